Background: an optimization exercise with open tools, aiming at small area and a short achievable clock period. Do not read the settings as production practice.
The RTL was checked by simulation tests, not by an equivalence proof against the original design.
Runs are listed by start time; runs that overlapped did not see each other's results, and the first one shown may already differ from the original design.
Not every run is shown, and edits may drop behaviour that the tests do not exercise.
No activity file was given, so power comes from the tool's default toggle rates.

<file path="flow/config.mk">
export PLATFORM = sky130hd
export DESIGN_NAME = alu16_top
export DESIGN_NICKNAME = alu16_top
export VERILOG_FILES = /design/flow/design.v
export SDC_FILE = /design/flow/constraint.sdc
export NUM_CORES = 4
export LEC_CHECK = 0
export CAP_MARGIN = 20
export CORE_MARGIN = 2
export CORE_UTILIZATION = 40
export SLEW_MARGIN = 20
</file>
<file path="flow/constraint.sdc">
create_clock -name core_clock -period 4.7 [get_ports {clk}]
set_input_delay 0.9400 -clock core_clock [delete_from_list [all_inputs] [get_ports {clk}]]
set_output_delay 0.9400 -clock core_clock [all_outputs]
set_load 0.01 [all_outputs]
</file>
<file path="flow/design.v">
module alu16_top(clk, valA, valB, aluop, sub, lr, cc, result);
	input clk;
	input [15:0] valA, valB;
	input [3:0] aluop;
	input sub, lr;
	output reg [3:0] cc;
	output reg [15:0] result;
	reg [15:0] a_q, b_q;
	reg [3:0] op_q;
	reg sub_q, lr_q;
	wire [3:0] cc_w;
	wire [15:0] result_w;
	ALU alu(.valA(a_q), .valB(b_q), .aluop(op_q), .sub(sub_q), .lr(lr_q), .cc(cc_w), .result(result_w));
	always @(posedge clk) begin
		a_q <= valA;
		b_q <= valB;
		op_q <= aluop;
		sub_q <= sub;
		lr_q <= lr;
		cc <= cc_w;
		result <= result_w;
	end
endmodule

module PG_Gen(A, B, P, G);
	input A, B;
	output P, G;
	assign P = A ^ B;  
	assign G = A & B;  
endmodule
module black_cell(Pin1, Pin2, Gin1, Gin2, P, G);
	input Pin1, Pin2, Gin1, Gin2;
	output P, G;
	assign P = Pin1 & Pin2;
	assign G = Gin2 | (Pin2 & Gin1);
endmodule
module Carry_Gen(P, G, Cin, Cout);
	input P, G, Cin;
	output Cout;
	assign Cout = G | (P & Cin);
endmodule
module KSA(A, B, Cin, Sum, Cout);
	input [15:0] A, B;
	input Cin;
	output [15:0] Sum;
	output Cout;
	wire [15:0] P_st_1, G_st_1, P_A, G_A, P_B, G_B, P_C, G_C, P_D, G_D, P_E, G_E;
	wire [16:1] Carry;
	PG_Gen PG_Gen0(.A(A[0]), .B(B[0]), .P(P_st_1[0]), .G(G_st_1[0]));
	PG_Gen PG_Gen1(.A(A[1]), .B(B[1]), .P(P_st_1[1]), .G(G_st_1[1]));
	PG_Gen PG_Gen2(.A(A[2]), .B(B[2]), .P(P_st_1[2]), .G(G_st_1[2]));
	PG_Gen PG_Gen3(.A(A[3]), .B(B[3]), .P(P_st_1[3]), .G(G_st_1[3]));
	PG_Gen PG_Gen4(.A(A[4]), .B(B[4]), .P(P_st_1[4]), .G(G_st_1[4]));
	PG_Gen PG_Gen5(.A(A[5]), .B(B[5]), .P(P_st_1[5]), .G(G_st_1[5]));
	PG_Gen PG_Gen6(.A(A[6]), .B(B[6]), .P(P_st_1[6]), .G(G_st_1[6]));
	PG_Gen PG_Gen7(.A(A[7]), .B(B[7]), .P(P_st_1[7]), .G(G_st_1[7]));
	PG_Gen PG_Gen8(.A(A[8]), .B(B[8]), .P(P_st_1[8]), .G(G_st_1[8]));
	PG_Gen PG_Gen9(.A(A[9]), .B(B[9]), .P(P_st_1[9]), .G(G_st_1[9]));
	PG_Gen PG_Gen10(.A(A[10]), .B(B[10]), .P(P_st_1[10]), .G(G_st_1[10]));
	PG_Gen PG_Gen11(.A(A[11]), .B(B[11]), .P(P_st_1[11]), .G(G_st_1[11]));
	PG_Gen PG_Gen12(.A(A[12]), .B(B[12]), .P(P_st_1[12]), .G(G_st_1[12]));
	PG_Gen PG_Gen13(.A(A[13]), .B(B[13]), .P(P_st_1[13]), .G(G_st_1[13]));
	PG_Gen PG_Gen14(.A(A[14]), .B(B[14]), .P(P_st_1[14]), .G(G_st_1[14]));
	PG_Gen PG_Gen15(.A(A[15]), .B(B[15]), .P(P_st_1[15]), .G(G_st_1[15]));
	black_cell BC_A0(.Pin2(P_st_1[0]), .Gin2(G_st_1[0]), .Pin1(1'b0), .Gin1(Cin), .P(P_A[0]), .G(G_A[0]));
	black_cell BC_A1(.Pin2(P_st_1[1]), .Gin2(G_st_1[1]), .Pin1(P_st_1[0]), .Gin1(G_st_1[0]), .P(P_A[1]), .G(G_A[1]));
	black_cell BC_A2(.Pin2(P_st_1[2]), .Gin2(G_st_1[2]), .Pin1(P_st_1[1]), .Gin1(G_st_1[1]), .P(P_A[2]), .G(G_A[2]));
	black_cell BC_A3(.Pin2(P_st_1[3]), .Gin2(G_st_1[3]), .Pin1(P_st_1[2]), .Gin1(G_st_1[2]), .P(P_A[3]), .G(G_A[3]));
	black_cell BC_A4(.Pin2(P_st_1[4]), .Gin2(G_st_1[4]), .Pin1(P_st_1[3]), .Gin1(G_st_1[3]), .P(P_A[4]), .G(G_A[4]));
	black_cell BC_A5(.Pin2(P_st_1[5]), .Gin2(G_st_1[5]), .Pin1(P_st_1[4]), .Gin1(G_st_1[4]), .P(P_A[5]), .G(G_A[5]));
	black_cell BC_A6(.Pin2(P_st_1[6]), .Gin2(G_st_1[6]), .Pin1(P_st_1[5]), .Gin1(G_st_1[5]), .P(P_A[6]), .G(G_A[6]));
	black_cell BC_A7(.Pin2(P_st_1[7]), .Gin2(G_st_1[7]), .Pin1(P_st_1[6]), .Gin1(G_st_1[6]), .P(P_A[7]), .G(G_A[7]));
	black_cell BC_A8(.Pin2(P_st_1[8]), .Gin2(G_st_1[8]), .Pin1(P_st_1[7]), .Gin1(G_st_1[7]), .P(P_A[8]), .G(G_A[8]));
	black_cell BC_A9(.Pin2(P_st_1[9]), .Gin2(G_st_1[9]), .Pin1(P_st_1[8]), .Gin1(G_st_1[8]), .P(P_A[9]), .G(G_A[9]));
	black_cell BC_A10(.Pin2(P_st_1[10]), .Gin2(G_st_1[10]), .Pin1(P_st_1[9]), .Gin1(G_st_1[9]), .P(P_A[10]), .G(G_A[10]));
	black_cell BC_A11(.Pin2(P_st_1[11]), .Gin2(G_st_1[11]), .Pin1(P_st_1[10]), .Gin1(G_st_1[10]), .P(P_A[11]), .G(G_A[11]));
	black_cell BC_A12(.Pin2(P_st_1[12]), .Gin2(G_st_1[12]), .Pin1(P_st_1[11]), .Gin1(G_st_1[11]), .P(P_A[12]), .G(G_A[12]));
	black_cell BC_A13(.Pin2(P_st_1[13]), .Gin2(G_st_1[13]), .Pin1(P_st_1[12]), .Gin1(G_st_1[12]), .P(P_A[13]), .G(G_A[13]));
	black_cell BC_A14(.Pin2(P_st_1[14]), .Gin2(G_st_1[14]), .Pin1(P_st_1[13]), .Gin1(G_st_1[13]), .P(P_A[14]), .G(G_A[14]));
	black_cell BC_A15(.Pin2(P_st_1[15]), .Gin2(G_st_1[15]), .Pin1(P_st_1[14]), .Gin1(G_st_1[14]), .P(P_A[15]), .G(G_A[15]));
	black_cell BC_B1(.Pin2(P_A[1]), .Gin2(G_A[1]), .Pin1(1'b0), .Gin1(Cin), .P(P_B[1]), .G(G_B[1]));
	black_cell BC_B2(.Pin2(P_A[2]), .Gin2(G_A[2]), .Pin1(P_A[0]), .Gin1(G_A[0]), .P(P_B[2]), .G(G_B[2]));
	black_cell BC_B3(.Pin2(P_A[3]), .Gin2(G_A[3]), .Pin1(P_A[1]), .Gin1(G_A[1]), .P(P_B[3]), .G(G_B[3]));
	black_cell BC_B4(.Pin2(P_A[4]), .Gin2(G_A[4]), .Pin1(P_A[2]), .Gin1(G_A[2]), .P(P_B[4]), .G(G_B[4]));
	black_cell BC_B5(.Pin2(P_A[5]), .Gin2(G_A[5]), .Pin1(P_A[3]), .Gin1(G_A[3]), .P(P_B[5]), .G(G_B[5]));
	black_cell BC_B6(.Pin2(P_A[6]), .Gin2(G_A[6]), .Pin1(P_A[4]), .Gin1(G_A[4]), .P(P_B[6]), .G(G_B[6]));
	black_cell BC_B7(.Pin2(P_A[7]), .Gin2(G_A[7]), .Pin1(P_A[5]), .Gin1(G_A[5]), .P(P_B[7]), .G(G_B[7]));
	black_cell BC_B8(.Pin2(P_A[8]), .Gin2(G_A[8]), .Pin1(P_A[6]), .Gin1(G_A[6]), .P(P_B[8]), .G(G_B[8]));
	black_cell BC_B9(.Pin2(P_A[9]), .Gin2(G_A[9]), .Pin1(P_A[7]), .Gin1(G_A[7]), .P(P_B[9]), .G(G_B[9]));
	black_cell BC_B10(.Pin2(P_A[10]), .Gin2(G_A[10]), .Pin1(P_A[8]), .Gin1(G_A[8]), .P(P_B[10]), .G(G_B[10]));
	black_cell BC_B11(.Pin2(P_A[11]), .Gin2(G_A[11]), .Pin1(P_A[9]), .Gin1(G_A[9]), .P(P_B[11]), .G(G_B[11]));
	black_cell BC_B12(.Pin2(P_A[12]), .Gin2(G_A[12]), .Pin1(P_A[10]), .Gin1(G_A[10]), .P(P_B[12]), .G(G_B[12]));
	black_cell BC_B13(.Pin2(P_A[13]), .Gin2(G_A[13]), .Pin1(P_A[11]), .Gin1(G_A[11]), .P(P_B[13]), .G(G_B[13]));
	black_cell BC_B14(.Pin2(P_A[14]), .Gin2(G_A[14]), .Pin1(P_A[12]), .Gin1(G_A[12]), .P(P_B[14]), .G(G_B[14]));
	black_cell BC_B15(.Pin2(P_A[15]), .Gin2(G_A[15]), .Pin1(P_A[13]), .Gin1(G_A[13]), .P(P_B[15]), .G(G_B[15]));
	black_cell BC_C3(.Pin2(P_B[3]), .Gin2(G_B[3]), .Pin1(1'b0), .Gin1(Cin), .P(P_C[3]), .G(G_C[3]));
	black_cell BC_C4(.Pin2(P_B[4]), .Gin2(G_B[4]), .Pin1(P_A[0]), .Gin1(G_A[0]), .P(P_C[4]), .G(G_C[4]));
	black_cell BC_C5(.Pin2(P_B[5]), .Gin2(G_B[5]), .Pin1(P_B[1]), .Gin1(G_B[1]), .P(P_C[5]), .G(G_C[5]));
	black_cell BC_C6(.Pin2(P_B[6]), .Gin2(G_B[6]), .Pin1(P_B[2]), .Gin1(G_B[2]), .P(P_C[6]), .G(G_C[6]));
	black_cell BC_C7(.Pin2(P_B[7]), .Gin2(G_B[7]), .Pin1(P_B[3]), .Gin1(G_B[3]), .P(P_C[7]), .G(G_C[7]));
	black_cell BC_C8(.Pin2(P_B[8]), .Gin2(G_B[8]), .Pin1(P_B[4]), .Gin1(G_B[4]), .P(P_C[8]), .G(G_C[8]));
	black_cell BC_C9(.Pin2(P_B[9]), .Gin2(G_B[9]), .Pin1(P_B[5]), .Gin1(G_B[5]), .P(P_C[9]), .G(G_C[9]));
	black_cell BC_C10(.Pin2(P_B[10]), .Gin2(G_B[10]), .Pin1(P_B[6]), .Gin1(G_B[6]), .P(P_C[10]), .G(G_C[10]));
	black_cell BC_C11(.Pin2(P_B[11]), .Gin2(G_B[11]), .Pin1(P_B[7]), .Gin1(G_B[7]), .P(P_C[11]), .G(G_C[11]));
	black_cell BC_C12(.Pin2(P_B[12]), .Gin2(G_B[12]), .Pin1(P_B[8]), .Gin1(G_B[8]), .P(P_C[12]), .G(G_C[12]));
	black_cell BC_C13(.Pin2(P_B[13]), .Gin2(G_B[13]), .Pin1(P_B[9]), .Gin1(G_B[9]), .P(P_C[13]), .G(G_C[13]));
	black_cell BC_C14(.Pin2(P_B[14]), .Gin2(G_B[14]), .Pin1(P_B[10]), .Gin1(G_B[10]), .P(P_C[14]), .G(G_C[14]));
	black_cell BC_C15(.Pin2(P_B[15]), .Gin2(G_B[15]), .Pin1(P_B[11]), .Gin1(G_B[11]), .P(P_C[15]), .G(G_C[15]));
	black_cell BC_D7(.Pin2(P_C[7]), .Gin2(G_C[7]), .Pin1(1'b0), .Gin1(Cin), .P(P_D[7]), .G(G_D[7]));
	black_cell BC_D8(.Pin2(P_C[8]), .Gin2(G_C[8]), .Pin1(P_A[0]), .Gin1(G_A[0]), .P(P_D[8]), .G(G_D[8]));
	black_cell BC_D9(.Pin2(P_C[9]), .Gin2(G_C[9]), .Pin1(P_B[1]), .Gin1(G_B[1]), .P(P_D[9]), .G(G_D[9]));
	black_cell BC_D10(.Pin2(P_C[10]), .Gin2(G_C[10]), .Pin1(P_B[2]), .Gin1(G_B[2]), .P(P_D[10]), .G(G_D[10]));
	black_cell BC_D11(.Pin2(P_C[11]), .Gin2(G_C[11]), .Pin1(P_C[3]), .Gin1(G_C[3]), .P(P_D[11]), .G(G_D[11]));
	black_cell BC_D12(.Pin2(P_C[12]), .Gin2(G_C[12]), .Pin1(P_C[4]), .Gin1(G_C[4]), .P(P_D[12]), .G(G_D[12]));
	black_cell BC_D13(.Pin2(P_C[13]), .Gin2(G_C[13]), .Pin1(P_C[5]), .Gin1(G_C[5]), .P(P_D[13]), .G(G_D[13]));
	black_cell BC_D14(.Pin2(P_C[14]), .Gin2(G_C[14]), .Pin1(P_C[6]), .Gin1(G_C[6]), .P(P_D[14]), .G(G_D[14]));
	black_cell BC_D15(.Pin2(P_C[15]), .Gin2(G_C[15]), .Pin1(P_C[7]), .Gin1(G_C[7]), .P(P_D[15]), .G(G_D[15]));
	black_cell BC_E15(.Pin2(P_D[15]), .Gin2(G_D[15]), .Pin1(1'b0), .Gin1(Cin), .P(P_E[15]), .G(G_E[15]));
	Carry_Gen carry_1(.P(P_A[0]), .G(G_A[0]), .Cin(Cin), .Cout(Carry[1]));
	Carry_Gen carry_2(.P(P_B[1]), .G(G_B[1]), .Cin(Cin), .Cout(Carry[2]));
	Carry_Gen carry_3(.P(P_B[2]), .G(G_B[2]), .Cin(Cin), .Cout(Carry[3]));
	Carry_Gen carry_4(.P(P_C[3]), .G(G_C[3]), .Cin(Cin), .Cout(Carry[4]));
	Carry_Gen carry_5(.P(P_C[4]), .G(G_C[4]), .Cin(Cin), .Cout(Carry[5]));
	Carry_Gen carry_6(.P(P_C[5]), .G(G_C[5]), .Cin(Cin), .Cout(Carry[6]));
	Carry_Gen carry_7(.P(P_C[6]), .G(G_C[6]), .Cin(Cin), .Cout(Carry[7]));
	Carry_Gen carry_8(.P(P_D[7]), .G(G_D[7]), .Cin(Cin), .Cout(Carry[8]));
	Carry_Gen carry_9(.P(P_D[8]), .G(G_D[8]), .Cin(Cin), .Cout(Carry[9]));
	Carry_Gen carry_10(.P(P_D[9]), .G(G_D[9]), .Cin(Cin), .Cout(Carry[10]));
	Carry_Gen carry_11(.P(P_D[10]), .G(G_D[10]), .Cin(Cin), .Cout(Carry[11]));
	Carry_Gen carry_12(.P(P_D[11]), .G(G_D[11]), .Cin(Cin), .Cout(Carry[12]));
	Carry_Gen carry_13(.P(P_D[12]), .G(G_D[12]), .Cin(Cin), .Cout(Carry[13]));
	Carry_Gen carry_14(.P(P_D[13]), .G(G_D[13]), .Cin(Cin), .Cout(Carry[14]));
	Carry_Gen carry_15(.P(P_D[14]), .G(G_D[14]), .Cin(Cin), .Cout(Carry[15]));
	Carry_Gen carry_16(.P(P_D[15]), .G(G_D[15]), .Cin(Cin), .Cout(Carry[16]));
	assign Sum[0] = Cin ^ P_st_1[0];
	assign Sum[1] = Carry[1] ^ P_st_1[1];
	assign Sum[2] = Carry[2] ^ P_st_1[2];
	assign Sum[3] = Carry[3] ^ P_st_1[3];
	assign Sum[4] = Carry[4] ^ P_st_1[4];
	assign Sum[5] = Carry[5] ^ P_st_1[5];
	assign Sum[6] = Carry[6] ^ P_st_1[6];
	assign Sum[7] = Carry[7] ^ P_st_1[7];
	assign Sum[8] = Carry[8] ^ P_st_1[8];
	assign Sum[9] = Carry[9] ^ P_st_1[9];
	assign Sum[10] = Carry[10] ^ P_st_1[10];
	assign Sum[11] = Carry[11] ^ P_st_1[11];
	assign Sum[12] = Carry[12] ^ P_st_1[12];
	assign Sum[13] = Carry[13] ^ P_st_1[13];
	assign Sum[14] = Carry[14] ^ P_st_1[14];
	assign Sum[15] = Carry[15] ^ P_st_1[15];
	assign Cout = Carry[16];
endmodule
module Shifter(shift, lr, in, out);
	input [3:0] shift;
	input lr;
	input [15:0] in;
	output [15:0] out;
	wire [15:0] st1, st2, st3;
	assign st1 = shift[0]? (lr? {in[14:0], 1'b0}:{in[15], in[15:1]}) : in[15:0];
	assign st2 = shift[1]? (lr? {st1[13:0], 2'b00}:{st1[15], st1[15], st1[15:2]}) : st1[15:0];
	assign st3 = shift[2]? (lr? {st2[11:0], 4'b0000}:{st2[15], st2[15], st2[15], st2[15], st2[15:4]}) : st2[15:0];
	assign out = shift[3]? 
	(lr? {st3[7:0], 8'b00000000}:{st3[15], st3[15], st3[15], st3[15], st3[15], st3[15], st3[15], st3[15], st3[15:8]}) : st3[15:0];
endmodule
module LShifter(shift, lr, in, out);
	input [3:0] shift;
	input lr;
	input [15:0] in;
	output [15:0] out;
	wire [15:0] st1, st2, st3;
	assign st1 = shift[0]? (lr? {in[14:0], 1'b0}:{1'b0, in[15:1]}) : in[15:0];
	assign st2 = shift[1]? (lr? {st1[13:0], 2'b00}:{2'b00, st1[15:2]}) : st1[15:0];
	assign st3 = shift[2]? (lr? {st2[11:0], 4'b0000}:{4'b0000, st2[15:4]}) : st2[15:0];
	assign out = shift[3]? 
	(lr? {st3[7:0], 8'b00000000}:{8'b00000000, st3[15:8]}) : st3[15:0];
endmodule
module Rotator(shift, lr, in, out);
	input [3:0] shift;
	input lr;
	input [15:0] in;
	output [15:0] out;
	wire [15:0] st1, st2, st3;
	assign st1 = shift[0]? (lr? {in[14:0], in[15]}:{in[0], in[15:1]}) : in[15:0];
	assign st2 = shift[1]? (lr? {st1[13:0], st1[15:14]}:{st1[1:0], st1[15:2]}) : st1[15:0];
	assign st3 = shift[2]? (lr? {st2[11:0], st2[15:12]}:{st2[3:0], st2[15:4]}) : st2[15:0];
	assign out = shift[3]? (lr? {st3[7:0], st3[15:8]}:{st3[7:0], st3[15:8]}) : st3[15:0];
endmodule
module ALU(valA, valB, aluop, sub, lr, cc, result);
	input [15:0] valA;
	input [15:0] valB;
	input [3:0] aluop;  
	input sub;  
	input lr;  
	output [3:0] cc;  
	output [15:0] result;
	wire [15:0] and16b, or16b, not16b, xor16b, ashift_out, lshift_out, rotate_out, add_out, svalB, result;  
	wire shift_co, add_co;
	wire [3:0] cc;
	wire N, Z, C, V;  
	assign and16b = valA & valB;
	assign or16b = valA | valB;
	assign not16b = ~valA;
	assign xor16b = valA ^ valB;
	Shifter arith_shifter(.shift(valB[3:0]), .lr(lr), .in(valA), .out(ashift_out));  
	LShifter logic_shifter(.shift(valB[3:0]), .lr(lr), .in(valA), .out(lshift_out));  
	Rotator rotator(.shift(valB[3:0]), .lr(lr), .in(valA), .out(rotate_out));
	assign svalB = sub ? ~valB : valB;
	KSA ksadder(.A(valA), .B(svalB), .Cin(sub), .Sum(add_out), .Cout(add_co));
	assign result = 
		(aluop == 4'b0000) ? add_out :  
		(aluop == 4'b0001) ? ashift_out :  
		(aluop == 4'b0010) ? lshift_out :  
		(aluop == 4'b0011) ? rotate_out :  
		(aluop == 4'b0100) ? and16b :  
		(aluop == 4'b0101) ? or16b :  
		(aluop == 4'b0110) ? not16b :  
		(aluop == 4'b0111) ? xor16b :  
		16'b0;  
	assign N = result[15];  
	assign Z = ~|result;  
	assign C = (aluop == 4'b0000) & add_co;  
	assign V = ((aluop == 4'b0001) | (aluop == 4'b0010) | (aluop == 4'b0011)) ? 
					lr & (valA > result) : 1'b0;
	assign cc = {N, Z, C, V};
endmodule
</file>
<file path="flow/run.sh">
#!/bin/bash
# synth_recipe.tcl (not shown) runs the flow's synth.tcl, then flattens the netlist and writes it again
# the make line also repeats each setting of config.mk as NAME=value (left out here)
make -C /OpenROAD-flow-scripts/flow DESIGN_CONFIG=/design/flow/config.mk WORK_HOME=/design/flow/orfs CLKGATE_MAP_FILE= SYNTH_SCRIPT=/design/flow/synth_recipe.tcl finish
</file>
==> metrics.md, run 1 <==
| Metric | Value |
|---|---|
| Post-DR wirelength/cell | 24.2 um |
| Most frequent cells in the layout | 74 x buf_4, 67 x a21oi_1, 64 x nor2_1, 64 x ha_1, 63 x inv_1 |
| CTS Buffer Depth | 2 |
| # port buffers | 58 |
| Post-CTS Setup Bufs | 0 |
| Main synth FF type | dfxtp_1 |
| WL final | 27.8 mm |
| Worst Path Class, Setup | reg -> reg |
| Peak supply drop | 182 uV |
| Post-synth EDFFs | 0 |
| Commonest non-fill, non-tap cell in the layout | buf_4 |
| Vias in the first global route | 6939 |
| Slew headroom | 50.3% |
| Crit. End Element | register |
| Via density | 6.29 |
| Site Rows | 47 |
| Avg Cell Area, Syn | 7.87 sq um |
| Clock H-tree levels | 3 |
| Comb power frac | 38.9% |
| Clock sink total | 57 |
| Core Region | 0.0165 sq mm |
| Global Route Usage Sum | 31.5% |
| Pre-antenna DRT Iters | 5 |
| Total power | roughly 2 mW |
| GP Congestion | 1.09 |
| Highest net fanout along the worst path | 31 |
| Synth warn | 1 |
| Initial antenna violation count | 0 |
| CP startpoint kind | register |
| Syn Inst Count | 854 |
| Clk pwr share | 32.9% |
| Area added between synthesis and finish | 19.9% |
| Hpwl dp | between 20 and 25 mm |
| Final Hold Fails | 0 |
| Status | no timing/DRC/antenna violations |
| Final hold slack | 0.801 ns |
| Total grt overflow | 0 |
| DRC | 0 |
| Total CTS buffers | 9 |
| RSZ-0062 raised after global routing | false |
| Clk root buf | clkbuf_16 |
| Number of diodes | 0 |
| Synth Net Count | 957 |
| Die W | ~130 um |
| Area share of the largest cell type after synthesis | between 10% and 20% |
| Mapped Area | 0.00672 sq mm |
| Area contributors post-synth | dfxtp_1 17%, ha_1 12%, mux2i_1 6.3% |
| Sequential area share after synthesis | 17.0% |
| Leading area contributor after synthesis | dfxtp_1 |
| Flop pwr share | 28.3% |
| Max-slew violations | 0 |
| Worst Hold Class | reg -> reg |
| Routed vias | 7234 |
| Post-route ant nets | 0 |
| Maxcap violations | 0 |
| Largest net degree at the start of global routing | 40 |
| Die Ht | 134 um |
| Crit path required time | 4.98 ns |
| Slew at the pin with the worst max-slew slack | approximately 0.74 ns |
| Clock insertion delay at the later pin of the skew report | 0.35 ns |
| Sw Share | 37.0% |
| Critical Path AT | 4.69 ns |
| IO Pins | 59 |
| Internal Power | 1.28 mW |
| Worst Clk Skew | 0.0124 ns |
| Tmin final | 4.41 ns |
| Worst-path clk slew | 0.06 ns |
| Initial Util | about two fifths |
| Layout cells sized above 1 | 14.7% |
| Ys async rst share | 0% |
| Initial drt markers | slightly below 900 |
| F_max | 227 MHz |
| Setup tns final | 0 ns |
| Cell area power density | 253 mW/mm^2 |
| CTS tree | built |
| Leak pwr | 3.40 nW |
| CTS Hold Buffers Added | 0 |
| Post-synth cell types | 84 |
| Setup violations, final | 0 |
| Nets | 1028 |
| Psw | 753 uW |
| Filler cell count | around 1600 |
| FF+latch count, synth | 57 |
| Global-route wire length before repair | approximately 42 mm |
| Die area | between 0.015 and 0.02 sq mm |
| Tcrit/Tclk final | a little over nine tenths |
==> sequential cells by signal, indices dropped and copies added (netlist names) <==
name and cells:
a_q 16, b_q 16, cc 4, lr_q 1, op_q 4, result 15, sub_q 1
==> routing by layer <==
layer	wire length [um]	track usage, %
met2	12100	48.3
met1	11800	42.6
met4	1220	13.5
met3	2660	7.15
met5	0	0
==> cells by family (layout without fill, tap and decap cells) <==
group                      count (synthesis)  in the layout  share of synthesized area [%]
AOI/OAI and AO/OA                        282            282                           29.3
xor gates and xnor gates                  28             28                           3.65
adders and majority gates                 64             64                           11.9
buffers and inverters                    138            214                           9.57
DFF                                       57             57                           17.0
muxes                                     61             61                           12.0
and+or+nand+nor                          224            224                           16.6
==> worst paths after layout <==
check / end / slack (ns) / depth (start not counted) / start
max: cc[0] / 0.29 / 17 / b_q[0]
min: cc[1] / 0.80 / 4 / b_q[15]
max reg2reg: cc[0] / 0.29 / 17 / b_q[0]
min reg2reg: cc[1] / 0.80 / 4 / b_q[15]
==> critical path, cell delays in order, from the launching register on <==
cell      delay [ns]
dfxtp_4         0.62
buf_4           0.32
buf_4           0.23
mux2i_1         0.39
nor2_1          0.17
nor2_1          0.24
o21ai_0         0.12
a21boi_0        0.26
nor3_1          0.08
o32ai_1         0.41
o21ai_0         0.31
inv_1           0.11
ha_1            0.24
and4_1          0.21
nand3_1         0.12
nor4_1          0.07
or3_1           0.31
nor2_1          0.11
==> Yosys cell counts (14+ instances only) <==
| library cell | instances |
|---|---|
| nor3_1 | 25 |
| nand2_1 | 53 |
| a31oi_1 | 15 |
| o21ai_0 | 41 |
| nor2_1 | 64 |
| inv_1 | 63 |
| xor2_1 | 19 |
| clkbuf_1 | 30 |
| a21oi_1 | 67 |
| a211oi_1 | 25 |
| a21o_1 | 14 |
| mux2i_1 | 42 |
| buf_2 | 25 |
| dfxtp_1 | 57 |
| ha_1 | 64 |
==> per-stage QoR <==
| stage | setup slack (ns) | area (sq um) | instances | util, % |
|---|---|---|---|---|
| 2_1_floorplan | 0.514 | 6720 | 854 | - |
| 3_3_place_gp | 0.300 | 7760 | 1134 | 47.0 |
| 3_5_place_dp | 0.292 | 7760 | 1134 | 47.0 |
| 4_1_cts | 0.292 | 8060 | 1150 | 48.7 |
| 5_1_grt | 0.0836 | 8060 | 1150 | 48.8 |
| 6_report | 0.292 | 8060 | 1150 | 48.8 |
==> what timing repair did <==
item                       4_1_cts  5_1_grt
hold endpoints to repair         0        0
setup endpoints to repair        0        1
resized for setup                0        1
==> layout make-up <==
type | instances | area (sq um) | area share [%]
Multi-Input combinational cell | 659 | 4940 | 61.3
Tap cell | 220 | 275 | 3.42
Timing Repair Buffer | 133 | 1160 | 14.4
Inverter | 65 | 244 | 3.03
Clock inverter | 5 | 53.8 | 0.668
Sequential cell | 57 | 1150 | 14.3
Clock buffer | 11 | 243 | 3.01
==> power by group through the flow <==
stage | Sequential, mW | Combinational, mW | Clock, mW
6_report | 0.576 | 0.792 | 0.669
5_1_grt | 0.580 | 0.855 | 0.701
4_1_cts | 0.575 | 0.773 | 0.682
3_5_place_dp | 0.585 | 0.767 | 0
3_3_place_gp | 0.584 | 0.775 | 0
2_1_floorplan | 0.558 | 0.508 | 0
==> run 2: changes to the inputs <==
==> flow/design.v (replaced) <==
module alu16_top(clk, valA, valB, aluop, sub, lr, cc, result);
	input clk;
	input [15:0] valA, valB;
	input [3:0] aluop;
	input sub, lr;
	output reg [3:0] cc;
	output reg [15:0] result;
	reg [15:0] a_q, b_q;
	reg [3:0] op_q;
	reg sub_q, lr_q;
	wire [3:0] cc_w;
	wire [15:0] result_w;
	ALU alu(.valA(a_q), .valB(b_q), .aluop(op_q), .sub(sub_q), .lr(lr_q), .cc(cc_w), .result(result_w));
	always @(posedge clk) begin
		a_q <= valA;
		b_q <= valB;
		op_q <= aluop;
		sub_q <= sub;
		lr_q <= lr;
		cc <= cc_w;
		result <= result_w;
	end
endmodule

module ALU(valA, valB, aluop, sub, lr, cc, result);
	input [15:0] valA;
	input [15:0] valB;
	input [3:0] aluop;
	input sub;
	input lr;
	output [3:0] cc;
	output [15:0] result;
	wire [15:0] a = valA;
	wire [3:0] s = valB[3:0];
	wire op_hi  = aluop[3];
	wire op_add = ~aluop[3] & ~aluop[2] & ~aluop[1] & ~aluop[0];
	wire op_sh  = ~aluop[3] & ~aluop[2] & (aluop[1] | aluop[0]);
	wire op_rot = ~aluop[3] & ~aluop[2] & aluop[1] & aluop[0];
	wire op_lg  = ~aluop[3] & aluop[2];
	wire [15:0] bx = valB ^ {16{sub}};
	wire [17:0] t = {1'b0, a, 1'b1} + {1'b0, bx, sub};
	wire [15:0] sum = t[16:1];
	wire co = t[17];
	wire [15:0] p = a ^ bx;
	wire [15:0] k = {a[14:0] | bx[14:0], sub};
	wire z_add = &(p ~^ k);
	reg [15:0] lg;
	always @(*) begin
		case (aluop[1:0])
			2'b00: lg = a & valB;
			2'b01: lg = a | valB;
			2'b10: lg = ~a;
			default: lg = a ^ valB;
		endcase
	end
	wire [15:0] x0 = lr ? {a[0], a[15:1]} : a;
	wire [3:0] r = s ^ {4{lr}};
	wire [15:0] x1 = r[0] ? {x0[0], x0[15:1]} : x0;
	wire [15:0] x2 = r[1] ? {x1[1:0], x1[15:2]} : x1;
	wire [15:0] x3 = r[2] ? {x2[3:0], x2[15:4]} : x2;
	wire [15:0] x4 = r[3] ? {x3[7:0], x3[15:8]} : x3;
	wire [15:0] th;
	genvar i;
	generate
		for (i = 0; i < 16; i = i + 1) begin : g_th
			assign th[i] = (i < s);
		end
	endgenerate
	wire [15:0] th_rev;
	generate
		for (i = 0; i < 16; i = i + 1) begin : g_thr
			assign th_rev[i] = th[15 - i];
		end
	endgenerate
	wire [15:0] msk = (lr ? th : th_rev) & {16{~op_rot}};
	wire fill = ~lr & ~aluop[1] & a[15];
	wire [15:0] sh = (x4 & ~msk) | (msk & {16{fill}});
	assign result = ({16{op_add}} & sum) | ({16{op_sh}} & sh) | ({16{op_lg}} & lg);
	wire z_lg = ~|lg;
	wire z_sh = ~|sh;
	wire Z = op_hi | (op_lg & z_lg) | (op_add & z_add) | (op_sh & z_sh);
	wire N = result[15];
	wire C = op_add & co;
	wire V = op_sh & lr & (a > sh);
	assign cc = {N, Z, C, V};
endmodule
==> run 2 against run 1 <==
Compared with the run above: combinational power shrank 5.2%; power is essentially flat; sequential share of layout area grew 2.2 points; area after synthesis shrank 12%; still clean; die area shrank 12%; worst hold slack lost 0.025 ns; count of clock-buffer cells in the layout is the same; highest routed layer unchanged; wire length shrank 35%; largest cell class unchanged.
==> metrics.md, run 2 <==
| Metric | Value |
|---|---|
| RSZ-0062 raised after global routing | false |
| Setup tns final | 0 ns (unchanged) |
| Routed vias | 5201 (-28%) |
| Number of diodes | 0 (unchanged) |
| Global Route Usage Sum | 23.4% (-8.1 points) |
| Clock sink total | 57 (unchanged) |
| CTS tree | built |
| Global-route wire length before repair | 28.5 mm (-33%) |
| Total grt overflow | 0 (unchanged) |
| Maxcap violations | 0 (unchanged) |
| Initial drt markers | 352 (-59%) |
| Worst-path cell chain | buf_4 -> mux2_1 -> mux2i_1 -> mux2i_1 -> mux2i_1 -> mux2_2 -> nand2_1 -> o21ai_0 -> ha_1 -> a21o_1 -> a21o_1 -> a21o_1 -> a21o_1 -> a21oi_1 -> nor2b_1 -> o21ai_0 -> a2111oi_0 |
| Sw Share | 33.8% (-3.1 points) |
| Met3 GRT Util | 4.96% (-2.2 points) |
| Initial antenna violation count | 0 (unchanged) |
| Syn Inst Count | 658 (-23%) |
| Largest net degree at the start of global routing | 53 (+33%) |
| GP Congestion | 0.981 (-10%) |
| Flop pwr share | 28.2% (about the same) |
| Layout cells sized above 1 | 11.6% (-3.1 points) |
| Busiest layer in global routing | met2 |
| Top-count cell post-synth | ha_1 |
| Die area | 0.0157 sq mm (-12%) |
| Die W | 125 um (-6.1%) |
| Filler cell count | 1376 (-16%) |
| Leading area contributor after synthesis | dfxtp_1 |
| Commonest non-fill, non-tap cell in the layout | ha_1 |
| F_max | 239 MHz (+5.2%) |
| Critical Path AT | 4.38 ns (-0.31 ns) |
| FF+latch count, synth | 57 (unchanged) |
| Synth Net Count | 776 (-19%) |
| CTS Hold Buffers Added | 0 (unchanged) |
| Post_cts resized | 0 (unchanged) |
| IO Pins | 59 (unchanged) |
| Area added between synthesis and finish | 17.8% |
| Delay-heaviest family, CP | multiplexers |
| Via density | 5.84 (-7.1%) |
| Clk root buf | clkbuf_16 |
| Status | no timing/DRC/antenna violations |
| Worst-path clk slew | 0.06 ns (about the same) |
| Post-synth EDFFs | 0 (unchanged) |
| Crit-path max cell delay | 0.64 ns (+0.02 ns) |
| Psw | 689 uW (-8.5%) |
| GR Layer Usage met1 | 30.1% (-13 points) |
| Crit path required time | 4.89 ns (-0.09 ns) |
| Tmin final | 4.19 ns (-0.217 ns) |
| Setup violations, final | 0 (unchanged) |
| Leak pwr | 3.08 nW (-9.6%) |
| Total CTS buffers | 9 (unchanged) |
| Post-route ant nets | 0 (unchanged) |
| Pre-antenna DRT Iters | 6 (+1) |
| Area contributors post-synth | dfxtp_1 19%, ha_1 17%, mux4_2 11% |
| Met2 Track Usage GR | 37.5% (-11 points) |
| Avg Cell Area, Syn | 8.97 sq um (+14%) |
| # port buffers | 58 (unchanged) |
| Clock insertion delay at the later pin of the skew report | 0.35 ns (about the same) |
| Max-slew violations | 0 (unchanged) |
| Area occupied by multi-input gates | 0.00435 sq mm (-12%) |
| Final Hold Fails | 0 (unchanged) |
| Cell area power density | 293 mW/mm^2 (+16%) |
| Clock H-tree levels | 3 (unchanged) |
| Comb power frac | 36.9% (-2.0 points) |
| Clk pwr share | 35.0% (+2.1 points) |
| Worst Hold Class | reg -> reg |
| Die Ht | 125 um (-6.1%) |
| Worst path bufs/invs | 1 (-2) |
| FF/Latch Area | 0.00114 sq mm (-0.44%) |
| Max stage delay cell, worst path | dfxtp_2 |
| Highest net fanout along the worst path | 22 (-29%) |
| WL final | 18.2 mm (-35%) |
| Crit. End Element | register |
| Most frequent cells in the layout | 79 x ha_1, 58 x inv_1, 58 x clkdlybuf4s50_1, 55 x dfxtp_1, 46 x o21ai_0 |
| Post-synth cell types | 60 (-29%) |
| Main synth FF type | dfxtp_1 |
| Slew at the pin with the worst max-slew slack | 0.984 ns (+0.248 ns) |
| Initial Util | 40.8% (+0.10 points) |
| Post-CTS Setup Bufs | 0 (unchanged) |
| Cell mode on critical path | a21o_1 |
| Total power | 2.04 mW (about the same) |
| Vias in the first global route | 5176 (-25%) |
| DRC | 0 (unchanged) |
| Worst Path Class, Setup | reg -> reg |
| Synth warn | 2 (+1) |
| Ys async rst share | 0% (unchanged) |
| Sequential area share after synthesis | 19.3% (+2.4 points) |
| Internal Power | 1.35 mW (+5.0%) |
| Slew headroom | 33.8% (-16 points) |
| Post-DR wirelength/cell | 20.4 um (-16%) |
| Mapped Area | 0.00590 sq mm (-12%) |
| Commonest cells post-synth | 79 x ha_1, 58 x inv_1, 57 x dfxtp_1 |
| Area share of the largest cell type after synthesis | 19.3% (+2.4 points) |
| CP startpoint kind | register |
| Site Rows | 44 (-6.4%) |
| Worst Clk Skew | 0.0133 ns (+0.000854 ns) |
| Peak supply drop | 260 uV (+42%) |
| Fin util | 48.0% (-0.71 points) |
| Regs by FF count | a_q x16, b_q x16, result x15 |
| Core Region | 0.0145 sq mm (-12%) |
| Nets | 819 (-20%) |
| Hpwl dp | 13.9 mm (-36%) |
| Tcrit/Tclk final | 89.2% (-4.6 points) |
| CTS Buffer Depth | 2 (unchanged) |
## run 2: cell count changes after synthesis, sizes merged, moves of 16 or more
cell	change
a211oi	-21
a21oi	-26
buf	-26
mux2	+16
nor2	-41
nor3	-16
xor2	+17
## run 2: tightest hold or removal path: cells and delay by family (launching register included)
| kind | cells | cell delay (ns) |
|---|---|---|
| compound gates | 1 | 0.06 |
| xor+xnor | 1 | 0.09 |
| fa+ha+maj | 1 | 0.17 |
| buf+inv | 1 | 0.05 |
| flops | 1 | 0.36 |
## run 2: metal layers
| metal | wire length (um) | vias to the layer above |
|---|---|---|
| met5 | 0 | - |
| met2 | 8230 | 202 |
| li1 | - | 2472 |
| met3 | 1230 | 50 |
| met1 | 7940 | 2477 |
| met4 | 764 | 0 |
## run 2: worst paths after layout
check,from,end,slack [ns],cells after the start
hold / removal,b_q[15],cc[1],0.78,4
setup / recovery,lr_q,cc[0],0.51,17
setup reg to reg,lr_q,cc[0],0.51,17
hold reg to reg,b_q[15],cc[1],0.78,4
## run 2: cells by family after synthesis
logic type      share of synthesized area (%)
compound gates                           17.2
simple gates                             10.7
buf+inv                                  7.02
mux                                      21.9
fa+ha+maj                                16.7
flops                                    19.3
xor+xnor                                 7.08
## run 2: metrics by stage
| stage | setup slack (ns) | instances | hold slack (ns) | area [sq um] |
|---|---|---|---|---|
| after floorplan | 1.29 | 658 | 0.595 | 5900 |
| after global placement | 0.834 | 874 | 0.767 | 6640 |
| after detailed placement | 0.629 | 874 | 0.765 | 6640 |
| after CTS | 0.603 | 890 | 0.777 | 6960 |
| after global routing | 0.104 | 890 | 0.825 | 6960 |
| final | 0.509 | 890 | 0.777 | 6960 |
## run 2: cell type report
cell class	count	area share (%)
Multi-Input combinational cell	502	62.6
Sequential cell	57	16.4
Timing Repair Buffer	72	9.86
Clock buffer	11	3.49
Tap cell	184	3.31
Inverter	59	3.18
Clock inverter	5	1.13
## run 2: power groups by stage
stage               Clock (mW)  Sequential (mW)  Combinational, mW
global placement             0            0.580              0.730
floorplan                    0            0.563              0.525
CTS                      0.726            0.573              0.746
detailed placement           0            0.583              0.741
finish                   0.712            0.574              0.751
global route             0.744            0.576              0.827
==> run 3: changes to the inputs <==
--- a/flow/config.mk
+++ b/flow/config.mk
@@ -6,4 +6,5 @@
 export NUM_CORES = 4
 export LEC_CHECK = 0
+export ABC_AREA = 1
 export CAP_MARGIN = 20
 export CORE_MARGIN = 2
==> run 3 against run 2 <==
Compared with the run above: critical path depth fell by 2; sequential share of layout area rose by 0.66 points; worst hold slack got worse by 0.18 ns; highest routed layer unchanged.
==> metrics.md, run 3 <==
| Metric | Value |
|---|---|
| Status | no timing/DRC/antenna violations |
| Top-count cell post-synth | nand2_1 |
| Regs by FF count | a_q x16, b_q x16, result x15 |
| Largest net degree at the start of global routing | 18 (-66%) |
| Layout cells sized above 1 | 6.63% (-5.0 points) |
| Placed Area | 0.00635 sq mm (-4.2%) |
| Cell mode on critical path | nand3_1 |
| Peak supply drop | 259 uV (-0.43%) |
| Area contributors post-synth | dfxtp_1 20%, ha_1 17%, nand2_1 13% |
| Synth warn | 2 (unchanged) |
| Main synth FF type | dfxtp_1 |
| Initial antenna violation count | 0 (unchanged) |
| Core Region | 0.0139 sq mm (-3.8%) |
| Ys async rst share | 0% (unchanged) |
| Nets | 1018 (+24%) |
| Commonest non-fill, non-tap cell in the layout | nand2_1 |
| Crit path required time | 4.90 ns (about the same) |
| Post-DR wirelength/cell | 17.7 um (-13%) |
| Filler cell count | 1449 (+5.3%) |
| Pre-antenna DRT Iters | 8 (+2) |
| Tcrit/Tclk final | 72.0% (-17 points) |
| Worst-path clk slew | 0.05 ns (about the same) |
| Global Route Usage Sum | 26.1% (+2.6 points) |
| Worst path bufs/invs | 3 (+2) |
| Slew headroom | 38.8% (+5.0 points) |
| Post-CTS Setup Bufs | 0 (unchanged) |
| Sw Share | 36.6% (+2.7 points) |
| Mapped Area | 0.00571 sq mm (-3.3%) |
| CP startpoint kind | register |
| Cell area power density | 297 mW/mm^2 (+1.4%) |
| CTS Hold Buffers Added | 0 (unchanged) |
| CTS tree | built |
| Vias in the first global route | 5281 (+2.0%) |
| Initial drt markers | 591 (+68%) |
| Leading area contributor after synthesis | dfxtp_1 |
| Sequential area share after synthesis | 20.0% (+0.67 points) |
| Critical Path AT | 3.58 ns (-0.80 ns) |
| Routed vias | 5870 (+13%) |
| CTS Buffer Depth | 2 (unchanged) |
| Crit. End Element | register |
| IO Pins | 59 (unchanged) |
| Leak pwr | 3.20 nW (+4.1%) |
| Number of diodes | 0 (unchanged) |
| Max stage delay cell, worst path | dfxtp_1 |
| Global-route wire length before repair | 29.6 mm (+3.9%) |
| Synth Net Count | 974 (+26%) |
| Area added between synthesis and finish | 16.9% |
| Final Hold Fails | 0 (unchanged) |
| Worst Clk Skew | 0.00823 ns (-0.00503 ns) |
| # port buffers | 58 (unchanged) |
| Post-route ant nets | 0 (unchanged) |
| WL final | 19.2 mm (+6.0%) |
| Avg Cell Area, Syn | 6.67 sq um (-26%) |
| DRC | 0 (unchanged) |
| Die Ht | 123 um (-1.6%) |
| Site Rows | 43 (-2.3%) |
| Syn Inst Count | 856 (+30%) |
| Clock H-tree levels | 3 (unchanged) |
| Comb power frac | 36.2% (-0.7 points) |
| Worst-path cell chain | nor2_2 -> inv_2 -> nand2_2 -> inv_2 -> nand3_1 -> nand3_1 -> nand3_1 -> nand2_1 -> inv_1 -> ha_1 -> nand2_1 -> nor2_1 -> nand4_1 -> o311ai_0 -> a31oi_1 |
| Initial Util | 41.0% (+0.18 points) |
| Setup tns final | 0 ns (unchanged) |
| Highest net fanout along the worst path | 17 (-23%) |
| F_max | 295 MHz (+24%) |
| Psw | 725 uW (+5.1%) |
| Clk pwr share | 35.1% (about the same) |
| Die W | 123 um (-1.6%) |
| Most frequent cells in the layout | 202 x nand2_1, 132 x nand3_1, 95 x inv_1, 79 x ha_1, 58 x clkdlybuf4s50_1 |
| Clock sink total | 57 (unchanged) |
| Max-slew violations | 0 (unchanged) |
| Clock insertion delay at the later pin of the skew report | 0.33 ns (-0.02 ns) |
| Clk root buf | clkbuf_16 |
| Design area | 0.00667 sq mm (-4.1%) |
| Tmin final | 3.39 ns (-0.806 ns) |
| Crit-path max cell delay | 0.92 ns (+0.28 ns) |
| GP Congestion | 0.973 (-0.81%) |
| Commonest cells post-synth | 202 x nand2_1, 132 x nand3_1, 95 x inv_1 |
| Delay-heaviest family, CP | simple AND/OR/NAND/NOR gates |
| Hpwl dp | 15.2 mm (+9.7%) |
| Internal Power | 1.26 mW (-6.7%) |
| Worst Path Class, Setup | reg -> reg |
| Via density | 5.41 (-7.4%) |
| Slew at the pin with the worst max-slew slack | 0.917 ns (-0.0679 ns) |
| Maxcap violations | 0 (unchanged) |
| Total grt overflow | 0 (unchanged) |
| Flop pwr share | 28.7% (+0.5 points) |
| Area share of the largest cell type after synthesis | 20.0% (+0.67 points) |
| RSZ-0062 raised after global routing | false |
| Post-synth cell types | 48 (-20%) |
| Total CTS buffers | 9 (unchanged) |
| Worst Hold Class | reg -> reg |
| FF+latch count, synth | 57 (unchanged) |
| Die area | 0.0152 sq mm (-3.2%) |
| Post-synth EDFFs | 0 (unchanged) |
| Setup violations, final | 0 (unchanged) |
| Post_cts resized | 0 (unchanged) |
==> run 3: cell types whose count changed after synthesis, sizes merged, moves of 10 or more <==
cell / delta
a21o: -13
inv: +49
o22ai: +10
nand3: +122
xor2: -28
mux4: -28
nand2: +164
nor2: +31
clkbuf: -15
or2: +12
mux2i: -42
xnor2: +10
o21ai: -13
mux2: -21
==> run 3: cells by family (layout without fill, tap and decap cells) <==
group | Yosys count | in the layout | synth area share, %
compound gates | 132 | 132 | 14.3
flops | 57 | 57 | 20.0
xor+xnor | 28 | 28 | 4.96
fa+ha+maj | 79 | 79 | 17.3
buf+inv | 138 | 187 | 10.5
simple gates | 422 | 422 | 32.9
==> run 3: final cells by class <==
cell class                 instances  area [sq um]  area share, %
clock buffer                      10           229           3.43
clock inverter                     6          91.3           1.37
inverter                         109           412           6.17
multi-input combinational        661          3970           59.4
sequential                        57          1140           17.1
tap                              180           225           3.37
timing repair buffer              62           611           9.15
==> run 3: routing by layer <==
metal	global-route usage (%)	part of all wire, %	up-vias
met5	0	0	-
met1	39.0	49	2627
li1	-	-	2948
met2	36.1	40	257
met3	6.23	8.1	38
met4	8.52	3.3	0
==> run 3: worst min-delay path, stage by stage (launching register included) <==
cell	delay [ns]
dfxtp_1	0.34
inv_1	0.06
nand2_1	0.06
nor2_1	0.05
nand2_1	0.06
==> run 3: final timing paths <==
check                             start     to  slack [ns]  depth (start not counted)
worst max-delay path               lr_q  cc[0]        1.31                         15
worst min-delay path            op_q[3]  cc[2]        0.60                          4
worst max register to register     lr_q  cc[0]        1.31                         15
worst min register to register  op_q[3]  cc[2]        0.60                          4
==> run 3: power by group through the flow <==
stage               logic, mW  clock network (mW)  registers, mW
global route            0.796               0.737          0.573
CTS                     0.704               0.707          0.568
finish                  0.717               0.695          0.570
detailed placement      0.699                   0          0.578
global placement        0.704                   0          0.578
floorplan               0.494                   0          0.558
==> run 3: stage by stage <==
step | hold WS [ns] | power [mW] | instances | setup WS (ns) | util [%]
4_1_cts | 0.596 | 1.98 | 1085 | 1.40 | 47.9
2_1_floorplan | 0.508 | 1.05 | 856 | 2.23 | -
5_1_grt | 0.676 | 2.11 | 1085 | 1.05 | 47.9
3_5_place_dp | 0.570 | 1.28 | 1069 | 1.41 | 45.6
3_3_place_gp | 0.582 | 1.28 | 1069 | 1.34 | 45.6
6_report | 0.596 | 1.98 | 1085 | 1.31 | 47.9
==> run 4: changes to the inputs <==
--- a/flow/config.mk
+++ b/flow/config.mk
@@ -10,3 +10,4 @@
 export CORE_MARGIN = 2
 export CORE_UTILIZATION = 40
+export SETUP_SLACK_MARGIN = 2.2
 export SLEW_MARGIN = 20
==> run 4 against run 3 <==
Compared with the run above: clock power about the same; area after synthesis is the same; synthesized cell count unchanged; core utilization grew 6.0 points; sequential cell count stayed put; clock skew about the same; sequential power about the same; final cell count increased by 1.2%; fmax is 29% higher; first-iteration DRC count shrank 13%; count of clock-buffer cells in the layout unchanged; wire length up 3.8%; critical path type unchanged; highest routed layer unchanged.
==> metrics.md, run 4 <==
| Metric | Value |
|---|---|
| Area share of the largest cell type after synthesis | 20.0% (unchanged) |
| IO Pins | 59 (unchanged) |
| Routed vias | 6005 (+2.3%) |
| Final hold slack | 0.624 ns (+0.0280 ns) |
| Worst Path Class, Setup | reg -> reg |
| Fin util | 53.9% (+6.0 points) |
| R2R Path Start | lr_q |
| Post-synth cell types | 48 (unchanged) |
| Regs by FF count | a_q x16, b_q x16, result x15 |
| Cells after DPL | 1069 (unchanged) |
| FF+latch count, synth | 57 (unchanged) |
| Fin worst setup slack | 2.08 ns (+0.766 ns) |
| DRC | 0 (unchanged) |
| Total grt overflow | 0 (unchanged) |
| Dpl ws | 1.41 ns (unchanged) |
| Max stage delay cell, worst path | dfxtp_4 |
| Initial antenna violation count | 0 (unchanged) |
| Total power | 2.11 mW (+6.7%) |
| CTS tree | built |
| Synth warn | 2 (unchanged) |
| Die W | 123 um (unchanged) |
| CTS Buffer Depth | 2 (unchanged) |
| Avg Cell Area, Syn | 6.67 sq um (unchanged) |
| Via density | 5.47 (+1.1%) |
| Commonest cells post-synth | 202 x nand2_1, 132 x nand3_1, 95 x inv_1 |
| Tmin final | 2.62 ns (-0.766 ns) |
| Ys async rst share | 0% (unchanged) |
| CP startpoint kind | register |
| CTS Hold Buffers Added | 0 (unchanged) |
| Post-DR wirelength/cell | 18.2 um (+2.6%) |
| Highest net fanout along the worst path | 16 (-1) |
| Worst-path clk slew | 0.05 ns (about the same) |
| Core Region | 0.0139 sq mm (unchanged) |
| GP Congestion | 0.973 (unchanged) |
| Cell area power density | 282 mW/mm^2 (-5.2%) |
| Clock H-tree levels | 3 (unchanged) |
| Syn Inst Count | 856 (unchanged) |
| Clock insertion delay at the later pin of the skew report | 0.32 ns (about the same) |
| Placed Area | 0.00635 sq mm (unchanged) |
| R2r endpoint | cc[0] |
| Crit-path max cell delay | 0.36 ns (-0.56 ns) |
| Worst Clk Skew | 0.00848 ns (+0.000247 ns) |
| Tcrit/Tclk final | 55.7% (-16 points) |
| Filler cell count | 1376 (-5.0%) |
| Final Hold Fails | 0 (unchanged) |
| Reg2Reg Depth | 16 (+1) |
| Post-route ant nets | 0 (unchanged) |
| Critical path depth | 16 (+1) |
| Leading area contributor after synthesis | dfxtp_1 |
| Fin cells | 1098 (+1.2%) |
| Peak supply drop | 262 uV (+1.4%) |
| Largest net degree at the start of global routing | 18 (unchanged) |
| Crit path required time | 4.90 ns (about the same) |
| Layout cells sized above 1 | 24.2% (+18 points) |
| Vias in the first global route | 5356 (+1.4%) |
| Worst Setup EP | cc[0] |
| Site Rows | 43 (unchanged) |
| Die Ht | 123 um (unchanged) |
| Initial drt markers | 514 (-13%) |
| Flop-to-flop setup slack | 2.08 ns (+0.77 ns) |
| Hold_sp | op_q[3] |
| Hpwl dp | 15.2 mm (unchanged) |
| Critical Path AT | 2.82 ns (-0.76 ns) |
| Sequential area share after synthesis | 20.0% (unchanged) |
| Worst-path cell chain | buf_4 -> buf_4 -> xor2_4 -> buf_12 -> nand3_2 -> nand3_1 -> nand2_1 -> nand2_1 -> nand3b_1 -> nand2_2 -> ha_4 -> nand2_1 -> inv_1 -> nand4_1 -> o311ai_2 -> a31oi_1 |
| RSZ-0062 raised after global routing | true |
| # port buffers | 58 (unchanged) |
| Worst Hold Class | reg -> reg |
| Nets | 1031 (+1.3%) |
| Initial Util | 41.0% (unchanged) |
| Post-synth EDFFs | 0 (unchanged) |
| Slew headroom | 48.2% (+9.4 points) |
| Top-count cell post-synth | nand2_1 |
| Delay-heaviest family, CP | simple AND/OR/NAND/NOR gates |
| Leak pwr | 3.48 nW (+8.6%) |
| Cell mode on critical path | nand2_1 |
| Main synth FF type | dfxtp_1 |
| Most frequent cells in the layout | 179 x nand2_1, 90 x inv_1, 68 x ha_1, 67 x nand3_2, 64 x nand3_1 |
| Worst path bufs/invs | 4 (+1) |
| Commonest non-fill, non-tap cell in the layout | nand2_1 |
| WL final | 20.0 mm (+3.8%) |
| Design area | 0.00751 sq mm (+12%) |
| Critical Path Start | lr_q |
| Clock sink total | 57 (unchanged) |
| Number of diodes | 0 (unchanged) |
| Maxcap violations | 0 (unchanged) |
| Global Route Usage Sum | 26.3% (+0.19 points) |
| Setup tns final | 0 ns (unchanged) |
| Mapped Area | 0.00571 sq mm (unchanged) |
| Status | no timing/DRC/antenna violations |
| Synth Net Count | 974 (unchanged) |
| Die area | 0.0152 sq mm (unchanged) |
| Area added between synthesis and finish | 31.5% |
| Clk root buf | clkbuf_16 |
| F_max | 382 MHz (+29%) |
| Global-route wire length before repair | 29.8 mm (+0.84%) |
| Area contributors post-synth | dfxtp_1 20%, ha_1 17%, nand2_1 13% |
| Max-slew violations | 0 (unchanged) |
| Crit. End Element | register |
| Total CTS buffers | 9 (unchanged) |
| Pre-antenna DRT Iters | 7 (-1) |
| Slew at the pin with the worst max-slew slack | 0.775 ns (-0.142 ns) |
| Setup violations, final | 0 (unchanged) |
run 4: cell types whose count changed in the layout (fill, tap and decap cells not counted), sizes merged:
cell / delta
buf: +11
clkbuf: +2
run 4: power by group:
part	internal, mW	switching [mW]	leakage (nW)
logic	0.339	0.511	2.85
clock network	0.465	0.230	0.145
registers	0.519	0.0502	0.480
run 4: per-layer routing:
| metal | vias up | part of all wire [%] | track usage [%] |
|---|---|---|---|
| li1 | 2985 | - | - |
| met1 | 2735 | 49 | 39.2 |
| met2 | 243 | 41 | 36.5 |
| met3 | 42 | 7.2 | 6.18 |
| met4 | 0 | 3.0 | 8.74 |
| met5 | - | 0 | 0 |
run 4: logic make-up (layout without fill, tap and decap cells):
family / count (synthesis) / after routing / synth area share [%]
buffers and inverters: 138 / 200 / 10.5
and+or+nand+nor: 422 / 422 / 32.9
AOI/OAI and AO/OA: 132 / 132 / 14.3
DFF: 57 / 57 / 20.0
adders and majority gates: 79 / 79 / 17.3
xor gates and xnor gates: 28 / 28 / 4.96
run 4: worst min path at each step:
stage                  to  slack, ns  cells after the start
finish              cc[2]       0.62                      4
CTS                 cc[2]       0.60                      4
floorplan           cc[2]       0.51                      4
global placement    cc[2]       0.58                      4
detailed placement  cc[2]       0.57                      4
global route        cc[2]       0.70                      4
run 4: area by class of cell:
cell class | instances | area, sq um | area share [%]
Clock buffer | 10 | 229 | 3.05
Clock inverter | 6 | 91.3 | 1.22
Inverter | 109 | 424 | 5.65
Multi-Input combinational cell | 661 | 4580 | 61.0
Sequential cell | 57 | 1180 | 15.7
Tap cell | 180 | 225 | 3.00
Timing Repair Buffer | 75 | 774 | 10.3
run 4: worst min-delay path, stage by stage (launching register included):
cell and delay (ns):
dfxtp_1 0.35, inv_1 0.07, nand2_1 0.06, nor2_1 0.05
nand2_1 0.06
run 4: timing repair:
item                       in CTS  in global routing
pin swaps                       3                 29
cloned                          0                  1
setup endpoints to repair      15                 10
buffers inserted                4                  8
resized for setup              40                146
==> run 5: changes to the inputs <==
==> flow/design.v (replaced) <==
module alu16_top(clk, valA, valB, aluop, sub, lr, cc, result);
	input clk;
	input [15:0] valA, valB;
	input [3:0] aluop;
	input sub, lr;
	output reg [3:0] cc;
	output reg [15:0] result;
	reg [15:0] a_q, b_q;
	reg [3:0] op_q;
	reg sub_q, lr_q;
	wire [3:0] cc_w;
	wire [15:0] result_w;
	ALU alu(.valA(a_q), .valB(b_q), .aluop(op_q), .sub(sub_q), .lr(lr_q), .cc(cc_w), .result(result_w));
	always @(posedge clk) begin
		a_q <= valA;
		b_q <= valB;
		op_q <= aluop;
		sub_q <= sub;
		lr_q <= lr;
		cc <= cc_w;
		result <= result_w;
	end
endmodule

module ALU(valA, valB, aluop, sub, lr, cc, result);
	input [15:0] valA;
	input [15:0] valB;
	input [3:0] aluop;
	input sub;
	input lr;
	output [3:0] cc;
	output [15:0] result;
	wire [15:0] a = valA;
	wire [15:0] b = valB;
	wire [3:0] s = valB[3:0];
	wire op_hi  = aluop[3];
	wire op_add = ~aluop[3] & ~aluop[2] & ~aluop[1] & ~aluop[0];
	wire op_sh  = ~aluop[3] & ~aluop[2] & (aluop[1] | aluop[0]);
	wire op_rot = ~aluop[3] & ~aluop[2] & aluop[1] & aluop[0];
	wire op_lg  = ~aluop[3] & aluop[2];
	wire [15:0] ax = a ^ {16{sub}};
	wire [15:0] g0 = b & ax;
	wire [15:0] t0 = b | ax;
	wire [15:0] g1, t1, g2, t2, g3, t3, g4;
	genvar i;
	generate
		for (i = 0; i < 16; i = i + 1) begin : g_l1
			if (i >= 1) begin
				assign g1[i] = g0[i] | (t0[i] & g0[i-1]);
				assign t1[i] = t0[i] & t0[i-1];
			end else begin
				assign g1[i] = g0[i];
				assign t1[i] = t0[i];
			end
		end
		for (i = 0; i < 16; i = i + 1) begin : g_l2
			if (i >= 2) begin
				assign g2[i] = g1[i] | (t1[i] & g1[i-2]);
				assign t2[i] = t1[i] & t1[i-2];
			end else begin
				assign g2[i] = g1[i];
				assign t2[i] = t1[i];
			end
		end
		for (i = 0; i < 16; i = i + 1) begin : g_l3
			if (i >= 4) begin
				assign g3[i] = g2[i] | (t2[i] & g2[i-4]);
				assign t3[i] = t2[i] & t2[i-4];
			end else begin
				assign g3[i] = g2[i];
				assign t3[i] = t2[i];
			end
		end
		for (i = 0; i < 16; i = i + 1) begin : g_l4
			if (i >= 8)
				assign g4[i] = g3[i] | (t3[i] & g3[i-8]);
			else
				assign g4[i] = g3[i];
		end
	endgenerate
	wire [16:0] k = {g4, 1'b0};
	wire [15:0] hx = a ^ b;
	wire [15:0] sum = hx ^ k[15:0];
	wire co = k[16] ^ sub;
	wire [15:0] kz = {sub ? g0[14:0] : t0[14:0], 1'b0};
	wire z_add = &(hx ~^ kz);
	wire lt11 = ~aluop[1];
	wire lt01 = aluop[1] | aluop[0];
	wire lt10 = aluop[0];
	wire lt00 = aluop[1] & ~aluop[0];
	wire [15:0] lg;
	generate
		for (i = 0; i < 16; i = i + 1) begin : g_lg
			assign lg[i] = b[i] ? (a[i] ? lt11 : lt01) : (a[i] ? lt10 : lt00);
		end
	endgenerate
	wire [15:0] ra1 = {a[0], a[15:1]};
	wire [15:0] ra2 = {a[1:0], a[15:2]};
	wire [15:0] x1 = s[0] ? ra1 : (lr ? ra2 : a);
	wire [3:0] r = s ^ {4{lr}};
	wire [15:0] x2 = r[1] ? {x1[1:0], x1[15:2]} : x1;
	wire [15:0] x3 = r[2] ? {x2[3:0], x2[15:4]} : x2;
	wire [15:0] x4 = r[3] ? {x3[7:0], x3[15:8]} : x3;
	wire [15:0] th;
	wire [15:0] th_rev;
	generate
		for (i = 0; i < 16; i = i + 1) begin : g_th
			assign th[i] = (i < s);
			assign th_rev[i] = (15 - i < s);
		end
	endgenerate
	wire [15:0] msk = (lr ? th : th_rev) & {16{~op_rot}};
	wire fill = ~lr & ~aluop[1] & a[15];
	wire [15:0] sh = (x4 & ~msk) | (msk & {16{fill}});
	assign result = ({16{op_add}} & sum) | ({16{op_sh}} & sh) | ({16{op_lg}} & lg);
	wire z_sh = ~|(a & ~(lr ? th_rev : th) | (a & {16{op_rot}}));
	wire z_lg = ~|lg;
	wire Z = op_hi | (op_lg & z_lg) | (op_add & z_add) | (op_sh & z_sh);
	wire N = result[15];
	wire C = op_add & co;
	wire [15:0] cg = a & ~sh;
	wire [15:0] ct = a | ~sh;
	wire [15:0] c1g, c1t, c2g, c2t, c3g, c3t;
	generate
		for (i = 0; i < 8; i = i + 1) begin : g_c1
			assign c1g[i] = cg[2*i+1] | (ct[2*i+1] & cg[2*i]);
			assign c1t[i] = ct[2*i+1] & ct[2*i];
		end
		for (i = 0; i < 4; i = i + 1) begin : g_c2
			assign c2g[i] = c1g[2*i+1] | (c1t[2*i+1] & c1g[2*i]);
			assign c2t[i] = c1t[2*i+1] & c1t[2*i];
		end
		for (i = 0; i < 2; i = i + 1) begin : g_c3
			assign c3g[i] = c2g[2*i+1] | (c2t[2*i+1] & c2g[2*i]);
		end
	endgenerate
	assign c1g[15:8] = 8'b0; assign c1t[15:8] = 8'b0;
	assign c2g[15:4] = 12'b0; assign c2t[15:4] = 12'b0;
	assign c3g[15:2] = 14'b0; assign c3t = 16'b0;
	wire gt = c3g[1] | (c2t[3] & c2t[2] & c3g[0]);
	wire V = op_sh & lr & gt;
	assign cc = {N, Z, C, V};
endmodule
==> run 5 against run 4 <==
Compared with the run above: still clean; critical path depth down 6; final area is 18% lower; power shrank 17%; sequential share of layout area rose by 3.1 points; setup slack better by 0.14 ns; global-route usage up 1.7 points; final cell count rose by 3.4%; combinational power is 28% lower; count of clock-buffer cells in the layout up 2; synthesized cell count grew 8.3%; clock skew is 0.0011 ns lower; fmax up 5.7%; largest cell class unchanged; largest power group unchanged.
==> metrics.md, run 5 <==
| Metric | Value |
|---|---|
| Synth Net Count | 966 (-0.82%) |
| Cell mode on critical path | nand2_1 |
| Worst Clk Skew | 0.00735 ns (-0.00113 ns) |
| Met2 Track Usage GR | 42.6% (+6.1 points) |
| Highest net fanout along the worst path | 9 (-7) |
| Setup violations, final | 0 (unchanged) |
| Dpl ws | 1.94 ns (+0.524 ns) |
| Largest net degree at the start of global routing | 29 (+11) |
| Main synth FF type | dfxtp_1 |
| Initial antenna violation count | 0 (unchanged) |
| Site Rows | 41 (-4.7%) |
| Crit-path max cell delay | 0.68 ns (+0.32 ns) |
| Critical Path AT | 2.67 ns (-0.15 ns) |
| R2R Path Start | a_q[2] |
| Area added between synthesis and finish | 17.4% |
| Commonest non-fill, non-tap cell in the layout | nand2_1 |
| Most frequent cells in the layout | 312 x nand2_1, 167 x nand3_1, 77 x inv_1, 68 x nor2_1, 60 x o21ai_0 |
| Flop-to-flop setup slack | 2.22 ns (+0.14 ns) |
| Avg Cell Area, Syn | 5.65 sq um (-15%) |
| WHS Endpoint | cc[2] |
| Peak supply drop | 188 uV (-28%) |
| Global-route wire length before repair | 30.7 mm (+3.1%) |
| Max stage delay cell, worst path | dfxtp_1 |
| Max-slew violations | 0 (unchanged) |
| Top-count cell post-synth | nand2_1 |
| Global Route Usage Sum | 28.0% (+1.7 points) |
| Ys async rst share | 0% (unchanged) |
| Commonest cells post-synth | 312 x nand2_1, 167 x nand3_1, 77 x inv_1 |
| Syn Inst Count | 927 (+8.3%) |
| F_max | 404 MHz (+5.7%) |
| Worst-path cell chain | xor2_1 -> nand2_1 -> a21oi_4 -> nand2_1 -> nand2_2 -> a21o_1 -> a21oi_2 -> or2_1 -> nand3_1 -> o211ai_1 |
| Post-route ant nets | 0 (unchanged) |
| Pre-antenna DRT Iters | 6 (-1) |
| Initial drt markers | 689 (+34%) |
| Initial Util | 41.2% (+0.22 points) |
| Fin worst setup slack | 2.22 ns (+0.142 ns) |
| Layout cells sized above 1 | 6.96% (-17 points) |
| Delay-heaviest family, CP | compound AO/OA/AOI/OAI gates |
| Post-DR wirelength/cell | 17.4 um (-4.2%) |
| Die W | 118 um (-4.1%) |
| Status | no timing/DRC/antenna violations |
| Slew at the pin with the worst max-slew slack | 0.584 ns (-0.190 ns) |
| R2r endpoint | result[12] |
| Placed Area | 0.00580 sq mm (-8.8%) |
| Final Hold Fails | 0 (unchanged) |
| Hold_sp | op_q[3] |
| Leading area contributor after synthesis | nand2_1 |
| # port buffers | 58 (unchanged) |
| WL final | 19.8 mm (-1.0%) |
| Design area | 0.00615 sq mm (-18%) |
| Leak pwr | 3.02 nW (-13%) |
| Die Ht | 118 um (-4.1%) |
| DRC | 0 (unchanged) |
| Hold Crit Depth | 4 (unchanged) |
| Critical path depth | 10 (-6) |
| FF+latch count, synth | 57 (unchanged) |
| Crit. End Element | register |
| Clock H-tree levels | 3 (unchanged) |
| Tcrit/Tclk final | 52.7% (-3.0 points) |
| Regs by FF count | a_q x16, b_q x16, result x15 |
| IO Pins | 59 (unchanged) |
| Number of diodes | 0 (unchanged) |
| Cell area power density | 287 mW/mm^2 (+1.9%) |
| CP startpoint kind | register |
| Slew headroom | 60.6% (+12 points) |
| CTS Hold Buffers Added | 0 (unchanged) |
| Worst path bufs/invs | 0 (-4) |
| GR Layer Usage met1 | 38.9% (-0.25 points) |
| Clock insertion delay at the later pin of the skew report | 0.33 ns (about the same) |
| Filler cell count | 1412 (+2.6%) |
| Area share of the largest cell type after synthesis | 22.4% (+2.4 points) |
| Worst-path clk slew | 0.05 ns (about the same) |
| Nets | 998 (-3.2%) |
| Synth warn | 1 (-1) |
| Busiest layer in global routing | met2 |
| Met3 GRT Util | 5.98% (-0.20 points) |
| Sequential area share after synthesis | 21.8% (+1.8 points) |
| Post-synth cell types | 45 (-6.3%) |
| Clk root buf | clkbuf_16 |
| Vias in the first global route | 5609 (+4.7%) |
| Die area | 0.0140 sq mm (-7.9%) |
| Worst Hold Class | reg -> reg |
| Mapped Area | 0.00524 sq mm (-8.2%) |
| Routed vias | 6318 (+5.2%) |
| Clock sink total | 57 (unchanged) |
| GP Congestion | 1.02 (+4.9%) |
| Total grt overflow | 0 (unchanged) |
| Post-synth EDFFs | 0 (unchanged) |
| Core Region | 0.0127 sq mm (-8.7%) |
| Worst Path Class, Setup | reg -> reg |
| Total CTS buffers | 9 (unchanged) |
| Area contributors post-synth | nand2_1 22%, dfxtp_1 22%, nand3_1 16% |
| Maxcap violations | 0 (unchanged) |
| Reg2Reg Depth | 10 (-6) |
| Tmin final | 2.48 ns (-0.142 ns) |
| CTS tree | built |
| Setup tns final | 0 ns (unchanged) |
| Via density | 5.57 (+1.8%) |
| Hpwl dp | 15.4 mm (+1.0%) |
| CTS Buffer Depth | 2 (unchanged) |
| Crit path required time | 4.89 ns (about the same) |
| RSZ-0062 raised after global routing | true |
## run 5: cell types whose count changed in the layout (fill, tap and decap cells not counted), moves of 9 or more
cell / before / now
dfxtp_1: 35 / 47
ha_1: 68 / 0
inv_1: 90 / 77
inv_2: 15 / 5
nand2_1: 179 / 312
nand2_2: 22 / 3
nand3_1: 64 / 167
nand3_2: 67 / 4
nor2_1: 48 / 68
o21ai_0: 16 / 60
xnor2_1: 17 / 8
xor2_1: 6 / 17
## run 5: layer usage
layer	vias up	share of wire, %
met3	42	9.6
met1	2830	44
met5	-	0
met2	329	44
met4	0	2.6
li1	3117	-
## run 5: area by class of cell
type                            count  area (sq um)  share of cell area (%)
Sequential cell                    57          1160                    18.8
Timing Repair Buffer               67           656                    10.7
Clock inverter                      3          17.5                   0.285
Multi-Input combinational cell    737          3520                    57.3
Clock buffer                       12           246                    4.01
Inverter                           87           338                    5.49
Tap cell                          172           215                    3.50
## run 5: logic make-up (layout without fill, tap and decap cells)
kind of cell	Yosys count	in the layout	synth area share (%)
AND/OR/NAND/NOR	575	575	47.2
AO/OA/AOI/OAI	137	137	15.4
buffers and inverters	133	169	11.5
flip-flops	57	57	21.8
XOR/XNOR	25	25	4.18
## run 5: worst reg2reg max path: stages, from the launching register on
cell and delay, ns:
dfxtp_1 0.68, xor2_1 0.28, nand2_1 0.13, a21oi_4 0.26, nand2_1 0.12, nand2_2 0.11
a21o_1 0.23, a21oi_2 0.11, or2_1 0.22, nand3_1 0.08, o211ai_1 0.12
## run 5: worst max path at each step
stage	startpoint	to	slack [ns]
3_3_place_gp	lr_q	cc[0]	1.87
5_1_grt	lr_q	cc[0]	2.12
3_5_place_dp	lr_q	cc[0]	1.94
2_1_floorplan	sub_q	cc[3]	2.86
4_1_cts	lr_q	cc[0]	2.06
6_report	a_q[2]	result[12]	2.22
## run 5: repair_timing
action | CTS | global route
setup buffers | 4 | 0
endpoints found under the setup margin | 10 | 12
gates resized for setup | 4 | 20
pin swaps | 2 | 0
## run 5: stage by stage
stage	hold WS (ns)	instances	power, mW	util (%)
2_1_floorplan	0.515	927	0.973	-
3_3_place_gp	0.659	1116	1.16	45.6
3_5_place_dp	0.647	1116	1.16	45.6
4_1_cts	0.664	1135	1.76	47.9
5_1_grt	0.713	1135	1.87	48.4
6_report	0.641	1135	1.77	48.4
## run 5: report_power, final
part / leakage [nW] / switching (mW) / internal (mW)
Sequential: 0.478 / 0.0503 / 0.519
Clock: 0.128 / 0.221 / 0.365
Combinational: 2.41 / 0.387 / 0.223
==> run 6: changes to the inputs <==
--- a/flow/config.mk
+++ b/flow/config.mk
@@ -10,4 +10,4 @@
 export CORE_MARGIN = 2
 export CORE_UTILIZATION = 40
-export SETUP_SLACK_MARGIN = 2.2
+export SETUP_SLACK_MARGIN = 2.5
 export SLEW_MARGIN = 20
==> run 6 against run 5 <==
Compared with the run above: first-iteration DRC count is 16% higher; count of clock-buffer cells in the layout stayed put; worst hold slack worse by 0.0020 ns; synthesized cell count stayed put; non-clock buffer count is 32 higher; core utilization is 7.4 points higher; sequential power is 0.7% lower; highest routed layer unchanged.
==> metrics.md, run 6 <==
| Metric | Value |
|---|---|
| Cell area power density | 267 mW/mm^2 (-7.1%) |
| IO Pins | 59 (unchanged) |
| Dpl ws | 1.94 ns (unchanged) |
| Hold_sp | op_q[3] |
| Tmin final | 2.20 ns (-0.274 ns) |
| Vias in the first global route | 5665 (+1.0%) |
| Design area | 0.00710 sq mm (+15%) |
| WL final | 21.2 mm (+7.0%) |
| Die Ht | 118 um (unchanged) |
| Setup violations, final | 0 (unchanged) |
| WHS Endpoint | cc[2] |
| Site Rows | 41 (unchanged) |
| Crit. End Element | register |
| R2r endpoint | cc[0] |
| Post-synth EDFFs | 0 (unchanged) |
| # port buffers | 58 (unchanged) |
| Global Route Usage Sum | 28.4% (+0.37 points) |
| Initial Util | 41.2% (unchanged) |
| Ys async rst share | 0% (unchanged) |
| Mapped Area | 0.00524 sq mm (unchanged) |
| Top-count cell post-synth | nand2_1 |
| Clk root buf | clkbuf_16 |
| CP startpoint kind | register |
| Die W | 118 um (unchanged) |
| Number of diodes | 0 (unchanged) |
| Status | no timing/DRC/antenna violations |
| Commonest non-fill, non-tap cell in the layout | nand2_1 |
| Critical Path AT | 2.47 ns (-0.20 ns) |
| Initial antenna violation count | 0 (unchanged) |
| Flop-to-flop setup slack | 2.50 ns (+0.27 ns) |
| Leak pwr | 3.41 nW (+13%) |
| Clock insertion delay at the later pin of the skew report | 0.33 ns (about the same) |
| Highest net fanout along the worst path | 7 (-2) |
| Reg2Reg Depth | 16 (+6) |
| Post-DR wirelength/cell | 18.1 um (+3.7%) |
| Sequential area share after synthesis | 21.8% (unchanged) |
| Slew headroom | 56.2% (-4.5 points) |
| Total grt overflow | 0 (unchanged) |
| Total CTS buffers | 9 (unchanged) |
| Via density | 5.71 (+2.5%) |
| Final hold slack | 0.639 ns (-0.00197 ns) |
| Syn Inst Count | 927 (unchanged) |
| F_max | 454 MHz (+12%) |
| DRC | 0 (unchanged) |
| Hold Crit Depth | 4 (unchanged) |
| Max-slew violations | 0 (unchanged) |
| CTS Buffer Depth | 2 (unchanged) |
| Fin worst setup slack | 2.50 ns (+0.274 ns) |
| FF+latch count, synth | 57 (unchanged) |
| R2R Path Start | lr_q |
| Clock H-tree levels | 3 (unchanged) |
| Regs by FF count | a_q x16, b_q x16, result x15 |
| RSZ-0062 raised after global routing | true |
| Area share of the largest cell type after synthesis | 22.4% (unchanged) |
| Total power | 1.89 mW (+7.2%) |
| Synth warn | 1 (unchanged) |
| Worst Hold Class | reg -> reg |
| Worst Path Class, Setup | reg -> reg |
| Maxcap violations | 0 (unchanged) |
| Worst-path clk slew | 0.05 ns (about the same) |
| Hpwl dp | 15.4 mm (unchanged) |
| Largest net degree at the start of global routing | 29 (unchanged) |
| Final Hold Fails | 0 (unchanged) |
| CTS Hold Buffers Added | 0 (unchanged) |
| CTS tree | built |
| Initial drt markers | 801 (+16%) |
| Routed vias | 6682 (+5.8%) |
| Synth Net Count | 966 (unchanged) |
| Global-route wire length before repair | 31.2 mm (+1.5%) |
| Tcrit/Tclk final | 46.9% (-5.8 points) |
| Main synth FF type | dfxtp_1 |
| Setup tns final | 0 ns (unchanged) |
| Placed Area | 0.00580 sq mm (unchanged) |
| Nets | 1034 (+3.6%) |
| Die area | 0.0140 sq mm (unchanged) |
| Slew at the pin with the worst max-slew slack | 0.651 ns (+0.0664 ns) |
| Worst Clk Skew | 0.00700 ns (-0.000344 ns) |
| Most frequent cells in the layout | 296 x nand2_1, 108 x nand3_1, 73 x inv_1, 62 x nor2_1, 62 x nand3_2 |
| Crit path required time | 4.97 ns (+0.08 ns) |
| Area contributors post-synth | nand2_1 22%, dfxtp_1 22%, nand3_1 16% |
| Core Region | 0.0127 sq mm (unchanged) |
| Avg Cell Area, Syn | 5.65 sq um (unchanged) |
| Area added between synthesis and finish | 35.5% |
| GP Congestion | 1.02 (unchanged) |
| Pre-antenna DRT Iters | 9 (+3) |
| Post-route ant nets | 0 (unchanged) |
| Post-synth cell types | 45 (unchanged) |
| Peak supply drop | 189 uV (+0.61%) |
| Layout cells sized above 1 | 21.4% (+14 points) |
| Clock sink total | 57 (unchanged) |
| Commonest cells post-synth | 312 x nand2_1, 167 x nand3_1, 77 x inv_1 |
| Leading area contributor after synthesis | nand2_1 |
[run 6: cell count changes in the layout (fill, tap and decap cells not counted), moves of 8 or more]
cell,before,now
nand2_1,312,296
dfxtp_1,47,38
nand3_2,4,62
o21ai_1,6,14
nand2_2,3,14
buf_4,7,26
nand3_1,167,108
a21oi_2,4,12
dfxtp_4,1,10
a21oi_1,31,23
o21ai_0,60,47
[run 6: kinds of logic (layout without fill, tap and decap cells)]
family,Yosys count,after routing,share of synthesized area (%)
xor gates and xnor gates,25,25,4.18
DFF,57,57,21.8
and+or+nand+nor,575,577,47.2
buffers and inverters,133,203,11.5
AOI/OAI and AO/OA,137,137,15.4
[run 6: how the worst max path moves through the flow]
stage / startpoint / to / slack, ns / depth (start not counted)
floorplan: sub_q / cc[3] / 2.86 / 12
global placement: lr_q / cc[0] / 1.87 / 16
detailed placement: lr_q / cc[0] / 1.94 / 16
CTS: lr_q / cc[0] / 2.42 / 17
global route: lr_q / cc[0] / 2.39 / 16
finish: lr_q / cc[0] / 2.50 / 16
[run 6: metal layers]
layer	GRT usage [%]	up-vias	part of all wire (%)
met2	43.8	402	44
li1	-	3187	-
met3	5.50	61	10
met1	39.4	3032	43
met4	9.90	0	3.1
met5	0	-	0
[run 6: timing repair]
| action | CTS | global route |
|---|---|---|
| cloned | 1 | 5 |
| endpoints found under the hold margin | 0 | 0 |
| endpoints found under the setup margin | 19 | 11 |
| gates resized for setup | 39 | 152 |
| pin swaps | 3 | 18 |
| setup buffers | 4 | 30 |
[run 6: critical path, cell delays in order (launching register included)]
cell and delay [ns]:
dfxtp_4 0.44, buf_12 0.16, nor2_4 0.05, nor2_4 0.13, buf_12 0.13, buf_6 0.10, buf_8 0.13, nand3_2 0.12
nand3_1 0.12, nand3_2 0.10, nand3_1 0.12, nand3_2 0.10, a21oi_1 0.12, nand2_1 0.06, nand2_1 0.08, nand2_1 0.07
a21oi_2 0.12
[run 6: final cells by class]
cell class,instances,area [sq um]
Sequential cell,57,1190
Clock buffer,12,246
Inverter,87,368
Timing Repair inverter,2,11.3
Timing Repair Buffer,99,1030
Tap cell,172,215
Multi-Input combinational cell,739,4020
Clock inverter,3,17.5
Fill cell,1338,5620
[run 6: per-stage QoR]
step           std cells  utilization [%]
2_1_floorplan        927                -
3_3_place_gp        1116             45.6
3_5_place_dp        1116             45.6
4_1_cts             1136             48.8
5_1_grt             1171             55.8
6_report            1171             55.8
[run 6: report_power, final]
part           internal (mW)  switching (mW)
registers              0.517          0.0481
logic                  0.287           0.451
clock network          0.366           0.223
total                   1.17           0.722
==> run 7: changes to the inputs <==
==> flow/design.v (replaced) <==
module alu16_top(clk, valA, valB, aluop, sub, lr, cc, result);
	input clk;
	input [15:0] valA, valB;
	input [3:0] aluop;
	input sub, lr;
	output reg [3:0] cc;
	output reg [15:0] result;
	reg [15:0] a_q, b_q;
	reg [3:0] op_q;
	reg sub_q, lr_q;
	wire [3:0] cc_w;
	wire [15:0] result_w;
	ALU alu(.valA(a_q), .valB(b_q), .aluop(op_q), .sub(sub_q), .lr(lr_q), .cc(cc_w), .result(result_w));
	always @(posedge clk) begin
		a_q <= valA;
		b_q <= valB;
		op_q <= aluop;
		sub_q <= sub;
		lr_q <= lr;
		cc <= cc_w;
		result <= result_w;
	end
endmodule

module ALU(valA, valB, aluop, sub, lr, cc, result);
	input [15:0] valA;
	input [15:0] valB;
	input [3:0] aluop;
	input sub;
	input lr;
	output [3:0] cc;
	output [15:0] result;
	wire [15:0] a = valA;
	wire [15:0] b = valB;
	wire [3:0] s = valB[3:0];
	wire op_add = ~aluop[3] & ~aluop[2] & ~aluop[1] & ~aluop[0];
	wire op_sh  = ~aluop[3] & ~aluop[2] & (aluop[1] | aluop[0]);
	wire op_rot = ~aluop[3] & ~aluop[2] & aluop[1] & aluop[0];
	wire op_lg  = ~aluop[3] & aluop[2];
	genvar i;
	wire [15:0] ax = a ^ {16{sub}};
	wire [15:0] g0 = b & ax;
	wire [15:0] t0 = b | ax;
	wire [15:0] g1, t1, g2, t2, g3, t3, g4;
	generate
		for (i = 0; i < 16; i = i + 1) begin : g_l1
			if (i % 2 == 1) begin
				assign g1[i] = g0[i] | (t0[i] & g0[i-1]);
				assign t1[i] = t0[i] & t0[i-1];
			end else begin
				assign g1[i] = g0[i];
				assign t1[i] = t0[i];
			end
		end
		for (i = 0; i < 16; i = i + 1) begin : g_l2
			if ((i / 2) % 2 == 1) begin
				assign g2[i] = g1[i] | (t1[i] & g1[(i / 2) * 2 - 1]);
				assign t2[i] = t1[i] & t1[(i / 2) * 2 - 1];
			end else begin
				assign g2[i] = g1[i];
				assign t2[i] = t1[i];
			end
		end
		for (i = 0; i < 16; i = i + 1) begin : g_l3
			if ((i / 4) % 2 == 1) begin
				assign g3[i] = g2[i] | (t2[i] & g2[(i / 4) * 4 - 1]);
				assign t3[i] = t2[i] & t2[(i / 4) * 4 - 1];
			end else begin
				assign g3[i] = g2[i];
				assign t3[i] = t2[i];
			end
		end
		for (i = 0; i < 16; i = i + 1) begin : g_l4
			if (i >= 8)
				assign g4[i] = g3[i] | (t3[i] & g3[7]);
			else
				assign g4[i] = g3[i];
		end
	endgenerate
	wire [16:0] k = {g4, 1'b0};
	wire [15:0] hx = a ^ b;
	wire [15:0] sum = hx ^ k[15:0];
	wire co = k[16] ^ sub;
	wire [15:0] kz = {sub ? g0[14:0] : t0[14:0], 1'b0};
	wire z_add = &(hx ~^ kz);
	wire lt11 = op_lg & ~aluop[1];
	wire lt01 = op_lg & (aluop[1] | aluop[0]);
	wire lt10 = op_lg & aluop[0];
	wire lt00 = op_lg & aluop[1] & ~aluop[0];
	wire [15:0] lg;
	generate
		for (i = 0; i < 16; i = i + 1) begin : g_lg
			assign lg[i] = b[i] ? (a[i] ? lt11 : lt01) : (a[i] ? lt10 : lt00);
		end
	endgenerate
	wire [3:0] ra = lr ? (~s + 4'd1) : s;
	wire [15:0] x1 = ra[0] ? {a[0], a[15:1]} : a;
	wire [15:0] x2 = ra[1] ? {x1[1:0], x1[15:2]} : x1;
	wire [15:0] x3 = ra[2] ? {x2[3:0], x2[15:4]} : x2;
	wire [15:0] x4 = ra[3] ? {x3[7:0], x3[15:8]} : x3;
	wire [15:0] wr;
	generate
		for (i = 0; i < 16; i = i + 1) begin : g_wr
			assign wr[i] = lr ? (i < s) : (15 - i < s);
		end
	endgenerate
	wire [15:0] keep = {16{op_sh}} & ~(wr & {16{~op_rot}});
	wire fill = op_sh & ~lr & ~aluop[1] & a[15];
	wire [15:0] fl = wr & {16{fill}};
	wire [15:0] sh = (x4 & keep) | fl;
	wire [15:0] nadd = sh | lg;
	assign result = ({16{op_add}} & sum) | nadd;
	wire Z = ~|nadd & (~op_add | z_add);
	wire N = result[15];
	wire C = op_add & co;
	wire [15:0] cg = a & ~sh;
	wire [15:0] ct = a | ~sh;
	wire [7:0] c1g, c1t;
	wire [3:0] c2g, c2t;
	wire [1:0] c3g, c3t;
	generate
		for (i = 0; i < 8; i = i + 1) begin : g_c1
			assign c1g[i] = cg[2*i+1] | (ct[2*i+1] & cg[2*i]);
			assign c1t[i] = ct[2*i+1] & ct[2*i];
		end
		for (i = 0; i < 4; i = i + 1) begin : g_c2
			assign c2g[i] = c1g[2*i+1] | (c1t[2*i+1] & c1g[2*i]);
			assign c2t[i] = c1t[2*i+1] & c1t[2*i];
		end
		for (i = 0; i < 2; i = i + 1) begin : g_c3
			assign c3g[i] = c2g[2*i+1] | (c2t[2*i+1] & c2g[2*i]);
			assign c3t[i] = c2t[2*i+1] & c2t[2*i];
		end
	endgenerate
	wire gt = c3g[1] | (c3t[1] & c3g[0]);
	wire V = op_sh & lr & gt;
	assign cc = {N, Z, C, V};
endmodule
--- a/flow/config.mk
+++ b/flow/config.mk
@@ -10,4 +10,4 @@
 export CORE_MARGIN = 2
 export CORE_UTILIZATION = 40
-export SETUP_SLACK_MARGIN = 2.5
+export SETUP_SLACK_MARGIN = 2.2
 export SLEW_MARGIN = 20
==> run 7 against run 6 <==
Compared with the run above: core utilization down 4.8 points; count of clock-buffer cells in the layout rose by 2; wire length fell by 14%; critical path depth shrank 2; area after synthesis is 4.9% lower; clock power rose by 16%; register-to-register slack got worse by 0.18 ns; sequential share of layout area rose by 2.1 points; global-route usage fell by 1.1 points; final cell count fell by 6.9%; synthesized cell count fell by 6.9%; critical path type unchanged.
==> metrics.md, run 7 <==
| Metric | Value |
|---|---|
| Hpwl dp | 13.5 mm (-12%) |
| Synth Net Count | 904 (-6.4%) |
| Synth Area in Simple Gates | 45.0% (-2.2 points) |
| Commonest non-fill, non-tap cell in the layout | nand2_1 |
| Area added between synthesis and finish | 23.4% |
| IO Pins | 59 (unchanged) |
| Max stage delay cell, worst path | dfxtp_2 |
| Peak supply drop | 242 uV (+28%) |
| # port buffers | 58 (unchanged) |
| F_max | 419 MHz (-7.6%) |
| R2R Path Start | b_q[2] |
| Syn Inst Count | 863 (-6.9%) |
| Number of diodes | 0 (unchanged) |
| CTS Buffer Depth | 2 (unchanged) |
| Slew at the pin with the worst max-slew slack | 0.756 ns (+0.105 ns) |
| Largest net degree at the start of global routing | 28 (-3.4%) |
| Flop-to-flop setup slack | 2.31 ns (-0.18 ns) |
| Setup violations, final | 0 (unchanged) |
| Core Region | 0.0121 sq mm (-5.2%) |
| Total grt overflow | 0 (unchanged) |
| Worst Clk Skew | 0.00954 ns (+0.00254 ns) |
| Global-route wire length before repair | 27.7 mm (-11%) |
| Sequential area share after synthesis | 22.9% (+1.1 points) |
| Vias in the first global route | 5384 (-5.0%) |
| Post-synth EDFFs | 0 (unchanged) |
| Cell mode on critical path | nand2_1 |
| Critical Path AT | 2.67 ns (+0.20 ns) |
| Main synth FF type | dfxtp_1 |
| Clk pwr share | 38.1% (+7.0 points) |
| Filler cell count | 1265 (-5.5%) |
| Initial antenna violation count | 0 (unchanged) |
| Top-count cell post-synth | nand2_1 |
| Area share of the largest cell type after synthesis | 24.3% (+2.0 points) |
| Synth warn | 1 (unchanged) |
| Sw Share | 33.9% (-4.2 points) |
| Mux share of post-synthesis cell area | 0% (unchanged) |
| Total power | 1.80 mW (-5.0%) |
| Global Route Usage Sum | 27.3% (-1.1 points) |
| CP startpoint kind | register |
| Layout cells sized above 1 | 10.4% (-11 points) |
| WHS Endpoint | cc[0] |
| CTS Hold Buffers Added | 0 (unchanged) |
| Slew headroom | 49.5% (-6.7 points) |
| Site Rows | 40 (-2.4%) |
| Worst-path clk slew | 0.05 ns (about the same) |
| Post-route ant nets | 0 (unchanged) |
| WL final | 18.3 mm (-14%) |
| Cell area power density | 292 mW/mm^2 (+9.7%) |
| Xor/xnor cell area share of the yosys netlist | 4.75% (+0.57 points) |
| Synth Area in Compound Gates | 15.7% (+0.34 points) |
| Die area | 0.0134 sq mm (-4.8%) |
| Die W | 116 um (-2.4%) |
| Post-Synth Adder-Cell Area | 0.502% (+0.50 points) |
| Clock H-tree levels | 3 (unchanged) |
| Initial drt markers | 582 (-27%) |
| Initial Util | 41.3% (+0.12 points) |
| Avg Cell Area, Syn | 5.77 sq um (+2.1%) |
| Hold Crit Depth | 2 (-2) |
| FF/Latch Area | 0.00116 sq mm (-2.4%) |
| Worst-path cell chain | nor2_1 -> nand2_1 -> nand2_1 -> nand2_1 -> nand2_4 -> inv_2 -> nand3_1 -> nand3_1 -> nand2_1 -> a211oi_2 -> nand2_1 -> nor2_1 -> nand2_1 -> nor2_1 |
| Clk root buf | clkbuf_16 |
| Nets | 958 (-7.4%) |
| Largest family of logic cells by synthesized area | simple AND/OR/NAND/NOR gates |
| Final Hold Fails | 0 (unchanged) |
| FF+latch count, synth | 57 (unchanged) |
| Total CTS buffers | 9 (unchanged) |
| Status | no timing/DRC/antenna violations |
| Area contributors post-synth | nand2_1 24%, dfxtp_1 23%, nand3_1 9.2% |
| Worst Hold Class | reg -> reg |
| Ys async rst share | 0% (unchanged) |
| Leak pwr | 3.02 nW (-11%) |
| Crit-path max cell delay | 0.49 ns (+0.05 ns) |
| R2r endpoint | cc[2] |
| Tcrit/Tclk final | 50.8% (+3.9 points) |
| Mapped Area | 0.00498 sq mm (-4.9%) |
| Reg2Reg Depth | 14 (-2) |
| Most frequent cells in the layout | 319 x nand2_1, 91 x nand3_1, 73 x inv_1, 70 x nor2_1, 58 x clkdlybuf4s50_1 |
| RSZ-0062 raised after global routing | false |
| Clock sink total | 57 (unchanged) |
| Flop pwr share | 31.3% (+1.4 points) |
| Regs by FF count | a_q x16, b_q x16, result x15 |
| Via density | 5.39 (-5.5%) |
| Comb power frac | 30.6% (-8.4 points) |
| Crit. End Element | register |
| Routed vias | 5877 (-12%) |
| Post-synth cell types | 38 (-16%) |
| Setup tns final | 0 ns (unchanged) |
| Highest net fanout along the worst path | 17 (+10) |
| Max-slew violations | 0 (unchanged) |
| Internal Power | 1.19 mW (+1.5%) |
| Psw | 610 uW (-15%) |
| DRC | 0 (unchanged) |
| Post-DR wirelength/cell | 16.7 um (-7.3%) |
| Tmin final | 2.39 ns (+0.182 ns) |
| Clock insertion delay at the later pin of the skew report | 0.35 ns (+0.02 ns) |
| Commonest cells post-synth | 323 x nand2_1, 92 x nand3_1, 74 x inv_1 |
| Worst Path Class, Setup | reg -> reg |
| Crit path required time | 4.99 ns (+0.02 ns) |
| Maxcap violations | 0 (unchanged) |
| Hold_sp | lr_q |
| Area occupied by multi-input gates | 0.00340 sq mm (-16%) |
| GP Congestion | 0.969 (-5.0%) |
| CTS tree | built |
| Leading area contributor after synthesis | nand2_1 |
| Die Ht | 116 um (-2.4%) |
| Pre-antenna DRT Iters | 6 (-3) |
## run 7: cell count changes after synthesis, sizes merged, moves of 8 or more
cell    change
nand2      +14
a221oi     +15
nand3b      +9
o211ai      -8
nand3      -78
o21ai      -25
a21oi      +16
buf        -10
nor3       +10
a211oi     +11
## run 7: repair_timing
action / CTS / global route
resized for setup: 19 / 25
setup endpoints to repair: 12 / 13
pin swaps: 3 / 7
gates cloned: 1 / 2
buffers inserted: 9 / 5
## run 7: metal layers
| metal | GRT usage, % | part of all wire [%] | up-vias |
|---|---|---|---|
| met1 | 33.2 | 42 | 2673 |
| met2 | 45.5 | 47 | 243 |
| met4 | 13.4 | 4.2 | 0 |
| met3 | 6.07 | 6.5 | 47 |
| li1 | - | - | 2914 |
| met5 | 0 | 0 | - |
## run 7: metrics by stage
step | area, sq um | instances | hold WS (ns) | setup slack, ns | util, %
finish | 6150 | 1090 | 0.624 | 2.31 | 51.0
global route | 6150 | 1090 | 0.644 | 2.20 | 51.0
CTS | 6010 | 1083 | 0.654 | 2.20 | 49.8
detailed placement | 5570 | 1057 | 0.673 | 1.82 | 46.2
global placement | 5570 | 1057 | 0.679 | 1.80 | 46.2
floorplan | 4980 | 863 | 0.582 | 2.38 | -
## run 7: cell type report
type	count	area share [%]
clock buffers	14	4.46
clock inverters	2	0.570
inverters	84	5.44
multi-input cells	687	55.3
flip-flops and latches	57	18.9
well taps	168	3.42
repair buffers	77	11.9
repair inverters	1	0.0611
## run 7: logic make-up (layout without fill, tap and decap cells)
kind of cell | Yosys count | in the layout
AND/OR/NAND/NOR | 529 | 530
AO/OA/AOI/OAI | 127 | 128
buffers and inverters | 121 | 178
flip-flops | 57 | 57
XOR/XNOR | 27 | 27
adder cells (fa/ha/maj) | 2 | 2
## run 7: worst max path at each step
| stage | from | to | slack [ns] |
|---|---|---|---|
| after floorplan | b_q[0] | cc[0] | 2.38 |
| after global placement | op_q[1] | cc[0] | 1.80 |
| after detailed placement | op_q[1] | cc[0] | 1.82 |
| after CTS | op_q[1] | cc[0] | 2.20 |
| after global routing | sub_q | cc[1] | 2.20 |
| final | b_q[2] | cc[2] | 2.31 |
## run 7: power by group through the flow
stage | logic [mW] | clock network, mW | registers, mW
after floorplan | 0.361 | 0 | 0.558
after global placement | 0.509 | 0 | 0.570
after detailed placement | 0.509 | 0 | 0.571
after CTS | 0.523 | 0.696 | 0.563
after global routing | 0.605 | 0.718 | 0.568
final | 0.550 | 0.685 | 0.562
## run 7: worst max-delay path: cells and delay by family (launching register included)
kind / cells / cell delay [ns]
AND/OR/NAND/NOR: 12 / 1.17
flip-flops: 1 / 0.49
AO/OA/AOI/OAI: 1 / 0.39
buffers and inverters: 1 / 0.28
==> run 8: changes to the inputs <==
==> flow/flow/run.sh (new file) <==
#!/bin/bash
# The standard layout, with the port buffers made from the small
# sky130_fd_sc_hd__buf_1 instead of the cell buffer_ports picks by default.
set -euo pipefail
bash standard.sh BUFFER_PORTS_ARGS="-buffer_cell sky130_fd_sc_hd__buf_1" finish > standard.log 2>&1
==> flow/standard.sh (new file) <==
#!/bin/bash
# synth_recipe.tcl (not shown) runs the flow's synth.tcl, then flattens the netlist and writes it again
# the make line also repeats each setting of config.mk as NAME=value (left out here)
make -C /OpenROAD-flow-scripts/flow DESIGN_CONFIG=/design/flow/config.mk WORK_HOME=/design/flow/orfs CLKGATE_MAP_FILE= SYNTH_SCRIPT=/design/flow/synth_recipe.tcl "${@:-finish}"
removed: flow/run.sh
==> run 8 against run 7 <==
Compared with the run above: combinational power down 2%; core utilization down 0.39 points; final area down 0.77%; count of clock-buffer cells in the layout down 1; register-to-register slack worse by 0.08 ns; sequential power about the same; fmax down 3.1%; global-route usage down 1.6 points; non-clock buffer count up 7; wire length down 3.9%; sequential cell count unchanged.
==> metrics.md, run 8 <==
| Metric | Value |
|---|---|
| Largest family of logic cells by synthesized area | simple AND/OR/NAND/NOR gates |
| Initial Util | 41.3% (unchanged) |
| Clock sink total | 57 (unchanged) |
| Total CTS buffers | 9 (unchanged) |
| Layout cells sized above 1 | 13.7% (+3.2 points) |
| Post-route ant nets | 0 (unchanged) |
| Post-synth cell types | 38 (unchanged) |
| Area added between synthesis and finish | 22.4% |
| # port buffers | 58 (unchanged) |
| Die Ht | 116 um (unchanged) |
| Syn Inst Count | 863 (unchanged) |
| RSZ-0062 raised after global routing | false |
| Vias in the first global route | 5209 (-3.3%) |
| Commonest non-fill, non-tap cell in the layout | nand2_1 |
| Area share of the largest cell type after synthesis | 24.3% (unchanged) |
| Leak pwr | 2.99 nW (-0.99%) |
| Initial antenna violation count | 0 (unchanged) |
| Commonest cells post-synth | 323 x nand2_1, 92 x nand3_1, 74 x inv_1 |
| GP Congestion | 1.00 (+3.6%) |
| Via density | 5.45 (+1.1%) |
| Initial drt markers | 549 (-5.7%) |
| Xor/xnor cell area share of the yosys netlist | 4.75% (unchanged) |
| Slew at the pin with the worst max-slew slack | 0.681 ns (-0.0751 ns) |
| Total grt overflow | 0 (unchanged) |
| CTS Buffer Depth | 2 (unchanged) |
| Synth Area in Compound Gates | 15.7% (unchanged) |
| Nets | 967 (+0.94%) |
| Area contributors post-synth | nand2_1 24%, dfxtp_1 23%, nand3_1 9.2% |
| Leading area contributor after synthesis | nand2_1 |
| Setup tns final | 0 ns (unchanged) |
| Mux share of post-synthesis cell area | 0% (unchanged) |
| Peak supply drop | 234 uV (-3.5%) |
| Reg2Reg Depth | 17 (+3) |
| Most frequent cells in the layout | 305 x nand2_1, 84 x nand3_1, 72 x inv_1, 69 x nor2_1, 58 x buf_1 |
| Post-synth EDFFs | 0 (unchanged) |
| Fin cells | 1098 (+0.73%) |
| Tcrit/Tclk final | 52.4% (+1.6 points) |
| Synth Net Count | 904 (unchanged) |
| Post-DR wirelength/cell | 16.0 um (-4.6%) |
| Site Rows | 40 (unchanged) |
| Cell area power density | 300 mW/mm^2 (+2.6%) |
| Fin util | 50.6% (-0.39 points) |
| Avg Cell Area, Syn | 5.77 sq um (unchanged) |
| Cells after DPL | 1057 (unchanged) |
| Maxcap violations | 0 (unchanged) |
| Status | no timing/DRC/antenna violations |
| Top-count cell post-synth | nand2_1 |
| Synth warn | 1 (unchanged) |
| WHS Endpoint | b_q[13] |
| Main synth FF type | dfxtp_1 |
| Mapped Area | 0.00498 sq mm (unchanged) |
| CTS tree | built |
| DRC | 0 (unchanged) |
| Hold Crit Depth | 1 (-1) |
| Routed vias | 5986 (+1.9%) |
| R2R Path Start | b_q[0] |
| Number of diodes | 0 (unchanged) |
| Global-route wire length before repair | 26.3 mm (-5.1%) |
| Tmin final | 2.46 ns (+0.0759 ns) |
| Crit. End Element | register |
| Worst Hold Class | in -> reg |
| Post-Synth Adder-Cell Area | 0.502% (unchanged) |
| CP startpoint kind | register |
| Highest net fanout along the worst path | 8 (-9) |
| Global Route Usage Sum | 25.6% (-1.6 points) |
| Largest net degree at the start of global routing | 28 (unchanged) |
| Clk root buf | clkbuf_16 |
| Critical Path AT | 2.75 ns (+0.08 ns) |
| Clock H-tree levels | 3 (unchanged) |
| Hpwl dp | 12.6 mm (-6.9%) |
| IO Pins | 59 (unchanged) |
| Flop-to-flop setup slack | 2.24 ns (-0.08 ns) |
| Core Region | 0.0121 sq mm (unchanged) |
| FF+latch count, synth | 57 (unchanged) |
| Worst Clk Skew | 0.00562 ns (-0.00392 ns) |
| Crit path required time | 4.99 ns (about the same) |
| Clock insertion delay at the later pin of the skew report | 0.35 ns (about the same) |
| Synth Area in Simple Gates | 45.0% (unchanged) |
| Worst-path clk slew | 0.05 ns (about the same) |
| Regs by FF count | a_q x16, b_q x16, result x15 |
| Ys async rst share | 0% (unchanged) |
| F_max | 406 MHz (-3.1%) |
| WL final | 17.5 mm (-3.9%) |
| Max-slew violations | 0 (unchanged) |
| Die W | 116 um (unchanged) |
| Sequential area share after synthesis | 22.9% (unchanged) |
| R2r endpoint | cc[2] |
| Hold_sp | valB[13] |
| Worst Path Class, Setup | reg -> reg |
| Pre-antenna DRT Iters | 6 (unchanged) |
| Final Hold Fails | 0 (unchanged) |
| Die area | 0.0134 sq mm (unchanged) |
| Setup violations, final | 0 (unchanged) |
| Slew headroom | 54.5% (+5.0 points) |
[run 8: cell types whose count changed in the layout (fill, tap and decap cells not counted), moves of 4 or more]
cell / delta
clkdlybuf4s50_1: -58
buf_4: +5
nand2_2: +11
nand3_1: -7
buf_1: +58
nand2_8: +4
nand3_2: +6
nand2_1: -14
[run 8: what timing repair did]
action | in CTS | in global routing
gates cloned | 3 | 4
endpoints found under the setup margin | 18 | 16
setup buffers | 3 | 16
pin swaps | 5 | 23
hold buffers | 0 | 0
endpoints found under the hold margin | 0 | 0
gates resized for setup | 22 | 61
[run 8: report_power, final]
part           switching [mW]  internal (mW)  total [mW]
combinational           0.349          0.190       0.539
sequential             0.0408          0.520       0.561
clock                   0.226          0.503       0.729
total                   0.616           1.21        1.83
[run 8: cell families after synthesis]
group / Yosys count
AND/OR/NAND/NOR: 529
buffers and inverters: 121
AO/OA/AOI/OAI: 127
adder cells (fa/ha/maj): 2
XOR/XNOR: 27
flip-flops: 57
[run 8: critical path: stages, from the launching register on]
cell and delay [ns]:
dfxtp_4 0.35, buf_12 0.14, clkinv_16 0.07, ha_4 0.27, inv_2 0.04, nand2_4 0.11, nand2_8 0.09, nand2_2 0.09
nand2_2 0.05, nand2_2 0.07, nand3_1 0.08, nand3b_1 0.12, nand2_2 0.10, a211oi_4 0.34, nand2_1 0.11, nor2_2 0.17
nand2_1 0.08, nor2_1 0.09
[run 8: final cells by class]
cell class                      instances  area [sq um]
Clock buffer                           13           270
Timing Repair inverter                  2          22.5
Multi-Input combinational cell        688          3540
Fill cell                            1258          5960
Inverter                               84           363
Tap cell                              168           210
Timing Repair Buffer                   84           468
Sequential cell                        57          1160
Clock inverter                          2          60.1
[run 8: metal layers]
metal,vias to the layer above,track usage (%),wire [um]
li1,2934,-,-
met1,2665,31.8,7400
met2,314,40.2,7840
met3,73,5.96,1390
met4,0,16.1,906
met5,-,0,0
[run 8: how the worst max path moves through the flow]
stage / cells after the start / to / from
final: 17 / cc[2] / b_q[0]
after global placement: 16 / cc[2] / b_q[0]
after floorplan: 19 / cc[0] / b_q[0]
after global routing: 21 / cc[0] / b_q[0]
after CTS: 16 / cc[2] / b_q[0]
after detailed placement: 16 / cc[2] / b_q[0]
[run 8: per-stage QoR]
stage | cell area (sq um) | power [mW] | hold slack, ns | worst slack, ns
CTS | 5700 | 1.78 | 0.671 | 2.18
detailed placement | 5210 | 1.03 | 0.676 | 1.71
global placement | 5210 | 1.03 | 0.684 | 1.68
floorplan | 4980 | 0.919 | 0.582 | 2.38
global route | 6100 | 1.92 | 0.675 | 2.17
finish | 6100 | 1.83 | 0.680 | 2.24
==> run 9: changes to the inputs <==
==> flow/run.sh (new file) <==
#!/bin/bash
# synth_recipe.tcl (not shown) runs the flow's synth.tcl, then flattens the netlist and writes it again
# the make line also repeats each setting of config.mk as NAME=value (left out here)
make -C /OpenROAD-flow-scripts/flow DESIGN_CONFIG=/design/flow/config.mk WORK_HOME=/design/flow/orfs CLKGATE_MAP_FILE= SYNTH_SCRIPT=/design/flow/synth_recipe.tcl finish
--- a/flow/config.mk
+++ b/flow/config.mk
@@ -10,4 +10,6 @@
 export CORE_MARGIN = 2
 export CORE_UTILIZATION = 40
+export CTS_CLUSTER_DIAMETER = 300
+export CTS_CLUSTER_SIZE = 60
 export SETUP_SLACK_MARGIN = 2.2
 export SLEW_MARGIN = 20
removed: flow/flow/run.sh
removed: flow/standard.sh
==> run 9 against run 8 <==
Compared with the run above: area after synthesis stayed put; sequential power barely moved; core utilization is 0.39 points higher; count of clock-buffer cells in the layout rose by 1; final cell count down 0.73%; setup slack better by 0.076 ns; fmax up 3.2%; die area is the same; final area up 0.78%; sequential share of layout area down 0.15 points; still clean on timing, DRC and antenna; first-iteration DRC count is 6.0% higher.
==> metrics.md, run 9 <==
| Metric | Value |
|---|---|
| Leading area contributor after synthesis | nand2_1 |
| RSZ-0062 raised after global routing | false |
| FF+latch count, synth | 57 (unchanged) |
| Number of diodes | 0 (unchanged) |
| Ys async rst share | 0% (unchanged) |
| Crit. End Element | register |
| Layout cells sized above 1 | 10.4% (-3.2 points) |
| Area contributors post-synth | nand2_1 24%, dfxtp_1 23%, nand3_1 9.2% |
| Syn Inst Count | 863 (unchanged) |
| Slew at the pin with the worst max-slew slack | 0.756 ns (+0.0751 ns) |
| Die area | 0.0134 sq mm (unchanged) |
| Top-count cell post-synth | nand2_1 |
| Cell area power density | 292 mW/mm^2 (-2.6%) |
| Regs by FF count | a_q x16, b_q x16, result x15 |
| Fin util | 51.0% (+0.39 points) |
| Crit path required time | 4.99 ns (about the same) |
| IO Pins | 59 (unchanged) |
| Post-synth EDFFs | 0 (unchanged) |
| Setup violations, final | 0 (unchanged) |
| Most frequent cells in the layout | 319 x nand2_1, 91 x nand3_1, 73 x inv_1, 70 x nor2_1, 58 x clkdlybuf4s50_1 |
| Clock insertion delay at the later pin of the skew report | 0.35 ns (about the same) |
| Clock H-tree levels | 3 (unchanged) |
| DRC | 0 (unchanged) |
| Maxcap violations | 0 (unchanged) |
| Global Route Usage Sum | 27.3% (+1.6 points) |
| Fin worst setup slack | 2.31 ns (+0.0759 ns) |
| R2r endpoint | cc[2] |
| Worst-path clk slew | 0.05 ns (about the same) |
| Worst Path Class, Setup | reg -> reg |
| Largest net degree at the start of global routing | 28 (unchanged) |
| Post-route ant nets | 0 (unchanged) |
| Slew headroom | 49.5% (-5.0 points) |
| Critical Path Start | b_q[2] |
| CP startpoint kind | register |
| Final Hold Fails | 0 (unchanged) |
| Main synth FF type | dfxtp_1 |
| CTS Buffer Depth | 2 (unchanged) |
| Total power | 1.80 mW (-1.8%) |
| Initial drt markers | 582 (+6.0%) |
| Setup tns final | 0 ns (unchanged) |
| Core Region | 0.0121 sq mm (unchanged) |
| CTS tree | built |
| Fin cells | 1090 (-0.73%) |
| Total CTS buffers | 9 (unchanged) |
| Vias in the first global route | 5384 (+3.4%) |
| Post-synth cell types | 38 (unchanged) |
| Die Ht | 116 um (unchanged) |
| Tcrit/Tclk final | 50.8% (-1.6 points) |
| Peak supply drop | 242 uV (+3.6%) |
| Commonest cells post-synth | 323 x nand2_1, 92 x nand3_1, 74 x inv_1 |
| Sequential area share after synthesis | 22.9% (unchanged) |
| Avg Cell Area, Syn | 5.77 sq um (unchanged) |
| Clk root buf | clkbuf_16 |
| Initial antenna violation count | 0 (unchanged) |
| Routed vias | 5877 (-1.8%) |
| GP Congestion | 0.969 (-3.5%) |
| Mapped Area | 0.00498 sq mm (unchanged) |
| Filler cell count | 1265 (+0.56%) |
| Hpwl dp | 13.5 mm (+7.4%) |
| Synth Net Count | 904 (unchanged) |
| Reg2Reg Depth | 14 (-3) |
| Nets | 958 (-0.93%) |
| Critical Path AT | 2.67 ns (-0.08 ns) |
| Status | no timing/DRC/antenna violations |
| Flop-to-flop setup slack | 2.31 ns (+0.08 ns) |
| # port buffers | 58 (unchanged) |
| R2R Path Start | b_q[2] |
| Worst Clk Skew | 0.00954 ns (+0.00392 ns) |
| Global-route wire length before repair | 27.7 mm (+5.4%) |
| CTS Hold Buffers Added | 0 (unchanged) |
| Max-slew violations | 0 (unchanged) |
| Leak pwr | 3.02 nW (+1.0%) |
| Area share of the largest cell type after synthesis | 24.3% (unchanged) |
| Commonest non-fill, non-tap cell in the layout | nand2_1 |
| Highest net fanout along the worst path | 17 (+9) |
| Worst Setup EP | cc[2] |
| Cells after DPL | 1057 (unchanged) |
| Worst Hold Class | reg -> reg |
| Tmin final | 2.39 ns (-0.0759 ns) |
| Post-DR wirelength/cell | 16.7 um (+4.9%) |
| FF/Latch Area | 0.00116 sq mm (unchanged) |
| Dpl ws | 1.82 ns (+0.114 ns) |
| Pre-antenna DRT Iters | 6 (unchanged) |
| Total grt overflow | 0 (unchanged) |
| Initial Util | 41.3% (unchanged) |
| Area occupied by multi-input gates | 0.00340 sq mm (-4.1%) |
| Die W | 116 um (unchanged) |
| Clock sink total | 57 (unchanged) |
| Area added between synthesis and finish | 23.4% |
| Site Rows | 40 (unchanged) |
| F_max | 419 MHz (+3.2%) |
| Synth warn | 1 (unchanged) |
| Via density | 5.39 (-1.1%) |
| WL final | 18.3 mm (+4.1%) |
## run 9: cell counts after synthesis
No cell type changed its count.
## run 9: cell families (layout without fill, tap and decap cells)
family / Yosys count / in the layout / synth area share (%)
buffers and inverters: 121 / 178 / 11.2
XOR/XNOR: 27 / 27 / 4.75
flip-flops: 57 / 57 / 22.9
AND/OR/NAND/NOR: 529 / 530 / 45.0
AO/OA/AOI/OAI: 127 / 128 / 15.7
adder cells (fa/ha/maj): 2 / 2 / 0.502
## run 9: power by group
group	leakage [nW]	switching, mW	internal (mW)	total (mW)
sequential	0.481	0.0420	0.520	0.562
combinational	2.39	0.335	0.215	0.550
clock	0.153	0.233	0.452	0.685
total	3.02	0.610	1.19	1.80
## run 9: repair_timing
item / CTS / global route
buffers inserted: 9 / 5
endpoints found under the setup margin: 12 / 13
gates resized for setup: 19 / 25
pin swaps: 3 / 7
cloned: 1 / 2
## run 9: layout make-up
cell class | instances | share of cell area [%]
clock inverter | 2 | 0.570
inverter | 84 | 5.44
sequential | 57 | 18.9
multi-input combinational | 687 | 55.3
clock buffer | 14 | 4.46
timing repair buffer | 77 | 11.9
timing repair inverter | 1 | 0.0611
tap | 168 | 3.42
## run 9: stage by stage
stage | hold WS, ns | cell area (sq um)
after floorplan | 0.582 | 4980
after global placement | 0.679 | 5570
after detailed placement | 0.673 | 5570
after CTS | 0.654 | 6010
after global routing | 0.644 | 6150
final | 0.624 | 6150
## run 9: worst min path at each step
stage | startpoint | to | slack, ns | cells past startpoint
floorplan | a_q[0] | result[0] | 0.58 | 3
global placement | b_q[12] | result[12] | 0.68 | 4
detailed placement | b_q[12] | result[12] | 0.67 | 4
CTS | lr_q | cc[0] | 0.65 | 2
global route | lr_q | cc[0] | 0.64 | 2
finish | lr_q | cc[0] | 0.62 | 2
## run 9: worst max-delay path, stage by stage (launching register included)
cell	delay [ns]
dfxtp_2	0.49
nor2_1	0.09
nand2_1	0.09
nand2_1	0.05
nand2_1	0.10
nand2_4	0.15
inv_2	0.28
nand3_1	0.12
nand3_1	0.12
nand2_1	0.11
a211oi_2	0.39
nand2_1	0.09
nor2_1	0.10
nand2_1	0.06
nor2_1	0.09
## run 9: metal layers
metal	global-route usage, %	wire length [um]	vias up
li1	-	-	2914
met1	33.2	7760	2673
met2	45.5	8540	243
met3	6.07	1190	47
met4	13.4	764	0
met5	0	0	-
==> run 10: changes to the inputs <==
--- a/flow/config.mk
+++ b/flow/config.mk
@@ -9,7 +9,8 @@
 export CAP_MARGIN = 20
 export CORE_MARGIN = 2
-export CORE_UTILIZATION = 40
-export CTS_CLUSTER_DIAMETER = 300
-export CTS_CLUSTER_SIZE = 60
+export CORE_UTILIZATION = 55
+export CTS_BUF_LIST = sky130_fd_sc_hd__clkbuf_8
+export CTS_CLUSTER_DIAMETER = 200
+export CTS_CLUSTER_SIZE = 30
 export SETUP_SLACK_MARGIN = 2.2
 export SLEW_MARGIN = 20
==> run 10 against run 9 <==
Compared with the run above: fmax down 3.5%; final cell count down 5.9%; critical path depth up 5; sequential power about the same; setup slack worse by 0.087 ns; final area down 1.4%; critical path type unchanged; largest cell class unchanged; largest power group is now combinational cells.
==> metrics.md, run 10 <==
| Metric | Value |
|---|---|
| Status | no timing/DRC/antenna violations |
| Final Hold Fails | 0 (unchanged) |
| F_max | 404 MHz (-3.5%) |
| Max-slew violations | 0 (unchanged) |
| Die area | 0.00983 sq mm (-26%) |
| Peak supply drop | 203 uV (-16%) |
| Clock sink total | 57 (unchanged) |
| Sequential area share after synthesis | 22.9% (unchanged) |
| Area occupied by multi-input gates | 0.00344 sq mm (+1.2%) |
| Leading area contributor after synthesis | nand2_1 |
| CTS tree | built |
| R2r endpoint | cc[0] |
| Vias in the first global route | 5602 (+4.0%) |
| Synth Area in Compound Gates | 15.7% (unchanged) |
| Die W | 99.2 um (-14%) |
| Slew at the pin with the worst max-slew slack | 0.889 ns (+0.133 ns) |
| RSZ-0062 raised after global routing | true |
| DRC | 0 (unchanged) |
| Crit path required time | 4.98 ns (about the same) |
| GP Congestion | 1.06 (+9.4%) |
| Synth warn | 1 (unchanged) |
| IO Pins | 59 (unchanged) |
| Core Region | 0.00876 sq mm (-27%) |
| Synth Area in Simple Gates | 45.0% (unchanged) |
| Total grt overflow | 0 (unchanged) |
| Main synth FF type | dfxtp_1 |
| Post-route ant nets | 0 (unchanged) |
| Slew headroom | 40.7% (-8.8 points) |
| Layout cells sized above 1 | 10.2% (-0.17 points) |
| Initial drt markers | 1008 (+73%) |
| Leak pwr | 2.99 nW (-0.99%) |
| Fin worst setup slack | 2.23 ns (-0.0870 ns) |
| Fin util | 69.1% (+18 points) |
| Mapped Area | 0.00498 sq mm (unchanged) |
| Mux share of post-synthesis cell area | 0% (unchanged) |
| Post-DR wirelength/cell | 17.9 um (+6.9%) |
| WHS Endpoint | cc[0] |
| Post-synth EDFFs | 0 (unchanged) |
| Setup tns final | 0 ns (unchanged) |
| Site Rows | 34 (-15%) |
| Global Route Usage Sum | 35.2% (+7.9 points) |
| Xor/xnor cell area share of the yosys netlist | 4.75% (unchanged) |
| Top-count cell post-synth | nand2_1 |
| FF+latch count, synth | 57 (unchanged) |
| CTS Buffer Depth | 2 (unchanged) |
| Filler cell count | 765 (-40%) |
| Total CTS buffers | 9 (unchanged) |
| Pre-antenna DRT Iters | 12 (+6) |
| Regs by FF count | a_q x16, b_q x16, result x15 |
| Post-Synth Adder-Cell Area | 0.502% (unchanged) |
| Post-synth cell types | 38 (unchanged) |
| Initial antenna violation count | 0 (unchanged) |
| Largest net degree at the start of global routing | 29 (+3.6%) |
| Hold_sp | lr_q |
| Die Ht | 99.2 um (-14%) |
| Worst Clk Skew | 0.0116 ns (+0.00211 ns) |
| Cells after DPL | 996 (-5.8%) |
| Syn Inst Count | 863 (unchanged) |
| CP startpoint kind | register |
| Largest family of logic cells by synthesized area | simple AND/OR/NAND/NOR gates |
| Hold Crit Depth | 2 (unchanged) |
| Cell area power density | 264 mW/mm^2 (-9.6%) |
| Crit. End Element | register |
| R2R Path Start | b_q[0] |
| Clock insertion delay at the later pin of the skew report | 0.35 ns (about the same) |
| CTS Hold Buffers Added | 0 (unchanged) |
| Max stage delay cell, worst path | dfxtp_4 |
| Reg2Reg Depth | 19 (+5) |
| Global-route wire length before repair | 27.7 mm (-0.15%) |
| Routed vias | 6270 (+6.7%) |
| Fin cells | 1026 (-5.9%) |
| # port buffers | 58 (unchanged) |
| Worst Hold Class | reg -> reg |
| Tcrit/Tclk final | 52.6% (+1.9 points) |
| Cell mode on critical path | nand2_1 |
| Design area | 0.00606 sq mm (-1.4%) |
| Nets | 955 (-0.31%) |
| Worst Path Class, Setup | reg -> reg |
| Commonest non-fill, non-tap cell in the layout | nand2_1 |
| Hpwl dp | 12.9 mm (-4.9%) |
| Delay-heaviest family, CP | simple AND/OR/NAND/NOR gates |
| Placed Area | 0.00549 sq mm (-1.5%) |
| Total power | 1.60 mW (-11%) |
| Initial Util | 56.8% (+16 points) |
| Worst-path clk slew | 0.07 ns (+0.02 ns) |
| Most frequent cells in the layout | 318 x nand2_1, 90 x nand3_1, 73 x inv_1, 68 x nor2_1, 58 x clkdlybuf4s50_1 |
| Flop-to-flop setup slack | 2.23 ns (-0.09 ns) |
| Worst-path cell chain | buf_12 -> inv_12 -> ha_4 -> inv_2 -> nand2_1 -> nand2_4 -> nand2_8 -> clkinv_8 -> nand2_1 -> nand3_1 -> nand3_1 -> nand2_1 -> o21ai_0 -> nand2_1 -> nand2_1 -> nand2_1 -> nand2_1 -> nand2_1 -> a21oi_1 |
| Area share of the largest cell type after synthesis | 24.3% (unchanged) |
| Critical Path AT | 2.75 ns (+0.08 ns) |
| Avg Cell Area, Syn | 5.77 sq um (unchanged) |
| Clock H-tree levels | 3 (unchanged) |
| Dpl ws | 1.80 ns (-0.0281 ns) |
| Clk root buf | clkbuf_8 |
| Via density | 6.11 (+13%) |
| Number of diodes | 0 (unchanged) |
| Crit-path max cell delay | 0.36 ns (-0.13 ns) |
| Setup violations, final | 0 (unchanged) |
| Highest net fanout along the worst path | 27 (+10) |
| Final hold slack | 0.657 ns (+0.0333 ns) |
| Ys async rst share | 0% (unchanged) |
| WL final | 18.4 mm (+0.66%) |
| Area added between synthesis and finish | 21.6% |
| Tmin final | 2.47 ns (+0.0870 ns) |
| Worst path bufs/invs | 4 (+3) |
| Area contributors post-synth | nand2_1 24%, dfxtp_1 23%, nand3_1 9.2% |
| Maxcap violations | 0 (unchanged) |
| Synth Net Count | 904 (unchanged) |
| Commonest cells post-synth | 323 x nand2_1, 92 x nand3_1, 74 x inv_1 |
| FF/Latch Area | 0.00116 sq mm (-0.32%) |
## run 10: cell types whose count changed in the layout (fill, tap and decap cells not counted), sizes merged
cell,delta
buf,-7
nand2,+2
clkinvlp,+1
clkbuf,-1
inv,-2
clkinv,+3
## run 10: cell families (layout without fill, tap and decap cells)
kind of cell             after synthesis  count (layout)
flip-flops                            57              57
XOR/XNOR                              27              27
AO/OA/AOI/OAI                        127             128
adder cells (fa/ha/maj)                2               2
AND/OR/NAND/NOR                      529             532
buffers and inverters                121             172
## run 10: power by group
| group | internal [mW] | total, mW | switching [mW] | leakage, nW |
|---|---|---|---|---|
| Combinational | 0.223 | 0.575 | 0.352 | 2.41 |
| Clock | 0.255 | 0.465 | 0.210 | 0.0981 |
| Sequential | 0.519 | 0.561 | 0.0422 | 0.480 |
| Total | 0.997 | 1.60 | 0.604 | 2.99 |
## run 10: worst max path at each step
stage	start	to	slack, ns	cells after the start
after CTS	b_q[0]	cc[0]	2.20	17
after global routing	b_q[0]	cc[2]	2.06	17
after global placement	b_q[0]	cc[0]	1.87	17
after detailed placement	b_q[0]	cc[0]	1.80	17
final	b_q[0]	cc[0]	2.23	19
after floorplan	b_q[0]	cc[0]	2.38	19
## run 10: cell type report
type / instances / area share [%]
Clock inverter: 5 / 0.930
Multi-Input combinational cell: 689 / 56.8
Timing Repair Buffer: 73 / 12.9
Tap cell: 108 / 2.23
Inverter: 84 / 5.76
Clock buffer: 10 / 2.27
Sequential cell: 57 / 19.1
## run 10: timing repair
action                                  4_1_cts  5_1_grt
cloned                                        3        4
hold endpoints to repair                      0        0
buffers inserted                              1        7
resized for setup                            25       32
pin swaps                                     3       17
endpoints found under the setup margin       17       15
## run 10: worst register-to-register path: stages (launching register included)
cell      delay [ns]
dfxtp_4         0.36
buf_12          0.14
inv_12          0.11
ha_4            0.18
inv_2           0.06
nand2_1         0.12
nand2_4         0.11
nand2_8         0.12
clkinv_8        0.10
nand2_1         0.09
nand3_1         0.09
nand3_1         0.11
nand2_1         0.13
o21ai_0         0.22
nand2_1         0.08
nand2_1         0.08
nand2_1         0.06
nand2_1         0.07
nand2_1         0.05
a21oi_1         0.13
## run 10: routing by layer
layer  track usage [%]  vias up  wire [um]
met5                 0        -          0
met4              16.3        0       1140
met3              5.13      113       2090
met2              57.1      499       8090
met1              46.2     2755       7050
li1                  -     2903          -
==> run 11: changes to the inputs <==
--- a/flow/design.v
+++ b/flow/design.v
@@ -84,14 +84,8 @@
 	wire [15:0] kz = {sub ? g0[14:0] : t0[14:0], 1'b0};
 	wire z_add = &(hx ~^ kz);
-	wire lt11 = op_lg & ~aluop[1];
-	wire lt01 = op_lg & (aluop[1] | aluop[0]);
-	wire lt10 = op_lg & aluop[0];
-	wire lt00 = op_lg & aluop[1] & ~aluop[0];
-	wire [15:0] lg;
-	generate
-		for (i = 0; i < 16; i = i + 1) begin : g_lg
-			assign lg[i] = b[i] ? (a[i] ? lt11 : lt01) : (a[i] ? lt10 : lt00);
-		end
-	endgenerate
+	wire l_and = op_lg & ~aluop[1];
+	wire l_hx  = op_lg & aluop[0];
+	wire l_not = op_lg & aluop[1] & ~aluop[0];
+	wire [15:0] lg = ({16{l_and}} & a & b) | ({16{l_hx}} & hx) | ({16{l_not}} & ~a);
 	wire [3:0] ra = lr ? (~s + 4'd1) : s;
 	wire [15:0] x1 = ra[0] ? {a[0], a[15:1]} : a;
@@ -114,6 +108,7 @@
 	wire N = result[15];
 	wire C = op_add & co;
-	wire [15:0] cg = a & ~sh;
-	wire [15:0] ct = a | ~sh;
+	wire [15:0] shl = x4 & keep;
+	wire [15:0] cg = a & ~shl;
+	wire [15:0] ct = a | ~shl;
 	wire [7:0] c1g, c1t;
 	wire [3:0] c2g, c2t;
--- a/flow/config.mk
+++ b/flow/config.mk
@@ -9,8 +9,5 @@
 export CAP_MARGIN = 20
 export CORE_MARGIN = 2
-export CORE_UTILIZATION = 55
-export CTS_BUF_LIST = sky130_fd_sc_hd__clkbuf_8
-export CTS_CLUSTER_DIAMETER = 200
-export CTS_CLUSTER_SIZE = 30
+export CORE_UTILIZATION = 40
 export SETUP_SLACK_MARGIN = 2.2
 export SLEW_MARGIN = 20
==> run 11 against run 10 <==
Compared with the run above: power grew 8.7%; sequential power is essentially flat; fmax grew 3.4%; largest cell class unchanged; still clean on timing, DRC and antenna; final cell count grew 3.9%; wire length is essentially flat; sequential cell count is the same.
==> metrics.md, run 11 <==
| Metric | Value |
|---|---|
| CP startpoint kind | register |
| Post-synth EDFFs | 0 (unchanged) |
| CTS tree | built |
| Slew headroom | 65.8% (+25 points) |
| Setup violations, final | 0 (unchanged) |
| FF+latch count, synth | 57 (unchanged) |
| Routed vias | 5826 (-7.1%) |
| Global-route wire length before repair | 28.3 mm (+2.5%) |
| Crit. End Element | register |
| IO Pins | 59 (unchanged) |
| CTS Hold Buffers Added | 0 (unchanged) |
| Max-slew violations | 0 (unchanged) |
| Post-synth cell types | 45 (+18%) |
| Worst Path Class, Setup | reg -> reg |
| Sequential area share after synthesis | 23.1% (+0.21 points) |
| Number of diodes | 0 (unchanged) |
| Most frequent cells in the layout | 261 x nand2_1, 94 x inv_1, 77 x nand3_1, 76 x nor2_1, 58 x clkdlybuf4s50_1 |
| Largest net degree at the start of global routing | 27 (-6.9%) |
| Leading area contributor after synthesis | dfxtp_1 |
| Die W | 115 um (+16%) |
| Area added between synthesis and finish | 25.8% |
| Clk root buf | clkbuf_16 |
| Avg Cell Area, Syn | 5.81 sq um (+0.59%) |
| Top-count cell post-synth | nand2_1 |
| Regs by FF count | a_q x16, b_q x16, result x15 |
| Commonest non-fill, non-tap cell in the layout | nand2_1 |
| Final hold slack | 0.606 ns (-0.0517 ns) |
| Global Route Usage Sum | 28.3% (-6.9 points) |
| F_max | 418 MHz (+3.4%) |
| WL final | 18.4 mm (about the same) |
| Final Hold Fails | 0 (unchanged) |
| Worst-path clk slew | 0.06 ns (about the same) |
| Commonest cells post-synth | 276 x nand2_1, 97 x inv_1, 88 x nand3_1 |
| Via density | 5.47 (-11%) |
| Dpl ws | 1.91 ns (+0.114 ns) |
| Synth Net Count | 891 (-1.4%) |
| Post-route ant nets | 0 (unchanged) |
| Pre-antenna DRT Iters | 6 (-6) |
| Highest net fanout along the worst path | 18 (-33%) |
| Leak pwr | 3.15 nW (+5.3%) |
| Crit path required time | 4.98 ns (about the same) |
| Placed Area | 0.00548 sq mm (-0.16%) |
| Main synth FF type | dfxtp_1 |
| Setup tns final | 0 ns (unchanged) |
| Nets | 956 (+0.10%) |
| Hpwl dp | 13.7 mm (+6.2%) |
| Post-DR wirelength/cell | 17.2 um (-3.8%) |
| Mapped Area | 0.00493 sq mm (-0.93%) |
| Total grt overflow | 0 (unchanged) |
| Worst Clk Skew | 0.0106 ns (-0.00101 ns) |
| Reg2Reg Depth | 18 (-1) |
| Status | no timing/DRC/antenna violations |
| Cells after DPL | 1022 (+2.6%) |
| Critical Path AT | 2.67 ns (-0.08 ns) |
| Worst Hold Class | reg -> reg |
| CTS Buffer Depth | 2 (unchanged) |
| Fin cells | 1066 (+3.9%) |
| Synth warn | 1 (unchanged) |
| Layout cells sized above 1 | 14.7% (+4.5 points) |
| Vias in the first global route | 5297 (-5.4%) |
| Total power | 1.74 mW (+8.7%) |
| Clock insertion delay at the later pin of the skew report | 0.34 ns (about the same) |
| R2R Path Start | b_q[0] |
| Critical Path Start | b_q[0] |
| Site Rows | 40 (+18%) |
| Die area | 0.0132 sq mm (+35%) |
| # port buffers | 58 (unchanged) |
| Worst Setup EP | cc[2] |
| GP Congestion | 0.998 (-5.9%) |
| Design area | 0.00621 sq mm (+2.5%) |
| Syn Inst Count | 850 (-1.5%) |
| RSZ-0062 raised after global routing | true |
| Total CTS buffers | 9 (unchanged) |
| Clock H-tree levels | 3 (unchanged) |
| Tmin final | 2.39 ns (-0.0818 ns) |
| Cell area power density | 280 mW/mm^2 (+6.1%) |
| Initial drt markers | 566 (-44%) |
| Initial Util | 41.1% (-16 points) |
| Die Ht | 115 um (+16%) |
| Initial antenna violation count | 0 (unchanged) |
| Clock sink total | 57 (unchanged) |
| Fin util | 51.7% (-17 points) |
| Tcrit/Tclk final | 50.9% (-1.7 points) |
| Maxcap violations | 0 (unchanged) |
| DRC | 0 (unchanged) |
| Area contributors post-synth | dfxtp_1 23%, nand2_1 21%, nand3_1 8.9% |
| R2r endpoint | cc[2] |
| Peak supply drop | 157 uV (-23%) |
| Flop-to-flop setup slack | 2.31 ns (+0.08 ns) |
| Slew at the pin with the worst max-slew slack | 0.507 ns (-0.382 ns) |
| Ys async rst share | 0% (unchanged) |
| Area share of the largest cell type after synthesis | 23.1% (-1.2 points) |
| Core Region | 0.0120 sq mm (+37%) |
| Fin worst setup slack | 2.31 ns (+0.0818 ns) |
## run 11: cell types whose count changed after synthesis, moves of 7 or more
cell,before,now
nand2_2,5,16
a21oi_1,52,39
o22ai_1,0,18
a221oi_1,15,1
nor2_1,71,78
inv_1,74,97
nand2_1,323,276
nor3_1,11,3
o21ai_0,28,45
## run 11: cell type report
| class | count | area (sq um) |
|---|---|---|
| well taps | 147 | 184 |
| flip-flops and latches | 57 | 1150 |
| clock buffers | 11 | 243 |
| repair buffers | 89 | 862 |
| inverters | 104 | 422 |
| clock inverters | 4 | 20.0 |
| fillers | 1253 | 5800 |
| multi-input cells | 654 | 3320 |
## run 11: worst max-delay path, cell delays in order (launching register included)
cell and delay (ns):
dfxtp_4 0.35, buf_12 0.12, inv_12 0.05, ha_4 0.28
inv_1 0.06, nand2_4 0.11, nand2_8 0.09, buf_4 0.15
nand2_2 0.08, nand3_2 0.10, nand3_2 0.08, nand2_2 0.09
nand2_2 0.09, nand2_2 0.07, nor2_2 0.12, nand3_1 0.10
nor3_2 0.20, nand2_1 0.07, nor2_1 0.10
## run 11: what timing repair did
item	CTS	global route
gates resized for setup	16	56
gates cloned	4	0
setup endpoints to repair	10	11
setup buffers	5	20
pin swaps	3	14
## run 11: worst min path at each step
stage,startpoint,end,slack [ns],cells past startpoint
4_1_cts,lr_q,cc[0],0.62,2
3_5_place_dp,a_q[0],result[0],0.68,3
2_1_floorplan,op_q[1],result[12],0.57,3
6_report,lr_q,cc[0],0.61,2
3_3_place_gp,b_q[15],cc[3],0.70,4
5_1_grt,lr_q,cc[0],0.63,2
## run 11: metal layers
| metal | part of all wire (%) | GRT usage (%) |
|---|---|---|
| met1 | 44 | 36.7 |
| met2 | 46 | 47.2 |
| met3 | 6.7 | 4.11 |
| met4 | 3.6 | 11.4 |
| met5 | 0 | 0 |
## run 11: where the power goes
part / switching (mW) / leakage, nW / internal, mW
logic: 0.358 / 2.54 / 0.234
clock network: 0.227 / 0.135 / 0.363
registers: 0.0403 / 0.479 / 0.519
## run 11: kinds of logic (layout without fill, tap and decap cells)
| kind of cell | after synthesis | in the layout | synth area share, % |
|---|---|---|---|
| AO/OA/AOI/OAI | 137 | 137 | 16.2 |
| XOR/XNOR | 21 | 21 | 3.73 |
| adder cells (fa/ha/maj) | 2 | 2 | 0.507 |
| buffers and inverters | 142 | 208 | 13.2 |
| flip-flops | 57 | 57 | 23.1 |
| AND/OR/NAND/NOR | 491 | 494 | 43.2 |
==> run 12: changes to the inputs <==
==> flow/flow/run.sh (new file) <==
#!/bin/bash
# The standard layout, with the port buffers made from the small
# sky130_fd_sc_hd__buf_1 instead of the cell buffer_ports picks by default.
set -euo pipefail
bash standard.sh BUFFER_PORTS_ARGS="-buffer_cell sky130_fd_sc_hd__buf_1" finish > standard.log 2>&1
==> flow/standard.sh (new file) <==
#!/bin/bash
# synth_recipe.tcl (not shown) runs the flow's synth.tcl, then flattens the netlist and writes it again
# the make line also repeats each setting of config.mk as NAME=value (left out here)
make -C /OpenROAD-flow-scripts/flow DESIGN_CONFIG=/design/flow/config.mk WORK_HOME=/design/flow/orfs CLKGATE_MAP_FILE= SYNTH_SCRIPT=/design/flow/synth_recipe.tcl "${@:-finish}"
--- a/flow/config.mk
+++ b/flow/config.mk
@@ -10,4 +10,5 @@
 export CORE_MARGIN = 2
 export CORE_UTILIZATION = 40
+export CTS_BUF_LIST = sky130_fd_sc_hd__clkbuf_8
 export SETUP_SLACK_MARGIN = 2.2
 export SLEW_MARGIN = 20
removed: flow/run.sh
==> run 12 against run 11 <==
Compared with the run above: first-iteration DRC count decreased by 12%; via count decreased by 5.6%; setup slack improved by 0.066 ns; sequential share of layout area increased by 2.5 points; largest cell class unchanged; clock skew decreased by 0.0035 ns; synthesized cell count unchanged; final area decreased by 12%; critical path type unchanged; power decreased by 9.7%; non-clock buffer count decreased by 22; wire length decreased by 13%; clock power decreased by about 10%; die area unchanged.
==> metrics.md, run 12 <==
| Metric | Value |
|---|---|
| Tcrit/Tclk final | 49.5% (-1.4 points) |
| Crit. End Element | register |
| Commonest cells post-synth | 276 x nand2_1, 97 x inv_1, 88 x nand3_1 |
| Die W | 115 um (unchanged) |
| Largest net degree at the start of global routing | 27 (unchanged) |
| Area occupied by multi-input gates | 0.00320 sq mm (-3.6%) |
| Number of diodes | 0 (unchanged) |
| Post-synth cell types | 45 (unchanged) |
| Sequential area share after synthesis | 23.1% (unchanged) |
| Post-DR wirelength/cell | 15.3 um (-11%) |
| Main synth FF type | dfxtp_1 |
| Hold_sp | lr_q |
| # port buffers | 58 (unchanged) |
| Worst Clk Skew | 0.00717 ns (-0.00347 ns) |
| CTS Buffer Depth | 2 (unchanged) |
| IO Pins | 59 (unchanged) |
| Initial drt markers | 499 (-12%) |
| Die Ht | 115 um (unchanged) |
| R2R Path Start | b_q[1] |
| Clock sink total | 57 (unchanged) |
| Post-route ant nets | 0 (unchanged) |
| Pre-antenna DRT Iters | 7 (+1) |
| Worst Path Class, Setup | reg -> reg |
| RSZ-0062 raised after global routing | true |
| Clk root buf | clkbuf_8 |
| Status | no timing/DRC/antenna violations |
| Setup tns final | 0 ns (unchanged) |
| Fin util | 45.5% (-6.2 points) |
| Site Rows | 40 (unchanged) |
| Area added between synthesis and finish | 10.8% |
| Avg Cell Area, Syn | 5.81 sq um (unchanged) |
| Synth Net Count | 891 (unchanged) |
| Clock H-tree levels | 3 (unchanged) |
| WL final | 16.0 mm (-13%) |
| Initial Util | 41.1% (unchanged) |
| Final Hold Fails | 0 (unchanged) |
| Routed vias | 5498 (-5.6%) |
| Slew at the pin with the worst max-slew slack | 0.492 ns (-0.0149 ns) |
| Crit path required time | 4.96 ns (-0.02 ns) |
| Total CTS buffers | 9 (unchanged) |
| Vias in the first global route | 4750 (-10%) |
| Area contributors post-synth | dfxtp_1 23%, nand2_1 21%, nand3_1 8.9% |
| Tmin final | 2.32 ns (-0.0663 ns) |
| Initial antenna violation count | 0 (unchanged) |
| Worst Hold Class | reg -> reg |
| Maxcap violations | 0 (unchanged) |
| Global-route wire length before repair | 25.0 mm (-12%) |
| Global Route Usage Sum | 24.6% (-3.6 points) |
| Syn Inst Count | 850 (unchanged) |
| Critical Path Start | b_q[1] |
| Core Region | 0.0120 sq mm (unchanged) |
| Cell area power density | 288 mW/mm^2 (+2.6%) |
| Mapped Area | 0.00493 sq mm (unchanged) |
| Most frequent cells in the layout | 274 x nand2_1, 97 x inv_1, 87 x nand3_1, 77 x nor2_1, 58 x buf_1 |
| Top-count cell post-synth | nand2_1 |
| Area share of the largest cell type after synthesis | 23.1% (unchanged) |
| CTS tree | built |
| FF/Latch Area | 0.00115 sq mm (unchanged) |
| Synth warn | 1 (unchanged) |
| Commonest non-fill, non-tap cell in the layout | nand2_1 |
| Highest net fanout along the worst path | 9 (-9) |
| Worst-path clk slew | 0.07 ns (about the same) |
| F_max | 430 MHz (+2.9%) |
| GP Congestion | 0.987 (-1.1%) |
| Post-synth EDFFs | 0 (unchanged) |
| Hpwl dp | 12.3 mm (-10%) |
| Total grt overflow | 0 (unchanged) |
| Critical Path AT | 2.58 ns (-0.09 ns) |
| Slew headroom | 67.2% (+1.3 points) |
| CP startpoint kind | register |
| Layout cells sized above 1 | 9.69% (-5.0 points) |
| Filler cell count | 1336 (+6.6%) |
| Leading area contributor after synthesis | dfxtp_1 |
| DRC | 0 (unchanged) |
| Peak supply drop | 150 uV (-4.4%) |
| Setup violations, final | 0 (unchanged) |
| Ys async rst share | 0% (unchanged) |
| Clock insertion delay at the later pin of the skew report | 0.36 ns (+0.02 ns) |
| Via density | 5.26 (-3.7%) |
| Regs by FF count | a_q x16, b_q x16, result x15 |
| Die area | 0.0132 sq mm (unchanged) |
| Max-slew violations | 0 (unchanged) |
| FF+latch count, synth | 57 (unchanged) |
| Leak pwr | 2.83 nW (-10%) |
| Nets | 934 (-2.3%) |
==> run 12: cell counts after synthesis <==
No cell type changed its count.
==> run 12: worst paths after layout <==
| kind | to | slack, ns | depth (start not counted) |
|---|---|---|---|
| hold reg to reg | cc[0] | 0.62 | 2 |
| setup / recovery | cc[0] | 2.38 | 16 |
| setup reg to reg | cc[0] | 2.38 | 16 |
| hold / removal | cc[0] | 0.62 | 2 |
==> run 12: layout make-up <==
| class | count | area share, % |
|---|---|---|
| Multi-Input combinational cell | 654 | 58.6 |
| Sequential cell | 57 | 21.1 |
| Inverter | 104 | 7.46 |
| Timing Repair Buffer | 67 | 5.29 |
| Tap cell | 147 | 3.36 |
| Clock buffer | 11 | 2.77 |
| Clock inverter | 5 | 1.42 |
==> run 12: stage by stage <==
stage / total power [mW] / hold WS [ns] / setup WS [ns] / instance area [sq um] / std cells
final: 1.57 / 0.621 / 2.38 / 5470 / 1045
after global routing: 1.67 / 0.635 / 2.14 / 5470 / 1045
after CTS: 1.57 / 0.643 / 2.23 / 5370 / 1040
after detailed placement: 1.03 / 0.656 / 1.59 / 5110 / 1021
after global placement: 1.03 / 0.668 / 1.60 / 5110 / 1021
after floorplan: 0.922 / 0.572 / 2.50 / 4930 / 850
==> run 12: kinds of logic after synthesis <==
kind of cell | Yosys count | synth area share, %
fa+ha+maj | 2 | 0.507
flops | 57 | 23.1
xor+xnor | 21 | 3.73
compound gates | 137 | 16.2
buf+inv | 142 | 13.2
simple gates | 491 | 43.2
==> run 12: timing repair <==
action | 4_1_cts | 5_1_grt
cloned | 0 | 3
hold buffers | 0 | 0
setup buffers | 3 | 2
setup endpoints to repair | 18 | 11
pin swaps | 1 | 3
gates resized for setup | 4 | 20
==> run 12: per-layer routing <==
metal  track usage [%]  wire length (um)  vias up
li1                  -                 -     2826
met1              31.5              7210     2445
met2              40.6              7380      195
met3              4.74               874       32
met4              10.3               549        0
met5                 0                 0        -
==> run 12: where the power goes <==
part | switching (mW) | total (mW) | leakage [nW] | internal [mW]
sequential | 0.0390 | 0.557 | 0.479 | 0.518
combinational | 0.324 | 0.485 | 2.23 | 0.161
clock | 0.206 | 0.531 | 0.115 | 0.325
==> run 12: critical path: stages (launching register included) <==
cell	delay, ns
dfxtp_4	0.38
inv_2	0.12
ha_2	0.30
nand2_2	0.16
nand2_2	0.11
o21ai_0	0.24
nand2_1	0.11
nand3_1	0.08
nand3b_1	0.17
nand2_1	0.10
nand2_1	0.05
nand2_1	0.07
nand2_1	0.08
nand2_1	0.07
nand2_1	0.06
nand2_1	0.06
a21oi_1	0.05
==> run 13: changes to the inputs <==
--- a/flow/design.v
+++ b/flow/design.v
@@ -82,5 +82,5 @@
 	wire [15:0] sum = hx ^ k[15:0];
 	wire co = k[16] ^ sub;
-	wire [15:0] kz = {sub ? g0[14:0] : t0[14:0], 1'b0};
+	wire [15:0] kz = {{15{~sub}} & t0[14:0], 1'b0};
 	wire z_add = &(hx ~^ kz);
 	wire l_and = op_lg & ~aluop[1];
==> run 13 against run 12 <==
Compared with the run above: still clean; largest cell class unchanged; critical endpoint is now result[1]; area after synthesis up 2.1%; worst hold slack better by 0.014 ns; core utilization up 3.4 points; first-iteration DRC count up 54%; clock skew up 0.0026 ns; setup slack worse by 0.075 ns.
==> metrics.md, run 13 <==
| Metric | Value |
|---|---|
| Worst Path Class, Setup | reg -> reg |
| Filler cell count | 1347 (+0.82%) |
| Hold Crit Depth | 2 (unchanged) |
| Number of diodes | 0 (unchanged) |
| # port buffers | 58 (unchanged) |
| Comb power frac | 34.3% (+3.5 points) |
| Max-slew violations | 0 (unchanged) |
| Synth Net Count | 913 (+2.5%) |
| F_max | 417 MHz (-3.1%) |
| Post-synth EDFFs | 0 (unchanged) |
| Tmin final | 2.40 ns (+0.0749 ns) |
| Most frequent cells in the layout | 301 x nand2_1, 104 x inv_1, 76 x nor2_1, 70 x nand3_1, 58 x buf_1 |
| Total CTS buffers | 9 (unchanged) |
| Internal Power | 1.01 mW (+0.57%) |
| Dpl ws | 1.89 ns (+0.305 ns) |
| RSZ-0062 raised after global routing | false |
| Commonest cells post-synth | 316 x nand2_1, 105 x inv_1, 80 x nand3_1 |
| Initial Util | 41.4% (+0.33 points) |
| DRC | 0 (unchanged) |
| FF+latch count, synth | 57 (unchanged) |
| Avg Cell Area, Syn | 5.78 sq um (-0.52%) |
| CP startpoint kind | register |
| Final hold slack | 0.635 ns (+0.0138 ns) |
| Slew at the pin with the worst max-slew slack | 0.529 ns (+0.0367 ns) |
| Area share of the largest cell type after synthesis | 23.6% (+0.43 points) |
| Pre-antenna DRT Iters | 5 (-2) |
| Area occupied by multi-input gates | 0.00345 sq mm (+7.9%) |
| Clock insertion delay at the later pin of the skew report | 0.35 ns (about the same) |
| Hpwl dp | 13.7 mm (+12%) |
| Leak pwr | 3.09 nW (+9.2%) |
| Area added between synthesis and finish | 18.1% |
| Main synth FF type | dfxtp_1 |
| Global Route Usage Sum | 27.4% (+2.8 points) |
| Initial drt markers | 767 (+54%) |
| WL final | 18.4 mm (+15%) |
| Core Region | 0.0122 sq mm (+1.3%) |
| Mapped Area | 0.00504 sq mm (+2.1%) |
| Syn Inst Count | 872 (+2.6%) |
| Largest net degree at the start of global routing | 29 (+7.4%) |
| Reg2Reg Depth | 14 (-2) |
| Ys async rst share | 0% (unchanged) |
| Routed vias | 5936 (+8.0%) |
| Top-count cell post-synth | nand2_1 |
| Setup tns final | 0 ns (unchanged) |
| CTS tree | built |
| Crit. End Element | register |
| Layout cells sized above 1 | 14.5% (+4.8 points) |
| Clock sink total | 57 (unchanged) |
| Synth warn | 1 (unchanged) |
| Worst Hold Class | reg -> reg |
| Setup violations, final | 0 (unchanged) |
| Psw | 639 uW (+12%) |
| Sequential area share after synthesis | 22.7% (-0.47 points) |
| Worst Clk Skew | 0.00982 ns (+0.00264 ns) |
| Critical Path AT | 2.62 ns (+0.04 ns) |
| Peak supply drop | 156 uV (+3.6%) |
| IO Pins | 59 (unchanged) |
| Maxcap violations | 0 (unchanged) |
| Clock H-tree levels | 3 (unchanged) |
| Worst-path cell chain | buf_12 -> clkinv_16 -> ha_4 -> inv_2 -> nand2_4 -> nand2_8 -> nand2_2 -> nand2_1 -> nand2_1 -> nand3_2 -> nand3_2 -> o211ai_1 -> buf_4 -> a31o_2 |
| Flop pwr share | 34.0% (-1.4 points) |
| Worst-path clk slew | 0.07 ns (about the same) |
| Fin util | 48.9% (+3.4 points) |
| Via density | 5.37 (+2.0%) |
| Clk pwr share | 31.7% (-2.0 points) |
| Global-route wire length before repair | 28.1 mm (+13%) |
| Initial antenna violation count | 0 (unchanged) |
| Die Ht | 116 um (+0.99%) |
| Nets | 974 (+4.3%) |
| Crit-path max cell delay | 0.36 ns (-0.02 ns) |
| FF/Latch Area | 0.00116 sq mm (+0.11%) |
| Sw Share | 38.8% (+2.6 points) |
| Tcrit/Tclk final | 51.0% (+1.6 points) |
| Critical path depth | 14 (-2) |
| Leading area contributor after synthesis | nand2_1 |
| Commonest non-fill, non-tap cell in the layout | nand2_1 |
| Delay-heaviest family, CP | simple AND/OR/NAND/NOR gates |
| Status | no timing/DRC/antenna violations |
| Site Rows | 40 (unchanged) |
| Cell area power density | 277 mW/mm^2 (-3.7%) |
| Worst path bufs/invs | 4 (+3) |
| Die area | 0.0135 sq mm (+2.0%) |
| Crit path required time | 4.92 ns (-0.04 ns) |
| Final Hold Fails | 0 (unchanged) |
| Post-synth cell types | 48 (+6.7%) |
| Total grt overflow | 0 (unchanged) |
| Slew headroom | 64.7% (-2.5 points) |
| GP Congestion | 1.00 (+1.6%) |
| CTS Buffer Depth | 2 (unchanged) |
| Die W | 116 um (+0.99%) |
| Vias in the first global route | 5200 (+9.5%) |
| Area contributors post-synth | nand2_1 24%, dfxtp_1 23%, nand3_1 8.0% |
| CTS Hold Buffers Added | 0 (unchanged) |
| Post-route ant nets | 0 (unchanged) |
| Clk root buf | clkbuf_8 |
| Max stage delay cell, worst path | dfxtp_4 |
| Post-DR wirelength/cell | 16.6 um (+8.6%) |
| Highest net fanout along the worst path | 14 (+5) |
| Fin worst setup slack | 2.30 ns (-0.0749 ns) |
| Regs by FF count | a_q x16, b_q x16, result x15 |
## run 13: cell types whose count changed after synthesis, sizes merged, moves of 4 or more
cell	before	now
o21bai	4	9
nand4	6	12
o21ai	57	38
a21oi	42	35
nand3	94	90
inv	104	111
xor2	9	5
nand2	297	335
## run 13: path summary, 6_finish.rpt
| check | start | endpoint | slack [ns] |
|---|---|---|---|
| worst max-delay path | b_q[0] | result[1] | 2.30 |
| worst min-delay path | lr_q | cc[0] | 0.63 |
| worst max register to register | b_q[0] | result[1] | 2.30 |
| worst min register to register | lr_q | cc[0] | 0.63 |
## run 13: power groups by stage
stage	Clock (mW)	Sequential, mW	Combinational, mW
after floorplan	0	0.554	0.381
after global placement	0	0.570	0.491
after detailed placement	0	0.569	0.488
after CTS	0.532	0.559	0.504
after global routing	0.558	0.564	0.622
final	0.522	0.560	0.565
## run 13: layer usage
| metal | part of all wire [%] | global-route usage [%] | vias up |
|---|---|---|---|
| li1 | - | - | 2913 |
| met1 | 44 | 38.0 | 2656 |
| met2 | 44 | 42.9 | 321 |
| met3 | 8.4 | 4.15 | 46 |
| met4 | 3.4 | 10.7 | 0 |
| met5 | 0 | 0 | - |
## run 13: kinds of logic (layout without fill, tap and decap cells)
group	Yosys count	count (layout)	synth area share (%)
adder cells (fa/ha/maj)	4	4	0.944
XOR/XNOR	18	18	3.28
AND/OR/NAND/NOR	529	531	45.6
flip-flops	57	57	22.7
buffers and inverters	146	210	13.0
AO/OA/AOI/OAI	118	118	14.4
## run 13: repair_timing
| item | in CTS | in global routing |
|---|---|---|
| buffers inserted | 1 | 18 |
| resized for setup | 18 | 51 |
| pin swaps | 3 | 14 |
| gates cloned | 2 | 2 |
| setup endpoints to repair | 13 | 4 |
## run 13: worst register-to-register path, stage by stage (launching register included)
cell and delay [ns]:
dfxtp_4 0.36, buf_12 0.16, clkinv_16 0.10, ha_4 0.30, inv_2 0.05, nand2_4 0.13
nand2_8 0.10, nand2_2 0.10, nand2_1 0.10, nand2_1 0.11, nand3_2 0.09, nand3_2 0.11
o211ai_1 0.15, buf_4 0.17, a31o_2 0.25
## run 13: per-stage QoR
step	power, mW	cell area, sq um	cells
after global routing	1.74	5950	1106
after floorplan	0.935	5040	872
after global placement	1.06	5260	1067
after CTS	1.59	5590	1086
final	1.65	5950	1106
after detailed placement	1.06	5260	1067
## run 13: layout make-up
| cell class | count | share of cell area, % |
|---|---|---|
| Clock buffer | 9 | 2.08 |
| Clock inverter | 7 | 1.60 |
| Inverter | 111 | 7.74 |
| Multi-Input combinational cell | 671 | 58.1 |
| Sequential cell | 57 | 19.4 |
| Tap cell | 168 | 3.53 |
| Timing Repair Buffer | 82 | 7.32 |
| Timing Repair inverter | 1 | 0.189 |
==> run 14: changes to the inputs <==
--- a/flow/config.mk
+++ b/flow/config.mk
@@ -10,5 +10,5 @@
 export CORE_MARGIN = 2
 export CORE_UTILIZATION = 40
-export CTS_BUF_LIST = sky130_fd_sc_hd__clkbuf_8
+export CTS_BUF_LIST = sky130_fd_sc_hd__clkbuf_4
 export SETUP_SLACK_MARGIN = 2.2
 export SLEW_MARGIN = 20
==> run 14 against run 13 <==
Compared with the run above: still clean on timing, DRC and antenna; count of clock-buffer cells in the layout did not move; final area shrank 4.1%; non-clock buffer count fell by 12; global-route usage is essentially flat; sequential share of layout area rose by 0.88 points; final cell count is 1.1% lower; first-iteration DRC count is 25% lower; wire length shrank 2.0%; largest power group is now sequential cells.
==> metrics.md, run 14 <==
| Metric | Value |
|---|---|
| Critical Path AT | 2.79 ns (+0.17 ns) |
| Worst Path Class, Setup | reg -> reg |
| Internal Power | 911 uW (-9.8%) |
| CTS Hold Buffers Added | 0 (unchanged) |
| Main synth FF type | dfxtp_1 |
| Leading area contributor after synthesis | nand2_1 |
| # port buffers | 58 (unchanged) |
| Initial Util | 41.4% (unchanged) |
| Sequential area share after synthesis | 22.7% (unchanged) |
| CP startpoint kind | register |
| Post-synth cell types | 48 (unchanged) |
| Total grt overflow | 0 (unchanged) |
| Initial antenna violation count | 1 (+1) |
| Commonest non-fill, non-tap cell in the layout | nand2_1 |
| Ys async rst share | 0% (unchanged) |
| Maxcap violations | 0 (unchanged) |
| Largest net degree at the start of global routing | 29 (unchanged) |
| Crit path required time | 5.09 ns (+0.17 ns) |
| Slew at the pin with the worst max-slew slack | 0.532 ns (+0.00281 ns) |
| F_max | 416 MHz (-0.24%) |
| Hold Crit Depth | 1 (-1) |
| Site Rows | 40 (unchanged) |
| Peak supply drop | 135 uV (-13%) |
| Worst-path cell chain | buf_12 -> inv_16 -> ha_4 -> inv_1 -> nand2_4 -> nand2_8 -> nand2_1 -> nand2_1 -> nand2_1 -> nand2_1 -> nand2_1 -> nand2_1 -> nand2_1 -> nand3_1 -> nor2_1 -> nand2_1 -> nor3_2 -> nand2_1 -> nor2_1 |
| CTS tree | built |
| Die Ht | 116 um (unchanged) |
| Highest net fanout along the worst path | 28 (+14) |
| Avg Cell Area, Syn | 5.78 sq um (unchanged) |
| Mapped Area | 0.00504 sq mm (unchanged) |
| Reg2Reg Depth | 19 (+5) |
| Area added between synthesis and finish | 13.2% |
| Setup violations, final | 0 (unchanged) |
| Placed Area | 0.00526 sq mm (unchanged) |
| Nets | 961 (-1.3%) |
| Top-count cell post-synth | nand2_1 |
| Flop pwr share | 36.7% (+2.7 points) |
| Syn Inst Count | 872 (unchanged) |
| Leak pwr | 2.97 nW (-3.7%) |
| GP Congestion | 1.00 (unchanged) |
| Hpwl dp | 13.7 mm (unchanged) |
| Design area | 0.00570 sq mm (-4.1%) |
| Dpl ws | 1.89 ns (unchanged) |
| Worst Clk Skew | 0.0134 ns (+0.00359 ns) |
| Flop-to-flop setup slack | 2.30 ns (about the same) |
| Synth warn | 1 (unchanged) |
| Most frequent cells in the layout | 310 x nand2_1, 105 x inv_1, 78 x nor2_1, 78 x nand3_1, 58 x buf_1 |
| Tmin final | 2.40 ns (+0.00576 ns) |
| R2r endpoint | cc[2] |
| Global Route Usage Sum | 27.4% (about the same) |
| Post-synth EDFFs | 0 (unchanged) |
| Max-slew violations | 0 (unchanged) |
| Crit. End Element | register |
| Initial drt markers | 572 (-25%) |
| DRC | 0 (unchanged) |
| Sw Share | 40.3% (+1.5 points) |
| Clk pwr share | 28.1% (-3.6 points) |
| R2R Path Start | b_q[0] |
| Commonest cells post-synth | 316 x nand2_1, 105 x inv_1, 80 x nand3_1 |
| Hold_sp | valA[13] |
| Crit-path max cell delay | 0.37 ns (about the same) |
| Die W | 116 um (unchanged) |
| Worst Hold Class | in -> reg |
| Clock sink total | 57 (unchanged) |
| Cell mode on critical path | nand2_1 |
| Status | no timing/DRC/antenna violations |
| Cell area power density | 267 mW/mm^2 (-3.5%) |
| Tcrit/Tclk final | 51.2% (+0.12 points) |
| Area contributors post-synth | nand2_1 24%, dfxtp_1 23%, nand3_1 8.0% |
| Via density | 5.28 (-1.6%) |
| Post-DR wirelength/cell | 16.5 um (-0.93%) |
| Fin worst setup slack | 2.30 ns (-0.00576 ns) |
| WHS Endpoint | a_q[13] |
| Layout cells sized above 1 | 11.0% (-3.5 points) |
| Core Region | 0.0122 sq mm (unchanged) |
| Slew headroom | 64.5% (-0.19 points) |
| Comb power frac | 35.2% (+0.9 points) |
| Total CTS buffers | 9 (unchanged) |
| Clock H-tree levels | 3 (unchanged) |
| Worst-path clk slew | 0.12 ns (+0.05 ns) |
| Die area | 0.0135 sq mm (unchanged) |
| Global-route wire length before repair | 28.0 mm (-0.39%) |
| Synth Net Count | 913 (unchanged) |
| WL final | 18.0 mm (-2.0%) |
| Psw | 614 uW (-3.9%) |
| Worst path bufs/invs | 3 (-1) |
| IO Pins | 59 (unchanged) |
| Regs by FF count | a_q x16, b_q x16, result x15 |
| RSZ-0062 raised after global routing | true |
| Final Hold Fails | 0 (unchanged) |
| Clock insertion delay at the later pin of the skew report | 0.44 ns (+0.09 ns) |
| Vias in the first global route | 5172 (-0.54%) |
| Area share of the largest cell type after synthesis | 23.6% (unchanged) |
| CTS Buffer Depth | 2 (unchanged) |
| Post-route ant nets | 0 (unchanged) |
| Routed vias | 5778 (-2.7%) |
| Pre-antenna DRT Iters | 7 (+2) |
| Max stage delay cell, worst path | dfxtp_4 |
| Clk root buf | clkbuf_4 |
| Setup tns final | 0 ns (unchanged) |
| FF+latch count, synth | 57 (unchanged) |
| Delay-heaviest family, CP | simple AND/OR/NAND/NOR gates |
run 14: how the worst max path moves through the flow:
stage               slack [ns]  endpoint  cells past startpoint   start
floorplan                 2.48     cc[0]                     20  b_q[0]
global placement          1.92     cc[2]                     16  b_q[0]
detailed placement        1.89     cc[0]                     20  b_q[0]
CTS                       2.20     cc[2]                     19  b_q[0]
global route              2.16     cc[2]                     19  b_q[0]
finish                    2.30     cc[2]                     19  b_q[0]
run 14: layout make-up:
type | instances | area (sq um)
fill | 1362 | 6460
multi-input combinational | 671 | 3370
sequential | 57 | 1160
inverter | 111 | 448
timing repair buffer | 70 | 345
tap | 168 | 210
clock inverter | 7 | 95.1
clock buffer | 9 | 67.6
antenna | 1 | 2.50
run 14: metal layers:
layer,wire length [um],vias to the layer above,track usage [%]
met4,675,0,10.3
met5,0,-,0
met1,8110,2543,38.0
met3,1490,53,4.31
li1,-,2896,-
met2,7750,286,43.0
run 14: kinds of logic (layout without fill, tap and decap cells):
group	after synthesis	count (layout)	synth area share (%)
xor+xnor	18	18	3.28
simple gates	529	531	45.6
other cells	0	1	0
buf+inv	146	197	13.0
fa+ha+maj	4	4	0.944
flops	57	57	22.7
compound gates	118	118	14.4
run 14: power groups by stage:
stage               Sequential [mW]  Clock, mW  Combinational (mW)
floorplan                     0.554          0               0.381
global placement              0.570          0               0.491
detailed placement            0.569          0               0.488
CTS                           0.559      0.440               0.505
global route                  0.564      0.465               0.594
finish                        0.560      0.428               0.537
run 14: repair_timing:
item                       CTS  global route
setup endpoints to repair   14             4
cloned                       2             1
resized for setup           19            25
pin swaps                    3             4
setup buffers                1             6
run 14: per-stage QoR:
stage	power [mW]	hold slack, ns	util (%)	instances
floorplan	0.935	0.598	-	872
global placement	1.06	0.652	43.2	1067
detailed placement	1.06	0.644	43.2	1067
CTS	1.50	0.563	45.5	1086
global route	1.62	0.553	46.9	1094
finish	1.52	0.580	46.9	1094
==> run 15: changes to the inputs <==
--- a/flow/design.v
+++ b/flow/design.v
@@ -88,5 +88,9 @@
 	wire l_not = op_lg & aluop[1] & ~aluop[0];
 	wire [15:0] lg = ({16{l_and}} & a & b) | ({16{l_hx}} & hx) | ({16{l_not}} & ~a);
-	wire [3:0] ra = lr ? (~s + 4'd1) : s;
+	wire [3:0] ra;
+	assign ra[0] = s[0];
+	assign ra[1] = s[1] ^ (lr & s[0]);
+	assign ra[2] = s[2] ^ (lr & (s[0] | s[1]));
+	assign ra[3] = s[3] ^ (lr & (s[0] | s[1] | s[2]));
 	wire [15:0] x1 = ra[0] ? {a[0], a[15:1]} : a;
 	wire [15:0] x2 = ra[1] ? {x1[1:0], x1[15:2]} : x1;
--- a/flow/config.mk
+++ b/flow/config.mk
@@ -10,5 +10,5 @@
 export CORE_MARGIN = 2
 export CORE_UTILIZATION = 40
-export CTS_BUF_LIST = sky130_fd_sc_hd__clkbuf_4
+export CTS_BUF_LIST = sky130_fd_sc_hd__clkbuf_8
 export SETUP_SLACK_MARGIN = 2.2
 export SLEW_MARGIN = 20
==> run 15 against run 14 <==
Compared with the run above: critical path type unchanged; combinational power is 14% lower; critical endpoint is now cc[0]; fmax is essentially flat; first-iteration DRC count is 0.70% higher; non-clock buffer count decreased by 6; clock power up 16%; sequential cell count unchanged; via count fell by 2.4%; sequential power hardly changed; worst hold slack better by 0.028 ns; largest power group unchanged; final area shrank 7.0%.
==> metrics.md, run 15 <==
| Metric | Value |
|---|---|
| IO Pins | 59 (unchanged) |
| Worst-path clk slew | 0.07 ns (-0.05 ns) |
| Tcrit/Tclk final | 51.1% (about the same) |
| Total grt overflow | 0 (unchanged) |
| Slew at the pin with the worst max-slew slack | 0.587 ns (+0.0553 ns) |
| CP startpoint kind | register |
| Clock H-tree levels | 3 (unchanged) |
| Die Ht | 113 um (-2.7%) |
| Reg2Reg Depth | 13 (-6) |
| Clock insertion delay at the later pin of the skew report | 0.35 ns (-0.09 ns) |
| Max-slew violations | 0 (unchanged) |
| Worst-path cell chain | buf_12 -> inv_2 -> nand2_1 -> nand2_1 -> o21ai_0 -> a21oi_1 -> nand3_1 -> nand2_1 -> nor2_1 -> nand2_1 -> nor2_1 -> nor2_1 -> a21oi_1 |
| Commonest cells post-synth | 306 x nand2_1, 103 x inv_1, 84 x nor2_1 |
| Sw Share | 36.8% (-3.4 points) |
| Sequential area share after synthesis | 24.0% (+1.3 points) |
| Leading area contributor after synthesis | nand2_1 |
| Largest net degree at the start of global routing | 42 (+45%) |
| GP Congestion | 1.04 (+3.8%) |
| Regs by FF count | a_q x16, b_q x16, result x15 |
| Post-synth EDFFs | 0 (unchanged) |
| Die area | 0.0128 sq mm (-5.3%) |
| Synth Net Count | 891 (-2.4%) |
| Die W | 113 um (-2.7%) |
| Ys async rst share | 0% (unchanged) |
| Core Region | 0.0115 sq mm (-5.3%) |
| Initial Util | 41.3% (-0.069 points) |
| Final Hold Fails | 0 (unchanged) |
| Status | no timing/DRC/antenna violations |
| Routed vias | 5640 (-2.4%) |
| Most frequent cells in the layout | 302 x nand2_1, 104 x inv_1, 83 x nor2_1, 78 x nand3_1, 65 x o21ai_0 |
| Avg Cell Area, Syn | 5.59 sq um (-3.2%) |
| Nets | 934 (-2.8%) |
| Clk pwr share | 32.8% (+4.7 points) |
| Critical Path AT | 2.67 ns (-0.12 ns) |
| Crit path required time | 4.96 ns (-0.13 ns) |
| Crit. End Element | register |
| Highest net fanout along the worst path | 21 (-25%) |
| Clk root buf | clkbuf_8 |
| Commonest non-fill, non-tap cell in the layout | nand2_1 |
| Psw | 560 uW (-8.7%) |
| Area contributors post-synth | nand2_1 24%, dfxtp_1 24%, nand3_1 8.2% |
| Fin util | 46.1% (-0.82 points) |
| Global Route Usage Sum | 25.8% (-1.6 points) |
| Total CTS buffers | 9 (unchanged) |
| Slew headroom | 60.8% (-3.7 points) |
| F_max | 416 MHz (about the same) |
| Worst Path Class, Setup | reg -> reg |
| Setup violations, final | 0 (unchanged) |
| Cell mode on critical path | nand2_1 |
| Max stage delay cell, worst path | o21ai_0 |
| Tmin final | 2.40 ns (-0.00108 ns) |
| Top-count cell post-synth | nand2_1 |
| Initial antenna violation count | 0 (-1) |
| Post-synth cell types | 38 (-21%) |
| Initial drt markers | 576 (+0.70%) |
| Area added between synthesis and finish | 11.4% |
| Pre-antenna DRT Iters | 7 (unchanged) |
| Post-DR wirelength/cell | 15.9 um (-3.6%) |
| Via density | 5.41 (+2.4%) |
| Clock sink total | 57 (unchanged) |
| Leak pwr | 2.76 nW (-7.3%) |
| DRC | 0 (unchanged) |
| Hold Crit Depth | 2 (+1) |
| Comb power frac | 30.5% (-4.7 points) |
| Layout cells sized above 1 | 5.78% (-5.2 points) |
| CTS Buffer Depth | 2 (unchanged) |
| Hpwl dp | 12.8 mm (-6.6%) |
| Filler cell count | 1302 (-4.4%) |
| Global-route wire length before repair | 25.7 mm (-8.0%) |
| Mapped Area | 0.00476 sq mm (-5.5%) |
| CTS tree | built |
| Synth warn | 1 (unchanged) |
| Worst path bufs/invs | 2 (-1) |
| Critical path depth | 13 (-6) |
| # port buffers | 58 (unchanged) |
| Main synth FF type | dfxtp_1 |
| CTS Hold Buffers Added | 0 (unchanged) |
| Delay-heaviest family, CP | compound AO/OA/AOI/OAI gates |
| Peak supply drop | 208 uV (+54%) |
| Fin worst setup slack | 2.30 ns (+0.00108 ns) |
| Final hold slack | 0.609 ns (+0.0283 ns) |
| FF+latch count, synth | 57 (unchanged) |
| Crit-path max cell delay | 0.49 ns (+0.12 ns) |
| Vias in the first global route | 5074 (-1.9%) |
| Site Rows | 39 (-2.5%) |
| WL final | 16.6 mm (-8.1%) |
| Worst Clk Skew | 0.00812 ns (-0.00529 ns) |
| Area share of the largest cell type after synthesis | 24.1% (+0.57 points) |
| Cell area power density | 287 mW/mm^2 (+7.2%) |
| Maxcap violations | 0 (unchanged) |
| Dpl ws | 1.92 ns (+0.0270 ns) |
| RSZ-0062 raised after global routing | true |
| Post-route ant nets | 0 (unchanged) |
| Worst Hold Class | reg -> reg |
| Syn Inst Count | 852 (-2.3%) |
| Flop pwr share | 36.7% (about the same) |
| Number of diodes | 0 (-1) |
| Internal Power | 960 uW (+5.5%) |
| Setup tns final | 0 ns (unchanged) |
## run 15: cell count changes in the layout (fill, tap and decap cells not counted), sizes merged, moves of 3 or more
cell,before,now
nand2,337,314
clkinvlp,4,1
o21bai,9,3
buf,69,63
or2,4,1
o21ai,38,70
nand3,90,80
o211ai,6,3
nor2,80,84
nand4,12,6
a21oi,35,31
a221oi,4,7
clkinv,1,4
## run 15: worst min-delay path: cells and delay by family, from the launching register on
kind,cells,cell delay (ns)
AOI/OAI and AO/OA,1,0.05
DFF,1,0.41
and+or+nand+nor,1,0.09
## run 15: final cells by class
type / instances / area [sq um] / area share [%]
inverter: 109 / 409 / 7.71
tap: 143 / 179 / 3.37
multi-input combinational: 654 / 3060 / 57.6
timing repair buffer: 64 / 297 / 5.59
clock buffer: 9 / 124 / 2.33
sequential: 57 / 1150 / 21.8
clock inverter: 7 / 86.3 / 1.63
## run 15: cell families after synthesis
group / after synthesis / synth area share, %
AOI/OAI and AO/OA: 138 / 16.4
DFF: 57 / 24.0
xor gates and xnor gates: 19 / 3.50
buffers and inverters: 143 / 13.0
adders and majority gates: 3 / 0.657
and+or+nand+nor: 492 / 42.4
## run 15: per-stage QoR
stage / power (mW) / cells / area, sq um
2_1_floorplan: 0.890 / 852 / 4760
3_3_place_gp: 1.01 / 1022 / 4970
3_5_place_dp: 1.01 / 1022 / 4970
4_1_cts: 1.51 / 1038 / 5190
5_1_grt: 1.61 / 1043 / 5310
6_report: 1.52 / 1043 / 5310
## run 15: power groups by stage
| stage | Combinational, mW | Clock [mW] | Sequential (mW) |
|---|---|---|---|
| CTS | 0.440 | 0.508 | 0.559 |
| global route | 0.520 | 0.531 | 0.563 |
| finish | 0.464 | 0.498 | 0.559 |
| global placement | 0.440 | 0 | 0.570 |
| floorplan | 0.336 | 0 | 0.554 |
| detailed placement | 0.437 | 0 | 0.568 |
## run 15: final timing paths
kind | from | end | slack, ns
setup / recovery | b_q[0] | cc[0] | 2.30
hold / removal | lr_q | cc[0] | 0.61
hold reg to reg | lr_q | cc[0] | 0.61
setup reg to reg | b_q[0] | cc[0] | 2.30
## run 15: layer usage
layer	up-vias	GRT usage, %	share of wire [%]
met5	-	0	0
met4	0	9.11	2.9
met3	39	4.82	8.8
met2	281	41.1	45
met1	2506	35.1	44
li1	2814	-	-
## run 15: repair_timing
action | CTS | global route
cloned | 0 | 3
gates resized for setup | 7 | 18
endpoints found under the hold margin | 0 | 0
setup endpoints to repair | 12 | 12
pin swaps | 0 | 2
buffers inserted | 0 | 2
==> run 16: changes to the inputs <==
--- a/flow/config.mk
+++ b/flow/config.mk
@@ -11,4 +11,4 @@
 export CORE_UTILIZATION = 40
 export CTS_BUF_LIST = sky130_fd_sc_hd__clkbuf_8
-export SETUP_SLACK_MARGIN = 2.2
+export SETUP_SLACK_MARGIN = 2.4
 export SLEW_MARGIN = 20
==> run 16 against run 15 <==
Compared with the run above: clock power about the same; die area unchanged; critical endpoint is now cc[2]; final area increased by 5.9%; still clean on timing, DRC and antenna; wire length increased by 2.8%; setup slack improved by 0.24 ns; area after synthesis unchanged; power increased by 2.4%; highest routed layer unchanged.
==> metrics.md, run 16 <==
| Metric | Value |
|---|---|
| Crit. End Element | register |
| Area share of the largest cell type after synthesis | 24.1% (unchanged) |
| Comb power frac | 31.9% (+1.4 points) |
| Leak pwr | 2.88 nW (+4.6%) |
| Setup violations, final | 0 (unchanged) |
| Sw Share | 37.2% (+0.31 points) |
| Total grt overflow | 0 (unchanged) |
| Die Ht | 113 um (unchanged) |
| Via density | 5.42 (+0.30%) |
| Largest net degree at the start of global routing | 42 (unchanged) |
| Tcrit/Tclk final | 46.1% (-5.1 points) |
| Critical Path Start | op_q[2] |
| Routed vias | 5771 (+2.3%) |
| Hold_sp | valB[9] |
| CP startpoint kind | register |
| Initial antenna violation count | 0 (unchanged) |
| Most frequent cells in the layout | 293 x nand2_1, 101 x inv_1, 79 x nor2_1, 77 x nand3_1, 61 x o21ai_0 |
| Max stage delay cell, worst path | dfxtp_1 |
| Crit-path max cell delay | 0.33 ns (-0.16 ns) |
| Maxcap violations | 0 (unchanged) |
| Filler cell count | 1270 (-2.5%) |
| Psw | 578 uW (+3.2%) |
| Tmin final | 2.16 ns (-0.239 ns) |
| Site Rows | 39 (unchanged) |
| Slew headroom | 62.2% (+1.5 points) |
| Top-count cell post-synth | nand2_1 |
| Reg2Reg Depth | 13 (unchanged) |
| Regs by FF count | a_q x16, b_q x16, result x15 |
| Post-synth cell types | 38 (unchanged) |
| WL final | 17.0 mm (+2.8%) |
| Syn Inst Count | 852 (unchanged) |
| Initial drt markers | 603 (+4.7%) |
| Crit path required time | 4.96 ns (about the same) |
| Clock sink total | 57 (unchanged) |
| Final Hold Fails | 0 (unchanged) |
| Vias in the first global route | 5080 (+0.12%) |
| Clk root buf | clkbuf_8 |
| Nets | 955 (+2.2%) |
| Post-DR wirelength/cell | 16.0 um (+0.73%) |
| Fin util | 48.8% (+2.7 points) |
| IO Pins | 59 (unchanged) |
| # port buffers | 58 (unchanged) |
| Mapped Area | 0.00476 sq mm (unchanged) |
| Post-synth EDFFs | 0 (unchanged) |
| CTS tree | built |
| Clock H-tree levels | 3 (unchanged) |
| Synth warn | 1 (unchanged) |
| Leading area contributor after synthesis | nand2_1 |
| Pre-antenna DRT Iters | 6 (-1) |
| Core Region | 0.0115 sq mm (unchanged) |
| Area added between synthesis and finish | 18.0% |
| Post-route ant nets | 0 (unchanged) |
| Main synth FF type | dfxtp_1 |
| Layout cells sized above 1 | 11.1% (+5.3 points) |
| Internal Power | 978 uW (+1.9%) |
| F_max | 462 MHz (+11%) |
| Peak supply drop | 210 uV (+0.98%) |
| Sequential area share after synthesis | 24.0% (unchanged) |
| Die area | 0.0128 sq mm (unchanged) |
| Worst-path clk slew | 0.07 ns (about the same) |
| Worst-path cell chain | inv_1 -> nor2_1 -> inv_1 -> nor2_4 -> clkinvlp_4 -> o22ai_1 -> a21oi_1 -> o211ai_1 -> inv_1 -> nand2_1 -> nor2_1 -> nand2_1 -> nor2_1 |
| Worst Hold Class | in -> reg |
| R2R Path Start | op_q[2] |
| Clock insertion delay at the later pin of the skew report | 0.35 ns (about the same) |
| Worst Clk Skew | 0.00949 ns (+0.00136 ns) |
| Initial Util | 41.3% (unchanged) |
| Highest net fanout along the worst path | 9 (-57%) |
| Hold Crit Depth | 1 (-1) |
| FF+latch count, synth | 57 (unchanged) |
| Setup tns final | 0 ns (unchanged) |
| Slew at the pin with the worst max-slew slack | 0.566 ns (-0.0212 ns) |
| CTS Buffer Depth | 2 (unchanged) |
| Total CTS buffers | 9 (unchanged) |
| Critical Path AT | 2.42 ns (-0.25 ns) |
| DRC | 0 (unchanged) |
| Worst Path Class, Setup | reg -> reg |
| Status | no timing/DRC/antenna violations |
| Ys async rst share | 0% (unchanged) |
| RSZ-0062 raised after global routing | true |
| Commonest non-fill, non-tap cell in the layout | nand2_1 |
| Commonest cells post-synth | 306 x nand2_1, 103 x inv_1, 84 x nor2_1 |
| Avg Cell Area, Syn | 5.59 sq um (unchanged) |
| Max-slew violations | 0 (unchanged) |
| Die W | 113 um (unchanged) |
| Global Route Usage Sum | 26.0% (+0.12 points) |
| Synth Net Count | 891 (unchanged) |
| Cell area power density | 277 mW/mm^2 (-3.3%) |
| Hpwl dp | 12.8 mm (unchanged) |
| Clk pwr share | 32.2% (-0.6 points) |
| Global-route wire length before repair | 25.8 mm (+0.40%) |
| Area contributors post-synth | nand2_1 24%, dfxtp_1 24%, nand3_1 8.2% |
| GP Congestion | 1.04 (unchanged) |
| Number of diodes | 0 (unchanged) |
| Flop pwr share | 35.8% (-0.9 points) |
run 16: cell counts after synthesis:
No cell type changed its count.
run 16: logic make-up after synthesis:
kind of cell | share of synthesized area (%)
compound gates | 16.4
xor+xnor | 3.50
fa+ha+maj | 0.657
buf+inv | 13.0
flops | 24.0
simple gates | 42.4
run 16: path summary, 6_finish.rpt:
| path | to | slack [ns] |
|---|---|---|
| min reg2reg | cc[3] | 0.72 |
| max reg2reg | cc[2] | 2.54 |
| min | b_q[9] | 0.67 |
| max | cc[2] | 2.54 |
run 16: final cells by class:
class                      count  area (sq um)  area share (%)
clock buffer                   9           124            2.20
clock inverter                 7          86.3            1.54
inverter                     109           425            7.57
multi-input combinational    654          3150            56.0
sequential                    57          1170            20.8
tap                          143           179            3.18
timing repair buffer          85           484            8.62
run 16: power by group through the flow:
| stage | registers, mW | clock network, mW | logic [mW] |
|---|---|---|---|
| 2_1_floorplan | 0.554 | 0 | 0.336 |
| 3_3_place_gp | 0.570 | 0 | 0.440 |
| 3_5_place_dp | 0.568 | 0 | 0.437 |
| 4_1_cts | 0.559 | 0.508 | 0.446 |
| 5_1_grt | 0.562 | 0.532 | 0.552 |
| 6_report | 0.558 | 0.501 | 0.497 |
run 16: worst max-delay path: cells and delay by family (launching register included):
family	cells	cell delay (ns)
AO/OA/AOI/OAI	3	0.44
buffers and inverters	4	0.60
flip-flops	1	0.33
AND/OR/NAND/NOR	6	0.70
run 16: repair_timing:
action | in CTS | in global routing
hold buffers | 0 | 0
gates cloned | 0 | 4
setup buffers | 0 | 22
setup endpoints to repair | 19 | 11
pin swaps | 0 | 10
resized for setup | 22 | 53
run 16: stage by stage:
step	power (mW)	instance area, sq um	setup slack [ns]	hold WS, ns	instances
6_report	1.56	5620	2.54	0.670	1064
5_1_grt	1.65	5620	2.40	0.655	1064
4_1_cts	1.51	5250	2.39	0.645	1038
3_5_place_dp	1.01	4970	1.92	0.700	1022
3_3_place_gp	1.01	4970	1.93	0.704	1022
2_1_floorplan	0.890	4760	2.82	0.609	852
run 16: per-layer routing:
metal | vias to the layer above | global-route usage (%) | share of wire, % | routed length, um
met5 | - | 0 | 0 | 0
met2 | 286 | 40.8 | 45 | 7580
met3 | 42 | 4.77 | 8.4 | 1420
met4 | 0 | 10.1 | 3.1 | 533
li1 | 2855 | - | - | -
met1 | 2588 | 35.4 | 44 | 7480
==> run 17: changes to the inputs <==
--- a/flow/config.mk
+++ b/flow/config.mk
@@ -11,4 +11,4 @@
 export CORE_UTILIZATION = 40
 export CTS_BUF_LIST = sky130_fd_sc_hd__clkbuf_8
-export SETUP_SLACK_MARGIN = 2.4
+export SETUP_SLACK_MARGIN = 2.5
 export SLEW_MARGIN = 20
==> run 17 against run 16 <==
Compared with the run above: still clean; wire length grew 2.7%; sequential share of layout area shrank 0.83 points; global-route usage up 0.71 points; register-to-register slack better by 0.02 ns; clock power about the same; via count rose by 2.0%; synthesized cell count unchanged; setup slack better by 0.023 ns; largest cell class unchanged; highest routed layer unchanged.
==> metrics.md, run 17 <==
| Metric | Value |
|---|---|
| Maxcap violations | 0 (unchanged) |
| Most frequent cells in the layout | 282 x nand2_1, 100 x inv_1, 76 x nor2_1, 74 x nand3_1, 58 x buf_1 |
| R2R Path Start | b_q[0] |
| Clk root buf | clkbuf_8 |
| Core Region | 0.0115 sq mm (unchanged) |
| Main synth FF type | dfxtp_1 |
| Commonest cells post-synth | 306 x nand2_1, 103 x inv_1, 84 x nor2_1 |
| Slew headroom | 62.6% (+0.39 points) |
| Worst Path Class, Setup | reg -> reg |
| Die W | 113 um (unchanged) |
| Post-route ant nets | 0 (unchanged) |
| Die area | 0.0128 sq mm (unchanged) |
| Max-slew violations | 0 (unchanged) |
| WHS Endpoint | b_q[9] |
| Synth Net Count | 891 (unchanged) |
| Layout cells sized above 1 | 15.4% (+4.3 points) |
| Worst Clk Skew | 0.00773 ns (-0.00176 ns) |
| Ys async rst share | 0% (unchanged) |
| Flop-to-flop setup slack | 2.56 ns (+0.02 ns) |
| Avg Cell Area, Syn | 5.59 sq um (unchanged) |
| RSZ-0062 raised after global routing | true |
| Total CTS buffers | 9 (unchanged) |
| Initial Util | 41.3% (unchanged) |
| Post-synth cell types | 38 (unchanged) |
| Slew at the pin with the worst max-slew slack | 0.560 ns (-0.00580 ns) |
| Hold_sp | valB[9] |
| Setup violations, final | 0 (unchanged) |
| Syn Inst Count | 852 (unchanged) |
| Largest net degree at the start of global routing | 22 (-48%) |
| Crit path required time | 5.00 ns (+0.04 ns) |
| Setup tns final | 0 ns (unchanged) |
| Mapped Area | 0.00476 sq mm (unchanged) |
| Clock insertion delay at the later pin of the skew report | 0.35 ns (about the same) |
| Routed vias | 5886 (+2.0%) |
| Synth warn | 1 (unchanged) |
| Die Ht | 113 um (unchanged) |
| Peak supply drop | 217 uV (+3.4%) |
| Tcrit/Tclk final | 45.6% (-0.50 points) |
| R2r endpoint | cc[2] |
| Regs by FF count | a_q x16, b_q x16, result x15 |
| CTS Hold Buffers Added | 0 (unchanged) |
| Nets | 969 (+1.5%) |
| CTS tree | built |
| Leading area contributor after synthesis | nand2_1 |
| Global Route Usage Sum | 26.7% (+0.71 points) |
| Reg2Reg Depth | 15 (+2) |
| Via density | 5.46 (+0.67%) |
| Leak pwr | 2.99 nW (+3.8%) |
| Commonest non-fill, non-tap cell in the layout | nand2_1 |
| Placed Area | 0.00497 sq mm (unchanged) |
| Crit-path max cell delay | 0.41 ns (+0.08 ns) |
| Post-synth EDFFs | 0 (unchanged) |
| Hold Crit Depth | 1 (unchanged) |
| Area contributors post-synth | nand2_1 24%, dfxtp_1 24%, nand3_1 8.2% |
| Initial drt markers | 501 (-17%) |
| Vias in the first global route | 5249 (+3.3%) |
| Total grt overflow | 0 (unchanged) |
| Design area | 0.00589 sq mm (+4.8%) |
| Cell area power density | 270 mW/mm^2 (-2.5%) |
| F_max | 467 MHz (+1.1%) |
| CTS Buffer Depth | 2 (unchanged) |
| Top-count cell post-synth | nand2_1 |
| Number of diodes | 0 (unchanged) |
| Total power | 1.59 mW (+2.2%) |
| Worst Hold Class | in -> reg |
| FF+latch count, synth | 57 (unchanged) |
| Final Hold Fails | 0 (unchanged) |
| Area added between synthesis and finish | 23.7% |
| Max stage delay cell, worst path | dfxtp_4 |
| Site Rows | 39 (unchanged) |
| IO Pins | 59 (unchanged) |
| Highest net fanout along the worst path | 8 (-1) |
| Filler cell count | 1233 (-2.9%) |
| Cell mode on critical path | nand2_1 |
| Hpwl dp | 12.8 mm (unchanged) |
| Clock H-tree levels | 3 (unchanged) |
| Global-route wire length before repair | 26.7 mm (+3.2%) |
| Crit. End Element | register |
| Sequential area share after synthesis | 24.0% (unchanged) |
| Initial antenna violation count | 0 (unchanged) |
| Worst-path clk slew | 0.07 ns (about the same) |
| Clock sink total | 57 (unchanged) |
| Post-DR wirelength/cell | 16.2 um (+1.4%) |
| DRC | 0 (unchanged) |
| CP startpoint kind | register |
| GP Congestion | 1.04 (unchanged) |
| WL final | 17.5 mm (+2.7%) |
| Tmin final | 2.14 ns (-0.0235 ns) |
| Critical Path AT | 2.44 ns (+0.02 ns) |
| Area share of the largest cell type after synthesis | 24.1% (unchanged) |
| # port buffers | 58 (unchanged) |
| Pre-antenna DRT Iters | 6 (unchanged) |
| Worst-path cell chain | buf_12 -> inv_6 -> nand2_2 -> nand2_4 -> nand2_8 -> nand2_4 -> nand2_1 -> nand3_1 -> nand4_1 -> nand2_1 -> inv_1 -> nand4_1 -> nor2_1 -> nand2_1 -> nor2_1 |
| Status | no timing/DRC/antenna violations |
==> run 17: stage by stage <==
step,instances,util (%),hold WS [ns],worst slack [ns]
global route,1078,51.1,0.657,2.44
CTS,1049,46.8,0.613,2.48
detailed placement,1022,43.1,0.700,1.92
floorplan,852,-,0.609,2.82
global placement,1022,43.1,0.704,1.93
finish,1078,51.1,0.671,2.56
==> run 17: final cells by class <==
class	instances	area (sq um)	share of cell area, %
Multi-Input combinational cell	657	3310	56.2
Sequential cell	57	1180	20.0
Timing Repair Buffer	95	576	9.77
Inverter	109	428	7.27
Tap cell	143	179	3.04
Clock buffer	9	124	2.10
Clock inverter	7	86.3	1.47
Timing Repair inverter	1	7.51	0.127
==> run 17: cell families (layout without fill, tap and decap cells) <==
family / Yosys count / in the layout / synth area share (%)
simple gates: 492 / 497 / 42.4
buf+inv: 143 / 221 / 13.0
compound gates: 138 / 138 / 16.4
flops: 57 / 57 / 24.0
xor+xnor: 19 / 19 / 3.50
fa+ha+maj: 3 / 3 / 0.657
==> run 17: worst max-delay path: cells and delay by family, from the launching register on <==
family                 cells  cell delay [ns]
buffers and inverters      3             0.34
DFF                        1             0.41
and+or+nand+nor           12             1.33
==> run 17: layer usage <==
layer | global-route usage [%] | part of all wire, % | vias to the layer above
met4 | 10.0 | 4.1 | 0
met5 | 0 | 0 | -
met1 | 35.8 | 43 | 2635
met2 | 43.1 | 45 | 297
li1 | - | - | 2894
met3 | 4.50 | 8.7 | 60
==> run 17: what timing repair did <==
action                                  in CTS  in global routing
endpoints found under the setup margin      19                 14
buffers inserted                             7                 25
resized for setup                           37                 89
pin swaps                                    3                 17
cloned                                       4                  4
==> run 17: worst max path at each step <==
stage | start | to | slack, ns | depth (start not counted)
after floorplan | sub_q | cc[1] | 2.82 | 10
after global placement | b_q[0] | cc[0] | 1.93 | 17
after detailed placement | b_q[0] | cc[0] | 1.92 | 17
after CTS | b_q[0] | cc[0] | 2.48 | 16
after global routing | b_q[0] | cc[0] | 2.44 | 17
final | b_q[0] | cc[2] | 2.56 | 15
==> run 17: report_power, final <==
| part | total, mW | internal, mW | switching (mW) |
|---|---|---|---|
| registers | 0.560 | 0.518 | 0.0416 |
| logic | 0.530 | 0.183 | 0.346 |
| clock network | 0.502 | 0.293 | 0.209 |
==> run 18: changes to the inputs <==
--- a/flow/config.mk
+++ b/flow/config.mk
@@ -11,4 +11,4 @@
 export CORE_UTILIZATION = 40
 export CTS_BUF_LIST = sky130_fd_sc_hd__clkbuf_8
-export SETUP_SLACK_MARGIN = 2.5
+export SETUP_SLACK_MARGIN = 2.7
 export SLEW_MARGIN = 20
==> run 18 against run 17 <==
Compared with the run above: combinational power increased by 23%; fmax up 2.1%; power rose by 7.5%; sequential cell count unchanged; global-route usage grew 2.0 points; register-to-register slack better by 0.04 ns; largest cell class unchanged; highest routed layer unchanged.
==> metrics.md, run 18 <==
| Metric | Value |
|---|---|
| Maxcap violations | 0 (unchanged) |
| Total CTS buffers | 9 (unchanged) |
| Die W | 113 um (unchanged) |
| Via density | 5.64 (+3.2%) |
| CP startpoint kind | register |
| Vias in the first global route | 5624 (+7.1%) |
| Number of diodes | 0 (unchanged) |
| Highest net fanout along the worst path | 8 (unchanged) |
| Area share of the largest cell type after synthesis | 24.1% (unchanged) |
| Post-route ant nets | 0 (unchanged) |
| Syn Inst Count | 852 (unchanged) |
| Sequential area share after synthesis | 24.0% (unchanged) |
| Clock sink total | 57 (unchanged) |
| Main synth FF type | dfxtp_1 |
| # port buffers | 58 (unchanged) |
| Layout cells sized above 1 | 24.4% (+9.0 points) |
| Leak pwr | 3.24 nW (+8.4%) |
| Core Region | 0.0115 sq mm (unchanged) |
| Tcrit/Tclk final | 44.6% (-0.93 points) |
| Die Ht | 113 um (unchanged) |
| FF+latch count, synth | 57 (unchanged) |
| Post-DR wirelength/cell | 17.3 um (+6.8%) |
| Filler cell count | 1130 (-8.4%) |
| GP Congestion | 1.04 (unchanged) |
| Cell area power density | 262 mW/mm^2 (-3.1%) |
| Metal-1 WL | 7.78 mm (+4.6%) |
| F_max | 477 MHz (+2.1%) |
| CTS Buffer Depth | 2 (unchanged) |
| Worst-path clk slew | 0.07 ns (about the same) |
| Mapped Area | 0.00476 sq mm (unchanged) |
| Crit path required time | 4.94 ns (-0.06 ns) |
| Critical Path AT | 2.34 ns (-0.10 ns) |
| Commonest non-fill, non-tap cell in the layout | nand2_1 |
| Status | no timing/DRC/antenna violations |
| Worst Clk Skew | 0.00726 ns (-0.000470 ns) |
| Crit. End Element | register |
| Ys async rst share | 0% (unchanged) |
| Setup violations, final | 0 (unchanged) |
| Worst Path Class, Setup | reg -> reg |
| Global Route Usage Sum | 28.6% (+2.0 points) |
| Area contributors post-synth | nand2_1 24%, dfxtp_1 24%, nand3_1 8.2% |
| Pre-antenna DRT Iters | 5 (-1) |
| Routed vias | 6216 (+5.6%) |
| Tmin final | 2.10 ns (-0.0435 ns) |
| Total grt overflow | 0 (unchanged) |
| Synth warn | 1 (unchanged) |
| Slew at the pin with the worst max-slew slack | 0.510 ns (-0.0497 ns) |
| Nets | 994 (+2.6%) |
| Initial drt markers | 692 (+38%) |
| Met2 WL post-DR | 8.43 mm (+7.8%) |
| Met3 WL | 1.74 mm (+15%) |
| Regs by FF count | a_q x16, b_q x16, result x15 |
| Clk root buf | clkbuf_8 |
| Site Rows | 39 (unchanged) |
| Die area | 0.0128 sq mm (unchanged) |
| Setup tns final | 0 ns (unchanged) |
| Post-synth cell types | 38 (unchanged) |
| Avg Cell Area, Syn | 5.59 sq um (unchanged) |
| Commonest cells post-synth | 306 x nand2_1, 103 x inv_1, 84 x nor2_1 |
| Peak supply drop | 211 uV (-2.6%) |
| Max-slew violations | 0 (unchanged) |
| DRC | 0 (unchanged) |
| IO Pins | 59 (unchanged) |
| Global-route wire length before repair | 28.6 mm (+7.2%) |
| WL final | 19.1 mm (+9.3%) |
| CTS tree | built |
| Area added between synthesis and finish | 37.2% |
| Top-count cell post-synth | nand2_1 |
| Post-synth EDFFs | 0 (unchanged) |
| Leading area contributor after synthesis | nand2_1 |
| Highest Signal Layer | met4 |
| Initial antenna violation count | 0 (unchanged) |
| Largest net degree at the start of global routing | 21 (-4.5%) |
| Most frequent cells in the layout | 258 x nand2_1, 96 x inv_1, 68 x nor2_1, 64 x nand3_1, 58 x buf_1 |
| Hpwl dp | 12.8 mm (unchanged) |
| Initial Util | 41.3% (unchanged) |
| Total power | 1.71 mW (+7.5%) |
| Synth Net Count | 891 (unchanged) |
| Clock H-tree levels | 3 (unchanged) |
| Final Hold Fails | 0 (unchanged) |
| Clock insertion delay at the later pin of the skew report | 0.35 ns (about the same) |
| RSZ-0062 raised after global routing | true |
| Slew headroom | 65.6% (+3.0 points) |
| Worst Hold Class | in -> reg |
run 18: layout make-up:
class | instances | area (sq um) | area share [%]
timing repair buffer | 120 | 856 | 13.1
sequential | 57 | 1180 | 18.1
clock buffer | 9 | 124 | 1.90
tap | 143 | 179 | 2.74
multi-input combinational | 657 | 3660 | 56.1
inverter | 109 | 435 | 6.66
clock inverter | 7 | 86.3 | 1.32
timing repair inverter | 1 | 7.51 | 0.115
run 18: power breakdown:
part	total [mW]	switching (mW)	internal, mW
clock	0.499	0.205	0.293
combinational	0.650	0.406	0.245
sequential	0.562	0.0446	0.518
total	1.71	0.656	1.06
run 18: final timing paths:
check | startpoint | end | slack [ns] | cells after the start
max | sub_q | cc[1] | 2.60 | 13
min | lr | lr_q | 0.68 | 1
max reg2reg | sub_q | cc[1] | 2.60 | 13
min reg2reg | lr_q | cc[0] | 0.71 | 3
run 18: per-stage QoR:
stage | utilization, % | worst slack [ns] | hold slack [ns] | area, sq um | cells
after floorplan | - | 2.82 | 0.609 | 4760 | 852
after global placement | 43.1 | 1.93 | 0.704 | 4970 | 1022
after detailed placement | 43.1 | 1.92 | 0.700 | 4970 | 1022
after CTS | 52.4 | 2.65 | 0.661 | 6040 | 1092
after global routing | 56.7 | 2.45 | 0.661 | 6530 | 1103
final | 56.7 | 2.60 | 0.675 | 6530 | 1103
run 18: kinds of logic (layout without fill, tap and decap cells):
| group | Yosys count | count (layout) | share of synthesized area, % |
|---|---|---|---|
| buffers and inverters | 143 | 246 | 13.0 |
| and+or+nand+nor | 492 | 497 | 42.4 |
| AOI/OAI and AO/OA | 138 | 138 | 16.4 |
| DFF | 57 | 57 | 24.0 |
| adders and majority gates | 3 | 3 | 0.657 |
| xor gates and xnor gates | 19 | 19 | 3.50 |
run 18: repair_timing:
item,4_1_cts,5_1_grt
pin swaps,37,38
cloned,8,2
gates resized for setup,129,102
endpoints found under the setup margin,19,16
buffers inserted,46,9
hold buffers,0,0
run 18: critical path: stages, from the launching register on:
cell and delay, ns:
dfxtp_4 0.40, buf_12 0.16, buf_12 0.12, xnor2_4 0.16
nor2_2 0.06, maj3_2 0.31, a21oi_4 0.21, nand2_8 0.12
nand2_4 0.10, nand2_4 0.06, nand2_2 0.08, nand3_2 0.07
nand2_1 0.06, nor2_1 0.06
run 18: metal layers:
layer | vias up | track usage, %
met2 | 356 | 45.5
met3 | 105 | 5.57
met1 | 2815 | 37.0
met4 | 0 | 14.9
li1 | 2940 | -
met5 | - | 0
==> run 19: changes to the inputs <==
--- a/flow/config.mk
+++ b/flow/config.mk
@@ -11,4 +11,5 @@
 export CORE_UTILIZATION = 40
 export CTS_BUF_LIST = sky130_fd_sc_hd__clkbuf_8
-export SETUP_SLACK_MARGIN = 2.7
+export PLACE_DENSITY = 0.75
+export SETUP_SLACK_MARGIN = 2.4
 export SLEW_MARGIN = 20
==> run 19 against run 18 <==
Compared with the run above: still clean on timing, DRC and antenna; clock power rose by about 10%; combinational power fell by 26%; critical path depth rose by 4; clock skew rose by 0.010 ns; via count fell by 7.2%; critical endpoint is now cc[0]; largest power group is now sequential cells.
==> metrics.md, run 19 <==
| Metric | Value |
|---|---|
| Status | no timing/DRC/antenna violations |
| Routed vias | 5768 (-7.2%) |
| Crit path required time | 4.96 ns (+0.02 ns) |
| Synth warn | 1 (unchanged) |
| CTS tree | built |
| DRC | 0 (unchanged) |
| Ys async rst share | 0% (unchanged) |
| CP startpoint kind | register |
| Die W | 113 um (unchanged) |
| Area added between synthesis and finish | 16.4% |
| Vias in the first global route | 4983 (-11%) |
| GP Congestion | 1.03 (-0.58%) |
| Initial Util | 41.3% (unchanged) |
| Crit-path max cell delay | 0.38 ns (-0.02 ns) |
| Pre-antenna DRT Iters | 17 (+12) |
| Post-synth EDFFs | 0 (unchanged) |
| Sequential area share after synthesis | 24.0% (unchanged) |
| Initial antenna violation count | 0 (unchanged) |
| Total grt overflow | 0 (unchanged) |
| Area share of the largest cell type after synthesis | 24.1% (unchanged) |
| IO Pins | 59 (unchanged) |
| Worst Clk Skew | 0.0173 ns (+0.0101 ns) |
| Tcrit/Tclk final | 46.9% (+2.3 points) |
| Site Rows | 39 (unchanged) |
| Via density | 5.45 (-3.4%) |
| Cell area power density | 288 mW/mm^2 (+9.8%) |
| Post-synth cell types | 38 (unchanged) |
| FF+latch count, synth | 57 (unchanged) |
| Clock insertion delay at the later pin of the skew report | 0.38 ns (+0.03 ns) |
| GR Layer Usage met1 | 34.8% (-2.2 points) |
| Final Hold Fails | 0 (unchanged) |
| Fin util | 48.1% (-8.6 points) |
| Critical Path AT | 2.46 ns (+0.12 ns) |
| Setup tns final | 0 ns (unchanged) |
| Commonest cells post-synth | 306 x nand2_1, 103 x inv_1, 84 x nor2_1 |
| # port buffers | 58 (unchanged) |
| Global-route wire length before repair | 25.4 mm (-11%) |
| Most frequent cells in the layout | 297 x nand2_1, 101 x inv_1, 79 x nor2_1, 77 x nand3_1, 60 x o21ai_0 |
| Global Route Usage Sum | 25.6% (-3.1 points) |
| Maxcap violations | 0 (unchanged) |
| Tmin final | 2.20 ns (+0.106 ns) |
| Met3 GRT Util | 3.86% (-1.7 points) |
| Worst-path clk slew | 0.08 ns (about the same) |
| Clk root buf | clkbuf_8 |
| WL final | 16.8 mm (-12%) |
| Worst-path cell chain | buf_12 -> inv_4 -> nand2_1 -> nand2_2 -> nand2_2 -> nand2_4 -> nand2_1 -> nand3_1 -> nand3_1 -> nand2_1 -> nand2_1 -> inv_1 -> nor2_1 -> nor2_1 -> nand2_1 -> nand2_1 -> a21oi_1 |
| Synth Net Count | 891 (unchanged) |
| Total CTS buffers | 9 (unchanged) |
| Slew at the pin with the worst max-slew slack | 0.555 ns (+0.0453 ns) |
| Highest net fanout along the worst path | 22 (+14) |
| Max stage delay cell, worst path | dfxtp_4 |
| Met2 Track Usage GR | 39.7% (-5.7 points) |
| Main synth FF type | dfxtp_1 |
| Core Region | 0.0115 sq mm (unchanged) |
| Syn Inst Count | 852 (unchanged) |
| Peak supply drop | 211 uV (about the same) |
| Leading area contributor after synthesis | nand2_1 |
| Busiest layer in global routing | met2 |
| Avg Cell Area, Syn | 5.59 sq um (unchanged) |
| F_max | 454 MHz (-4.8%) |
| Cell mode on critical path | nand2_1 |
| Number of diodes | 0 (unchanged) |
| Initial drt markers | 618 (-11%) |
| Die area | 0.0128 sq mm (unchanged) |
| Worst Hold Class | in -> reg |
| Top-count cell post-synth | nand2_1 |
| Worst Path Class, Setup | reg -> reg |
| Post-route ant nets | 0 (unchanged) |
| Layout cells sized above 1 | 9.72% (-15 points) |
| Crit. End Element | register |
| Post-DR wirelength/cell | 15.9 um (-8.4%) |
| Die Ht | 113 um (unchanged) |
| Leak pwr | 2.86 nW (-12%) |
| Max-slew violations | 0 (unchanged) |
| Clock sink total | 57 (unchanged) |
| Hpwl dp | 12.5 mm (-2.4%) |
| Clock H-tree levels | 3 (unchanged) |
| Area contributors post-synth | nand2_1 24%, dfxtp_1 24%, nand3_1 8.2% |
| CTS Buffer Depth | 2 (unchanged) |
| Mapped Area | 0.00476 sq mm (unchanged) |
| Setup violations, final | 0 (unchanged) |
| Commonest non-fill, non-tap cell in the layout | nand2_1 |
| Regs by FF count | a_q x16, b_q x16, result x15 |
| Nets | 950 (-4.4%) |
| Slew headroom | 62.9% (-2.7 points) |
| Largest net degree at the start of global routing | 45 (+110%) |
| RSZ-0062 raised after global routing | true |
-- run 19: cell types whose count changed in the layout (fill, tap and decap cells not counted), moves of 7 or more --
cell     change
a21oi_1      +8
buf_4       -31
dfxtp_1      +8
nand2_1     +39
nand2_2     -24
nand2_4     -12
nand3_1     +13
nand3_2      -9
nor2_1      +11
nor2_2       -7
o21ai_0     +18
o21ai_1      -9
o21ai_2      -8
-- run 19: logic make-up (layout without fill, tap and decap cells) --
logic type / Yosys count / after routing / share of synthesized area, %
AND/OR/NAND/NOR: 492 / 496 / 42.4
buffers and inverters: 143 / 203 / 13.0
AO/OA/AOI/OAI: 138 / 138 / 16.4
flip-flops: 57 / 57 / 24.0
XOR/XNOR: 19 / 19 / 3.50
adder cells (fa/ha/maj): 3 / 3 / 0.657
-- run 19: critical path, delay by kind of cell (launching register included) --
| kind | cells | cell delay, ns |
|---|---|---|
| and+or+nand+nor | 13 | 1.31 |
| DFF | 1 | 0.38 |
| buffers and inverters | 3 | 0.33 |
| AOI/OAI and AO/OA | 1 | 0.05 |
-- run 19: worst paths after layout --
path | from | endpoint | slack, ns | depth (start not counted)
max | b_q[0] | cc[0] | 2.50 | 17
min | valA[1] | a_q[1] | 0.65 | 1
max reg2reg | b_q[0] | cc[0] | 2.50 | 17
min reg2reg | lr_q | cc[0] | 0.73 | 3
-- run 19: metrics by stage --
stage / hold slack [ns] / instance area [sq um] / std cells / setup slack, ns / power [mW]
floorplan: 0.609 / 4760 / 852 / 2.82 / 0.890
global placement: 0.733 / 4980 / 1023 / 2.01 / 1.00
detailed placement: 0.705 / 4980 / 1023 / 1.98 / 1.00
CTS: 0.644 / 5260 / 1039 / 2.41 / 1.56
global route: 0.651 / 5540 / 1059 / 2.36 / 1.68
finish: 0.649 / 5540 / 1059 / 2.50 / 1.59
-- run 19: where the power goes --
| part | switching [mW] | leakage (nW) | internal (mW) |
|---|---|---|---|
| Sequential | 0.0427 | 0.480 | 0.518 |
| Combinational | 0.322 | 2.26 | 0.160 |
| Clock | 0.210 | 0.123 | 0.342 |
| Total | 0.575 | 2.86 | 1.02 |
-- run 19: routing by layer --
layer  vias to the layer above  wire (um)  part of all wire [%]
li1                       2851          -                     -
met1                      2536       7160                    43
met2                       338       7460                    44
met3                        43       1580                   9.4
met4                         0        600                   3.6
met5                         -          0                     0
-- run 19: cell type report --
class                   instances  area, sq um
clock inverters                 4         73.8
inverters                     109          419
repair buffers                 78          402
clock buffers                  12          165
well taps                     143          179
multi-input cells             656         3140
flip-flops and latches         57         1170
fillers                      1212         5970
-- run 19: what timing repair did --
action	CTS	global route
endpoints found under the setup margin	19	9
gates resized for setup	15	45
cloned	0	5
buffers inserted	0	15
hold buffers	0	0
pin swaps	0	4
==> run 20: changes to the inputs <==
--- a/flow/config.mk
+++ b/flow/config.mk
@@ -7,9 +7,8 @@
 export LEC_CHECK = 0
 export ABC_AREA = 1
-export CAP_MARGIN = 20
+export CAP_MARGIN = 0
 export CORE_MARGIN = 2
 export CORE_UTILIZATION = 40
 export CTS_BUF_LIST = sky130_fd_sc_hd__clkbuf_8
-export PLACE_DENSITY = 0.75
 export SETUP_SLACK_MARGIN = 2.4
-export SLEW_MARGIN = 20
+export SLEW_MARGIN = 0
==> run 20 against run 19 <==
Compared with the run above: final cell count is 0.47% higher; core utilization is 0.65 points higher; die area stayed put; critical endpoint is now cc[2].
==> metrics.md, run 20 <==
| Metric | Value |
|---|---|
| Status | no timing/DRC/antenna violations |
| Initial antenna violation count | 0 (unchanged) |
| Placed Area | 0.00497 sq mm (-0.15%) |
| CTS tree | built |
| Critical Path AT | 2.42 ns (-0.04 ns) |
| F_max | 462 MHz (+1.8%) |
| Setup violations, final | 0 (unchanged) |
| Slew headroom | 62.2% (-0.68 points) |
| Commonest cells post-synth | 306 x nand2_1, 103 x inv_1, 84 x nor2_1 |
| Cell area power density | 277 mW/mm^2 (-3.7%) |
| Syn Inst Count | 852 (unchanged) |
| Slew at the pin with the worst max-slew slack | 0.566 ns (+0.0102 ns) |
| Global Route Usage Sum | 26.0% (+0.40 points) |
| Site Rows | 39 (unchanged) |
| Hpwl dp | 12.8 mm (+2.5%) |
| Maxcap violations | 0 (unchanged) |
| Avg Cell Area, Syn | 5.59 sq um (unchanged) |
| Worst Path Class, Setup | reg -> reg |
| Die Ht | 113 um (unchanged) |
| Total CTS buffers | 9 (unchanged) |
| CP startpoint kind | register |
| Clock insertion delay at the later pin of the skew report | 0.35 ns (-0.03 ns) |
| Post-synth EDFFs | 0 (unchanged) |
| Worst Hold Class | in -> reg |
| Main synth FF type | dfxtp_1 |
| Final Hold Fails | 0 (unchanged) |
| Die area | 0.0128 sq mm (unchanged) |
| Die W | 113 um (unchanged) |
| DRC | 0 (unchanged) |
| WL final | 17.0 mm (+1.3%) |
| Initial Util | 41.3% (unchanged) |
| Global-route wire length before repair | 25.8 mm (+1.7%) |
| Post-DR wirelength/cell | 16.0 um (+0.79%) |
| Area added between synthesis and finish | 18.0% |
| Total grt overflow | 0 (unchanged) |
| Regs by FF count | a_q x16, b_q x16, result x15 |
| Layout cells sized above 1 | 11.1% (+1.4 points) |
| Largest net degree at the start of global routing | 42 (-6.7%) |
| Fin worst setup slack | 2.54 ns (+0.0394 ns) |
| Post-synth cell types | 38 (unchanged) |
| Nets | 955 (+0.53%) |
| Core Region | 0.0115 sq mm (unchanged) |
| Via density | 5.42 (-0.42%) |
| Clk root buf | clkbuf_8 |
| Setup tns final | 0 ns (unchanged) |
| FF+latch count, synth | 57 (unchanged) |
| Crit path required time | 4.96 ns (about the same) |
| Most frequent cells in the layout | 293 x nand2_1, 101 x inv_1, 79 x nor2_1, 77 x nand3_1, 61 x o21ai_0 |
| Worst-path clk slew | 0.07 ns (about the same) |
| Synth Net Count | 891 (unchanged) |
| Mapped Area | 0.00476 sq mm (unchanged) |
| Ys async rst share | 0% (unchanged) |
| Synth warn | 1 (unchanged) |
| CTS Hold Buffers Added | 0 (unchanged) |
| Tmin final | 2.16 ns (-0.0394 ns) |
| Max-slew violations | 0 (unchanged) |
| Post-route ant nets | 0 (unchanged) |
| Dpl ws | 1.92 ns (-0.0617 ns) |
| Vias in the first global route | 5080 (+1.9%) |
| Number of diodes | 0 (unchanged) |
| Clock sink total | 57 (unchanged) |
| Routed vias | 5771 (+0.052%) |
| RSZ-0062 raised after global routing | true |
| Initial drt markers | 603 (-2.4%) |
| Tcrit/Tclk final | 46.1% (-0.84 points) |
| Crit. End Element | register |
| Area contributors post-synth | nand2_1 24%, dfxtp_1 24%, nand3_1 8.2% |
| Peak supply drop | 210 uV (-0.74%) |
| Leak pwr | 2.88 nW (+0.73%) |
| GP Congestion | 1.04 (+0.58%) |
| Area share of the largest cell type after synthesis | 24.1% (unchanged) |
| Leading area contributor after synthesis | nand2_1 |
| Worst Clk Skew | 0.00949 ns (-0.00782 ns) |
| Top-count cell post-synth | nand2_1 |
| Pre-antenna DRT Iters | 6 (-11) |
| # port buffers | 58 (unchanged) |
| Highest net fanout along the worst path | 9 (-59%) |
| IO Pins | 59 (unchanged) |
| Sequential area share after synthesis | 24.0% (unchanged) |
| CTS Buffer Depth | 2 (unchanged) |
| Design area | 0.00562 sq mm (+1.4%) |
| Clock H-tree levels | 3 (unchanged) |
| Commonest non-fill, non-tap cell in the layout | nand2_1 |
## run 20: cell counts after synthesis
No cell type changed its count.
## run 20: final timing paths
path | startpoint | to | slack [ns] | cells past startpoint
max | op_q[2] | cc[2] | 2.54 | 13
min | valB[9] | b_q[9] | 0.67 | 1
max reg2reg | op_q[2] | cc[2] | 2.54 | 13
min reg2reg | b_q[15] | cc[3] | 0.72 | 4
## run 20: where the power goes
| group | internal (mW) | total, mW | switching [mW] |
|---|---|---|---|
| registers | 0.518 | 0.558 | 0.0404 |
| clock network | 0.293 | 0.501 | 0.208 |
| logic | 0.167 | 0.497 | 0.330 |
| total | 0.978 | 1.56 | 0.578 |
## run 20: area by class of cell
type / count / area [sq um]
flip-flops and latches: 57 / 1170
fillers: 1270 / 5900
repair buffers: 85 / 484
clock buffers: 9 / 124
inverters: 109 / 425
multi-input cells: 654 / 3150
well taps: 143 / 179
clock inverters: 7 / 86.3
## run 20: worst max-delay path, cell delays in order, from the launching register on
cell        delay [ns]
dfxtp_1           0.33
inv_1             0.04
nor2_1            0.20
inv_1             0.13
nor2_4            0.27
clkinvlp_4        0.31
o22ai_1           0.26
a21oi_1           0.07
o211ai_1          0.11
inv_1             0.12
nand2_1           0.09
nor2_1            0.06
nand2_1           0.05
nor2_1            0.03
## run 20: per-layer routing
| metal | share of wire [%] | track usage (%) |
|---|---|---|
| met5 | 0 | 0 |
| met4 | 3.1 | 10.1 |
| met3 | 8.4 | 4.77 |
| met2 | 45 | 40.8 |
| met1 | 44 | 35.4 |
## run 20: what timing repair did
item / CTS / global route
resized for setup: 22 / 53
cloned: 0 / 4
setup buffers: 0 / 22
endpoints found under the setup margin: 19 / 11
pin swaps: 0 / 10
## run 20: cells by family after synthesis
family / Yosys count / synth area share (%)
and+or+nand+nor: 492 / 42.4
adders and majority gates: 3 / 0.657
buffers and inverters: 143 / 13.0
DFF: 57 / 24.0
AOI/OAI and AO/OA: 138 / 16.4
xor gates and xnor gates: 19 / 3.50
## run 20: through the flow
stage	instances	utilization [%]	hold slack, ns	power [mW]
after global placement	1022	43.1	0.704	1.01
after floorplan	852	-	0.609	0.890
final	1064	48.8	0.670	1.56
after CTS	1038	45.6	0.645	1.51
after detailed placement	1022	43.1	0.700	1.01
after global routing	1064	48.8	0.655	1.65
==> run 21: changes to the inputs <==
--- a/flow/design.v
+++ b/flow/design.v
@@ -82,6 +82,4 @@
 	wire [15:0] sum = hx ^ k[15:0];
 	wire co = k[16] ^ sub;
-	wire [15:0] kz = {{15{~sub}} & t0[14:0], 1'b0};
-	wire z_add = &(hx ~^ kz);
 	wire l_and = op_lg & ~aluop[1];
 	wire l_hx  = op_lg & aluop[0];
@@ -109,10 +107,9 @@
 	wire [15:0] nadd = sh | lg;
 	assign result = ({16{op_add}} & sum) | nadd;
-	wire Z = ~|nadd & (~op_add | z_add);
+	wire Z = ~|result;
 	wire N = result[15];
 	wire C = op_add & co;
-	wire [15:0] shl = x4 & keep;
-	wire [15:0] cg = a & ~shl;
-	wire [15:0] ct = a | ~shl;
+	wire [15:0] cg = a & ~sh;
+	wire [15:0] ct = a | ~sh;
 	wire [7:0] c1g, c1t;
 	wire [3:0] c2g, c2t;
--- a/flow/config.mk
+++ b/flow/config.mk
@@ -7,8 +7,8 @@
 export LEC_CHECK = 0
 export ABC_AREA = 1
-export CAP_MARGIN = 0
+export CAP_MARGIN = 20
 export CORE_MARGIN = 2
 export CORE_UTILIZATION = 40
 export CTS_BUF_LIST = sky130_fd_sc_hd__clkbuf_8
 export SETUP_SLACK_MARGIN = 2.4
-export SLEW_MARGIN = 0
+export SLEW_MARGIN = 20
==> run 21 against run 20 <==
Compared with the run above: power grew 6.3%; fmax is 4.7% lower; final area is 0.96% higher; clock skew up 0.0064 ns; area after synthesis down 4.3%; synthesized cell count is 11% lower; largest cell class unchanged; non-clock buffer count increased by 8; critical path type unchanged; via count decreased by 7.2%.
==> metrics.md, run 21 <==
| Metric | Value |
|---|---|
| Status | no timing/DRC/antenna violations |
| Number of diodes | 0 (unchanged) |
| Avg Cell Area, Syn | 5.98 sq um (+7.0%) |
| Die Ht | 111 um (-2.1%) |
| Initial drt markers | 466 (-23%) |
| Post-route ant nets | 0 (unchanged) |
| Core Region | 0.0110 sq mm (-4.6%) |
| Placed Area | 0.00474 sq mm (-4.6%) |
| Fin cells | 984 (-7.5%) |
| Cell area power density | 292 mW/mm^2 (+5.3%) |
| Clk root buf | clkbuf_8 |
| Total grt overflow | 0 (unchanged) |
| Mapped Area | 0.00456 sq mm (-4.3%) |
| Via density | 5.44 (+0.30%) |
| Crit path required time | 4.98 ns (+0.02 ns) |
| Critical Path AT | 2.55 ns (+0.13 ns) |
| Max-slew violations | 0 (unchanged) |
| Highest net fanout along the worst path | 8 (-1) |
| F_max | 440 MHz (-4.7%) |
| Leading area contributor after synthesis | dfxtp_1 |
| Site Rows | 38 (-2.6%) |
| Clock sink total | 57 (unchanged) |
| Critical Path Start | b_q[1] |
| Crit. End Element | register |
| # port buffers | 58 (unchanged) |
| Post-synth EDFFs | 0 (unchanged) |
| Die W | 111 um (-2.1%) |
| Syn Inst Count | 762 (-11%) |
| Initial Util | 41.5% (+0.14 points) |
| Commonest non-fill, non-tap cell in the layout | nand2_1 |
| Regs by FF count | a_q x16, b_q x16, result x15 |
| Die area | 0.0123 sq mm (-4.2%) |
| CP startpoint kind | register |
| Sequential area share after synthesis | 25.0% (+1.1 points) |
| Initial antenna violation count | 0 (unchanged) |
| Ys async rst share | 0% (unchanged) |
| Worst-path clk slew | 0.07 ns (about the same) |
| Leak pwr | 2.80 nW (-3.0%) |
| Filler cell count | 1123 (-12%) |
| Synth warn | 1 (unchanged) |
| Slew at the pin with the worst max-slew slack | 0.619 ns (+0.0538 ns) |
| Largest net degree at the start of global routing | 20 (-52%) |
| Most frequent cells in the layout | 244 x nand2_1, 95 x nand3_1, 67 x inv_1, 58 x buf_1, 50 x dfxtp_1 |
| Setup tns final | 0 ns (unchanged) |
| Global-route wire length before repair | 24.3 mm (-6.2%) |
| Post-DR wirelength/cell | 15.8 um (-1.3%) |
| Synth Net Count | 801 (-10%) |
| Tcrit/Tclk final | 48.3% (+2.3 points) |
| Layout cells sized above 1 | 18.4% (+7.3 points) |
| RSZ-0062 raised after global routing | true |
| Tmin final | 2.27 ns (+0.107 ns) |
| Pre-antenna DRT Iters | 5 (-1) |
| R2R Path Start | b_q[1] |
| Maxcap violations | 0 (unchanged) |
| CTS Hold Buffers Added | 0 (unchanged) |
| WL final | 15.5 mm (-8.8%) |
| Area added between synthesis and finish | 24.5% |
| Design area | 0.00567 sq mm (+0.96%) |
| Final Hold Fails | 0 (unchanged) |
| Hold_sp | a_q[0] |
| Cells after DPL | 933 (-8.7%) |
| Slew headroom | 58.7% (-3.6 points) |
| Routed vias | 5353 (-7.2%) |
| Setup violations, final | 0 (unchanged) |
| CTS tree | built |
| Global Route Usage Sum | 24.5% (-1.5 points) |
| IO Pins | 59 (unchanged) |
| Top-count cell post-synth | nand2_1 |
| Vias in the first global route | 4942 (-2.7%) |
| Worst Path Class, Setup | reg -> reg |
| Area contributors post-synth | dfxtp_1 25%, nand2_1 22%, nand3_1 11% |
| DRC | 0 (unchanged) |
| Post-synth cell types | 45 (+18%) |
| FF+latch count, synth | 57 (unchanged) |
| GP Congestion | 0.989 (-4.9%) |
| Clock insertion delay at the later pin of the skew report | 0.35 ns (about the same) |
| Clock H-tree levels | 3 (unchanged) |
| Total CTS buffers | 9 (unchanged) |
| Main synth FF type | dfxtp_1 |
| Commonest cells post-synth | 271 x nand2_1, 103 x nand3_1, 70 x inv_1 |
| CTS Buffer Depth | 2 (unchanged) |
| Worst Hold Class | reg -> reg |
| Worst Clk Skew | 0.0159 ns (+0.00642 ns) |
| Total power | 1.65 mW (+6.3%) |
| Peak supply drop | 256 uV (+22%) |
| Nets | 879 (-8.0%) |
| Area share of the largest cell type after synthesis | 25.0% (+0.92 points) |
| Hpwl dp | 11.0 mm (-14%) |
run 21: timing repair:
item	4_1_cts	5_1_grt
cloned	2	3
gates resized for setup	30	78
setup buffers	10	21
pin swaps	3	27
hold endpoints to repair	0	0
endpoints found under the setup margin	10	4
run 21: cells by family after synthesis:
logic type      Yosys count  synth area share [%]
buf+inv                 106                  11.2
flops                    57                  25.0
compound gates           97                  12.0
xor+xnor                 27                  5.36
simple gates            475                  46.4
run 21: critical path, cell delays in order (launching register included):
cell and delay (ns):
dfxtp_4 0.42, clkinvlp_4 0.20, nand2_4 0.12, buf_4 0.12
nand3_1 0.10, o21ai_1 0.19, a21oi_1 0.14, nand3_2 0.11
nand2_4 0.08, nor2_4 0.12, nand2_2 0.08, nor2_4 0.13
nand3_2 0.10, nor2_2 0.11, nand3_1 0.07, nor2_1 0.11
run 21: per-layer routing:
layer | vias to the layer above | routed length, um | GRT usage (%)
li1 | 2625 | - | -
met2 | 262 | 7170 | 40.0
met4 | 0 | 652 | 9.92
met3 | 49 | 1120 | 6.62
met5 | - | 0 | 0
met1 | 2417 | 6580 | 30.5
run 21: final timing paths:
check               to  cells past startpoint  slack, ns
max reg2reg      cc[2]                     15       2.43
max              cc[2]                     15       2.43
min          result[0]                      3       0.66
min reg2reg  result[0]                      3       0.66
run 21: final cells by class:
| type | count | area (sq um) | share of cell area [%] |
|---|---|---|---|
| clock inverters | 6 | 133 | 2.34 |
| flip-flops and latches | 57 | 1160 | 20.5 |
| well taps | 140 | 175 | 3.09 |
| multi-input cells | 602 | 3210 | 56.7 |
| repair buffers | 93 | 556 | 9.79 |
| inverters | 77 | 308 | 5.43 |
| clock buffers | 9 | 124 | 2.18 |
run 21: stage by stage:
step,util (%),worst slack [ns],hold slack (ns)
3_3_place_gp,43.2,2.05,0.628
6_report,51.6,2.43,0.659
5_1_grt,51.6,2.27,0.653
3_5_place_dp,43.2,1.95,0.618
2_1_floorplan,-,2.83,0.567
4_1_cts,47.7,2.40,0.632
run 21: report_power, final:
group / leakage (nW) / switching [mW] / internal (mW)
Combinational: 2.19 / 0.321 / 0.182
Sequential: 0.479 / 0.0360 / 0.518
Clock: 0.131 / 0.196 / 0.402
==> run 22: changes to the inputs <==
--- a/flow/config.mk
+++ b/flow/config.mk
@@ -11,4 +11,5 @@
 export CORE_UTILIZATION = 40
 export CTS_BUF_LIST = sky130_fd_sc_hd__clkbuf_8
+export PLACE_DENSITY = 0.75
 export SETUP_SLACK_MARGIN = 2.4
 export SLEW_MARGIN = 20
==> run 22 against run 21 <==
Compared with the run above: worst hold slack lost 0.014 ns; non-clock buffer count shrank 8; die area unchanged; core utilization down 3.0 points; still clean; fmax grew 1.8%.
==> metrics.md, run 22 <==
| Metric | Value |
|---|---|
| Clock H-tree levels | 3 (unchanged) |
| Regs by FF count | a_q x16, b_q x16, result x15 |
| WL final | 14.0 mm (-9.7%) |
| Top-count cell post-synth | nand2_1 |
| Nets | 868 (-1.3%) |
| R2R Path Start | b_q[0] |
| Setup violations, final | 0 (unchanged) |
| Leading area contributor after synthesis | dfxtp_1 |
| Layout cells sized above 1 | 14.9% (-3.5 points) |
| IO Pins | 59 (unchanged) |
| Core Region | 0.0110 sq mm (unchanged) |
| Placed Area | 0.00474 sq mm (unchanged) |
| Fin cells | 974 (-1.0%) |
| Worst Clk Skew | 0.00998 ns (-0.00592 ns) |
| Initial drt markers | 413 (-11%) |
| Total CTS buffers | 9 (unchanged) |
| Ys async rst share | 0% (unchanged) |
| Vias in the first global route | 4673 (-5.4%) |
| Worst-path clk slew | 0.07 ns (about the same) |
| Post-DR wirelength/cell | 14.4 um (-8.8%) |
| Tmin final | 2.23 ns (-0.0411 ns) |
| Cells after DPL | 933 (unchanged) |
| Area share of the largest cell type after synthesis | 25.0% (unchanged) |
| FF+latch count, synth | 57 (unchanged) |
| Setup tns final | 0 ns (unchanged) |
| Cell area power density | 279 mW/mm^2 (-4.3%) |
| Filler cell count | 1095 (-2.5%) |
| Crit-path max cell delay | 0.40 ns (-0.02 ns) |
| DRC | 0 (unchanged) |
| Site Rows | 38 (unchanged) |
| Global-route wire length before repair | 22.5 mm (-7.3%) |
| CTS tree | built |
| Final Hold Fails | 0 (unchanged) |
| Clk root buf | clkbuf_8 |
| Reg2Reg Depth | 15 (unchanged) |
| Worst-path cell chain | buf_4 -> nand2_1 -> nor2_2 -> nand2_1 -> o21ai_1 -> a21oi_1 -> nand3_1 -> nand2_1 -> inv_2 -> nand3b_4 -> nor2_2 -> nand3_2 -> nor2_2 -> nand3_1 -> nor2_1 |
| RSZ-0062 raised after global routing | true |
| Max-slew violations | 0 (unchanged) |
| Highest net fanout along the worst path | 11 (+3) |
| Die Ht | 111 um (unchanged) |
| Most frequent cells in the layout | 262 x nand2_1, 99 x nand3_1, 67 x inv_1, 58 x buf_1, 49 x dfxtp_1 |
| Hpwl dp | 10.2 mm (-7.8%) |
| Maxcap violations | 0 (unchanged) |
| Slew headroom | 61.3% (+2.6 points) |
| Worst Path Class, Setup | reg -> reg |
| Via density | 5.37 (-1.2%) |
| Slew at the pin with the worst max-slew slack | 0.580 ns (-0.0391 ns) |
| Area contributors post-synth | dfxtp_1 25%, nand2_1 22%, nand3_1 11% |
| Total power | 1.49 mW (-9.9%) |
| Peak supply drop | 187 uV (-27%) |
| Hold_sp | b_q[4] |
| Main synth FF type | dfxtp_1 |
| Die area | 0.0123 sq mm (unchanged) |
| Tcrit/Tclk final | 47.5% (-0.87 points) |
| Synth Net Count | 801 (unchanged) |
| Post-route ant nets | 0 (unchanged) |
| Avg Cell Area, Syn | 5.98 sq um (unchanged) |
| # port buffers | 58 (unchanged) |
| Critical Path AT | 2.53 ns (-0.02 ns) |
| F_max | 448 MHz (+1.8%) |
| Crit path required time | 5.00 ns (+0.02 ns) |
| Post-synth cell types | 45 (unchanged) |
| Flop-to-flop setup slack | 2.47 ns (+0.04 ns) |
| Number of diodes | 0 (unchanged) |
| Leak pwr | 2.63 nW (-5.8%) |
| GP Congestion | 0.984 (-0.52%) |
| Global Route Usage Sum | 22.5% (-1.9 points) |
| Clock sink total | 57 (unchanged) |
| CTS Hold Buffers Added | 0 (unchanged) |
| Worst path bufs/invs | 2 (unchanged) |
| Commonest non-fill, non-tap cell in the layout | nand2_1 |
| Hold Crit Depth | 2 (-1) |
| Worst Hold Class | reg -> reg |
| Routed vias | 5234 (-2.2%) |
| Sequential area share after synthesis | 25.0% (unchanged) |
| Synth warn | 1 (unchanged) |
| Area added between synthesis and finish | 17.2% |
| WHS Endpoint | result[4] |
| Initial antenna violation count | 0 (unchanged) |
| R2r endpoint | cc[2] |
| CTS Buffer Depth | 2 (unchanged) |
| Status | no timing/DRC/antenna violations |
| Max stage delay cell, worst path | dfxtp_4 |
| Commonest cells post-synth | 271 x nand2_1, 103 x nand3_1, 70 x inv_1 |
| CP startpoint kind | register |
| Pre-antenna DRT Iters | 6 (+1) |
| Total grt overflow | 0 (unchanged) |
| Mapped Area | 0.00456 sq mm (unchanged) |
| Die W | 111 um (unchanged) |
| Crit. End Element | register |
| Syn Inst Count | 762 (unchanged) |
| Post-synth EDFFs | 0 (unchanged) |
| Largest net degree at the start of global routing | 24 (+20%) |
| Delay-heaviest family, CP | simple AND/OR/NAND/NOR gates |
| Initial Util | 41.5% (unchanged) |
| Clock insertion delay at the later pin of the skew report | 0.36 ns (about the same) |
| Design area | 0.00534 sq mm (-5.9%) |
run 22: cell counts after synthesis:
No cell type changed its count.
run 22: power breakdown:
part	internal [mW]	switching, mW
combinational	0.161	0.295
clock	0.259	0.221
sequential	0.517	0.0363
run 22: how the worst max path moves through the flow:
stage | startpoint | endpoint | slack [ns] | cells past startpoint
after floorplan | b_q[0] | cc[0] | 2.83 | 15
after global placement | b_q[0] | cc[2] | 1.98 | 15
after detailed placement | b_q[0] | cc[2] | 1.98 | 15
after CTS | op_q[3] | cc[0] | 2.36 | 13
after global routing | sub_q | cc[2] | 2.32 | 13
final | b_q[0] | cc[2] | 2.47 | 15
run 22: repair_timing:
item                                    CTS  global route
pin swaps                                 1            10
buffers inserted                          7            18
endpoints found under the setup margin   14             5
gates resized for setup                  16            51
gates cloned                              0             0
run 22: through the flow:
| stage | util, % | hold slack [ns] | worst slack, ns |
|---|---|---|---|
| floorplan | - | 0.567 | 2.83 |
| finish | 48.6 | 0.644 | 2.47 |
| detailed placement | 43.2 | 0.623 | 1.98 |
| CTS | 45.9 | 0.640 | 2.36 |
| global route | 48.6 | 0.650 | 2.32 |
| global placement | 43.2 | 0.629 | 1.98 |
run 22: kinds of logic (layout without fill, tap and decap cells):
| group | after synthesis | in the layout | synth area share, % |
|---|---|---|---|
| compound gates | 97 | 97 | 12.0 |
| xor+xnor | 27 | 27 | 5.36 |
| buf+inv | 106 | 178 | 11.2 |
| flops | 57 | 57 | 25.0 |
| simple gates | 475 | 475 | 46.4 |
run 22: final cells by class:
class                   count  area (sq um)  share of cell area (%)
repair buffers             85           437                    8.18
multi-input cells         599          3050                    57.2
well taps                 140           175                    3.28
clock buffers              10           138                    2.58
clock inverters             6          66.3                    1.24
flip-flops and latches     57          1160                    21.8
inverters                  77           307                    5.74
run 22: worst reg2reg max path, delay by kind of cell, from the launching register on:
kind / cells / cell delay (ns)
DFF: 1 / 0.40
AOI/OAI and AO/OA: 2 / 0.28
buffers and inverters: 2 / 0.29
and+or+nand+nor: 11 / 1.21
run 22: routing by layer:
metal  share of wire [%]  vias to the layer above  global-route usage [%]
met1                  44                     2379                    29.9
met2                  46                      230                    36.4
met4                 2.9                        0                    7.83
li1                    -                     2588                       -
met5                   0                        -                       0
met3                 7.9                       37                    4.59
==> run 23: changes to the inputs <==
--- a/flow/design.v
+++ b/flow/design.v
@@ -82,4 +82,6 @@
 	wire [15:0] sum = hx ^ k[15:0];
 	wire co = k[16] ^ sub;
+	wire [15:0] kz = {{15{~sub}} & t0[14:0], 1'b0};
+	wire z_add = &(hx ~^ kz);
 	wire l_and = op_lg & ~aluop[1];
 	wire l_hx  = op_lg & aluop[0];
@@ -107,9 +109,10 @@
 	wire [15:0] nadd = sh | lg;
 	assign result = ({16{op_add}} & sum) | nadd;
-	wire Z = ~|result;
+	wire Z = ~|nadd & (~op_add | z_add);
 	wire N = result[15];
 	wire C = op_add & co;
-	wire [15:0] cg = a & ~sh;
-	wire [15:0] ct = a | ~sh;
+	wire [15:0] shl = x4 & keep;
+	wire [15:0] cg = a & ~shl;
+	wire [15:0] ct = a | ~shl;
 	wire [7:0] c1g, c1t;
 	wire [3:0] c2g, c2t;
--- a/flow/config.mk
+++ b/flow/config.mk
@@ -10,5 +10,5 @@
 export CORE_MARGIN = 2
 export CORE_UTILIZATION = 40
-export CTS_BUF_LIST = sky130_fd_sc_hd__clkbuf_8
+export CTS_BUF_LIST = sky130_fd_sc_hd__clkbuf_4
 export PLACE_DENSITY = 0.75
 export SETUP_SLACK_MARGIN = 2.4
==> run 23 against run 22 <==
Compared with the run above: global-route usage increased by 3.0 points; sequential cell count is the same; final cell count is 8.5% higher; non-clock buffer count is 7 lower; worst hold slack worse by 0.094 ns; fmax is essentially flat; wire length is 18% higher; largest power group unchanged; critical endpoint unchanged; setup slack better by 0.00054 ns; count of clock-buffer cells in the layout shrank 1; still clean; critical path type unchanged.
==> metrics.md, run 23 <==
| Metric | Value |
|---|---|
| RSZ-0062 raised after global routing | true |
| Clock H-tree levels | 3 (unchanged) |
| Hpwl dp | 12.5 mm (+22%) |
| DRC | 0 (unchanged) |
| WL final | 16.6 mm (+18%) |
| Total power | 1.44 mW (-3.0%) |
| Core Region | 0.0115 sq mm (+4.9%) |
| Area added between synthesis and finish | 14.1% |
| Clock insertion delay at the later pin of the skew report | 0.47 ns (+0.11 ns) |
| Die Ht | 113 um (+2.1%) |
| FF/Latch Area | 0.00116 sq mm (+0.11%) |
| Hold Crit Depth | 1 (-1) |
| Total grt overflow | 0 (unchanged) |
| Status | no timing/DRC/antenna violations |
| Final Hold Fails | 0 (unchanged) |
| Cells after DPL | 1023 (+9.6%) |
| Delay-heaviest family, CP | simple AND/OR/NAND/NOR gates |
| Crit. End Element | register |
| Critical path depth | 12 (-3) |
| Post-route ant nets | 0 (unchanged) |
| Area contributors post-synth | nand2_1 24%, dfxtp_1 24%, nand3_1 8.2% |
| Worst path bufs/invs | 3 (+1) |
| IO Pins | 59 (unchanged) |
| Top-count cell post-synth | nand2_1 |
| Tmin final | 2.23 ns (-0.000540 ns) |
| Synth Net Count | 891 (+11%) |
| CTS Hold Buffers Added | 0 (unchanged) |
| Mapped Area | 0.00476 sq mm (+4.5%) |
| Die W | 113 um (+2.1%) |
| Routed vias | 5773 (+10%) |
| Leading area contributor after synthesis | nand2_1 |
| Design area | 0.00543 sq mm (+1.8%) |
| Sequential area share after synthesis | 24.0% (-1.1 points) |
| Leak pwr | 2.81 nW (+6.7%) |
| Layout cells sized above 1 | 8.86% (-6.0 points) |
| Total CTS buffers | 9 (unchanged) |
| Largest net degree at the start of global routing | 45 (+88%) |
| Syn Inst Count | 852 (+12%) |
| Worst-path clk slew | 0.12 ns (+0.05 ns) |
| Commonest non-fill, non-tap cell in the layout | nand2_1 |
| Critical Path AT | 2.62 ns (+0.09 ns) |
| Maxcap violations | 0 (unchanged) |
| Worst-path cell chain | nor2_1 -> o21ai_4 -> inv_2 -> nand4_1 -> inv_2 -> nand3_1 -> nand3_1 -> inv_2 -> nand3_1 -> nor2_1 -> nand2_1 -> nor2_1 |
| Global-route wire length before repair | 25.3 mm (+13%) |
| Number of diodes | 0 (unchanged) |
| Clk root buf | clkbuf_4 |
| Most frequent cells in the layout | 298 x nand2_1, 101 x inv_1, 80 x nor2_1, 77 x nand3_1, 63 x o21ai_0 |
| Vias in the first global route | 4981 (+6.6%) |
| Tcrit/Tclk final | 47.5% (about the same) |
| Via density | 5.46 (+1.6%) |
| Pre-antenna DRT Iters | 19 (+13) |
| Slew headroom | 60.0% (-1.3 points) |
| Placed Area | 0.00498 sq mm (+5.0%) |
| CTS tree | built |
| Global Route Usage Sum | 25.5% (+3.0 points) |
| CP startpoint kind | register |
| Fin cells | 1057 (+8.5%) |
| Synth warn | 1 (unchanged) |
| Max-slew violations | 0 (unchanged) |
| Main synth FF type | dfxtp_1 |
| Slew at the pin with the worst max-slew slack | 0.594 ns (+0.0139 ns) |
| Post-synth cell types | 38 (-16%) |
| Nets | 948 (+9.2%) |
| Worst Path Class, Setup | reg -> reg |
| CTS Buffer Depth | 2 (unchanged) |
| Cell area power density | 266 mW/mm^2 (-4.7%) |
| Worst Hold Class | in -> reg |
| R2R Path Start | op_q[3] |
| Setup tns final | 0 ns (unchanged) |
| Post-DR wirelength/cell | 15.7 um (+9.0%) |
| Setup violations, final | 0 (unchanged) |
| Post-synth EDFFs | 0 (unchanged) |
| Area share of the largest cell type after synthesis | 24.1% (-0.92 points) |
| F_max | 448 MHz (about the same) |
| Peak supply drop | 198 uV (+5.8%) |
| Fin util | 47.2% (-1.4 points) |
| # port buffers | 58 (unchanged) |
| Area occupied by multi-input gates | 0.00312 sq mm (+2.0%) |
| Reg2Reg Depth | 12 (-3) |
| Max stage delay cell, worst path | dfxtp_1 |
| Initial antenna violation count | 0 (unchanged) |
| Initial drt markers | 623 (+51%) |
| GP Congestion | 1.03 (+5.1%) |
| Avg Cell Area, Syn | 5.59 sq um (-6.5%) |
| Commonest cells post-synth | 306 x nand2_1, 103 x inv_1, 84 x nor2_1 |
| Site Rows | 39 (+2.6%) |
| Worst Clk Skew | 0.0259 ns (+0.0159 ns) |
| FF+latch count, synth | 57 (unchanged) |
| Clock sink total | 57 (unchanged) |
| Filler cell count | 1224 (+12%) |
| Initial Util | 41.3% (-0.14 points) |
| R2r endpoint | cc[2] |
| Highest net fanout along the worst path | 10 (-1) |
| Die area | 0.0128 sq mm (+4.3%) |
| Ys async rst share | 0% (unchanged) |
| Critical Path Start | op_q[3] |
| Flop-to-flop setup slack | 2.47 ns (about the same) |
| Crit-path max cell delay | 0.33 ns (-0.07 ns) |
| Worst Setup EP | cc[2] |
| Regs by FF count | a_q x16, b_q x16, result x15 |
| Crit path required time | 5.08 ns (+0.08 ns) |
## run 23: changes by cell type after synthesis, moves of 6 or more
cell      before  now
nor2_1        49   84
inv_1         70  103
xor2_1        19    6
o21ai_1       11    2
clkbuf_1       4   15
o21ai_0       33   67
o22ai_1        7   13
nand3_1      103   78
nand2_2       12    5
nand2_1      271  306
xnor2_1        7   13
a221oi_1       1    7
## run 23: worst min-delay path by stage
stage                     startpoint         to  slack, ns
after floorplan              b_q[15]      cc[3]       0.61
after global placement        b_q[4]  result[4]       0.73
after detailed placement      b_q[4]  result[4]       0.70
after CTS                    valA[1]     a_q[1]       0.53
after global routing         valA[1]     a_q[1]       0.54
final                        valA[1]     a_q[1]       0.55
## run 23: final cells by class
type / count / area share, %
Clock inverter: 7 / 1.57
Timing Repair Buffer: 78 / 7.39
Clock buffer: 9 / 1.24
Sequential cell: 57 / 21.4
Multi-Input combinational cell: 654 / 57.3
Inverter: 109 / 7.72
Tap cell: 143 / 3.29
## run 23: stage by stage
stage	worst slack [ns]	hold slack [ns]
finish	2.47	0.550
floorplan	2.82	0.609
CTS	2.38	0.526
global route	2.33	0.543
detailed placement	1.98	0.705
global placement	2.01	0.733
## run 23: repair_timing
action | in CTS | in global routing
endpoints found under the setup margin | 19 | 12
endpoints found under the hold margin | 0 | 0
pin swaps | 0 | 3
gates cloned | 0 | 3
gates resized for setup | 14 | 39
buffers inserted | 0 | 15
## run 23: worst register-to-register path, delay by kind of cell (launching register included)
kind            cells  cell delay, ns
compound gates      1            0.18
flops               1            0.33
simple gates        8            1.10
buf+inv             3            0.54
## run 23: logic make-up (layout without fill, tap and decap cells)
group           Yosys count  in the layout  share of synthesized area (%)
simple gates            492            494                           42.4
buf+inv                 143            203                           13.0
flops                    57             57                           24.0
xor+xnor                 19             19                           3.50
fa+ha+maj                 3              3                          0.657
compound gates          138            138                           16.4
## run 23: power breakdown
part	switching [mW]	leakage (nW)	internal (mW)	total (mW)
clock	0.197	0.0824	0.210	0.407
combinational	0.319	2.25	0.160	0.478
sequential	0.0425	0.480	0.517	0.560
## run 23: routing by layer
metal | GRT usage (%) | wire (um) | vias to the layer above
li1 | - | - | 2834
met1 | 34.6 | 6930 | 2527
met2 | 39.3 | 7220 | 347
met3 | 4.93 | 1810 | 65
met4 | 11.6 | 615 | 0
met5 | 0 | 0 | -
==> run 24: changes to the inputs <==
--- a/flow/design.v
+++ b/flow/design.v
@@ -82,6 +82,4 @@
 	wire [15:0] sum = hx ^ k[15:0];
 	wire co = k[16] ^ sub;
-	wire [15:0] kz = {{15{~sub}} & t0[14:0], 1'b0};
-	wire z_add = &(hx ~^ kz);
 	wire l_and = op_lg & ~aluop[1];
 	wire l_hx  = op_lg & aluop[0];
@@ -109,10 +107,9 @@
 	wire [15:0] nadd = sh | lg;
 	assign result = ({16{op_add}} & sum) | nadd;
-	wire Z = ~|nadd & (~op_add | z_add);
+	wire Z = ~|result;
 	wire N = result[15];
 	wire C = op_add & co;
-	wire [15:0] shl = x4 & keep;
-	wire [15:0] cg = a & ~shl;
-	wire [15:0] ct = a | ~shl;
+	wire [15:0] cg = a & ~sh;
+	wire [15:0] ct = a | ~sh;
 	wire [7:0] c1g, c1t;
 	wire [3:0] c2g, c2t;
--- a/flow/config.mk
+++ b/flow/config.mk
@@ -10,6 +10,6 @@
 export CORE_MARGIN = 2
 export CORE_UTILIZATION = 40
-export CTS_BUF_LIST = sky130_fd_sc_hd__clkbuf_4
-export PLACE_DENSITY = 0.75
+export CTS_BUF_LIST = sky130_fd_sc_hd__clkbuf_8
+export PLACE_DENSITY = 0.9
 export SETUP_SLACK_MARGIN = 2.4
 export SLEW_MARGIN = 20
==> run 24 against run 23 <==
Compared with the run above: still clean; sequential cell count is the same; sequential power shrank 0.7%; fmax fell by 3.0%; setup slack worse by 0.068 ns; final cell count down 7.3%; sequential share of layout area shrank 0.86 points; first-iteration DRC count grew 51%; worst hold slack improved by 0.11 ns; critical path depth is 3 higher; power is 6.8% higher; synthesized cell count is 11% lower; global-route usage fell by 3.2 points; critical endpoint unchanged.
==> metrics.md, run 24 <==
| Metric | Value |
|---|---|
| Status | no timing/DRC/antenna violations |
| Top-count cell post-synth | nand2_1 |
| Worst Clk Skew | 0.00830 ns (-0.0176 ns) |
| Hold Crit Depth | 1 (unchanged) |
| Total grt overflow | 0 (unchanged) |
| WHS Endpoint | a_q[8] |
| Nets | 874 (-7.8%) |
| CP startpoint kind | register |
| Most frequent cells in the layout | 240 x nand2_1, 93 x nand3_1, 66 x inv_1, 58 x buf_1, 49 x dfxtp_1 |
| Vias in the first global route | 4584 (-8.0%) |
| Crit. End Element | register |
| Worst-path clk slew | 0.07 ns (-0.05 ns) |
| Routed vias | 5578 (-3.4%) |
| Largest net degree at the start of global routing | 40 (-11%) |
| Clock H-tree levels | 3 (unchanged) |
| Setup tns final | 0 ns (unchanged) |
| Final Hold Fails | 0 (unchanged) |
| Clock insertion delay at the later pin of the skew report | 0.37 ns (-0.10 ns) |
| CTS Buffer Depth | 2 (unchanged) |
| Syn Inst Count | 762 (-11%) |
| Mapped Area | 0.00456 sq mm (-4.3%) |
| Highest net fanout along the worst path | 8 (-2) |
| Cell area power density | 273 mW/mm^2 (+2.6%) |
| Regs by FF count | a_q x16, b_q x16, result x15 |
| Setup violations, final | 0 (unchanged) |
| CTS Hold Buffers Added | 0 (unchanged) |
| # port buffers | 58 (unchanged) |
| Fin worst setup slack | 2.40 ns (-0.0678 ns) |
| Initial antenna violation count | 0 (unchanged) |
| IO Pins | 59 (unchanged) |
| Hpwl dp | 10.2 mm (-19%) |
| Area contributors post-synth | dfxtp_1 25%, nand2_1 22%, nand3_1 11% |
| Crit path required time | 5.01 ns (-0.07 ns) |
| Maxcap violations | 0 (unchanged) |
| Die Ht | 111 um (-2.1%) |
| Tcrit/Tclk final | 48.9% (+1.4 points) |
| Post-route ant nets | 0 (unchanged) |
| Layout cells sized above 1 | 18.8% (+9.9 points) |
| CTS tree | built |
| Post-DR wirelength/cell | 16.2 um (+3.0%) |
| Pre-antenna DRT Iters | 10 (-9) |
| Core Region | 0.0110 sq mm (-4.6%) |
| Slew headroom | 63.4% (+3.4 points) |
| Global Route Usage Sum | 22.3% (-3.2 points) |
| RSZ-0062 raised after global routing | true |
| Via density | 5.69 (+4.2%) |
| Worst Path Class, Setup | reg -> reg |
| Site Rows | 38 (-2.6%) |
| Synth warn | 1 (unchanged) |
| Commonest non-fill, non-tap cell in the layout | nand2_1 |
| Flop-to-flop setup slack | 2.40 ns (-0.07 ns) |
| Initial Util | 41.5% (+0.14 points) |
| Reg2Reg Depth | 15 (+3) |
| FF/Latch Area | 0.00116 sq mm (-0.11%) |
| Synth Area in Simple Gates | 46.4% (+4.0 points) |
| Main synth FF type | dfxtp_1 |
| Worst Hold Class | in -> reg |
| DRC | 0 (unchanged) |
| Xor/xnor cell area share of the yosys netlist | 5.36% (+1.9 points) |
| Post-synth cell types | 45 (+18%) |
| Global-route wire length before repair | 22.1 mm (-13%) |
| Leak pwr | 2.76 nW (-1.8%) |
| R2r endpoint | cc[2] |
| Leading area contributor after synthesis | dfxtp_1 |
| Clk root buf | clkbuf_8 |
| R2R Path Start | b_q[1] |
| Max-slew violations | 0 (unchanged) |
| Mux share of post-synthesis cell area | 0% (unchanged) |
| Sequential area share after synthesis | 25.0% (+1.1 points) |
| Slew at the pin with the worst max-slew slack | 0.548 ns (-0.0460 ns) |
| Number of diodes | 0 (unchanged) |
| Die area | 0.0123 sq mm (-4.2%) |
| GP Congestion | 1.00 (-3.1%) |
| Synth Net Count | 801 (-10%) |
| Dpl ws | 2.04 ns (+0.0570 ns) |
| Tmin final | 2.30 ns (+0.0678 ns) |
| Peak supply drop | 228 uV (+15%) |
| FF+latch count, synth | 57 (unchanged) |
| Hold_sp | valA[8] |
| Largest family of logic cells by synthesized area | simple AND/OR/NAND/NOR gates |
| Critical Path AT | 2.61 ns (about the same) |
| Clock sink total | 57 (unchanged) |
| Area added between synthesis and finish | 24.1% |
| WL final | 15.8 mm (-4.5%) |
| Die W | 111 um (-2.1%) |
| Avg Cell Area, Syn | 5.98 sq um (+7.0%) |
| Post-synth EDFFs | 0 (unchanged) |
| Total CTS buffers | 9 (unchanged) |
| Initial drt markers | 941 (+51%) |
| Synth Area in Compound Gates | 12.0% (-4.5 points) |
| F_max | 435 MHz (-3.0%) |
| Ys async rst share | 0% (unchanged) |
| Filler cell count | 1028 (-16%) |
| Area share of the largest cell type after synthesis | 25.0% (+0.92 points) |
| Commonest cells post-synth | 271 x nand2_1, 103 x nand3_1, 70 x inv_1 |
| Post-Synth Adder-Cell Area | 0% (-0.66 points) |
| Area occupied by multi-input gates | 0.00326 sq mm (+4.8%) |
## run 24: metrics by stage
step / std cells / util [%] / power, mW / hold WS (ns) / cell area, sq um
4_1_cts: 954 / 45.9 / 1.45 / 0.625 / 5040
2_1_floorplan: 762 / - / 0.879 / 0.567 / 4560
3_3_place_gp: 933 / 43.2 / 0.961 / 0.622 / 4740
6_report: 980 / 51.5 / 1.54 / 0.657 / 5650
5_1_grt: 980 / 51.5 / 1.63 / 0.639 / 5650
3_5_place_dp: 933 / 43.2 / 0.965 / 0.633 / 4740
## run 24: how the worst max path moves through the flow
stage               cells after the start  slack [ns]  startpoint  endpoint
floorplan                              15        2.83      b_q[0]     cc[0]
global placement                       13        2.07        lr_q     cc[0]
detailed placement                     13        2.04        lr_q     cc[0]
CTS                                    17        2.41      b_q[0]     cc[2]
global route                           15        2.32      b_q[1]     cc[2]
finish                                 15        2.40      b_q[1]     cc[2]
## run 24: per-layer routing
layer / part of all wire (%) / up-vias / GRT usage (%)
met5: 0 / - / 0
met4: 7.4 / 0 / 12.0
met3: 11 / 124 / 7.00
met2: 43 / 420 / 34.3
met1: 38 / 2421 / 28.0
li1: - / 2613 / -
## run 24: report_power, final
group	leakage (nW)	switching, mW	internal, mW
logic	2.17	0.331	0.181
clock network	0.109	0.204	0.271
registers	0.479	0.0381	0.518
total	2.76	0.573	0.970
## run 24: worst max-delay path: stages (launching register included)
cell and delay [ns]:
dfxtp_4 0.42, clkinvlp_4 0.19, nand2_4 0.15, nand2_4 0.09
nand2_4 0.10, nand2_4 0.11, nand2_2 0.11, nand3_1 0.11
nand3b_1 0.17, nand2_2 0.09, nand3b_4 0.17, nor2_4 0.12
nand3_2 0.11, nor2_2 0.13, nand3_1 0.08, nor2_1 0.08
## run 24: final cells by class
cell class / instances / area share [%]
multi-input cells: 605 / 57.7
flip-flops and latches: 57 / 20.6
clock buffers: 11 / 2.68
repair buffers: 85 / 9.47
well taps: 140 / 3.10
inverters: 77 / 5.49
clock inverters: 5 / 0.952
## run 24: kinds of logic after synthesis
group / count (synthesis)
compound gates: 97
xor+xnor: 27
buf+inv: 106
flops: 57
simple gates: 475
## run 24: repair_timing
item | 4_1_cts | 5_1_grt
gates resized for setup | 17 | 99
hold endpoints to repair | 0 | 0
cloned | 0 | 9
setup endpoints to repair | 7 | 4
buffers inserted | 5 | 17
pin swaps | 1 | 28
==> run 25: changes to the inputs <==
--- a/flow/config.mk
+++ b/flow/config.mk
@@ -11,5 +11,5 @@
 export CORE_UTILIZATION = 40
 export CTS_BUF_LIST = sky130_fd_sc_hd__clkbuf_8
-export PLACE_DENSITY = 0.9
-export SETUP_SLACK_MARGIN = 2.4
+export PLACE_DENSITY = 0.75
+export SETUP_SLACK_MARGIN = 2.5
 export SLEW_MARGIN = 20
==> run 25 against run 24 <==
Compared with the run above: still clean; fmax is 2.4% higher; wire length is 4.1% lower; first-iteration DRC count is 43% lower.
==> metrics.md, run 25 <==
| Metric | Value |
|---|---|
| Slew at the pin with the worst max-slew slack | 0.631 ns (+0.0832 ns) |
| Total CTS buffers | 9 (unchanged) |
| F_max | 446 MHz (+2.4%) |
| Crit. End Element | register |
| Hpwl dp | 10.2 mm (+0.25%) |
| Leak pwr | 2.81 nW (+1.8%) |
| Global-route wire length before repair | 22.7 mm (+2.7%) |
| CTS Buffer Depth | 2 (unchanged) |
| Number of diodes | 0 (unchanged) |
| GP Congestion | 0.984 (-1.8%) |
| Die Ht | 111 um (unchanged) |
| Synth warn | 1 (unchanged) |
| Dpl ws | 1.98 ns (-0.0616 ns) |
| Clock H-tree levels | 3 (unchanged) |
| Global Route Usage Sum | 22.7% (+0.34 points) |
| Cells after DPL | 933 (unchanged) |
| Syn Inst Count | 762 (unchanged) |
| Setup violations, final | 0 (unchanged) |
| RSZ-0062 raised after global routing | true |
| Placed Area | 0.00474 sq mm (unchanged) |
| Die W | 111 um (unchanged) |
| Worst Clk Skew | 0.00915 ns (+0.000845 ns) |
| CTS Hold Buffers Added | 0 (unchanged) |
| Slew headroom | 57.9% (-5.5 points) |
| Setup tns final | 0 ns (unchanged) |
| Via density | 5.46 (-4.1%) |
| Ys async rst share | 0% (unchanged) |
| Pre-antenna DRT Iters | 5 (-5) |
| Post-route ant nets | 0 (unchanged) |
| Top-count cell post-synth | nand2_1 |
| Post-synth EDFFs | 0 (unchanged) |
| Tmin final | 2.24 ns (-0.0547 ns) |
| Cell area power density | 270 mW/mm^2 (-1.2%) |
| Design area | 0.00576 sq mm (+1.9%) |
| Avg Cell Area, Syn | 5.98 sq um (unchanged) |
| Worst-path clk slew | 0.07 ns (about the same) |
| CP startpoint kind | register |
| Largest net degree at the start of global routing | 24 (-40%) |
| Leading area contributor after synthesis | dfxtp_1 |
| Area added between synthesis and finish | 26.5% |
| Synth Net Count | 801 (unchanged) |
| Area contributors post-synth | dfxtp_1 25%, nand2_1 22%, nand3_1 11% |
| IO Pins | 59 (unchanged) |
| Main synth FF type | dfxtp_1 |
| Fin worst setup slack | 2.46 ns (+0.0547 ns) |
| DRC | 0 (unchanged) |
| Clk root buf | clkbuf_8 |
| Nets | 886 (+1.4%) |
| Flop-to-flop setup slack | 2.46 ns (+0.05 ns) |
| Regs by FF count | a_q x16, b_q x16, result x15 |
| FF+latch count, synth | 57 (unchanged) |
| Vias in the first global route | 4747 (+3.6%) |
| Post-synth cell types | 45 (unchanged) |
| Site Rows | 38 (unchanged) |
| Routed vias | 5415 (-2.9%) |
| Fin cells | 992 (+1.2%) |
| Most frequent cells in the layout | 244 x nand2_1, 89 x nand3_1, 66 x inv_1, 58 x buf_1, 44 x dfxtp_1 |
| Filler cell count | 1035 (+0.68%) |
| Final Hold Fails | 0 (unchanged) |
| Post-DR wirelength/cell | 15.3 um (-5.3%) |
| Initial antenna violation count | 0 (unchanged) |
| # port buffers | 58 (unchanged) |
| Clock sink total | 57 (unchanged) |
| Total grt overflow | 0 (unchanged) |
| Tcrit/Tclk final | 47.7% (-1.2 points) |
| Commonest non-fill, non-tap cell in the layout | nand2_1 |
| Sequential area share after synthesis | 25.0% (unchanged) |
| Worst Path Class, Setup | reg -> reg |
| Maxcap violations | 0 (unchanged) |
| Status | no timing/DRC/antenna violations |
| Highest net fanout along the worst path | 8 (unchanged) |
| Initial drt markers | 532 (-43%) |
| Clock insertion delay at the later pin of the skew report | 0.36 ns (about the same) |
| Critical Path AT | 2.54 ns (-0.07 ns) |
| Peak supply drop | 186 uV (-18%) |
| Area share of the largest cell type after synthesis | 25.0% (unchanged) |
| Mapped Area | 0.00456 sq mm (unchanged) |
| Core Region | 0.0110 sq mm (unchanged) |
| Die area | 0.0123 sq mm (unchanged) |
| Layout cells sized above 1 | 22.2% (+3.4 points) |
| Max-slew violations | 0 (unchanged) |
| CTS tree | built |
| Commonest cells post-synth | 271 x nand2_1, 103 x nand3_1, 70 x inv_1 |
| Worst Hold Class | reg -> reg |
| Initial Util | 41.5% (unchanged) |
| WL final | 15.2 mm (-4.1%) |
| Crit path required time | 4.99 ns (-0.02 ns) |
| Fin util | 52.5% (+0.98 points) |
[run 25: per-stage QoR]
stage	total power, mW	hold slack, ns
3_3_place_gp	0.964	0.629
3_5_place_dp	0.964	0.623
6_report	1.55	0.644
2_1_floorplan	0.879	0.567
5_1_grt	1.65	0.650
4_1_cts	1.46	0.640
[run 25: final timing paths]
path,from,endpoint,cells after the start
worst min-delay path,b_q[4],result[4],2
worst max-delay path,b_q[1],cc[2],16
worst min register to register,b_q[4],result[4],2
worst max register to register,b_q[1],cc[2],16
[run 25: cell families (layout without fill, tap and decap cells)]
| group | count (synthesis) | count (layout) | synth area share (%) |
|---|---|---|---|
| AO/OA/AOI/OAI | 97 | 97 | 12.0 |
| XOR/XNOR | 27 | 27 | 5.36 |
| buffers and inverters | 106 | 192 | 11.2 |
| flip-flops | 57 | 57 | 25.0 |
| AND/OR/NAND/NOR | 475 | 479 | 46.4 |
[run 25: area by class of cell]
cell class	count	area, sq um	area share [%]
timing repair buffer	99	573	9.95
sequential	57	1170	20.3
tap	140	175	3.04
multi-input combinational	603	3330	57.8
inverter	77	308	5.34
clock buffer	10	138	2.39
clock inverter	6	66.3	1.15
[run 25: where the power goes]
group	leakage, nW	internal (mW)	total, mW	switching [mW]
logic	2.23	0.189	0.519	0.330
clock network	0.0949	0.259	0.479	0.220
registers	0.480	0.518	0.555	0.0373
[run 25: per-layer routing]
metal | up-vias | routed length [um] | GRT usage, %
met5 | - | 0 | 0
met4 | 0 | 682 | 8.67
met3 | 73 | 1330 | 4.70
met2 | 293 | 6910 | 36.8
met1 | 2418 | 6250 | 29.6
li1 | 2631 | - | -
[run 25: what timing repair did]
| action | 4_1_cts | 5_1_grt |
|---|---|---|
| setup buffers | 18 | 21 |
| pin swaps | 3 | 35 |
| cloned | 0 | 4 |
| gates resized for setup | 29 | 114 |
| endpoints found under the setup margin | 17 | 5 |
[run 25: critical path: stages, from the launching register on]
cell,delay (ns)
dfxtp_4,0.40
clkinvlp_4,0.18
nand2_4,0.12
nand2_2,0.11
nand2_4,0.12
nand2_4,0.10
nand2_1,0.12
nand3_1,0.10
nand3_2,0.12
nand2_1,0.09
inv_2,0.08
nand3b_4,0.08
nor2_2,0.14
nand3_2,0.12
nor2_2,0.10
nand3_1,0.07
nor2_1,0.10
==> run 26: changes to the inputs <==
--- a/flow/config.mk
+++ b/flow/config.mk
@@ -12,4 +12,4 @@
 export CTS_BUF_LIST = sky130_fd_sc_hd__clkbuf_8
 export PLACE_DENSITY = 0.75
-export SETUP_SLACK_MARGIN = 2.5
+export SETUP_SLACK_MARGIN = 2.3
 export SLEW_MARGIN = 20
==> run 26 against run 25 <==
Compared with the run above: global-route usage shrank 0.40 points; non-clock buffer count shrank 16; clock power is essentially flat; sequential power is essentially flat.
==> metrics.md, run 26 <==
| Metric | Value |
|---|---|
| FF/Latch Area | 0.00116 sq mm (-0.86%) |
| Worst path bufs/invs | 2 (unchanged) |
| Mapped Area | 0.00456 sq mm (unchanged) |
| Maxcap violations | 0 (unchanged) |
| Pre-antenna DRT Iters | 6 (+1) |
| DRC | 0 (unchanged) |
| Worst-path cell chain | clkinvlp_4 -> nand2_1 -> inv_1 -> o21ai_0 -> a21oi_1 -> nand3_1 -> nand2_1 -> nor2_1 -> nand2_1 -> nor2_2 -> nand3_1 -> nor2_2 -> nand3_1 -> nor2_1 |
| # port buffers | 58 (unchanged) |
| Layout cells sized above 1 | 12.0% (-10 points) |
| Avg Cell Area, Syn | 5.98 sq um (unchanged) |
| Flop pwr share | 37.6% (+1.9 points) |
| WL final | 13.7 mm (-9.8%) |
| Critical Path AT | 2.55 ns (about the same) |
| Commonest non-fill, non-tap cell in the layout | nand2_1 |
| Via density | 5.27 (-3.5%) |
| IO Pins | 59 (unchanged) |
| Initial drt markers | 488 (-8.3%) |
| Total grt overflow | 0 (unchanged) |
| Setup violations, final | 0 (unchanged) |
| Top-count cell post-synth | nand2_1 |
| Worst Path Class, Setup | reg -> reg |
| Tmin final | 2.25 ns (+0.00455 ns) |
| Crit path required time | 5.00 ns (about the same) |
| Leak pwr | 2.61 nW (-7.1%) |
| Reg2Reg Depth | 14 (-2) |
| RSZ-0062 raised after global routing | false |
| Global-route wire length before repair | 22.3 mm (-2.1%) |
| Area share of the largest cell type after synthesis | 25.0% (unchanged) |
| F_max | 445 MHz (-0.20%) |
| Internal Power | 931 uW (-3.6%) |
| Crit. End Element | register |
| Crit-path max cell delay | 0.44 ns (+0.04 ns) |
| Commonest cells post-synth | 271 x nand2_1, 103 x nand3_1, 70 x inv_1 |
| Syn Inst Count | 762 (unchanged) |
| Global Route Usage Sum | 22.3% (-0.40 points) |
| Area occupied by multi-input gates | 0.00297 sq mm (-11%) |
| Leading area contributor after synthesis | dfxtp_1 |
| Hpwl dp | 10.2 mm (unchanged) |
| Most frequent cells in the layout | 267 x nand2_1, 101 x nand3_1, 67 x inv_1, 58 x buf_1, 52 x dfxtp_1 |
| Nets | 866 (-2.3%) |
| Die Ht | 111 um (unchanged) |
| R2R Path Start | b_q[3] |
| Die W | 111 um (unchanged) |
| Status | no timing/DRC/antenna violations |
| Critical path depth | 14 (-2) |
| Max stage delay cell, worst path | dfxtp_4 |
| Clock sink total | 57 (unchanged) |
| R2r endpoint | cc[2] |
| Die area | 0.0123 sq mm (unchanged) |
| Psw | 541 uW (-7.9%) |
| Area contributors post-synth | dfxtp_1 25%, nand2_1 22%, nand3_1 11% |
| Comb power frac | 29.8% (-3.6 points) |
| GP Congestion | 0.984 (unchanged) |
| Worst-path clk slew | 0.07 ns (about the same) |
| Core Region | 0.0110 sq mm (unchanged) |
| Main synth FF type | dfxtp_1 |
| Largest net degree at the start of global routing | 24 (unchanged) |
| Design area | 0.00524 sq mm (-9.1%) |
| Clock insertion delay at the later pin of the skew report | 0.36 ns (about the same) |
| Clock H-tree levels | 3 (unchanged) |
| Tcrit/Tclk final | 47.8% (+0.097 points) |
| Ys async rst share | 0% (unchanged) |
| Sw Share | 36.7% (-1.1 points) |
| CP startpoint kind | register |
| Vias in the first global route | 4619 (-2.7%) |
| Number of diodes | 0 (unchanged) |
| Fin worst setup slack | 2.45 ns (-0.00455 ns) |
| Post-synth EDFFs | 0 (unchanged) |
| Clk root buf | clkbuf_8 |
| Cell area power density | 281 mW/mm^2 (+4.3%) |
| Synth warn | 1 (unchanged) |
| Routed vias | 5120 (-5.4%) |
| Delay-heaviest family, CP | simple AND/OR/NAND/NOR gates |
| Worst Hold Class | reg -> reg |
| Area added between synthesis and finish | 14.9% |
| Post-route ant nets | 0 (unchanged) |
| FF+latch count, synth | 57 (unchanged) |
| CTS tree | built |
| Peak supply drop | 184 uV (-1.3%) |
| Regs by FF count | a_q x16, b_q x16, result x15 |
| Placed Area | 0.00474 sq mm (unchanged) |
| Sequential area share after synthesis | 25.0% (unchanged) |
| Initial antenna violation count | 0 (unchanged) |
| Dpl ws | 1.98 ns (unchanged) |
| Final Hold Fails | 0 (unchanged) |
| Flop-to-flop setup slack | 2.45 ns (about the same) |
| Worst Setup EP | cc[2] |
| Critical Path Start | b_q[3] |
| Post-DR wirelength/cell | 14.1 um (-8.0%) |
| Slew at the pin with the worst max-slew slack | 0.575 ns (-0.0569 ns) |
| Worst Clk Skew | 0.00938 ns (+0.000234 ns) |
| Slew headroom | 61.7% (+3.8 points) |
| Fin cells | 972 (-2.0%) |
| Highest net fanout along the worst path | 11 (+3) |
| Setup tns final | 0 ns (unchanged) |
| Cells after DPL | 933 (unchanged) |
| Max-slew violations | 0 (unchanged) |
| Filler cell count | 1110 (+7.2%) |
| Final hold slack | 0.643 ns (-0.000785 ns) |
| Site Rows | 38 (unchanged) |
| Clk pwr share | 32.6% (+1.7 points) |
| Synth Net Count | 801 (unchanged) |
| Total CTS buffers | 9 (unchanged) |
| CTS Hold Buffers Added | 0 (unchanged) |
| Initial Util | 41.5% (unchanged) |
| Post-synth cell types | 45 (unchanged) |
| CTS Buffer Depth | 2 (unchanged) |
## run 26: cell counts after synthesis
No cell type changed its count.
## run 26: worst min path at each step
stage / from / endpoint / slack, ns / cells past startpoint
2_1_floorplan: b_q[4] / result[4] / 0.57 / 2
3_3_place_gp: b_q[4] / result[4] / 0.63 / 2
3_5_place_dp: b_q[4] / result[4] / 0.62 / 2
4_1_cts: b_q[4] / result[4] / 0.64 / 2
5_1_grt: sub / sub_q / 0.65 / 1
6_report: b_q[4] / result[4] / 0.64 / 2
## run 26: worst register-to-register path: stages, from the launching register on
cell and delay [ns]:
dfxtp_4 0.44, clkinvlp_4 0.17, nand2_1 0.17, inv_1 0.07, o21ai_0 0.24, a21oi_1 0.11
nand3_1 0.10, nand2_1 0.13, nor2_1 0.13, nand2_1 0.08, nor2_2 0.13, nand3_1 0.14
nor2_2 0.12, nand3_1 0.07, nor2_1 0.09
## run 26: timing repair
action	CTS	global route
buffers inserted	4	19
setup endpoints to repair	6	5
pin swaps	1	4
cloned	0	0
resized for setup	5	33
endpoints found under the hold margin	0	0
## run 26: area by class of cell
cell class | instances | area share [%]
multi-input combinational | 599 | 56.7
sequential | 57 | 22.2
timing repair buffer | 83 | 8.05
inverter | 77 | 5.81
tap | 140 | 3.35
clock buffer | 10 | 2.63
clock inverter | 6 | 1.27
## run 26: metrics by stage
step,total power [mW],utilization (%)
global placement,0.964,43.2
finish,1.47,47.7
detailed placement,0.964,43.2
floorplan,0.879,-
CTS,1.44,45.4
global route,1.57,47.7
## run 26: cells by family (layout without fill, tap and decap cells)
family | count (synthesis) | after routing | share of synthesized area [%]
buf+inv | 106 | 176 | 11.2
flops | 57 | 57 | 25.0
xor+xnor | 27 | 27 | 5.36
compound gates | 97 | 97 | 12.0
simple gates | 475 | 475 | 46.4
## run 26: power by group through the flow
stage,Clock (mW),Combinational (mW),Sequential [mW]
after floorplan,0,0.323,0.556
after global placement,0,0.397,0.566
after detailed placement,0,0.398,0.566
after CTS,0.486,0.401,0.556
after global routing,0.512,0.495,0.558
final,0.480,0.439,0.553
## run 26: layer usage
layer,GRT usage [%],wire [um],up-vias
met5,0,0,-
met4,8.08,453,0
met3,4.59,1070,43
met2,35.7,6120,253
met1,29.7,6040,2241
li1,-,-,2583
==> run 27: changes to the inputs <==
--- a/flow/config.mk
+++ b/flow/config.mk
@@ -11,5 +11,6 @@
 export CORE_UTILIZATION = 40
 export CTS_BUF_LIST = sky130_fd_sc_hd__clkbuf_8
+export GPL_ROUTABILITY_DRIVEN = 0
 export PLACE_DENSITY = 0.75
-export SETUP_SLACK_MARGIN = 2.3
+export SETUP_SLACK_MARGIN = 2.4
 export SLEW_MARGIN = 20
==> run 27 against run 26 <==
Compared with the run above: still clean; largest power group unchanged; clock power down 9.0%; die area unchanged; sequential share of layout area down 2.3 points; power up 3.8%; non-clock buffer count up 13; fmax up 0.99%; via count up 7.6%.
==> metrics.md, run 27 <==
| Metric | Value |
|---|---|
| Commonest cells post-synth | 271 x nand2_1, 103 x nand3_1, 70 x inv_1 |
| Worst path bufs/invs | 3 (+1) |
| Routed vias | 5511 (+7.6%) |
| Slew at the pin with the worst max-slew slack | 0.605 ns (+0.0306 ns) |
| FF/Latch Area | 0.00116 sq mm (+0.32%) |
| Total grt overflow | 0 (unchanged) |
| Tmin final | 2.23 ns (-0.0220 ns) |
| Max stage delay cell, worst path | dfxtp_1 |
| IO Pins | 59 (unchanged) |
| Synth warn | 1 (unchanged) |
| Top-count cell post-synth | nand2_1 |
| Final Hold Fails | 0 (unchanged) |
| Cell mode on critical path | nand2_1 |
| Clock H-tree levels | 3 (unchanged) |
| Mapped Area | 0.00456 sq mm (unchanged) |
| Setup tns final | 0 ns (unchanged) |
| Post-route ant nets | 0 (unchanged) |
| Post-DR wirelength/cell | 15.6 um (+11%) |
| Total power | 1.53 mW (+3.8%) |
| Global-route wire length before repair | 22.2 mm (-0.18%) |
| Max-slew violations | 0 (unchanged) |
| Global Route Usage Sum | 22.4% (+0.14 points) |
| Clock insertion delay at the later pin of the skew report | 0.36 ns (about the same) |
| Post-synth EDFFs | 0 (unchanged) |
| Leak pwr | 2.85 nW (+9.2%) |
| Via density | 5.56 (+5.6%) |
| Highest net fanout along the worst path | 10 (-1) |
| Area share of the largest cell type after synthesis | 25.0% (unchanged) |
| F_max | 449 MHz (+0.99%) |
| Tcrit/Tclk final | 47.4% (-0.47 points) |
| Crit. End Element | register |
| # port buffers | 58 (unchanged) |
| Worst Path Class, Setup | reg -> reg |
| Avg Cell Area, Syn | 5.98 sq um (unchanged) |
| Area added between synthesis and finish | 28.4% |
| Sequential area share after synthesis | 25.0% (unchanged) |
| Site Rows | 38 (unchanged) |
| Syn Inst Count | 762 (unchanged) |
| Synth Net Count | 801 (unchanged) |
| Crit path required time | 4.95 ns (-0.05 ns) |
| Pre-antenna DRT Iters | 7 (+1) |
| Worst-path cell chain | nor2_4 -> o21ai_4 -> nor4_4 -> buf_4 -> buf_4 -> nand2_1 -> nand2_1 -> nand2_1 -> nand2_1 -> nor2_2 -> nand2_1 -> inv_1 -> a21oi_2 -> a21oi_1 |
| Regs by FF count | a_q x16, b_q x16, result x15 |
| Area contributors post-synth | dfxtp_1 25%, nand2_1 22%, nand3_1 11% |
| Setup violations, final | 0 (unchanged) |
| Die W | 111 um (unchanged) |
| Initial antenna violation count | 0 (unchanged) |
| Most frequent cells in the layout | 241 x nand2_1, 92 x nand3_1, 67 x inv_1, 58 x buf_1, 49 x dfxtp_1 |
| Largest net degree at the start of global routing | 21 (-13%) |
| Number of diodes | 0 (unchanged) |
| Peak supply drop | 230 uV (+25%) |
| Post-synth cell types | 45 (unchanged) |
| Fin cells | 991 (+2.0%) |
| Hpwl dp | 9.95 mm (-2.3%) |
| CTS tree | built |
| Die Ht | 111 um (unchanged) |
| Commonest non-fill, non-tap cell in the layout | nand2_1 |
| Ys async rst share | 0% (unchanged) |
| Status | no timing/DRC/antenna violations |
| Leading area contributor after synthesis | dfxtp_1 |
| Clk root buf | clkbuf_8 |
| Main synth FF type | dfxtp_1 |
| Total CTS buffers | 9 (unchanged) |
| CTS Hold Buffers Added | 0 (unchanged) |
| CP startpoint kind | register |
| FF+latch count, synth | 57 (unchanged) |
| DRC | 0 (unchanged) |
| Core Region | 0.0110 sq mm (unchanged) |
| WL final | 15.4 mm (+13%) |
| CTS Buffer Depth | 2 (unchanged) |
| Fin util | 53.3% (+5.6 points) |
| Critical Path AT | 2.48 ns (-0.07 ns) |
| Initial Util | 41.5% (unchanged) |
| Clock sink total | 57 (unchanged) |
| Maxcap violations | 0 (unchanged) |
| Worst-path clk slew | 0.07 ns (about the same) |
| Crit-path max cell delay | 0.34 ns (-0.10 ns) |
| Cells after DPL | 933 (unchanged) |
| Worst Hold Class | in -> reg |
| Filler cell count | 1060 (-4.5%) |
| Die area | 0.0123 sq mm (unchanged) |
| Vias in the first global route | 4648 (+0.63%) |
| Worst Clk Skew | 0.0104 ns (+0.00104 ns) |
| Cell area power density | 261 mW/mm^2 (-7.1%) |
| Slew headroom | 59.6% (-2.0 points) |
| RSZ-0062 raised after global routing | true |
| Area occupied by multi-input gates | 0.00339 sq mm (+14%) |
| Final hold slack | 0.660 ns (+0.0171 ns) |
| Delay-heaviest family, CP | simple AND/OR/NAND/NOR gates |
| Nets | 885 (+2.2%) |
| Layout cells sized above 1 | 21.7% (+9.7 points) |
| Initial drt markers | 649 (+33%) |
==> run 27: changes by cell type in the layout (fill, tap and decap cells not counted), sizes merged <==
cell / change
buf: +11
clkinv: +2
bufbuf: +1
clkinvlp: -1
nand2: +6
==> run 27: area by class of cell <==
type	instances	area share (%)
repair buffers	96	10.6
clock buffers	9	2.12
inverters	77	5.30
multi-input cells	605	58.0
well taps	140	2.99
flip-flops and latches	57	19.9
clock inverters	7	1.09
==> run 27: metal layers <==
layer | vias up | routed length, um | GRT usage (%) | part of all wire [%]
li1 | 2639 | - | - | -
met1 | 2374 | 5920 | 28.7 | 38
met2 | 374 | 6640 | 34.4 | 43
met3 | 124 | 1710 | 6.51 | 11
met4 | 0 | 1170 | 11.3 | 7.6
met5 | - | 0 | 0 | 0
==> run 27: logic make-up after synthesis <==
kind of cell / Yosys count / share of synthesized area [%]
DFF: 57 / 25.0
and+or+nand+nor: 475 / 46.4
xor gates and xnor gates: 27 / 5.36
AOI/OAI and AO/OA: 97 / 12.0
buffers and inverters: 106 / 11.2
==> run 27: stage by stage <==
stage | setup slack (ns) | instance area [sq um]
6_report | 2.47 | 5850
5_1_grt | 2.32 | 5850
4_1_cts | 2.39 | 5060
3_5_place_dp | 2.04 | 4740
3_3_place_gp | 2.10 | 4740
2_1_floorplan | 2.83 | 4560
==> run 27: worst paths after layout <==
check | end | cells past startpoint | startpoint | slack [ns]
hold reg to reg | result[4] | 2 | b_q[4] | 0.66
hold / removal | b_q[6] | 1 | valB[6] | 0.66
setup reg to reg | cc[0] | 14 | op_q[3] | 2.47
setup / recovery | cc[0] | 14 | op_q[3] | 2.47
==> run 27: power breakdown <==
group / internal, mW / switching, mW / total (mW) / leakage (nW)
Sequential: 0.518 / 0.0358 / 0.554 / 0.479
Combinational: 0.197 / 0.341 / 0.538 / 2.27
Clock: 0.239 / 0.198 / 0.437 / 0.102
==> run 27: repair_timing <==
action / CTS / global route
resized for setup: 15 / 138
gates cloned: 1 / 7
pin swaps: 1 / 33
endpoints found under the setup margin: 7 / 5
buffers inserted: 5 / 29
endpoints found under the hold margin: 0 / 0
==> run 28: changes to the inputs <==
--- a/flow/config.mk
+++ b/flow/config.mk
@@ -11,6 +11,5 @@
 export CORE_UTILIZATION = 40
 export CTS_BUF_LIST = sky130_fd_sc_hd__clkbuf_8
-export GPL_ROUTABILITY_DRIVEN = 0
 export PLACE_DENSITY = 0.75
-export SETUP_SLACK_MARGIN = 2.4
+export SETUP_SLACK_MARGIN = 2.2
 export SLEW_MARGIN = 20
==> run 28 against run 27 <==
Compared with the run above: via count is 6.9% lower; die area unchanged; clock power increased by about 10%; critical path type unchanged; largest cell class unchanged.
==> metrics.md, run 28 <==
| Metric | Value |
|---|---|
| Nets | 863 (-2.5%) |
| Global-route wire length before repair | 22.3 mm (+0.18%) |
| Total CTS buffers | 9 (unchanged) |
| Critical Path AT | 2.62 ns (+0.14 ns) |
| Largest net degree at the start of global routing | 24 (+14%) |
| Worst Clk Skew | 0.00973 ns (-0.000693 ns) |
| Global Route Usage Sum | 22.3% (-0.14 points) |
| Clock insertion delay at the later pin of the skew report | 0.36 ns (about the same) |
| Slew headroom | 61.9% (+2.3 points) |
| Setup violations, final | 0 (unchanged) |
| IO Pins | 59 (unchanged) |
| Clock H-tree levels | 3 (unchanged) |
| Number of diodes | 0 (unchanged) |
| Ys async rst share | 0% (unchanged) |
| Leading area contributor after synthesis | dfxtp_1 |
| Syn Inst Count | 762 (unchanged) |
| Crit path required time | 5.00 ns (+0.05 ns) |
| Layout cells sized above 1 | 11.2% (-11 points) |
| Leak pwr | 2.58 nW (-9.3%) |
| Area contributors post-synth | dfxtp_1 25%, nand2_1 22%, nand3_1 11% |
| Pre-antenna DRT Iters | 5 (-2) |
| Total grt overflow | 0 (unchanged) |
| Maxcap violations | 0 (unchanged) |
| Clock sink total | 57 (unchanged) |
| Tmin final | 2.32 ns (+0.0904 ns) |
| FF+latch count, synth | 57 (unchanged) |
| Commonest non-fill, non-tap cell in the layout | nand2_1 |
| # port buffers | 58 (unchanged) |
| Regs by FF count | a_q x16, b_q x16, result x15 |
| WL final | 13.6 mm (-12%) |
| Mapped Area | 0.00456 sq mm (unchanged) |
| Die Ht | 111 um (unchanged) |
| Status | no timing/DRC/antenna violations |
| Initial Util | 41.5% (unchanged) |
| Post-route ant nets | 0 (unchanged) |
| Peak supply drop | 185 uV (-20%) |
| GP Congestion | 0.984 |
| Routed vias | 5130 (-6.9%) |
| Highest net fanout along the worst path | 16 (+6) |
| Final Hold Fails | 0 (unchanged) |
| Placed Area | 0.00474 sq mm (unchanged) |
| Synth warn | 1 (unchanged) |
| Main synth FF type | dfxtp_1 |
| Max-slew violations | 0 (unchanged) |
| Worst-path clk slew | 0.07 ns (about the same) |
| Area share of the largest cell type after synthesis | 25.0% (unchanged) |
| Hpwl dp | 10.2 mm (+2.4%) |
| Sequential area share after synthesis | 25.0% (unchanged) |
| Site Rows | 38 (unchanged) |
| CP startpoint kind | register |
| Cells after DPL | 933 (unchanged) |
| Filler cell count | 1106 (+4.3%) |
| Setup tns final | 0 ns (unchanged) |
| Most frequent cells in the layout | 268 x nand2_1, 101 x nand3_1, 67 x inv_1, 58 x buf_1, 52 x dfxtp_1 |
| Fin cells | 969 (-2.2%) |
| Design area | 0.00518 sq mm (-11%) |
| F_max | 432 MHz (-3.9%) |
| CTS Buffer Depth | 2 (unchanged) |
| Crit. End Element | register |
| Via density | 5.29 (-4.8%) |
| Die W | 111 um (unchanged) |
| Commonest cells post-synth | 271 x nand2_1, 103 x nand3_1, 70 x inv_1 |
| Core Region | 0.0110 sq mm (unchanged) |
| Slew at the pin with the worst max-slew slack | 0.571 ns (-0.0338 ns) |
| Post-synth cell types | 45 (unchanged) |
| Clk root buf | clkbuf_8 |
| Worst Hold Class | reg -> reg |
| CTS tree | built |
| Avg Cell Area, Syn | 5.98 sq um (unchanged) |
| Fin util | 47.2% (-6.1 points) |
| Top-count cell post-synth | nand2_1 |
| Synth Net Count | 801 (unchanged) |
| Area added between synthesis and finish | 13.8% |
| Post-DR wirelength/cell | 14.0 um (-9.9%) |
| CTS Hold Buffers Added | 0 (unchanged) |
| Die area | 0.0123 sq mm (unchanged) |
| Worst Path Class, Setup | reg -> reg |
| Vias in the first global route | 4619 (-0.62%) |
| Initial drt markers | 389 (-40%) |
| RSZ-0062 raised after global routing | true |
| Cell area power density | 282 mW/mm^2 (+8.1%) |
| Tcrit/Tclk final | 49.3% (+1.9 points) |
| Post-synth EDFFs | 0 (unchanged) |
| Total power | 1.46 mW (-4.2%) |
| Initial antenna violation count | 0 (unchanged) |
| DRC | 0 (unchanged) |
## run 28: path summary, 6_finish.rpt
path	from	end	slack [ns]	cells past startpoint
max	b_q[2]	cc[2]	2.38	16
min	b_q[4]	result[4]	0.64	2
max reg2reg	b_q[2]	cc[2]	2.38	16
min reg2reg	b_q[4]	result[4]	0.64	2
## run 28: critical path, cell delays in order (launching register included)
cell and delay (ns):
dfxtp_2 0.43, inv_2 0.13, nand2_1 0.14, nand2_4 0.06, inv_2 0.07, nand2_2 0.05
nand2_2 0.26, nand3_1 0.12, nand3_1 0.08, nand2_1 0.13, nor2_1 0.13, nand2_1 0.08
nor2_2 0.12, nand3_1 0.12, nor2_1 0.15, nand3_1 0.09, nor2_1 0.09
## run 28: cells by family after synthesis
| kind of cell | Yosys count | share of synthesized area [%] |
|---|---|---|
| AOI/OAI and AO/OA | 97 | 12.0 |
| xor gates and xnor gates | 27 | 5.36 |
| buffers and inverters | 106 | 11.2 |
| DFF | 57 | 25.0 |
| and+or+nand+nor | 475 | 46.4 |
## run 28: power breakdown
group          total, mW  internal, mW  switching, mW
clock network      0.481         0.259          0.221
logic              0.429         0.150          0.279
registers          0.554         0.517         0.0368
## run 28: layout make-up
type / count / area, sq um / area share [%]
clock inverter: 6 / 66.3 / 1.28
multi-input combinational: 599 / 2940 / 56.8
tap: 140 / 175 / 3.38
timing repair buffer: 80 / 399 / 7.70
inverter: 77 / 304 / 5.87
clock buffer: 10 / 138 / 2.66
sequential: 57 / 1160 / 22.3
## run 28: stage by stage
step	worst slack [ns]	hold slack [ns]
finish	2.38	0.639
global route	2.19	0.650
CTS	2.25	0.643
detailed placement	1.98	0.623
global placement	1.98	0.629
floorplan	2.83	0.567
## run 28: per-layer routing
| metal | global-route usage (%) | part of all wire (%) | up-vias |
|---|---|---|---|
| li1 | - | - | 2576 |
| met1 | 29.7 | 44 | 2266 |
| met2 | 35.7 | 45 | 246 |
| met3 | 4.59 | 8.0 | 42 |
| met4 | 8.08 | 3.0 | 0 |
| met5 | 0 | 0 | - |
## run 28: repair_timing
action                                  CTS  global route
pin swaps                                 1             2
endpoints found under the setup margin    4             3
setup buffers                             4            16
resized for setup                         5            24

port drivers added, routing unchanged:
No port has a modelled driver above. Below, the same layouts with a new extraction and two added sets of constraints. Step 1, drivers: a clkbuf_16 drives clk and a buf_2 each remaining input, both assumed. Step 2, shift: input delay + t, output delay - t, t = (earliest + latest rising clock arrival at the registers) / 2. This alone moves slack from input paths to output paths. Three values: ideal ports, drivers, drivers and shift; two values: the first two.
run	shift t [ns]	setup WS [ns]	worst data-port slew with drivers (ns)	cell pins on the clock port's net
run 1	0.387	0.292 / 0.292 / 0.292	0.05	1
run 2	0.383	0.509 / 0.509 / 0.509	0.03	1
run 3	0.363	1.314 / 1.314 / 1.314	0.04	1
run 4	0.359	2.081 / 2.081 / 2.081	0.04	1
run 5	0.371	2.222 / 2.222 / 2.222	0.04	1
run 6	0.370	2.496 / 2.482 / 2.496	0.04	1
run 7	0.380	2.315 / 2.315 / 2.315	0.04	1
run 8	0.384	2.239 / 2.239 / 2.239	0.03	1
run 9	0.380	2.315 / 2.315 / 2.315	0.04	1
run 10	0.378	2.228 / 2.228 / 2.228	0.05	1
run 11	0.378	2.309 / 2.309 / 2.309	0.04	1
run 12	0.394	2.376 / 2.376 / 2.376	0.03	1
run 13	0.385	2.301 / 2.301 / 2.301	0.03	1
run 14	0.470	2.295 / 2.295 / 2.295	0.03	1
run 15	0.380	2.296 / 2.296 / 2.296	0.03	1
run 16	0.382	2.535 / 2.535 / 2.535	0.03	1
run 17	0.383	2.559 / 2.559 / 2.559	0.03	1
run 18	0.379	2.602 / 2.602 / 2.602	0.03	1
run 19	0.406	2.496 / 2.496 / 2.496	0.03	1
run 20	0.382	2.535 / 2.535 / 2.535	0.03	1
run 21	0.378	2.428 / 2.428 / 2.428	0.03	1
run 22	0.393	2.469 / 2.469 / 2.469	0.03	1
run 23	0.491	2.470 / 2.470 / 2.470	0.03	1
run 24	0.395	2.402 / 2.402 / 2.402	0.05	1
run 25	0.390	2.456 / 2.456 / 2.456	0.03	1
run 26	0.394	2.452 / 2.452 / 2.452	0.03	1
run 27	0.392	2.474 / 2.474 / 2.474	0.04	1
run 28	0.393	2.384 / 2.384 / 2.384	0.03	1
After both steps every run listed still meets setup and hold.
